Context: an optimization exercise on an open-source flow, tuned for small area, a short achievable clock period and few clock cycles. The choices shown serve that exercise and are no tape-out recipe.
RTL that was checked went through simulation tests only; none was proved equivalent to the original.
Order is by start time. A run may have started before the one above it ended, and the first run may already hold edits.
Some runs may be left out. An edit can pass the tests and still lose a function that they never use.
The RTL of runs 2 to 9 and 25 was laid out without a check of its function.
The clock cells of runs 18 to 29 and 31 to 35 come from the design's own scripts or RTL, not from TritonCTS.
The clock port is modelled as an ideal driver, which makes a skipped or thinned clock tree look cheaper than it is; a real chip needs a root buffer or a tree.
Power is estimated from default activity; no workload was simulated.

--- design/flow/config.mk ---
export PLATFORM = sky130hd
export DESIGN_NAME = LZ77_Encoder
export DESIGN_NICKNAME = LZ77_Encoder
export VERILOG_FILES = /design/flow/design.v
export SDC_FILE = /design/flow/constraint.sdc
export NUM_CORES = 8
export LEC_CHECK = 0
export CAP_MARGIN = 40
export CORE_MARGIN = 2
export CORE_UTILIZATION = 30
export PLACE_DENSITY = 0.35
export SLEW_MARGIN = 40
--- design/flow/constraint.sdc ---
create_clock -name core_clock -period 13.0 [get_ports {clk}]
set_input_delay 2.6000 -clock core_clock [delete_from_list [all_inputs] [get_ports {clk}]]
set_output_delay 2.6000 -clock core_clock [all_outputs]
set_load 0.01 [all_outputs]
--- design/flow/design.v ---
module LZ77_Encoder(clk,reset,chardata,valid,encode,finish,offset,match_len,char_nxt);
input               clk;
input               reset;
input       [7:0]   chardata;
output reg          valid;
output              encode;
output reg          finish;
output reg  [3:0]   offset;
output reg  [2:0]   match_len;
output      [7:0]   char_nxt;
assign encode = 1'b1;
reg [79:0] hist;
reg [9:0]  vld;
reg        st;
reg [9:1]  al;
always @(posedge clk)
    hist <= {hist[71:0], chardata};
always @(posedge clk or posedge reset)
    if (reset) vld <= 10'd0;
    else       vld <= {vld[8:0], 1'b1};
wire [7:0] cur = hist[7:0];
assign char_nxt = hist[15:8];
wire [9:1] eq;
genvar g;
generate
    for (g = 1; g <= 9; g = g + 1) begin : cmp
        assign eq[g] = (hist[8*g +: 8] == cur);
    end
endgenerate
wire [9:1] ale = st ? vld[9:1] : al;
wire [2:0] je  = st ? 3'd0 : match_len;
wire [9:1] a   = ale & eq;
wire [2:0] jn  = je + 3'd1;
reg        stop;
reg [9:1]  a_pr;
integer k;
always @(*) begin
    stop = 1'b0;
    for (k = 1; k <= 7; k = k + 1)
        if (jn == k && a[k]) stop = 1'b1;
    for (k = 1; k <= 9; k = k + 1)
        a_pr[k] = a[k] & ~(stop && (jn > k));
end
reg [3:0] enc;
always @(*) begin
    enc = 4'd0;
    for (k = 1; k <= 9; k = k + 1)
        if (a_pr[k]) enc = k - 1;
end
wire kill = (a == 9'd0) || (je == 3'd7);
wire en   = vld[0];
wire emit = en & kill & ~finish;
always @(posedge clk) begin
    st <= kill | ~en;
    al <= a_pr;
    if (kill) begin
        match_len <= je;
        if (st) offset <= 4'd0;
    end else begin
        match_len <= jn;
        offset    <= enc;
    end
end
always @(posedge clk or posedge reset)
    if (reset) begin
        valid  <= 1'b0;
        finish <= 1'b0;
    end else begin
        valid <= emit;
        if (emit && cur == 8'h24) finish <= 1'b1;
    end
endmodule
--- design/flow/run.sh ---
#!/bin/bash
# synth_recipe.tcl (not shown) runs the flow's synth.tcl, then flattens the netlist and writes it again
# the make line also repeats each setting of config.mk as NAME=value (left out here)
make -C /OpenROAD-flow-scripts/flow DESIGN_CONFIG=/design/flow/config.mk WORK_HOME=/design/flow/orfs CLKGATE_MAP_FILE= SYNTH_SCRIPT=/design/flow/synth_recipe.tcl finish
==> impl.org, run 1 <==
** Floorplanning
- Floorplan row count :: 42
- Core ar. :: around 0.013 sq mm
- Vertical extent of the die :: 121.4 um
- The die covers about 0.015 sq mm.
- Die X-Extent :: approximately 120 um
- For this configuration, the core starts out at a cell density of 0.3099.
- # IOs :: 28

** Logic synthesis
- Post-synthesis cell area :: between 0.004 and 0.005 sq mm
- Register bit count reported by yosys :: 109
- Counting flops with a built-in enable in the synthesized netlist gives 4.
- In the synthesized netlist, the number of instances is 351.
- Mapped Avg Cell Area :: 11.78 sq um
- For this run, the number of Yosys warnings is 1.
- Main flop type after synthesis :: sky130_fd_sc_hd__dfxtp_1
- Count of different cell masters after synthesis :: between 60 and 70
- Counting flops with an async set or reset pin after synthesis yields a share of 0.1101.
- Sequential area share after synthesis :: 0.5517

** STA
- Final critical-path share of the clock period :: 0.2974
- Number of slew-limit violations in the final report :: 0
- Min Tclk post-route :: a little under 4000 ps
- Setup violations remaining at the end of the flow were counted as 0.
- Transition at the pin with the smallest max-transition slack :: 841.1 ps
- Across the routed clock network, the largest skew measured is around 11 ps.
- Worst rel slew slack :: 0.4341
- Static timing analysis puts the maximum clock frequency at 258.7 MHz.
- Setup repair after global routing left no endpoint under its margin.
- Sum of negative setup slack :: 0 ps
- Final count of hold timing violations :: 0

** Route
- Detailed-routing iteration count for the pre-antenna-repair pass :: 6
- The highest metal layer carrying signal wires in the routed design is met4.
- Wire segments on met2 add up to 4.215 mm in the final route.
- For this block, wires on met1 add up to about 4.1 mm.
- After detailed routing, the number of remaining DRC violations is 0.
- Via count :: approximately 2,400
- In the routed layout, each cell is associated on average with a via count of 4.372.
- The first routing iteration left 103 violations.
- Post-DR wirelength/cell :: approximately 16 um
- The routed design has about 9 mm of wire.
- The routed design uses between 200 and 300 um of met3 wire.
- Once detail routing completed, the nets flagged for antenna violations numbered 0.

** Power
- Cell internal pwr :: approximately 0.51 mW
- Leak :: 1.779 nW
- Power share of the sequential group :: 0.543
- Total power density per cell area :: around 140 mW/mm^2
- The worst-case IR drop observed on VDD is 0.06408 mV.
- For this design the total switching power over the nets is between 0.15 and 0.2 mW.
- Of the total power, the share spent switching nets is 0.2406.
- Portion of total power attributed to combinational logic :: 0.066
- Clk pwr share :: 0.391

** Cells and area
- Number of nets in the layout :: around 380
- Fill cells in the final layout number between 1,000 and 1,500.
- Relative to the synthesized area, the layout overhead comes to 14.13%.
- With fillers left out, the area of the finished cells amounts to roughly 0.0047 sq mm.
- End-of-flow core utilization :: 0.3537
- Final std cells w/o fill :: around 550
- The number of antenna diodes in the final layout is 0.
- Of the cells placed in the final design, the portion with a size suffix greater than 1 is 0.08871.

** Place
- RD Place Congestion :: ~0.84
- Number of I/O port buffers :: 26
- Once placement completed, the tool counted placed cells totaling 532.
- Once detailed placement completed, the half-perimeter wirelength came to 6.953 mm.
- In this run the cell area measured after placement is 0.004436 sq mm.

** GRT
- In the global route stage, overall resource usage came out at 0.1347.
- Number of global-route vias before repair :: 2,505
- The number of antenna violations at the first check in global routing was 0.
- Leftover overflow at the end of global routing :: 0
- Entering global routing, the biggest net connects 19 pins.
- The first global-routing pass estimated around 14 mm of wire.

** Run
- The tool flagged a number of max-cap violations equal to 0.

** Worst setup path
- The kind of cell with the highest combined delay along the critical path is buffers and inverters.
- Startpoint of the most critical setup path :: hist[11]
- Buf+Inv Stages, Crit Path :: 1
- Data arrives at the worst endpoint at about 1300 ps.
- Startpoint Class :: flop
- Slowest Stage Delay on Critical Path :: approximately 550 ps
- Critical path data required time :: 10,400 ps
- The critical path goes through clkdlybuf4s50_1.
- Crit. End Element :: output port
- The critical path in this run is classified as flop to output port.
- Of all nets on the critical path, the largest fanout is 3.
- Startpoint of the lowest-slack register-to-register path :: st
- The largest individual stage delay along the critical path comes from the cell sky130_fd_sc_hd__clkdlybuf4s50_1.

** Clock tree
- Clk buf depth :: 2
- CTS saw 109 sinks.
- Counting the buffers created by CTS gives 9.
- Post CTS Setup Buffer Count :: 0
- Clock-pin slew was measured on the worst setup and hold paths at ~70 ps.
- H-tree depth :: 3
- Hold-fix buffer count after cts :: 0
- The root buffer cell chosen for the clock tree is sky130_fd_sc_hd__clkbuf_16.
- Gates resized, CTS repair :: 0
- Clock insertion delay at the later pin of the skew report :: around 350 ps
- CTS tree :: built

** Worst hold path
- Hold Path Origin :: hist[37]
- Worst min path class :: flop to flop

** Outcome
- The run finished with no timing, DRC or antenna violations.
## layout make-up
cell class / instances / area [sq um] / area share
multi-input combinational: 212 / 1639 / 0.3472
inverter: 9 / 33.78 / 0.007156
tap: 176 / 220.2 / 0.04665
sequential: 109 / 2282 / 0.4834
timing repair buffer: 26 / 260.3 / 0.05513
clock buffer: 11 / 242.7 / 0.05142
clock inverter: 5 / 42.54 / 0.009011
## state kept, by name (all words and copies together) (netlist names)
name,flops
valid,1
hist,80
finish,1
st,1
al,9
match_len,3
offset,4
vld,10
## power by group through the flow
stage / registers [mW] / logic [mW] / clock network [mW]
global placement: 0.376 / 0.0460 / 0
finish: 0.368 / 0.0446 / 0.265
CTS: 0.369 / 0.0462 / 0.274
floorplan: 0.368 / 0.0402 / 0
global route: 0.371 / 0.0498 / 0.292
detailed placement: 0.377 / 0.0461 / 0
## metal layers
metal  GRT usage  up-vias
met2      0.2177       42
met1      0.1679     1107
met4     0.07399        0
li1            -     1232
met5           0        -
met3     0.02773       15
## synth_stat cells, types with 5 or more instances
cell	instances	area (sq um)
sky130_fd_sc_hd__buf_4	9	67.56
sky130_fd_sc_hd__inv_1	8	30.03
sky130_fd_sc_hd__buf_6	10	112.6
sky130_fd_sc_hd__a21oi_1	5	25.02
sky130_fd_sc_hd__nand4_1	7	43.79
sky130_fd_sc_hd__nand3_1	10	50.05
sky130_fd_sc_hd__dfxtp_1	93	1862
sky130_fd_sc_hd__nand2_1	16	60.06
sky130_fd_sc_hd__ha_1	5	62.56
sky130_fd_sc_hd__o211ai_1	6	45.04
sky130_fd_sc_hd__xor2_1	10	87.58
sky130_fd_sc_hd__nor4_1	14	87.58
sky130_fd_sc_hd__nor2_1	8	30.03
sky130_fd_sc_hd__dfrtp_1	12	300.3
sky130_fd_sc_hd__xnor2_1	59	516.8
sky130_fd_sc_hd__nand2b_1	6	37.54
## final timing paths
check                              end  depth (start not counted)  slack (ps)
max in group asynchronous       vld[3]                          2       10090
min                           hist[45]                          0         360
min reg2reg                   hist[45]                          0         360
max reg2reg                  offset[0]                          8        9490
min in group asynchronous       vld[9]                          2        2580
max                        char_nxt[3]                          1        9130
## kinds of logic (layout without fill, tap and decap cells)
kind of cell / Yosys count / after routing / synth area share
AOI/OAI and AO/OA: 33 / 33 / 0.05839
xor gates and xnor gates: 73 / 73 / 0.1618
adders and majority gates: 5 / 5 / 0.01512
buffers and inverters: 31 / 51 / 0.05445
DFF: 109 / 109 / 0.5517
muxes: 7 / 7 / 0.01996
other: 1 / 2 / 0.0009066
and+or+nand+nor: 92 / 92 / 0.1376
## layout by cell type (no fill, tap or decap), types with 3 or more instances in the layout
cell type                          n
sky130_fd_sc_hd__xor2_2            4
sky130_fd_sc_hd__or3_1             3
sky130_fd_sc_hd__xor2_1           10
sky130_fd_sc_hd__clkdlybuf4s50_1  26
sky130_fd_sc_hd__nor2_1            8
sky130_fd_sc_hd__mux2i_1           3
sky130_fd_sc_hd__inv_1             8
sky130_fd_sc_hd__dfxtp_1          93
sky130_fd_sc_hd__nor4_1           13
sky130_fd_sc_hd__and2_1            3
sky130_fd_sc_hd__dfrtp_1          12
sky130_fd_sc_hd__o2111ai_1         3
sky130_fd_sc_hd__nand2_1          16
sky130_fd_sc_hd__o21ai_0           4
sky130_fd_sc_hd__xnor2_1          59
sky130_fd_sc_hd__nand2b_1          6
sky130_fd_sc_hd__ha_1              5
sky130_fd_sc_hd__nand4_1           7
sky130_fd_sc_hd__nor3_1            4
sky130_fd_sc_hd__clkbuf_16         9
sky130_fd_sc_hd__nand3_1          10
sky130_fd_sc_hd__edfxtp_1          4
sky130_fd_sc_hd__a21oi_1           5
sky130_fd_sc_hd__o211ai_1          6
## through the flow
step	hold WS, ps	power, mW	setup slack, ps
floorplan	345.6	0.4078	9950
global placement	353.5	0.4224	9446
detailed placement	354.1	0.4226	9505
CTS	363.7	0.6893	9106
global route	368.7	0.7129	9070
finish	362.2	0.6777	9134
Testbench counts, summed over its fixed seeds: cycles 24,720.
==> inputs of run 2 (changes only) <==
--- a/design/flow/design.v
+++ b/design/flow/design.v
@@ -12,3 +12,3 @@
 reg [79:0] hist;
-reg [9:0]  vld;
+reg [3:0]  cnt;
 reg        st;
@@ -18,4 +18,4 @@
 always @(posedge clk or posedge reset)
-    if (reset) vld <= 10'd0;
-    else       vld <= {vld[8:0], 1'b1};
+    if (reset)           cnt <= 4'd0;
+    else if (cnt != 4'd9) cnt <= cnt + 4'd1;
 wire [7:0] cur = hist[7:0];
@@ -23,2 +23,3 @@
 wire [9:1] eq;
+wire [9:1] mask;
 genvar g;
@@ -26,9 +27,10 @@
     for (g = 1; g <= 9; g = g + 1) begin : cmp
-        assign eq[g] = (hist[8*g +: 8] == cur);
+        assign eq[g]   = (hist[8*g +: 8] == cur);
+        assign mask[g] = (cnt >= g);
     end
 endgenerate
-wire [9:1] ale = st ? vld[9:1] : al;
-wire [2:0] je  = st ? 3'd0 : match_len;
-wire [9:1] a   = ale & eq;
-wire [2:0] jn  = je + 3'd1;
+wire       en = (cnt != 4'd0);
+wire [2:0] je = st ? 3'd0 : match_len;
+wire [9:1] a  = al & eq;
+wire [2:0] jn = je + 3'd1;
 reg        stop;
@@ -47,17 +49,12 @@
     for (k = 1; k <= 9; k = k + 1)
-        if (a_pr[k]) enc = k - 1;
+        if (a[k]) enc = k - 1;
 end
 wire kill = (a == 9'd0) || (je == 3'd7);
-wire en   = vld[0];
+wire nk   = kill | ~en;
 wire emit = en & kill & ~finish;
 always @(posedge clk) begin
-    st <= kill | ~en;
-    al <= a_pr;
-    if (kill) begin
-        match_len <= je;
-        if (st) offset <= 4'd0;
-    end else begin
-        match_len <= jn;
-        offset    <= enc;
-    end
+    st        <= nk;
+    al        <= nk ? mask : a_pr;
+    match_len <= kill ? je : jn;
+    if (!(kill && !st)) offset <= enc;
 end
==> impl.org, run 2 <==
** Floorplanning
- Area of the die :: between 0.01 and 0.015 sq mm
- Core ar. :: around 0.013 sq mm
- Die X-Extent :: between 100 and 150 um
- Vertical extent of the die :: roughly 120 um
- 28 I/O pins were placed.
- The initialized floorplan defines 42 standard-cell rows.
- For this configuration, the core starts out at a cell density of 0.3033.

** Worst setup path
- Flop2flop setup slack :: between 10,000 and 15,000 ps
- Startpoint of the lowest-slack register-to-register path :: hist[4]
- Along the worst path, the maximum fanout reaches 3.
- Kind of cell with the highest combined delay on the critical path :: buffers and inverters
- Number of cells on the worst reg-to-reg path :: 6
- Slowest Stage Delay on Critical Path :: between 500 and 600 ps
- Worst r2r dst :: offset[0]
- Startpoint of the most critical setup path :: hist[8]
- Crit path max-delay cell type :: sky130_fd_sc_hd__clkdlybuf4s50_1
- Traced cell by cell, the critical path runs through clkdlybuf4s50_1.
- Number of logic stages on the critical path including buffering :: 1
- Buf+Inv Stages, Crit Path :: 1
- Crit Path Class :: flop to output port
- Data arrival time at the worst-slack endpoint :: ~1300 ps
- Critical path destination :: char_nxt[0]
- STA classifies the critical path startpoint as a flop.
- The worst setup path is captured at an output port.
- Critical path data required time :: 10,400 ps

** Logic synthesis
- Post-Syn Instances :: roughly 340
- For this run, the register share of the synthesized area comes to 0.5372.
- Of all cell types, the one taking the most synthesized area is sky130_fd_sc_hd__dfxtp_1.
- Dividing the synthesized area by the synthesized cell count gives between 10 and 15 sq um.
- Counting distinct cell types in the post-synthesis netlist gives 48.
- Ranking of synthesized cells by instance count :: sky130_fd_sc_hd__dfxtp_1, sky130_fd_sc_hd__xnor2_1, sky130_fd_sc_hd__nand2_1
- For this run, the number of Yosys warnings is 1.
- Register bit count reported by yosys :: slightly above 100
- The most used flip-flop cell after synthesis is sky130_fd_sc_hd__dfxtp_1.
- The synthesized netlist occupies a cell area of around 0.004 sq mm.
- Yosys instantiated no cell more often than sky130_fd_sc_hd__dfxtp_1.
- Largest cells by area after synthesis :: sky130_fd_sc_hd__dfxtp_1, sky130_fd_sc_hd__xnor2_1, sky130_fd_sc_hd__dfrtp_1, sky130_fd_sc_hd__edfxtp_1, sky130_fd_sc_hd__ha_1
- Counting flops with a built-in enable in the synthesized netlist gives 4.
- Share of flip-flops with an asynchronous set or reset :: 0.05825
- The share of synthesized area in the top cell type comes to 0.4691.

** GRT
- Initial antenna violation count :: 0
- Entering global routing, the biggest net connects 18 pins.
- For this run, the total global-route usage over all layers was measured as 0.1197.
- Global-route wire length before repair :: ~13 mm
- Number of global-route vias before repair :: around 2,300
- Global routing finished with a remaining overflow of 0.

** Route
- Via count :: between 2,000 and 2,500
- For this run, the detailed router's first-pass iteration total came to 4.
- The first routing iteration left 63 violations.
- In the routed design, unresolved DRC markers number 0.
- The final layout contains routed wiring with a total length of around 7.6 mm.
- After detailed routing, the number of vias per cell comes to between 4 and 5.
- Post-DR wirelength/cell :: ~14 um
- Post-detailed-route count of antenna-violating nets :: 0

** STA
- Min Tclk post-route :: ~3900 ps
- Adding up every negative setup slack in the final design gives 0 ps.
- At the pin with the least slew margin, the transition time is slightly below 700 ps.
- Across all hold checks on the routed design, the worst slack comes to between 300 and 400 ps.
- Setup clock skew after layout :: around 10 ps
- Dividing the final minimum period by the clock period gives 0.2972.
- # setup viols final :: 0
- RSZ-0062 raised after global routing :: no
- For this run, the top clock speed supported by timing is approximately 260 MHz.
- Final count of hold timing violations :: 0
- The max-slew violation total from the final report was 0.
- The worst pin sits at a relative slew slack of 0.5363.

** Clock tree
- CTS tree :: built
- H-tree depth :: 3
- Buffers inserted during clock tree synthesis total 9.
- Clock latency on the worst-skew pair, taken at its later pin, is ~340 ps.
- Once the clock tree was built, the resizer swapped 0 gates to a different size.
- Sinks on Clock Net :: between 100 and 150
- Clock tree synthesis selected as its root buffer the cell sky130_fd_sc_hd__clkbuf_16.
- After clock tree synthesis, the clock-pin slew on the worst setup and hold paths is about 70 ps.
- Post CTS Setup Buffer Count :: 0
- Hold-fix buffer count after cts :: 0
- Clk buf depth :: 2

** Run
- Count of maximum capacitance violations :: 0

** Place
- Detailed placement finished with a half-perimeter wire length of approximately 6.0 mm.
- At the end of routability-driven placement, the weighted congestion stood at a little under 0.8.
- Number of I/O port buffers :: 26

** Power
- In this run the power density over the cells is roughly 140 mW/mm^2.
- Peak supply drop :: ~0.048 mV
- Leak :: 1.721 nW

** Outcome
- The flow ran to the end and the layout has no timing, DRC or antenna violations.

** Cells and area
- Most used cells in the layout excluding fill and tap cells :: sky130_fd_sc_hd__dfxtp_1, sky130_fd_sc_hd__xnor2_1, sky130_fd_sc_hd__clkdlybuf4s50_1
- The register with the most flip-flops in the layout has 80 of them.
- The library cell used most frequently in the layout, excluding fill and tap cells, is sky130_fd_sc_hd__dfxtp_1.
- Ratio of cells with drive above 1 in the final layout :: 0.1068
- The largest registers in the layout are hist: 80 flops, al: 9 flops.
- Reg with most FFs :: hist
- Relative to the synthesized area, the layout overhead comes to 15.16%.
- At the end of the flow, the number of nets in the layout was roughly 380.
- Count of antenna diodes in the layout :: 0
- After filler insertion, the fill cell instance count of the layout stands at approximately 1,300.

** Worst hold path
- Worst min path class :: flop to flop
- The worst hold path was traced through 0 stages.
-- run 2: logic make-up after synthesis --
kind of cell | share of synthesized area
AND/OR/NAND/NOR | 0.1283
adder cells (fa/ha/maj) | 0.02837
other | 0.0009449
buffers and inverters | 0.05107
AO/OA/AOI/OAI | 0.06778
flip-flops | 0.5372
XOR/XNOR | 0.1788
multiplexers | 0.007567
-- run 2: power breakdown --
part | leakage, nW | total [mW] | internal (mW) | switching [mW]
Clock | 0.145 | 0.262 | 0.143 | 0.120
Combinational | 0.678 | 0.0479 | 0.0283 | 0.0196
Sequential | 0.898 | 0.351 | 0.335 | 0.0160
-- run 2: metal layers --
layer	part of all wire	track usage	wire (um)
met1	0.49	0.1556	3753
met2	0.45	0.1814	3408
met3	0.036	0.03161	279
met4	0.026	0.06399	202
met5	0	0	0
-- run 2: worst min path at each step --
stage	start	end	slack, ps
6_report	hist[32]	hist[40]	360
5_1_grt	hist[25]	hist[33]	370
4_1_cts	hist[32]	hist[40]	360
3_5_place_dp	hist[67]	hist[75]	360
3_3_place_gp	hist[68]	hist[76]	350
2_1_floorplan	hist[16]	hist[24]	350
-- run 2: cell type report --
type	instances	area, sq um	area share
Sequential cell	103	2132	0.4665
Clock inverter	4	33.78	0.007391
Clock buffer	12	256.5	0.05612
Inverter	9	33.78	0.007391
Timing Repair Buffer	26	260.3	0.05694
Multi-Input combinational cell	211	1634	0.3575
Tap cell	176	220.2	0.04818
-- run 2: through the flow --
step / total power [mW] / setup WS (ps) / area, sq um / util / cells
3_3_place_gp: 0.4083 / 9518 / 4280 / 0.3271 / 525
2_1_floorplan: 0.3931 / 9950 / 3969 / - / 343
3_5_place_dp: 0.4080 / 9501 / 4280 / 0.3271 / 525
6_report: 0.6613 / 9137 / 4571 / 0.3493 / 541
5_1_grt: 0.6923 / 9070 / 4571 / 0.3493 / 541
4_1_cts: 0.6734 / 9105 / 4571 / 0.3493 / 541
==> inputs of run 3 (changes only) <==
==> design/flow/flow/run.sh (new file) <==
#!/bin/bash
# Standard synthesis, then the standard ORFS layout with faster port buffers
# and a setup margin that makes repair_timing work towards a short period.
set -euo pipefail
MARGIN=$(cat flow/margin.txt)
bash standard.sh synth > synth.log 2>&1
bash standard.sh "BUFFER_PORTS_ARGS=-buffer_cell sky130_fd_sc_hd__buf_2" \
  SETUP_SLACK_MARGIN=$MARGIN finish > layout.log 2>&1
==> design/flow/flow/margin.txt (new file) <==
9.6
==> design/flow/standard.sh (new file) <==
#!/bin/bash
# synth_recipe.tcl (not shown) runs the flow's synth.tcl, then flattens the netlist and writes it again
# the make line also repeats each setting of config.mk as NAME=value (left out here)
make -C /OpenROAD-flow-scripts/flow DESIGN_CONFIG=/design/flow/config.mk WORK_HOME=/design/flow/orfs CLKGATE_MAP_FILE= SYNTH_SCRIPT=/design/flow/synth_recipe.tcl "${@:-finish}"
removed: design/flow/run.sh
==> impl.org, run 3 <==
** Power
- Leak :: about 1.8 nW
- Overall power consumption after layout is estimated at between 0.6 and 0.7 mW.
- Peak supply drop :: about 0.086 mV
- Total power density per cell area :: 149.9 mW/mm^2

** Floorplanning
- Starting density of the core :: 0.3033
- Floorplan row count :: 42
- Vertical extent of the die :: about 120 um
- After floorplanning, the core was sized to cover approximately 0.013 sq mm.
- Area of the die :: about 0.014 sq mm
- Measured along the x axis, the die boundary spans about 120 um.
- # IOs :: 28

** Cells and area
- The net count of the finished layout is ~390.
- Count of antenna diodes in the layout :: 0
- Ranked by flip-flop count, first place goes to hist.
- Area growth, synth to finish :: 16.68%
- Once layout is complete, the utilization of the core stands at 0.3539.
- In the layout the commonest cells are sky130_fd_sc_hd__dfxtp_1, sky130_fd_sc_hd__xnor2_1, sky130_fd_sc_hd__nand2_1.
- Final std cells w/o fill :: between 500 and 600
- The largest registers in the layout are hist: 80 flops, al: 9 flops.
- Leaving out fill and tap cells, the most frequent cell in the layout is sky130_fd_sc_hd__dfxtp_1.
- Flip-flop count of the largest register, all copies and words added :: 80
- Summed area of non-filler cells in the final layout :: 0.004631 sq mm
- In the final layout, the share of cells above drive strength 1 is 0.2267.

** STA
- Timing would allow up to 289.5 MHz.
- Min Tclk post-route :: between 3000 and 4000 ps
- Hold is met by roughly 370 ps.
- Transition at the pin with the smallest max-transition slack :: ~700 ps
- The clock arrives with 7.155 ps of skew.
- Setup violations remaining at the end of the flow were counted as 0.
- Final critical-path share of the clock period :: 0.2657
- Setup repair after global routing could not meet its margin everywhere.
- Setup slack on the critical path of the routed design comes to 9546 ps.
- The max-slew violation total from the final report came to 0.
- Sum of negative setup slack :: 0 ps
- In this run the tightest slew margin relative to its limit is 0.5341.
- Final count of hold timing violations :: 0

** Route
- Total Routed Length :: 7.821 mm
- The pre-antenna-repair detailed-routing pass consisted of 4 iterations.
- DRC :: 0
- The detailed router placed 2,346 vias in this run.
- Post-DR wirelength/cell :: around 14 um
- Iteration-0 DRC count of the detailed router :: 77
- The detail route stage leaves a number of antenna-violating nets equal to 0.
- Dividing the detail-routed via count by the number of cells gives around 4.3.

** Clock tree
- The H-tree was split into 3 levels.
- CTS root buffer :: sky130_fd_sc_hd__clkbuf_16
- The clock net in this run drives a total of between 100 and 150 sinks.
- Clock insertion delay at the later pin of the skew report :: between 300 and 400 ps
- No sink is reached through more buffers than the 2 on the longest clock path.
- Post-CTS clock slew at the launch and capture registers of the worst setup and hold paths :: 70 ps
- The number of clock buffers added by TritonCTS is 9.
- CTS tree :: built

** Logic synthesis
- For this run, the leading register cell type out of synthesis is sky130_fd_sc_hd__dfxtp_1.
- For this run, asynchronously set or reset flops after synthesis account for 0.05825.
- For this run, the number of Yosys warnings is 1.
- By count the netlist is led by sky130_fd_sc_hd__dfxtp_1, sky130_fd_sc_hd__xnor2_1, sky130_fd_sc_hd__nand2_1.
- Sequential area share after synthesis :: 0.5372
- Averaged over all synthesized cells, the footprint is ~12 sq um.
- Of all cell types, the one taking the most synthesized area is sky130_fd_sc_hd__dfxtp_1.
- Most numerous cell in the Yosys netlist :: sky130_fd_sc_hd__dfxtp_1
- Ranked by total cell area, the synthesized netlist is headed by sky130_fd_sc_hd__dfxtp_1, sky130_fd_sc_hd__xnor2_1, sky130_fd_sc_hd__dfrtp_1, sky130_fd_sc_hd__edfxtp_1, sky130_fd_sc_hd__ha_1.
- The number of different library cells used by synthesis comes to 48.
- Yosys mapped a number of flops with a built-in enable equal to 4.
- Register bit count reported by yosys :: 103
- Post-Syn Instances :: 343
- Area share of the leading cell type in the synthesized netlist :: 0.4691
- Post-synthesis cell area :: about 0.0040 sq mm

** GRT
- In the global route stage, overall resource usage came out at 0.1238.
- Leftover overflow at the end of global routing :: 0
- Initial antenna violation count :: 0
- Entering global routing, the biggest net connects 18 pins.
- Number of global-route vias before repair :: about 2,400
- The first global-routing pass estimated 13.03 mm of wire.

** Worst setup path
- Crit. End Element :: output port
- Crit Path Class :: flop to output port
- Slowest Stage Delay on Critical Path :: 370 ps
- The number of buffers and inverters on the critical path is 1.
- Of all nets on the critical path, the largest fanout is 2.
- In this design, the largest share of critical-path delay is due to flip-flops.
- STA puts the critical path data arrival time at ~850 ps.
- Crit path max-delay cell type :: sky130_fd_sc_hd__dfrtp_1
- Walking the worst path, the cells encountered are buf_2.
- Critical path data required time :: 10,400 ps
- Startpoint Class :: flop

** Place
- In this run, placement finished with an instance count of between 500 and 600.
- RD Place Congestion :: around 0.81
- OpenSTA, run right after detailed placement, puts the worst setup slack at 9898 ps.
- Placed instance area :: 0.004150 sq mm
- Number of I/O port buffers :: 26
- Once detailed placement completed, the half-perimeter wirelength came to 5.974 mm.

** Outcome
- Status :: timing/DRC/antenna clean

** Run
- The tool flagged a number of max-cap violations equal to 0.

** Worst hold path
- Worst min path class :: flop to flop
[run 3: cell counts after synthesis]
Identical to the previous run, type by type.
[run 3: cell families after synthesis]
kind of cell             count (synthesis)  share of synthesized area
flip-flops                             103                     0.5372
XOR/XNOR                                75                     0.1788
adder cells (fa/ha/maj)                  9                    0.02837
buffers and inverters                   29                    0.05107
multiplexers                             2                   0.007567
AO/OA/AOI/OAI                           39                    0.06778
AND/OR/NAND/NOR                         85                     0.1283
other                                    1                  0.0009449
[run 3: power breakdown]
part / internal [mW] / total, mW / switching, mW
sequential: 0.335 / 0.351 / 0.0155
combinational: 0.0275 / 0.0484 / 0.0208
clock: 0.172 / 0.295 / 0.123
total: 0.534 / 0.694 / 0.160
[run 3: final timing paths]
kind,endpoint,slack [ps],cells after the start,startpoint
setup / recovery,finish,9550,1,finish
hold / removal,hist[75],370,0,hist[67]
setup reg to reg,offset[1],10260,6,hist[4]
hold reg to reg,hist[75],370,0,hist[67]
max in group asynchronous,valid,10660,2,reset
min in group asynchronous,cnt[2],2150,2,reset
[run 3: cell type report]
class | count | area (sq um)
Tap cell | 176 | 220.2
Fill cell | 1350 | 8454
Clock buffer | 11 | 232.7
Multi-Input combinational cell | 211 | 1634
Timing Repair Buffer | 36 | 274.0
Inverter | 9 | 33.78
Clock inverter | 5 | 90.09
Sequential cell | 103 | 2146
[run 3: what timing repair did]
| item | CTS | global route |
|---|---|---|
| endpoints found under the setup margin | 17 | 17 |
| setup buffers | 9 | 1 |
| hold buffers | 0 | 0 |
| gates resized for setup | 20 | 2 |
[run 3: layer usage]
layer | GRT usage | wire length, um
met5 | 0 | 0
met4 | 0.06920 | 190
met3 | 0.02443 | 238
met2 | 0.1839 | 3511
met1 | 0.1681 | 3881
==> inputs of run 4 (changes only) <==
--- a/design/flow/design.v
+++ b/design/flow/design.v
@@ -17,5 +17,18 @@
     hist <= {hist[71:0], chardata};
+reg [3:0] cnt_nx;
+always @(*)
+    case (cnt)
+        4'd0: cnt_nx = 4'd1;
+        4'd1: cnt_nx = 4'd2;
+        4'd2: cnt_nx = 4'd3;
+        4'd3: cnt_nx = 4'd4;
+        4'd4: cnt_nx = 4'd5;
+        4'd5: cnt_nx = 4'd6;
+        4'd6: cnt_nx = 4'd7;
+        4'd7: cnt_nx = 4'd8;
+        default: cnt_nx = 4'd9;
+    endcase
 always @(posedge clk or posedge reset)
-    if (reset)           cnt <= 4'd0;
-    else if (cnt != 4'd9) cnt <= cnt + 4'd1;
+    if (reset) cnt <= 4'd0;
+    else       cnt <= cnt_nx;
 wire [7:0] cur = hist[7:0];
@@ -28,5 +41,13 @@
         assign eq[g]   = (hist[8*g +: 8] == cur);
-        assign mask[g] = (cnt >= g);
     end
 endgenerate
+assign mask[1] = |cnt;
+assign mask[2] = cnt[3] | cnt[2] | cnt[1];
+assign mask[3] = cnt[3] | cnt[2] | (cnt[1] & cnt[0]);
+assign mask[4] = cnt[3] | cnt[2];
+assign mask[5] = cnt[3] | (cnt[2] & (cnt[1] | cnt[0]));
+assign mask[6] = cnt[3] | (cnt[2] & cnt[1]);
+assign mask[7] = cnt[3] | (cnt[2] & cnt[1] & cnt[0]);
+assign mask[8] = cnt[3];
+assign mask[9] = cnt[3] & cnt[0];
 wire       en = (cnt != 4'd0);
@@ -34,3 +55,3 @@
 wire [9:1] a  = al & eq;
-wire [2:0] jn = je + 3'd1;
+wire [2:0] jn = {je[2] ^ (je[1] & je[0]), je[1] ^ je[0], ~je[0]};
 reg        stop;
@@ -41,5 +62,5 @@
     for (k = 1; k <= 7; k = k + 1)
-        if (jn == k && a[k]) stop = 1'b1;
+        if (je == k - 1 && a[k]) stop = 1'b1;
     for (k = 1; k <= 9; k = k + 1)
-        a_pr[k] = a[k] & ~(stop && (jn > k));
+        a_pr[k] = a[k] & ~(stop && (je >= k));
 end
==> design/flow/flow/run.sh (replaced) <==
#!/bin/bash
# Layout flow: the standard synthesis, then the ORFS layout steps with
# settings from flow/params.sh (port buffer cell, setup margin for
# repair_timing, clock tree buffers), and optionally every logic cell reset to
# its smallest drive strength right after synthesis so that repair_timing
# only upsizes what the timing needs. Each tool's output goes to a log here.
set -euo pipefail
source flow/params.sh
R=orfs/results/$FLOW_PLATFORM/LZ77_Encoder/base
bash standard.sh synth > synth.log 2>&1
if [[ "${DOWNSIZE:-0}" == 1 ]]; then
  IN_DB=$R/1_synth.odb openroad -no_init -exit flow/downsize.tcl > downsize.log 2>&1
fi
bash standard.sh "${MAKEVARS[@]}" finish > layout.log 2>&1
==> design/flow/flow/downsize.tcl (new file) <==
# Swap every logic cell to the smallest-area cell of its family (same
# function, other drive strength). Flip-flops keep their type.
read_db $::env(IN_DB)
set db [ord::get_db]
set fam {}
foreach lib [$db getLibs] {
  foreach m [$lib getMasters] {
    set n [$m getName]
    if {[regexp {^(sky130_fd_sc_hd__[a-z0-9]+)_([0-9]+)$} $n -> base drv]} {
      dict lappend fam $base $m
    }
  }
}
set swapped 0
foreach inst [[ord::get_db_block] getInsts] {
  set m [$inst getMaster]
  set n [$m getName]
  if {![regexp {^(sky130_fd_sc_hd__[a-z0-9]+)_([0-9]+)$} $n -> base drv]} continue
  if {[regexp {__(df|edf|sdf|dl|sedf|clk|conb|tap|fill|decap)} $n]} continue
  set best $m
  set ba [expr {[$m getWidth] * [$m getHeight]}]
  foreach c [dict get $fam $base] {
    set a [expr {[$c getWidth] * [$c getHeight]}]
    if {$a < $ba} { set best $c; set ba $a }
  }
  if {$best ne $m} {
    $inst swapMaster $best
    incr swapped
  }
}
puts "downsized $swapped instances"
write_db $::env(IN_DB)
==> design/flow/flow/params.sh (new file) <==
DOWNSIZE=0
MAKEVARS=("BUFFER_PORTS_ARGS=-buffer_cell sky130_fd_sc_hd__buf_2" SETUP_SLACK_MARGIN=9.6)
removed: design/flow/flow/margin.txt
==> impl.org, run 4 <==
** Floorplanning
- Measured along the x axis, the die boundary spans approximately 120 um.
- In this run the core area contains 41 standard-cell rows.
- The floorplan step set the die height to roughly 120 um.
- The core region is ~0.013 sq mm.
- The die covers ~0.014 sq mm.
- # IOs :: 28
- The initial utilization of the core area, before any placement, comes to 0.3069.

** Power
- For this design the static power due to leakage is 1.720 nW.
- VDD sags by at most between 0.08 and 0.09 mV.
- Total Power Consumption :: between 0.6 and 0.7 mW
- Total power density per cell area :: between 150 and 200 mW/mm^2

** Worst setup path
- Cells along the critical path :: buf_2
- Slowest Stage Delay on Critical Path :: between 300 and 400 ps
- Startpoint of the lowest-slack register-to-register path :: hist[2]
- Data arrival time at the worst-slack endpoint :: slightly below 900 ps
- Of all nets on the critical path, the largest fanout is 3.
- Crit Path Class :: flop to output port
- STA classifies the critical path startpoint as a flop.
- The slowest stage of the critical path belongs to the cell sky130_fd_sc_hd__dfrtp_1.
- The number of buffers and inverters on the critical path is 1.
- Data on the critical path is required at its endpoint by between 10,000 and 15,000 ps.
- The endpoint identified for the worst register-to-register timing path is offset[3].
- In this design, the largest share of critical-path delay is due to flip-flops.
- Measured in cells, the most critical reg-to-reg path has a length of 6.
- The worst setup path is captured at an output port.
- Flop2flop setup slack :: about 10,000 ps

** Clock tree
- TritonCTS built the clock tree.
- The clock net in this run drives a total of just over 100 sinks.
- Clock insertion delay at the later pin of the skew report :: around 350 ps
- CTS root buffer :: sky130_fd_sc_hd__clkbuf_16
- The clock tree synthesis step divided the H-tree into 3 levels.
- Clk buf depth :: 2
- Hold-fix buffer count after cts :: 0
- Post-CTS clock slew at the launch and capture registers of the worst setup and hold paths :: 70 ps
- TritonCTS buffer count :: 9

** Cells and area
- Most common library cell in the layout ignoring fill and taps :: sky130_fd_sc_hd__dfxtp_1
- Most used cells in the layout excluding fill and tap cells :: sky130_fd_sc_hd__dfxtp_1, sky130_fd_sc_hd__xnor2_1, sky130_fd_sc_hd__nand2_1
- Number of nets in the layout :: 386
- The layout has between 1,000 and 1,500 filler cells.
- Area growth, synth to finish :: 16.19%
- Counting flops per register, the top entry is hist.
- The number of antenna diodes in the final layout is 0.
- After routing the design area is between 0.004 and 0.005 sq mm.
- The largest registers in the layout are hist: 80 flops, al: 9 flops.
- Of the cells placed in the final design, the portion with a size suffix greater than 1 is 0.1855.
- The register with the most flip-flops in the layout has 80 of them.

** GRT
- The first global-routing pass estimated 12.84 mm of wire.
- Entering global routing, the biggest net connects 19 pins.
- GRT Resource Usage Total :: 0.1241
- The via count of the first global-routing pass is 2,350.
- The number of antenna violations at the first check in global routing is 0.
- For this run the aggregate overflow at the end of global routing stands at 0.

** Logic synthesis
- The synthesized design contains a little over 100 register bits.
- Library cell with the largest summed area after synthesis :: sky130_fd_sc_hd__dfxtp_1
- In the synthesized netlist, the cells that appear most often are sky130_fd_sc_hd__dfxtp_1, sky130_fd_sc_hd__xnor2_1, sky130_fd_sc_hd__nand2_1.
- Area share of the leading cell type in the synthesized netlist :: 0.4826
- Post-Syn Instances :: 342
- Sorting the synthesized cells by area gives the leading types as sky130_fd_sc_hd__dfxtp_1, sky130_fd_sc_hd__xnor2_1, sky130_fd_sc_hd__dfrtp_1, sky130_fd_sc_hd__edfxtp_1, sky130_fd_sc_hd__ha_1.
- Number of synthesis warnings :: 1
- For this run, asynchronously set or reset flops after synthesis account for 0.05825.
- Mapped Avg Cell Area :: ~11 sq um
- The most used flip-flop cell after synthesis is sky130_fd_sc_hd__dfxtp_1.
- Of the synthesized area, sequential elements account for 0.5527.
- Counting flops with a built-in enable in the synthesized netlist gives 4.
- Most numerous cell in the Yosys netlist :: sky130_fd_sc_hd__dfxtp_1
- In this run the cell area of the synthesized design comes to 0.003857 sq mm.
- Count of different cell masters after synthesis :: 44

** STA
- Timing would allow up to between 200 and 300 MHz.
- Setup repair after global routing could not meet its margin everywhere.
- The max-slew violation total from the final report came to 0.
- At the pin with the least slew margin, the transition time is approximately 710 ps.
- Min Tclk post-route :: around 3500 ps
- Final count of hold timing violations :: 0
- # setup viols final :: 0
- Worst rel slew slack :: 0.5216
- Sum of negative setup slack :: 0 ps
- Setup clock skew after layout :: approximately 9 ps
- Final critical-path share of the clock period :: 0.2679

** Route
- In this run, the number of DRC markers left after iteration 0 of detailed routing was 125.
- Before antenna repair, the detailed router went through 4 iterations.
- After detailed routing, the number of remaining DRC violations is 0.
- The routed layout has about 2,300 vias.
- In this run the remaining antenna-violating nets after routing total 0.
- The final layout contains routed wiring with a total length of approximately 8 mm.
- Dividing the detail-routed via count by the number of cells gives 4.270.
- After detailed routing, the average wire length per cell comes to about 15 um.

** Place
- Detailed placement finished with a half-perimeter wire length of a little over 6 mm.
- Number of I/O port buffers :: 26
- At the end of routability-driven placement, the weighted congestion stood at about 0.75.
- In this run the cell area measured after placement is around 0.0040 sq mm.

** Worst hold path
- The worst hold path terminates at hist[29].
- Along the worst hold path, the cell count comes to 0.
- The worst hold path belongs to the class flop to flop.
- The worst hold path begins at hist[21].

** Run
- Count of maximum capacitance violations :: 0

** Outcome
- Status :: timing/DRC/antenna clean
==> run 4: changes by cell type in the layout (fill, tap and decap cells not counted), moves of 3 or more <==
cell                      change
sky130_fd_sc_hd__nor3_1       +8
sky130_fd_sc_hd__xnor2_2      -4
sky130_fd_sc_hd__nor2_1       -6
sky130_fd_sc_hd__a21oi_1      -4
sky130_fd_sc_hd__mux2i_1      +4
sky130_fd_sc_hd__xor2_2       -3
sky130_fd_sc_hd__inv_1        +4
sky130_fd_sc_hd__inv_6        +3
sky130_fd_sc_hd__xor2_1       +7
sky130_fd_sc_hd__o21ai_0      -6
sky130_fd_sc_hd__a31oi_1      +5
sky130_fd_sc_hd__nor4b_1      +3
sky130_fd_sc_hd__nor3_2       -3
==> run 4: layer usage <==
layer	routed length [um]	GRT usage	vias to the layer above	part of all wire
met1	3858	0.1581	1064	0.48
met3	381	0.04183	11	0.048
met4	127	0.04518	0	0.016
li1	-	-	1194	-
met5	0	0	-	0
met2	3621	0.1959	54	0.45
==> run 4: metrics by stage <==
| stage | hold WS (ps) | utilization | instances | setup WS [ps] |
|---|---|---|---|---|
| detailed placement | 354.3 | 0.3203 | 518 | 9817 |
| global route | 368.3 | 0.3566 | 544 | 9471 |
| global placement | 354.7 | 0.3203 | 518 | 9837 |
| floorplan | 331.9 | - | 342 | 9950 |
| CTS | 365.3 | 0.3564 | 544 | 9494 |
| finish | 360.7 | 0.3566 | 544 | 9518 |
==> run 4: cell families after synthesis <==
logic type,share of synthesized area
simple gates,0.1239
buf+inv,0.05774
xor+xnor,0.1657
fa+ha+maj,0.02919
mux,0.01038
compound gates,0.05936
flops,0.5527
other cells,0.0009721
==> run 4: worst max-delay path by stage <==
stage,startpoint,end,slack (ps),cells after the start
2_1_floorplan,hist[8],char_nxt[0],9950,1
3_3_place_gp,match_len[0],match_len[0],9840,1
3_5_place_dp,match_len[0],match_len[0],9820,1
4_1_cts,finish,finish,9490,1
5_1_grt,finish,finish,9470,1
6_report,finish,finish,9520,1
==> run 4: what timing repair did <==
| action | 4_1_cts | 5_1_grt |
|---|---|---|
| gates resized for setup | 21 | 1 |
| setup buffers | 10 | 0 |
| endpoints found under the setup margin | 17 | 17 |
==> run 4: area by class of cell <==
type,instances,area [sq um],share of cell area
timing repair buffer,36,267.8,0.05974
multi-input combinational,205,1503,0.3353
clock buffer,9,225.2,0.05025
sequential,103,2148,0.4793
inverter,12,45.04,0.01005
tap,172,215.2,0.04802
clock inverter,7,77.57,0.01731
==> run 4: report_power, final <==
part	internal [mW]	switching, mW	leakage, nW
sequential	0.335	0.0154	0.900
clock	0.152	0.127	0.153
combinational	0.0247	0.0196	0.668
total	0.512	0.162	1.72
==> inputs of run 5 (changes only) <==
==> design/flow/flow/params.sh (replaced) <==
DOWNSIZE=1
MAKEVARS=("BUFFER_PORTS_ARGS=-buffer_cell sky130_fd_sc_hd__buf_2" SETUP_SLACK_MARGIN=9.6)
==> impl.org, run 5 <==
** Worst setup path
- Kind of cell with the highest combined delay on the critical path :: flip-flops
- STA classifies the critical path startpoint as a flop.
- Buf+Inv Stages, Crit Path :: 1
- The worst setup path is of the flop to output port kind.
- Data arrival time at the worst-slack endpoint :: between 800 and 900 ps
- Crit path max-delay cell type :: sky130_fd_sc_hd__dfrtp_1
- For the worst setup path, the data required time is 10,400 ps.
- Cells along the critical path :: buf_2
- CP max FO :: 3
- Crit. End Element :: output port
- In this design, the stage delay of the slowest critical-path cell is about 380 ps.

** Power
- Leak :: 1.715 nW
- Peak supply drop :: a little under 0.09 mV
- The share of total power dissipated in sequential elements is 0.526.
- The share of total power dissipated in combinational logic is 0.067.
- Clk pwr share :: 0.407
- Switching share of total power :: 0.2256
- Total power density per cell area :: 149.6 mW/mm^2
- Cell internal pwr :: roughly 0.52 mW
- Summed over all nets, the switching power comes to roughly 0.15 mW.

** Floorplanning
- The floorplan has 40 rows.
- During I/O placement, the number of pins put on the boundary was 28.
- For this configuration, the core starts out at a cell density of 0.3078.
- The die covers between 0.01 and 0.015 sq mm.
- Die X-Extent :: ~120 um
- Vertical extent of the die :: 115.2 um
- The total area inside the core boundary comes to 0.01206 sq mm.

** STA
- # setup viols final :: 0
- Final critical-path setup slack :: about 9500 ps
- The number of hold violations in the final report came to 0.
- Hold is met by roughly 360 ps.
- Number of slew-limit violations in the final report :: 0
- Static timing analysis puts the maximum clock frequency at ~290 MHz.
- Final critical-path share of the clock period :: 0.2669
- In the final timing run, aggregate negative setup slack is 0 ps.
- Measured against its own limit, the worst slew margin works out to 0.5427.
- Setup clock skew after layout :: around 7.6 ps
- RSZ-0062 raised after global routing :: yes
- The routed design could run at a clock period as short as ~3500 ps.
- Transition at the pin with the smallest max-transition slack :: roughly 690 ps

** Route
- After detailed routing, the total wire length is ~8 mm.
- Post-detailed-route count of antenna-violating nets :: 0
- Routed vias/inst :: around 4.3
- For this run, the detailed router's first-pass iteration total came to 4.
- Via count :: approximately 2,300
- After detailed routing, the number of remaining DRC violations is 0.
- Post-DR wirelength/cell :: 14.46 um
- Iteration-0 DRC count of the detailed router :: about 130

** Outcome
- Status :: timing/DRC/antenna clean

** Logic synthesis
- In this run the mean area of a mapped cell was roughly 11 sq um.
- After technology mapping, the gate count stands at 342.
- For this run, the number of Yosys warnings is 1.
- Post-synthesis cell area :: 0.003712 sq mm

** Run
- Count of maximum capacitance violations :: 0

** GRT
- Global-route wire length before repair :: between 10 and 15 mm
- GRT Resource Usage Total :: 0.1297
- The number of antenna violations at the first check in global routing was 0.
- Leftover overflow at the end of global routing :: 0
- Number of global-route vias before repair :: roughly 2,300
- Entering global routing, the biggest net connects 19 pins.

** Clock tree
- TritonCTS buffer count :: 9
- CTS root buffer :: sky130_fd_sc_hd__clkbuf_16
- The clock drives between 100 and 150 sinks.
- H-tree depth :: 3
- Clock latency on the worst-skew pair, taken at its later pin, is around 340 ps.
- CTS tree :: built
- The clock passes through at most 2 buffers.
- Clock-pin slew was measured on the worst setup and hold paths at roughly 70 ps.

** Cells and area
- In the final design database the tool counted around 390 nets.
- Most common library cell in the layout ignoring fill and taps :: sky130_fd_sc_hd__dfxtp_1
- Registers with the most flip-flops :: hist: 80 flops, al: 9 flops
- Summed area of non-filler cells in the final layout :: roughly 0.0045 sq mm
- Flip-flop count of the largest register, all copies and words added :: 80
- Leaving out fill and tap cells, the most frequent cells in the layout are sky130_fd_sc_hd__dfxtp_1, sky130_fd_sc_hd__xnor2_1, sky130_fd_sc_hd__nand2_1.
- Relative to the synthesized area, the layout overhead comes to 19.92%.
- Ratio of cells with drive above 1 in the final layout :: 0.1733
- Count of antenna diodes in the layout :: 0
- Reg with most FFs :: hist

** Place
- Setup Slack @ Placement :: 9825 ps
- RD Place Congestion :: around 0.76
- Detailed placer's ending HPWL :: ~6 mm
- After detailed placement, the total cell area comes to between 0.003 and 0.004 sq mm.
- During placement, the flow inserted port buffers numbering 26.

** Worst hold path
- Worst min path class :: flop to flop
-- run 5: cell types whose count changed in the layout (fill, tap and decap cells not counted), moves of 2 or more --
cell                       change
sky130_fd_sc_hd__buf_4         +3
sky130_fd_sc_hd__clkbuf_1      +2
sky130_fd_sc_hd__clkinv_2      -2
sky130_fd_sc_hd__inv_6         -2
-- run 5: worst reg2reg max path: cells and delay by family (launching register included) --
kind	cells	cell delay (ps)
AO/OA/AOI/OAI	1	160
flip-flops	1	730
AND/OR/NAND/NOR	4	1080
buffers and inverters	1	260
XOR/XNOR	1	200
-- run 5: worst paths after layout --
| check | from | endpoint | slack (ps) | depth (start not counted) |
|---|---|---|---|---|
| setup / recovery | finish | finish | 9530 | 1 |
| hold / removal | hist[63] | hist[71] | 360 | 0 |
| setup reg to reg | hist[3] | offset[0] | 10280 | 7 |
| hold reg to reg | hist[63] | hist[71] | 360 | 0 |
| max in group asynchronous | reset | cnt[3] | 10650 | 2 |
| min in group asynchronous | reset | valid | 2160 | 2 |
-- run 5: stage by stage --
stage | std cells | power [mW] | util
after global routing | 543 | 0.6980 | 0.3691
after floorplan | 342 | 0.3857 | -
after CTS | 542 | 0.6788 | 0.3677
final | 543 | 0.6661 | 0.3691
after detailed placement | 516 | 0.3997 | 0.3304
after global placement | 516 | 0.3999 | 0.3304
-- run 5: power groups by stage --
| stage | clock [mW] | combinational (mW) | sequential, mW |
|---|---|---|---|
| after floorplan | 0 | 0.0349 | 0.351 |
| after global placement | 0 | 0.0417 | 0.358 |
| after detailed placement | 0 | 0.0414 | 0.358 |
| after CTS | 0.282 | 0.0454 | 0.351 |
| after global routing | 0.295 | 0.0498 | 0.353 |
| final | 0.271 | 0.0447 | 0.350 |
-- run 5: cell type report --
class / count / area [sq um]
clock buffers: 12 / 246.5
clock inverters: 4 / 52.55
fillers: 1236 / 7610
inverters: 12 / 45.04
multi-input cells: 205 / 1453
flip-flops and latches: 103 / 2148
well taps: 168 / 210.2
repair buffers: 39 / 296.5
-- run 5: timing repair --
action,4_1_cts,5_1_grt
setup buffers,10,1
setup endpoints to repair,17,17
gates resized for setup,21,2
hold buffers,0,0
-- run 5: routing by layer --
layer,part of all wire,vias to the layer above,GRT usage
met1,0.47,1068,0.1604
met2,0.46,51,0.2102
li1,-,1198,-
met5,0,-,0
met4,0.013,0,0.03855
met3,0.050,8,0.05008
==> inputs of run 6 (changes only) <==
==> design/flow/flow/params.sh (replaced) <==
DOWNSIZE=1
MAKEVARS=("BUFFER_PORTS_ARGS=-buffer_cell sky130_fd_sc_hd__buf_2" SETUP_SLACK_MARGIN=9.6 "CTS_BUF_LIST=sky130_fd_sc_hd__clkbuf_8" CTS_CLUSTER_SIZE=30)
==> impl.org, run 6 <==
** GRT
- Entering global routing, the biggest net connects 19 pins.
- Number of global-route vias before repair :: between 2,000 and 2,500
- Across every metal layer, demand over resource in global routing totals 0.1297.
- The number of antenna violations at the first check in global routing was 0.
- Leftover overflow at the end of global routing :: 0
- The first global-routing pass estimated between 10 and 15 mm of wire.

** Floorplanning
- Die X-Extent :: 115.2 um
- The floorplan step defined a core boundary enclosing between 0.01 and 0.015 sq mm.
- Starting density of the core :: 0.3078
- Vertical extent of the die :: 115.2 um
- Pin placement for this block handled 28 I/O pins.
- Area of the die :: roughly 0.013 sq mm
- Floorplan row count :: 40

** Worst setup path
- Crit path max-delay cell type :: sky130_fd_sc_hd__dfrtp_1
- CP max FO :: 3
- The critical path is of the flop to output port type.
- Crit. End Element :: output port
- Kind of cell with the highest combined delay on the critical path :: flip-flops
- The worst setup path is launched from a flop.
- Slowest Stage Delay on Critical Path :: around 400 ps
- At the worst endpoint, the arrival time is around 910 ps.
- Buf+Inv Stages, Crit Path :: 1
- At the worst endpoint, the required time is 10,400 ps.
- Walking the worst path, the cells encountered are buf_2.

** Place
- The placed instances occupy a cell area of roughly 0.0040 sq mm.
- RD Place Congestion :: between 0.7 and 0.8
- Number of I/O port buffers :: 26
- OpenSTA, run right after detailed placement, puts the worst setup slack at ~9800 ps.
- After detailed placement, the design holds a cell count of a little over 500.
- Summed over all nets, the half-perimeter wirelength after detailed placement is roughly 6.0 mm.

** Logic synthesis
- Number of synthesis warnings :: 1
- Each instance of the synthesized netlist takes up on average between 10 and 15 sq um.
- Counting every instance in the synthesized netlist gives about 340.
- Post-synthesis cell area :: around 0.0037 sq mm

** Power
- Leak :: 1.677 nW
- Dividing total power by cell area gives a power density of roughly 140 mW/mm^2.
- VDD sags by at most around 0.079 mV.
- Total Power Consumption :: around 0.60 mW

** Cells and area
- Registers with the most flip-flops :: hist: 80 flops, al: 9 flops
- Compared with the post-synthesis result, the final layout area differs by 17.19%.
- The count of cells in the finished layout, fillers not included, comes to 543.
- The register with the most flip-flops in the layout has 80 of them.
- At the end of the flow, the number of nets in the layout was approximately 390.
- In the layout the commonest cells are sky130_fd_sc_hd__dfxtp_1, sky130_fd_sc_hd__xnor2_1, sky130_fd_sc_hd__nand2_1.
- Of the cells placed in the final design, the portion with a size suffix greater than 1 is 0.1733.
- Leaving out fill and tap cells, the most frequent cell in the layout is sky130_fd_sc_hd__dfxtp_1.
- The register with the most flip-flops in the final layout is hist.
- After routing the design area is about 0.0044 sq mm.
- The number of antenna diodes in the final layout is 0.

** Outcome
- The run finished with no timing, DRC or antenna violations.

** Route
- For this block, the initial DRC count from the detailed router was 136.
- Post-detailed-route count of antenna-violating nets :: 0
- Total Routed Length :: between 7 and 8 mm
- In the final routed layout, each cell accounts on average for approximately 14 um.
- Dividing the detail-routed via count by the number of cells gives 4.271.
- Before antenna repair, the detailed router went through 4 iterations.
- For this block, the via count after detailed routing is between 2,000 and 2,500.
- In the routed design, unresolved DRC markers number 0.

** Clock tree
- In this run, post-CTS hold repair placed 0 buffers.
- H-tree depth :: 3
- The clock net in this run drives a total of 103 sinks.
- Clock insertion delay at the later pin of the skew report :: approximately 380 ps
- Post-CTS clock slew at the launch and capture registers of the worst setup and hold paths :: about 100 ps
- In this run the deepest clock path goes through 2 buffers.
- CTS root buffer :: sky130_fd_sc_hd__clkbuf_8
- CTS tree :: built
- TritonCTS created 9 clock buffers.

** Run
- Across the run, the number of max-cap violations was 0.

** STA
- The worst path needs 3511 ps of the cycle, external delays included.
- Achievable Freq :: ~280 MHz
- Final critical-path share of the clock period :: 0.2701
- Setup repair after global routing could not meet its margin everywhere.
- Transition at the pin with the smallest max-transition slack :: 693.2 ps
- Final critical-path setup slack :: approximately 9500 ps
- Final count of hold timing violations :: 0
- Setup clock skew after layout :: around 12 ps
- Sum of negative setup slack :: 0 ps
- In this run the tightest slew margin relative to its limit is 0.5343.
- # setup viols final :: 0
- Number of slew-limit violations in the final report :: 0

** Worst hold path
- Worst min path class :: flop to flop
run 6: per-stage QoR:
stage / util / hold slack [ps]
detailed placement: 0.3304 / 354.2
global placement: 0.3304 / 353.3
global route: 0.3607 / 374.4
CTS: 0.3593 / 369.3
finish: 0.3607 / 367.6
floorplan: - / 329.1
run 6: routing by layer:
metal  global-route usage  wire length (um)  vias up
met3              0.05166               448        5
li1                     -                 -     1195
met2               0.2098              3634       49
met1               0.1597              3688     1070
met4              0.03855                86        0
met5                    0                 0        -
run 6: what timing repair did:
item,4_1_cts,5_1_grt
resized for setup,21,2
setup endpoints to repair,17,17
pin swaps,0,0
setup buffers,10,1
run 6: final timing paths:
path / slack, ps / cells past startpoint / startpoint / to
worst max-delay path: 9490 / 1 / finish / finish
worst min-delay path: 370 / 0 / hist[30] / hist[38]
worst min register to register: 370 / 0 / hist[30] / hist[38]
max in group asynchronous: 10690 / 2 / reset / cnt[3]
min in group asynchronous: 2120 / 2 / reset / cnt[0]
worst max register to register: 10260 / 7 / hist[3] / offset[0]
run 6: where the power goes:
group          switching [mW]  internal [mW]
Clock                   0.109         0.0938
Combinational          0.0196         0.0251
Sequential             0.0152          0.335
run 6: final cells by class:
type | count | area (sq um)
timing repair buffer | 39 | 296.5
tap | 168 | 210.2
clock inverter | 6 | 60.06
sequential | 103 | 2148
fill | 1243 | 7711
clock buffer | 10 | 137.6
multi-input combinational | 205 | 1453
inverter | 12 | 45.04
run 6: worst register-to-register path, delay by kind of cell, from the launching register on:
kind | cells | cell delay (ps)
and+or+nand+nor | 4 | 1040
DFF | 1 | 730
xor gates and xnor gates | 1 | 190
AOI/OAI and AO/OA | 1 | 230
buffers and inverters | 1 | 260
==> inputs of run 7 (changes only) <==
==> design/flow/flow/params.sh (replaced) <==
DOWNSIZE=1
MAKEVARS=("BUFFER_PORTS_ARGS=-buffer_cell sky130_fd_sc_hd__buf_2" "CTS_BUF_LIST=sky130_fd_sc_hd__clkbuf_8" CTS_CLUSTER_SIZE=30)
==> impl.org, run 7 <==
** Outcome
- The flow ran to the end and the layout has no timing, DRC or antenna violations.

** Worst setup path
- In this design, the stage delay of the slowest critical-path cell is roughly 430 ps.
- On the critical path the largest part of the delay comes from flip-flops.
- The worst setup path is captured at an output port.
- The worst setup path is of the flop to output port kind.
- Along the worst path, the maximum fanout reaches 7.
- Startpoint of the most critical setup path :: match_len[0]
- The critical path goes through buf_2.
- The worst register-to-register path begins at hist[3].
- Data arrival time at the worst-slack endpoint :: between 900 and 1000 ps
- Startpoint Class :: flop
- Crit path max-delay cell type :: sky130_fd_sc_hd__dfxtp_1
- Buf+Inv Stages, Crit Path :: 1
- Worst r2r dst :: offset[0]
- For the worst flop-to-flop path, the logic depth is 7.
- Flop2flop setup slack :: 10,280 ps
- Critical path data required time :: between 10,000 and 15,000 ps

** Logic synthesis
- After synthesis, the mean cell area works out to roughly 11 sq um.
- For this run, the number of Yosys warnings is 1.
- Summing every instance area after synthesis gives 0.003712 sq mm.
- Post-Syn Instances :: 342

** Worst hold path
- Worst min path class :: flop to flop
- In this run the most critical hold path is launched from hist[30].
- Endpoint of the worst hold-timing path :: hist[38]
- Hold path depth :: 0

** Floorplanning
- Die X-Extent :: between 100 and 150 um
- In this run the count of I/O pins placed on the die edge is 28.
- The total area inside the core boundary comes to 0.01206 sq mm.
- The die covers about 0.013 sq mm.
- Vertical extent of the die :: around 120 um
- The floorplan has 40 rows.
- Starting density of the core :: 0.3078

** Cells and area
- Filler cell count :: between 1,000 and 1,500
- Area growth, synth to finish :: 12.67%
- 0 antenna diodes ended up in the layout.
- Flip-flop count of the largest register, all copies and words added :: 80
- The net count of the finished layout is ~380.
- Reg with most FFs :: hist
- Registers with the most flip-flops :: hist: 80 flops, al: 9 flops
- Ratio of cells with drive above 1 in the final layout :: 0.1181
- Leaving out fill and tap cells, the most frequent cell in the layout is sky130_fd_sc_hd__dfxtp_1.
- The top cell types in the final layout, fill and taps aside, are sky130_fd_sc_hd__dfxtp_1, sky130_fd_sc_hd__xnor2_1, sky130_fd_sc_hd__buf_2.

** STA
- For the pin with the worst max-slew slack, the measured transition is a little under 700 ps.
- Sum of negative setup slack :: 0 ps
- # setup viols final :: 0
- Setup repair after global routing left no endpoint under its margin.
- In the finished design, the share of the clock period the worst path needs comes to 0.2743.
- Static timing analysis puts the maximum clock frequency at about 280 MHz.
- After layout, the minimum clock period comes to 3565 ps.
- The number of hold violations in the final report was 0.
- Worst rel slew slack :: 0.5407
- The clock arrives with 9.654 ps of skew.
- Number of slew-limit violations in the final report :: 0

** Clock tree
- The root buffer cell chosen for the clock tree is sky130_fd_sc_hd__clkbuf_8.
- Sinks on Clock Net :: approximately 100
- TritonCTS built the clock tree.
- The number of hold buffers added after CTS was 0.
- H-tree depth :: 3
- TritonCTS buffer count :: 9
- Clock insertion delay at the later pin of the skew report :: approximately 370 ps
- Clk buf depth :: 2
- Post-CTS clock slew at the launch and capture registers of the worst setup and hold paths :: ~90 ps
- Post-CTS timing repair inserted 0 buffers for setup.
- Gates resized, CTS repair :: 0

** Route
- Dividing the detail-routed wire length by the instance count gives 14.65 um.
- Wires add up to 7.794 mm.
- For this run, the detailed router's first-pass iteration total came to 4.
- DRC :: 0
- In this run, the number of DRC markers left after iteration 0 of detailed routing was around 120.
- Using the TritonRoute via totals, the vias-per-cell ratio works out to ~4.3.
- The detail route stage leaves a number of antenna-violating nets equal to 0.
- Detailed routing inserted a total of 2,266 vias.

** Place
- Detailed placer's ending HPWL :: 5.991 mm
- RD Place Congestion :: around 0.76
- Number of I/O port buffers :: 26

** GRT
- The via count of the first global-routing pass was 2,277.
- The first global-routing pass estimated between 10 and 15 mm of wire.
- Initial antenna violation count :: 0
- Global routing finished with a remaining overflow of 0.
- Largest net degree at the start of global routing :: 19
- GRT Resource Usage Total :: 0.1287

** Power
- Total power density per cell area :: roughly 140 mW/mm^2
- Total Power Consumption :: between 0.5 and 0.6 mW
- Leak :: approximately 1.6 nW
- Across the VDD grid, the largest voltage drop is between 0.07 and 0.08 mV.

** Run
- Count of maximum capacitance violations :: 0
[run 7: how the worst max path moves through the flow]
stage,endpoint,slack (ps),cells after the start
global route,match_len[0],9350,1
CTS,match_len[0],9400,1
finish,match_len[0],9430,1
floorplan,char_nxt[0],9930,1
detailed placement,match_len[0],9830,1
global placement,match_len[0],9830,1
[run 7: layout make-up]
cell class | instances | area, sq um | area share
Sequential cell | 103 | 2132 | 0.5097
Tap cell | 168 | 210.2 | 0.05025
Clock inverter | 6 | 60.06 | 0.01436
Clock buffer | 10 | 137.6 | 0.03290
Multi-Input combinational cell | 205 | 1453 | 0.3473
Inverter | 12 | 45.04 | 0.01077
Timing Repair Buffer | 28 | 145.1 | 0.03470
[run 7: through the flow]
step / utilization / cell area (sq um) / hold slack [ps] / instances / worst slack, ps
2_1_floorplan: - / 3712 / 329.1 / 342 / 9927
3_3_place_gp: 0.3304 / 3985 / 353.3 / 516 / 9828
3_5_place_dp: 0.3304 / 3985 / 354.2 / 516 / 9825
4_1_cts: 0.3468 / 4183 / 369.3 / 532 / 9403
5_1_grt: 0.3468 / 4183 / 374.4 / 532 / 9354
6_report: 0.3468 / 4183 / 367.6 / 532 / 9435
[run 7: report_power, final]
| part | leakage (nW) | internal [mW] | switching (mW) |
|---|---|---|---|
| clock | 0.106 | 0.0938 | 0.109 |
| combinational | 0.598 | 0.0216 | 0.0186 |
| sequential | 0.898 | 0.335 | 0.0155 |
[run 7: routing by layer]
layer  part of all wire  global-route usage  wire length (um)  vias to the layer above
met1               0.47              0.1574              3681                     1035
met2               0.46              0.2090              3577                       52
li1                   -                   -                 -                     1174
met3              0.058             0.05166               450                        5
met5                  0                   0                 0                        -
met4              0.011             0.03855                86                        0
==> inputs of run 8 (changes only) <==
==> design/flow/flow/params.sh (replaced) <==
DOWNSIZE=1
MAKEVARS=("BUFFER_PORTS_ARGS=-buffer_cell sky130_fd_sc_hd__buf_2" "CTS_BUF_LIST=sky130_fd_sc_hd__clkbuf_8" CTS_CLUSTER_SIZE=30 SETUP_SLACK_MARGIN=9.45)
==> impl.org, run 8 <==
** Cells and area
- Counting flops per register, the top entry is hist.
- Flip-flop count of the largest register, all copies and words added :: 80
- The number of antenna diodes in the final layout is 0.
- The largest registers in the layout are hist: 80 flops, al: 9 flops.
- In the layout the commonest cells are sky130_fd_sc_hd__dfxtp_1, sky130_fd_sc_hd__xnor2_1, sky130_fd_sc_hd__buf_2.
- Most common library cell in the layout ignoring fill and taps :: sky130_fd_sc_hd__dfxtp_1
- After the last flow step, the layout net total stands at approximately 380.
- From synthesis to final layout, the design area changed by 13.04%.
- Summed area of non-filler cells in the final layout :: ~0.0042 sq mm
- Fill cells in the final layout number 1,251.
- Of the cells placed in the final design, the portion with a size suffix greater than 1 is 0.1429.

** Route
- For this run, design rule violations remaining after detail routing come to 0.
- Using the TritonRoute via totals, the vias-per-cell ratio works out to 4.256.
- In the final routed layout, each cell accounts on average for between 10 and 15 um.
- Via count :: 2,264
- Top Layer Used :: met4
- Total Routed Length :: 7.786 mm
- Iteration-0 DRC count of the detailed router :: roughly 120
- Wire length the detailed router placed on met1 :: 3.668 mm
- Detailed-routing iteration count for the pre-antenna-repair pass :: 4
- Summed over all nets, wire length on met2 after detailed routing comes to 3.581 mm.
- Post-detailed-route count of antenna-violating nets :: 0
- Metal3 WL :: between 400 and 500 um

** Floorplanning
- The floorplan step defined a core boundary enclosing 0.01206 sq mm.
- In this run the count of I/O pins placed on the die edge is 28.
- Vertical extent of the die :: between 100 and 150 um
- Die X-Extent :: 115.2 um
- Starting density of the core :: 0.3078
- Area of the die :: 0.01328 sq mm
- Floorplan row count :: 40

** Worst setup path
- Crit. End Element :: output port
- Number of logic stages on the critical path including buffering :: 1
- The largest single stage delay on the critical path is 390 ps.
- Buf+Inv Stages, Crit Path :: 1
- Data arrival time at the worst-slack endpoint :: about 910 ps
- The worst setup path is of the flop to output port kind.
- Worst r2r dst :: offset[0]
- In this run the critical register-to-register path is launched from hist[3].
- Along the worst path, the maximum fanout reaches 3.
- Data on the critical path is required at its endpoint by roughly 10,000 ps.
- For this design, the slowest cell found on the critical path is sky130_fd_sc_hd__dfrtp_1.
- Critical path destination :: finish
- The critical path goes through buf_2.
- Flop2flop setup slack :: a little over 10,000 ps
- The worst setup path is launched from a flop.
- The worst register-to-register path has a depth of 7.
- On the critical path the largest part of the delay comes from flip-flops.
- In this run the worst setup path begins at finish.

** Clock tree
- Sinks on Clock Net :: about 100
- CTS tree :: built
- TritonCTS buffer count :: 9
- The clock passes through at most 2 buffers.
- Post-CTS clock slew at the launch and capture registers of the worst setup and hold paths :: approximately 100 ps
- Clock insertion delay at the later pin of the skew report :: 370 ps
- Post CTS Setup Buffer Count :: 0
- H-tree depth :: 3
- CTS root buffer :: sky130_fd_sc_hd__clkbuf_8

** Power
- Leak :: ~1.6 nW
- Portion of total power attributed to combinational logic :: 0.068
- Cell internal pwr :: approximately 0.45 mW
- Power share of the sequential group :: 0.591
- The share of total power dissipated in the clock network is 0.341.
- The worst-case IR drop observed on VDD is a little under 0.08 mV.
- Switching share of total power :: 0.2404
- Power spread over the standard cell area amounts to 141.3 mW/mm^2.
- Net switching component of the power :: between 0.1 and 0.15 mW

** STA
- Setup repair after global routing could not meet its margin everywhere.
- Transition at the pin with the smallest max-transition slack :: 718.7 ps
- Achievable Freq :: 285.0 MHz
- Dividing the final minimum period by the clock period gives 0.2699.
- Setup clock skew after layout :: roughly 9.5 ps
- The worst path needs roughly 3500 ps of the cycle, external delays included.
- After routing, the total negative slack on setup checks comes to 0 ps.
- The number of hold violations in the final report came to 0.
- # setup viols final :: 0
- Worst rel slew slack :: 0.5172
- Number of slew-limit violations in the final report :: 0

** GRT
- The number of antenna violations at the first check in global routing was 0.
- Entering global routing, the biggest net connects 19 pins.
- Number of global-route vias before repair :: 2,277
- For this run, the total global-route usage over all layers was measured as 0.1285.
- Leftover overflow at the end of global routing :: 0
- Global-route wire length before repair :: between 10 and 15 mm

** Place
- The wire-length estimate of the detail-placed layout is approximately 6.0 mm.
- Input and output buffers added on the ports amount to 26.
- Placed instance area :: 0.003985 sq mm
- Routability-driven placement finished with a final weighted congestion of about 0.76.

** Outcome
- The flow ran to the end and the layout has no timing, DRC or antenna violations.

** Logic synthesis
- Post-synthesis cell area :: between 0.003 and 0.004 sq mm
- After synthesis, the mean cell area works out to 10.85 sq um.
- In the synthesized netlist, the number of instances is about 340.
- For this run, the number of Yosys warnings is 1.

** Run
- Count of maximum capacitance violations :: 0

** Worst hold path
- The worst hold path belongs to the class flop to flop.
-- run 8: worst min-delay path by stage --
stage                     cells after the start  slack, ps  endpoint     start
final                                         0        370  hist[38]  hist[30]
after global routing                          0        370  hist[71]  hist[63]
after CTS                                     0        370  hist[53]  hist[45]
after detailed placement                      0        350  hist[71]  hist[63]
after global placement                        0        350  hist[76]  hist[68]
after floorplan                               0        330  hist[10]   hist[2]
-- run 8: metal layers --
layer / track usage / up-vias
met5: 0 / -
met4: 0.03855 / 0
met3: 0.05166 / 5
met2: 0.2090 / 52
met1: 0.1571 / 1033
li1: - / 1174
-- run 8: cell type report --
cell class / instances / area, sq um / share of cell area
flip-flops and latches: 103 / 2146 / 0.5113
well taps: 168 / 210.2 / 0.05009
multi-input cells: 205 / 1453 / 0.3462
repair buffers: 28 / 145.1 / 0.03459
inverters: 12 / 45.04 / 0.01073
clock buffers: 10 / 137.6 / 0.03280
clock inverters: 6 / 60.06 / 0.01431
-- run 8: power by group through the flow --
stage               Sequential (mW)  Combinational (mW)  Clock [mW]
floorplan                     0.351              0.0349           0
global placement              0.358              0.0417           0
detailed placement            0.358              0.0414           0
CTS                           0.351              0.0416       0.213
global route                  0.354              0.0450       0.224
finish                        0.351              0.0403       0.202
-- run 8: metrics by stage --
stage	power (mW)	utilization	setup WS [ps]	instances	hold slack, ps
floorplan	0.3857	-	9927	342	329.1
global placement	0.3999	0.3304	9828	516	353.3
detailed placement	0.3997	0.3304	9825	516	354.2
CTS	0.6053	0.3469	9456	532	369.3
global route	0.6227	0.3479	9433	532	374.4
finish	0.5930	0.3479	9492	532	367.6
-- run 8: what timing repair did --
item | CTS | global route
resized for setup | 1 | 9
endpoints found under the setup margin | 1 | 10
hold buffers | 0 | 0
pin swaps | 0 | 0
==> inputs of run 9 (changes only) <==
==> design/flow/flow/params.sh (replaced) <==
DOWNSIZE=1
MAKEVARS=("BUFFER_PORTS_ARGS=-buffer_cell sky130_fd_sc_hd__buf_2" "CTS_BUF_LIST=sky130_fd_sc_hd__clkbuf_8" CTS_CLUSTER_SIZE=30 SETUP_SLACK_MARGIN=9.3)
==> impl.org, run 9 <==
** Route
- Via count :: ~2,300
- Wire length the detailed router placed on met1 :: about 3.7 mm
- Dividing the detail-routed wire length by the instance count gives 14.65 um.
- Summed over all nets, wire length on met3 after detailed routing comes to around 450 um.
- Met2 Wirelength :: 3.577 mm
- In the routed layout, each cell is associated on average with a via count of ~4.3.
- DRC :: 0
- The detail route stage leaves a number of antenna-violating nets equal to 0.
- For this block, the initial DRC count from the detailed router was ~120.
- Summed over all layers, the routed wires come to between 7 and 8 mm.
- Top Layer Used :: met4
- Detailed-routing iteration count for the pre-antenna-repair pass :: 4

** Worst setup path
- STA classifies the critical path startpoint as a flop.
- Data arrival time at the worst-slack endpoint :: 970 ps
- Counting cells, the worst reg-to-reg path comes to 7.
- Of all nets on the critical path, the largest fanout is 7.
- In this run the number of cells on the critical path is 1.
- Critical path data required time :: about 10,000 ps
- The critical path starts at match_len[0].
- The critical path in this run is classified as flop to output port.
- Crit. End Element :: output port
- The largest single stage delay on the critical path is approximately 430 ps.
- Kind of cell with the highest combined delay on the critical path :: flip-flops
- The slowest stage of the critical path is the sky130_fd_sc_hd__dfxtp_1 cell.
- Together, buffers and inverters on the worst path number 1.
- Startpoint of the lowest-slack register-to-register path :: hist[3]
- Cells along the critical path :: buf_2

** Cells and area
- Of the cells placed in the final design, the portion with a size suffix greater than 1 is 0.1181.
- After the last flow step, the layout net total stands at 378.
- The largest registers in the layout are hist: 80 flops, al: 9 flops.
- The library cell used most frequently in the layout, excluding fill and tap cells, is sky130_fd_sc_hd__dfxtp_1.
- Count of antenna diodes in the layout :: 0
- Reg with most FFs :: hist
- Leaving out fill and tap cells, the most frequent cells in the layout are sky130_fd_sc_hd__dfxtp_1, sky130_fd_sc_hd__xnor2_1, sky130_fd_sc_hd__buf_2.
- Area growth, synth to finish :: 12.67%
- After routing the design area is between 0.004 and 0.005 sq mm.
- The register with the most flip-flops in the layout has 80 of them.
- Filler cell count :: 1,246

** Run
- Count of maximum capacitance violations :: 0

** Outcome
- The flow ran to the end and the layout has no timing, DRC or antenna violations.

** STA
- Achievable Freq :: between 200 and 300 MHz
- Final critical-path setup slack :: between 9000 and 10,000 ps
- Headroom to the max-slew limit came out at 0.5407.
- # setup viols final :: 0
- RSZ-0062 raised after global routing :: no
- Final critical-path share of the clock period :: 0.2743
- Number of slew-limit violations in the final report :: 0
- The number of hold violations in the final report came to 0.
- Between clock sinks in the finished design, the worst skew comes to between 9 and 10 ps.
- The worst path in the final design needs a cycle of between 3000 and 4000 ps, including I/O delays and setup.
- At the pin with the least slew margin, the transition time is just under 700 ps.
- Sum of negative setup slack :: 0 ps

** Place
- Detailed placer's ending HPWL :: about 6 mm
- Before CTS, the worst setup slack after placement is a little under 10,000 ps.
- Once placement finished, the instance area stood at around 0.004 sq mm.
- At the end of routability-driven placement, the weighted congestion stood at around 0.76.
- Number of I/O port buffers :: 26

** Floorplanning
- Core ar. :: ~0.012 sq mm
- For this configuration, the core starts out at a cell density of 0.3078.
- The floorplan step defined a die boundary enclosing about 0.013 sq mm.
- Pin placement for this block handled 28 I/O pins.
- Measured along the y axis, the die boundary spans roughly 120 um.
- Floorplan row count :: 40
- Die X-Extent :: between 100 and 150 um

** Clock tree
- Gates resized during post-CTS repair numbered 0.
- CTS tree :: built
- The H-tree was split into 3 levels.
- Sinks on Clock Net :: 103
- The number of setup buffers added after CTS is 0.
- TritonCTS buffer count :: 9
- The tree is rooted in a sky130_fd_sc_hd__clkbuf_8.
- At the later pin of the worst-skew pair, clock insertion delay measures 370 ps.
- Hold-fix buffer count after cts :: 0
- The longest clock path from root to sink contains 2 buffers.
- After clock tree synthesis, the clock-pin slew on the worst setup and hold paths is ~90 ps.

** Worst hold path
- Counting instances, the worst hold path has a depth of 0.
- Hold Path Origin :: hist[30]
- The path class of the tightest hold or removal check is flop to flop.

** Power
- Total power density per cell area :: approximately 140 mW/mm^2
- Across the VDD grid, the largest voltage drop is 0.07719 mV.
- Leak :: roughly 1.6 nW

** Logic synthesis
- In this run the mean area of a mapped cell was 10.85 sq um.
- The cell count after synthesis came out at 342.
- For this run, the number of Yosys warnings is 1.
- Post-synthesis cell area :: 0.003712 sq mm

** GRT
- Entering global routing, the biggest net connects 19 pins.
- Global-route wire length before repair :: between 10 and 15 mm
- Leftover overflow at the end of global routing :: 0
- The number of antenna violations at the first check in global routing came to 0.
- Number of global-route vias before repair :: roughly 2,300
- GRT Resource Usage Total :: 0.1287
run 9: metal layers:
layer,global-route usage,up-vias
met5,0,-
met4,0.03855,0
met3,0.05166,5
met2,0.2090,52
met1,0.1574,1035
li1,-,1174
run 9: area by class of cell:
type / count / area (sq um) / share of cell area
clock inverter: 6 / 60.06 / 0.01436
tap: 168 / 210.2 / 0.05025
clock buffer: 10 / 137.6 / 0.03290
inverter: 12 / 45.04 / 0.01077
multi-input combinational: 205 / 1453 / 0.3473
sequential: 103 / 2132 / 0.5097
timing repair buffer: 28 / 145.1 / 0.03470
run 9: final timing paths:
check | slack [ps] | end
worst max-delay path | 9430 | match_len[0]
worst min-delay path | 370 | hist[38]
worst max register to register | 10280 | offset[0]
worst min register to register | 370 | hist[38]
max in group asynchronous | 10690 | cnt[3]
min in group asynchronous | 2120 | cnt[0]
run 9: stage by stage:
step | cells | hold WS [ps] | power, mW | utilization
global placement | 516 | 353.3 | 0.3999 | 0.3304
detailed placement | 516 | 354.2 | 0.3997 | 0.3304
global route | 532 | 374.4 | 0.6225 | 0.3468
floorplan | 342 | 329.1 | 0.3857 | -
finish | 532 | 367.6 | 0.5931 | 0.3468
CTS | 532 | 369.3 | 0.6053 | 0.3468
run 9: power breakdown:
part | total (mW) | switching (mW) | internal [mW]
Clock | 0.203 | 0.109 | 0.0938
Sequential | 0.350 | 0.0155 | 0.335
Combinational | 0.0402 | 0.0186 | 0.0216
==> inputs of run 10 (changes only) <==
--- a/design/flow/design.v
+++ b/design/flow/design.v
@@ -36,3 +36,2 @@
 wire [9:1] eq;
-wire [9:1] mask;
 genvar g;
@@ -40,5 +39,6 @@
     for (g = 1; g <= 9; g = g + 1) begin : cmp
-        assign eq[g]   = (hist[8*g +: 8] == cur);
+        assign eq[g] = (hist[8*g +: 8] == cur);
     end
 endgenerate
+wire [9:1] mask;
 assign mask[1] = |cnt;
@@ -56,13 +56,4 @@
 wire [2:0] jn = {je[2] ^ (je[1] & je[0]), je[1] ^ je[0], ~je[0]};
-reg        stop;
-reg [9:1]  a_pr;
+reg [3:0] enc;
 integer k;
-always @(*) begin
-    stop = 1'b0;
-    for (k = 1; k <= 7; k = k + 1)
-        if (je == k - 1 && a[k]) stop = 1'b1;
-    for (k = 1; k <= 9; k = k + 1)
-        a_pr[k] = a[k] & ~(stop && (je >= k));
-end
-reg [3:0] enc;
 always @(*) begin
@@ -77,3 +68,3 @@
     st        <= nk;
-    al        <= nk ? mask : a_pr;
+    al        <= nk ? mask : a;
     match_len <= kill ? je : jn;
==> design/flow/flow/params.sh (replaced) <==
DOWNSIZE=1
MAKEVARS=("BUFFER_PORTS_ARGS=-buffer_cell sky130_fd_sc_hd__buf_2" "CTS_BUF_LIST=sky130_fd_sc_hd__clkbuf_8" CTS_CLUSTER_SIZE=30 SETUP_SLACK_MARGIN=9.45)
==> impl.org, run 10 <==
** Cells and area
- In the layout the commonest cells are sky130_fd_sc_hd__dfxtp_1, sky130_fd_sc_hd__xnor2_1, sky130_fd_sc_hd__buf_2.
- hist holds more flip-flops than any other register.
- The library cell used most frequently in the layout, excluding fill and tap cells, is sky130_fd_sc_hd__dfxtp_1.
- Ratio of cells with drive above 1 in the final layout :: 0.1605
- The largest registers in the layout are hist: 80 flops, al: 9 flops.
- Area growth, synth to finish :: 13.53%
- Final std cells w/o fill :: approximately 490
- Summed area of non-filler cells in the final layout :: just over 0.004 sq mm
- 0 antenna diodes ended up in the layout.
- Once layout is complete, the utilization of the core stands at 0.3523.
- Filler cell count :: around 1,200
- The register with the most flip-flops in the layout has 80 of them.
- Number of nets in the layout :: between 300 and 400

** Floorplanning
- Vertical extent of the die :: 113.4 um
- Die X-Extent :: between 100 and 150 um
- Floorplan row count :: 39
- Starting density of the core :: 0.3103
- 28 I/O pins were placed.
- The core region is 0.01156 sq mm.
- Area of the die :: around 0.013 sq mm

** STA
- Post-route worst hold slack :: 362.2 ps
- Setup violations remaining at the end of the flow were counted as 0.
- Between clock sinks in the finished design, the worst skew comes to 9.304 ps.
- Achievable Freq :: 286.1 MHz
- In the finished design, the share of the clock period the worst path needs comes to 0.2689.
- Worst rel slew slack :: 0.5497
- Number of slew-limit violations in the final report :: 0
- Final count of hold timing violations :: 0
- Sum of negative setup slack :: 0 ps
- Setup repair after global routing left no endpoint under its margin.
- Final critical-path setup slack :: ~9500 ps
- The routed design could run at a clock period as short as roughly 3500 ps.
- For the pin with the worst max-slew slack, the measured transition is roughly 670 ps.

** Logic synthesis
- For this run, the number of Yosys warnings is 1.
- Post-Syn Instances :: 325
- Mapped Avg Cell Area :: about 11 sq um
- Post-synthesis cell area :: about 0.0036 sq mm

** Worst setup path
- The worst setup path is captured at an output port.
- Crit Path Class :: flop to output port
- Startpoint Class :: flop
- CP max FO :: 2
- At the worst endpoint, the required time is 10,400 ps.
- In this design, the largest share of critical-path delay is due to flip-flops.
- Walking the worst path, the cells encountered are buf_2.
- Crit path max-delay cell type :: sky130_fd_sc_hd__dfrtp_1
- Counting both buffers and inverters, the worst setup path holds a total of 1.
- For this run, the slowest stage of the critical path takes 380 ps.
- At the worst endpoint, the arrival time is 900 ps.

** Clock tree
- After clock tree synthesis, the clock-pin slew on the worst setup and hold paths is roughly 100 ps.
- The later pin in the worst-skew pair is clocked with a latency of ~380 ps.
- In this run the number of H-tree levels came out at 3.
- In this run the deepest clock path goes through 2 buffers.
- TritonCTS buffer count :: 9
- The clock drives approximately 100 sinks.
- CTS root buffer :: sky130_fd_sc_hd__clkbuf_8
- Hold-fix buffer count after cts :: 0
- TritonCTS built the clock tree.

** Route
- Post-detailed-route count of antenna-violating nets :: 0
- Detailed-routing iteration count for the pre-antenna-repair pass :: 4
- Iteration-0 DRC count of the detailed router :: approximately 90
- In the routed design, unresolved DRC markers number 0.
- For this block, the routed nets add up to approximately 7.6 mm of wire.
- Detailed routing inserted a total of about 2,200 vias.
- In the final routed layout, each cell accounts on average for around 15 um.
- Routed vias/inst :: 4.413

** Power
- Power spread over the standard cell area amounts to roughly 150 mW/mm^2.
- Total power for the finished layout comes to about 0.6 mW.
- Peak supply drop :: ~0.08 mV
- Leak :: between 1.5 and 2 nW

** Place
- RD Place Congestion :: 0.7316
- Summing all placed instances gives a cell area of 0.003826 sq mm.
- Placed insts :: roughly 480
- Setup Slack @ Placement :: between 9000 and 10,000 ps
- Port buffering added 26 buffers.
- Once detailed placement completed, the half-perimeter wirelength came to 5.865 mm.

** GRT
- Entering global routing, the biggest net connects 17 pins.
- Global-route wire length before repair :: roughly 12 mm
- Summed over all layers, the global routing overflow is 0.
- The number of antenna violations at the first check in global routing came to 0.
- The via count of the first global-routing pass came to between 2,000 and 2,500.
- For this run, the total global-route usage over all layers was measured as 0.1324.

** Run
- The tool flagged a number of max-cap violations equal to 0.

** Outcome
- The run finished with no timing, DRC or antenna violations.

** Worst hold path
- Worst min path class :: flop to flop
==> run 10: final timing paths <==
check | from | to | slack [ps] | cells after the start
worst max-delay path | finish | finish | 9500 | 1
worst min-delay path | hist[26] | hist[34] | 360 | 0
worst max register to register | hist[4] | offset[0] | 10210 | 7
worst min register to register | hist[26] | hist[34] | 360 | 0
max in group asynchronous | reset | cnt[1] | 10690 | 2
min in group asynchronous | reset | cnt[3] | 2110 | 2
==> run 10: layout make-up <==
cell class                      count  area (sq um)  area share
Clock buffer                       10         137.6     0.03378
Sequential cell                   103          2141      0.5255
Clock inverter                      6         83.83     0.02058
Timing Repair Buffer               27         137.6     0.03378
Inverter                            5         18.77    0.004607
Tap cell                          143         178.9     0.04392
Multi-Input combinational cell    198          1376      0.3378
==> run 10: repair_timing <==
item,in CTS,in global routing
gates resized for setup,0,7
buffers inserted,1,0
cloned,0,0
setup endpoints to repair,1,7
==> run 10: worst register-to-register path, delay by kind of cell (launching register included) <==
kind	cells	cell delay, ps
xor+xnor	1	200
flops	1	740
compound gates	1	460
simple gates	5	1100
==> run 10: power breakdown <==
part | total (mW) | internal, mW | leakage (nW) | switching, mW
Sequential | 0.350 | 0.335 | 0.898 | 0.0154
Clock | 0.223 | 0.113 | 0.118 | 0.110
Combinational | 0.0441 | 0.0230 | 0.549 | 0.0210
Total | 0.618 | 0.471 | 1.56 | 0.147
==> run 10: metal layers <==
| layer | routed length [um] | up-vias | global-route usage |
|---|---|---|---|
| met5 | 0 | - | 0 |
| met2 | 3507 | 33 | 0.2040 |
| li1 | - | 1113 | - |
| met4 | 159 | 0 | 0.04553 |
| met1 | 3664 | 1013 | 0.1704 |
| met3 | 290 | 12 | 0.05154 |
Testbench counts for the RTL of run 10, summed over its fixed seeds: cycles 24,720.
==> inputs of run 11 (changes only) <==
==> design/flow/flow/params.sh (replaced) <==
DOWNSIZE=1
MAKEVARS=("BUFFER_PORTS_ARGS=-buffer_cell sky130_fd_sc_hd__buf_2" "CTS_ARGS=-sink_clustering_enable -repair_clock_nets -dont_use_dummy_load -sink_clustering_size 30 -buf_list sky130_fd_sc_hd__clkbuf_8" SETUP_SLACK_MARGIN=9.45)
==> impl.org, run 11 <==
** Cells and area
- Fill cells in the final layout number about 1,200.
- Registers with the most flip-flops :: hist: 80 flops, al: 9 flops
- Across the whole layout, storage elements account for approximately 0.0021 sq mm.
- Leaving out fill and tap cells, the most frequent cell in the layout is sky130_fd_sc_hd__dfxtp_1.
- In the final layout, the multi-input gates occupy between 0.001 and 0.0015 sq mm.
- The register with the most flip-flops in the final layout is hist.
- Ratio of cells with drive above 1 in the final layout :: 0.1462
- The register with the most flip-flops in the layout has 80 of them.
- Measured on the finished design, the core utilization comes to 0.3438.
- Once layout is done, the placed cells without fillers occupy between 0.003 and 0.004 sq mm.
- In the layout the commonest cells are sky130_fd_sc_hd__dfxtp_1, sky130_fd_sc_hd__xnor2_1, sky130_fd_sc_hd__buf_2.
- After the last flow step, the layout net total stands at roughly 360.
- Area growth, synth to finish :: 10.81%
- Count of antenna diodes in the layout :: 0

** Power
- Dividing total power by cell area gives a power density of 139.1 mW/mm^2.
- Total Power Consumption :: around 0.55 mW
- IR analysis of the VDD net gives a maximum drop of roughly 0.08 mV.
- Leak :: between 1.5 and 2 nW

** STA
- Final critical-path setup slack :: 9507 ps
- Measured against its own limit, the worst slew margin works out to 0.5458.
- The max-slew violation total from the final report came to 0.
- RSZ-0062 raised after global routing :: no
- Achievable Freq :: around 290 MHz
- Setup clock skew after layout :: 15.77 ps
- Sum of negative setup slack :: 0 ps
- Final critical-path share of the clock period :: 0.2687
- # setup viols final :: 0
- Final count of hold timing violations :: 0
- Transition at the pin with the smallest max-transition slack :: ~680 ps
- Min Tclk post-route :: between 3000 and 4000 ps

** Place
- OpenSTA, run right after detailed placement, puts the worst setup slack at slightly below 10,000 ps.
- RD Place Congestion :: roughly 0.73
- Detailed placer's ending HPWL :: slightly below 6 mm
- In this run the tool buffered the top-level ports with 26 buffer cells.
- Placed instance area :: around 0.0038 sq mm

** Worst setup path
- STA puts the critical path data arrival time at ~890 ps.
- The worst setup path is launched from a flop.
- Critical path data required time :: 10,400 ps
- Cells along the critical path :: buf_2
- The kind of cell with the highest combined delay along the critical path is flip-flops.
- Buf+Inv Stages, Crit Path :: 1
- Crit path max-delay cell type :: sky130_fd_sc_hd__dfxtp_1
- Slowest Stage Delay on Critical Path :: between 300 and 400 ps
- CP max FO :: 3
- STA classifies the critical path endpoint as an output port.
- Crit Path Class :: flop to output port

** GRT
- Met1 capacity usage during global routing :: 0.1687
- Global Route met2 Usage :: 0.2060
- Most crowded layer after global routing :: met2
- Met3 layer usage reported by global route :: 0.04835
- In the global route stage, overall resource usage came out at 0.1317.
- The via count of the first global-routing pass was between 2,000 and 2,500.
- The total overflow left after global routing is 0.
- The first global-routing pass estimated 12.30 mm of wire.
- Largest net degree at the start of global routing :: 17
- The number of antenna violations at the first check in global routing came to 0.

** Clock tree
- Sinks on Clock Net :: 103
- Clock latency on the worst-skew pair, taken at its later pin, is between 300 and 400 ps.
- Clk buf depth :: 2
- After clock tree synthesis, the clock-pin slew on the worst setup and hold paths is around 90 ps.
- The cell sitting at the root of the clock tree is a sky130_fd_sc_hd__clkbuf_8.
- Hold-fix buffer count after cts :: 0
- TritonCTS buffer count :: 9
- CTS tree :: built
- H-tree depth :: 3

** Route
- The pre-antenna-repair detailed-routing pass consisted of 4 iterations.
- Post-DR wirelength/cell :: roughly 16 um
- Via count :: around 2,200
- Total Routed Length :: between 7 and 8 mm
- Routed vias/inst :: between 4 and 5
- In this run the remaining antenna-violating nets after routing total 0.
- DRC :: 0
- Iteration-0 DRC count of the detailed router :: a little over 90

** Floorplanning
- After floorplanning, the core was sized to cover 0.01156 sq mm.
- Vertical extent of the die :: roughly 110 um
- During I/O placement, the number of pins put on the boundary was 28.
- For this configuration, the core starts out at a cell density of 0.3103.
- The die is 113.4 um wide.
- Floorplan row count :: 39
- The die covers 0.01285 sq mm.

** Logic synthesis
- The synthesized netlist occupies a cell area of between 0.003 and 0.004 sq mm.
- Synthesis produced ~330 cells.
- Number of synthesis warnings :: 1
- Mapped Avg Cell Area :: around 11 sq um

** Run
- Across the run, the number of max-cap violations was 0.

** Outcome
- Status :: timing/DRC/antenna clean

** Worst hold path
- The tightest min-delay check is of the flop to flop type.
run 11: cell type report:
type	instances	area share
Clock buffer	9	0.03115
Inverter	5	0.004720
Multi-Input combinational cell	198	0.3461
Sequential cell	103	0.5384
Tap cell	143	0.04500
Timing Repair Buffer	27	0.03461
run 11: metrics by stage:
step | hold slack [ps] | cells
global route | 373.6 | 485
detailed placement | 355.9 | 475
CTS | 365.3 | 484
floorplan | 329.1 | 325
global placement | 354.2 | 475
finish | 363.4 | 485
run 11: worst paths after layout:
check	start	to	slack [ps]	cells after the start
max	hist[13]	char_nxt[5]	9510	1
min	hist[67]	hist[75]	360	0
max reg2reg	hist[3]	offset[0]	10190	7
min reg2reg	hist[67]	hist[75]	360	0
max in group asynchronous	reset	valid	10680	2
min in group asynchronous	reset	cnt[2]	2130	2
run 11: what timing repair did:
item / in CTS / in global routing
hold endpoints to repair: 0 / 0
endpoints found under the setup margin: 0 / 8
buffers inserted: 0 / 1
gates resized for setup: 0 / 7
run 11: report_power, final:
| group | internal (mW) | total (mW) | leakage (nW) | switching, mW |
|---|---|---|---|---|
| Sequential | 0.335 | 0.350 | 0.898 | 0.0154 |
| Combinational | 0.0230 | 0.0440 | 0.549 | 0.0210 |
| Clock | 0.0623 | 0.159 | 0.0647 | 0.0962 |
| Total | 0.420 | 0.553 | 1.51 | 0.133 |
run 11: metal layers:
layer	up-vias	wire, um
met3	11	300
li1	1107	-
met4	0	157
met1	1008	3627
met2	36	3490
met5	-	0
==> inputs of run 12 (changes only) <==
==> design/flow/flow/params.sh (replaced) <==
DOWNSIZE=1
MAKEVARS=("BUFFER_PORTS_ARGS=-buffer_cell sky130_fd_sc_hd__buf_2" "CTS_ARGS=-sink_clustering_enable -repair_clock_nets -dont_use_dummy_load -sink_clustering_size 55 -buf_list sky130_fd_sc_hd__clkbuf_16" SETUP_SLACK_MARGIN=9.45)
==> impl.org, run 12 <==
** Outcome
- Status :: timing/DRC/antenna clean

** Floorplanning
- Row generation in the floorplan step produced 39 rows.
- Area of the die :: approximately 0.013 sq mm
- Die X-Extent :: between 100 and 150 um
- For this design the top-level I/O count stands at 28.
- The die is between 100 and 150 um tall.
- Core ar. :: 0.01156 sq mm
- The initial utilization of the core area, before any placement, comes to 0.3103.

** STA
- Transition at the pin with the smallest max-transition slack :: ~690 ps
- # setup viols final :: 0
- Dividing the final minimum period by the clock period gives 0.2671.
- Final count of hold timing violations :: 0
- Once routing completed, OpenROAD measured the worst setup slack at approximately 9500 ps.
- Setup repair after global routing left no endpoint under its margin.
- For this run, the top clock speed supported by timing is around 290 MHz.
- Setup total negative slack on the finished layout was measured at 0 ps.
- The max-slew violation total from the final report was 0.
- Worst rel slew slack :: 0.5415
- Post-route worst hold slack :: between 300 and 400 ps
- Setup clock skew after layout :: approximately 10 ps
- The smallest clock period supported by the final layout is computed as 3473 ps.

** Worst setup path
- Slowest Stage Delay on Critical Path :: about 400 ps
- CP max FO :: 3
- The worst setup path is captured at an output port.
- Crit Path Class :: flop to output port
- In this run the critical register-to-register path is launched from hist[4].
- Critical path data required time :: 10,400 ps
- The worst setup path is launched from a flop.
- Data arrival time at the worst-slack endpoint :: between 800 and 900 ps
- The largest individual stage delay along the critical path comes from the cell sky130_fd_sc_hd__dfrtp_1.
- Startpoint of the most critical setup path :: finish
- The cell family contributing the most delay on the critical path is flip-flops.
- Together, buffers and inverters on the worst path number 1.
- Walking the worst path, the cells encountered are buf_2.

** Cells and area
- Once layout is complete, the cells apart from fillers number slightly below 500.
- Registers with the most flip-flops :: hist: 80 flops, al: 9 flops
- Area growth, synth to finish :: 13.18%
- 0 antenna diodes ended up in the layout.
- Most used cells in the layout excluding fill and tap cells :: sky130_fd_sc_hd__dfxtp_1, sky130_fd_sc_hd__xnor2_1, sky130_fd_sc_hd__buf_2
- For this run, the post-layout net count is ~360.
- Flip-flop count of the largest register, all copies and words added :: 80
- The library cell used most frequently in the layout, excluding fill and tap cells, is sky130_fd_sc_hd__dfxtp_1.
- Sequential cell area in the final layout :: 0.002132 sq mm
- The layout has 1,172 filler cells.
- Of the cells placed in the final design, the portion with a size suffix greater than 1 is 0.1232.
- The register with the most flip-flops in the final layout is hist.
- In the final layout, the multi-input gates occupy 0.001376 sq mm.

** Place
- Before CTS, the worst setup slack after placement is about 9900 ps.
- Counting tap cells, the placed design contains a total of about 480 instances.
- RD Place Congestion :: ~0.73
- Detailed placement finished with a half-perimeter wire length of between 5 and 6 mm.
- Input and output buffers added on the ports amount to 26.

** Route
- Wires add up to 7.591 mm.
- Post-DR wirelength/cell :: 15.68 um
- In this run the remaining antenna-violating nets after routing total 0.
- DRC :: 0
- Detailed-routing iteration count for the pre-antenna-repair pass :: 4
- The first routing iteration left 76 violations.
- Routed vias/inst :: 4.467
- The detailed router placed 2,162 vias in this run.

** Clock tree
- TritonCTS buffer count :: 9
- CTS root buffer :: sky130_fd_sc_hd__clkbuf_16
- TritonCTS built the clock tree.
- Sinks on Clock Net :: between 100 and 150
- Clock-pin slew was measured on the worst setup and hold paths at roughly 60 ps.
- Hold-fix buffer count after cts :: 0
- In this run, post-CTS repair resized a total of 0 instances.
- The later pin in the worst-skew pair is clocked with a latency of about 350 ps.
- H-tree depth :: 3
- After clock tree synthesis, the setup repair step added 0 buffers.
- Clk buf depth :: 2

** GRT
- Leftover overflow at the end of global routing :: 0
- Largest net degree at the start of global routing :: 17
- Number of global-route vias before repair :: 2,263
- Across every metal layer, demand over resource in global routing totals 0.1327.
- Initial antenna violation count :: 0
- The first global-routing pass estimated 12.31 mm of wire.

** Power
- VDD sags by at most between 0.08 and 0.09 mV.
- Switching share of total power :: 0.2285
- Summed over all nets, the switching power comes to roughly 0.14 mW.
- Of the total power, registers draw 0.564.
- Cell internal pwr :: approximately 0.48 mW
- In this run the power density over the cells is approximately 150 mW/mm^2.
- In this run the static leakage power is approximately 1.6 nW.
- Total Power Consumption :: slightly above 0.6 mW
- Portion of total power attributed to combinational logic :: 0.069
- Clk pwr share :: 0.367

** Worst hold path
- The worst hold path belongs to the class flop to flop.
- The worst hold path begins at hist[67].

** Logic synthesis
- A synthesized cell averages 11.04 sq um.
- Summing every instance area after synthesis gives between 0.003 and 0.004 sq mm.
- For this run, the number of Yosys warnings is 1.
- Post-Syn Instances :: 325

** Run
- Max-cap violations in this run came to 0.
run 12: cell types whose count changed in the layout (fill, tap and decap cells not counted), sizes merged:
cell | before | now
buf | 27 | 26
run 12: worst paths after layout:
check | end | slack (ps) | cells after the start
max in group asynchronous | valid | 10650 | 2
hold reg to reg | hist[75] | 360 | 0
setup reg to reg | offset[2] | 10190 | 7
hold / removal | hist[75] | 360 | 0
min in group asynchronous | cnt[2] | 2150 | 2
setup / recovery | finish | 9530 | 1
run 12: through the flow:
| step | utilization | instance area, sq um |
|---|---|---|
| global placement | 0.3308 | 3826 |
| floorplan | - | 3588 |
| finish | 0.3512 | 4061 |
| CTS | 0.3503 | 4051 |
| global route | 0.3512 | 4061 |
| detailed placement | 0.3308 | 3826 |
run 12: final cells by class:
type                       count  share of cell area
tap                          143             0.04405
inverter                       5            0.004621
clock buffer                   9             0.05545
multi-input combinational    198              0.3389
timing repair buffer          26             0.03204
sequential                   103              0.5250
run 12: routing by layer:
layer / vias up / share of wire / track usage
met5: - / 0 / 0
met4: 0 / 0.025 / 0.05691
met3: 13 / 0.042 / 0.04942
met2: 43 / 0.45 / 0.2044
met1: 998 / 0.48 / 0.1676
li1: 1108 / - / -
run 12: power groups by stage:
stage / registers [mW] / logic (mW) / clock network [mW]
2_1_floorplan: 0.351 / 0.0368 / 0
3_3_place_gp: 0.359 / 0.0448 / 0
3_5_place_dp: 0.358 / 0.0443 / 0
4_1_cts: 0.351 / 0.0445 / 0.238
5_1_grt: 0.354 / 0.0488 / 0.251
6_report: 0.351 / 0.0432 / 0.228
==> inputs of run 13 (changes only) <==
==> design/flow/flow/params.sh (replaced) <==
DOWNSIZE=1
MAKEVARS=("BUFFER_PORTS_ARGS=-buffer_cell sky130_fd_sc_hd__buf_2" "CTS_ARGS=-sink_clustering_enable -repair_clock_nets -dont_use_dummy_load -sink_clustering_size 30 -buf_list {sky130_fd_sc_hd__clkbuf_4 sky130_fd_sc_hd__clkbuf_8}" SETUP_SLACK_MARGIN=9.45)
==> impl.org, run 13 <==
** Outcome
- Status :: timing/DRC/antenna clean

** Cells and area
- The largest registers in the layout are hist: 80 flops, al: 9 flops.
- More flip-flops sit in one register than any other, and that register is hist.
- Ratio of cells with drive above 1 in the final layout :: 0.1462
- Once layout is complete, the utilization of the core stands at 0.3438.
- Most used cells in the layout excluding fill and tap cells :: sky130_fd_sc_hd__dfxtp_1, sky130_fd_sc_hd__xnor2_1, sky130_fd_sc_hd__buf_2
- Most common library cell in the layout ignoring fill and taps :: sky130_fd_sc_hd__dfxtp_1
- At the end of the flow, the number of nets in the layout was between 300 and 400.
- Area growth, synth to finish :: 10.81%
- Flip-flop count of the largest register, all copies and words added :: 80
- The number of antenna diodes in the final layout is 0.
- Filler cell count :: between 1,000 and 1,500

** Route
- The first TritonRoute pass finished after 4 iterations.
- After detailed routing, the total wire length is ~7.6 mm.
- Post-detailed-route count of antenna-violating nets :: 0
- Iteration-0 DRC count of the detailed router :: between 90 and 100
- After detailed routing, the average wire length per cell comes to 15.62 um.
- Using the TritonRoute via totals, the vias-per-cell ratio works out to roughly 4.5.
- In the routed design, unresolved DRC markers number 0.
- The routed layout has 2,162 vias.

** Worst setup path
- Crit. End Element :: output port
- Walking the worst path, the cells encountered are buf_2.
- Critical path data required time :: between 10,000 and 15,000 ps
- The worst register-to-register path begins at hist[3].
- Crit Path Class :: flop to output port
- In this design, the largest share of critical-path delay is due to flip-flops.
- Flop2flop setup slack :: just over 10,000 ps
- Crit path max-delay cell type :: sky130_fd_sc_hd__dfxtp_1
- Number of logic stages on the critical path including buffering :: 1
- Counting both buffers and inverters, the worst setup path holds a total of 1.
- For this run, the slowest stage of the critical path takes about 370 ps.
- Number of cells on the worst reg-to-reg path :: 7
- Of all nets on the critical path, the largest fanout is 3.
- Critical path destination :: char_nxt[5]
- Startpoint of the most critical setup path :: hist[13]
- STA puts the critical path data arrival time at 890 ps.
- STA classifies the critical path startpoint as a flop.
- Worst r2r dst :: offset[0]

** Floorplanning
- In this run the horizontal extent of the chip is 113.4 um.
- The floorplan step defined a die boundary enclosing around 0.013 sq mm.
- Vertical extent of the die :: 113.4 um
- Starting density of the core :: 0.3103
- 28 I/O pins were placed.
- The initialized floorplan defines 39 standard-cell rows.
- The total area inside the core boundary comes to approximately 0.012 sq mm.

** STA
- After routing, the total negative slack on setup checks comes to 0 ps.
- Transition at the pin with the smallest max-transition slack :: between 600 and 700 ps
- Final count of hold timing violations :: 0
- Of the available clock period, the critical path in the final layout requires 0.2687.
- Setup violations remaining at the end of the flow were counted as 0.
- Worst rel slew slack :: 0.5458
- Number of slew-limit violations in the final report :: 0
- Setup repair after global routing left no endpoint under its margin.
- For the final database, setup skew stands at 15.77 ps.
- Achievable Freq :: ~290 MHz
- For the finished layout, the period the worst path requires is 3493 ps.

** Clock tree
- Hold repair after CTS inserted 0 buffers.
- Clk buf depth :: 2
- H-tree depth :: 3
- At the later pin of the worst-skew pair, clock insertion delay measures about 370 ps.
- Clock-pin slew was measured on the worst setup and hold paths at 90 ps.
- TritonCTS buffer count :: 9
- CTS tree :: built
- The root buffer cell chosen for the clock tree is sky130_fd_sc_hd__clkbuf_8.
- Clock tree synthesis found a total of 103 sinks.

** Run
- Count of maximum capacitance violations :: 0

** Place
- The wire-length estimate of the detail-placed layout is 5.865 mm.
- At the end of routability-driven placement, the weighted congestion stood at about 0.73.
- Number of I/O port buffers :: 26

** GRT
- Initial antenna violation count :: 0
- Largest net degree at the start of global routing :: 17
- The total overflow left after global routing is 0.
- Number of global-route vias before repair :: roughly 2,300
- GRT Resource Usage Total :: 0.1317
- Global-route wire length before repair :: ~12 mm

** Worst hold path
- The tightest min-delay check is of the flop to flop type.

** Logic synthesis
- Number of synthesis warnings :: 1
- After technology mapping, the gate count stands at 325.
- After synthesis, the mean cell area works out to 11.04 sq um.
- The mapped netlist covers 0.003588 sq mm.

** Power
- Summed over all cells, the static leakage comes to around 1.5 nW.
- The worst-case IR drop observed on VDD is around 0.078 mV.
- Total Power Consumption :: approximately 0.55 mW
- Total power density per cell area :: roughly 140 mW/mm^2
==> run 13: layer usage <==
| metal | global-route usage | vias to the layer above | share of wire | routed length, um |
|---|---|---|---|---|
| met5 | 0 | - | 0 | 0 |
| met4 | 0.04553 | 0 | 0.021 | 157 |
| met3 | 0.04835 | 11 | 0.040 | 300 |
| met2 | 0.2060 | 36 | 0.46 | 3490 |
| met1 | 0.1687 | 1008 | 0.48 | 3627 |
| li1 | - | 1107 | - | - |
==> run 13: what timing repair did <==
| action | in CTS | in global routing |
|---|---|---|
| endpoints found under the setup margin | 0 | 8 |
| gates resized for setup | 0 | 7 |
| endpoints found under the hold margin | 0 | 0 |
| setup buffers | 0 | 1 |
==> run 13: worst min path at each step <==
stage,endpoint,slack [ps],startpoint,cells past startpoint
3_3_place_gp,hist[39],350,hist[31],0
4_1_cts,hist[75],370,hist[67],0
5_1_grt,hist[29],370,hist[21],0
3_5_place_dp,hist[31],360,hist[23],0
2_1_floorplan,hist[10],330,hist[2],0
6_report,hist[75],360,hist[67],0
==> run 13: cell type report <==
type | instances | area (sq um) | share of cell area
clock buffers | 9 | 123.9 | 0.03115
repair buffers | 27 | 137.6 | 0.03461
well taps | 143 | 178.9 | 0.04500
inverters | 5 | 18.77 | 0.004720
multi-input cells | 198 | 1376 | 0.3461
flip-flops and latches | 103 | 2141 | 0.5384
==> run 13: report_power, final <==
| part | switching [mW] | total (mW) | leakage (nW) | internal (mW) |
|---|---|---|---|---|
| clock | 0.0962 | 0.159 | 0.0647 | 0.0623 |
| sequential | 0.0154 | 0.350 | 0.898 | 0.335 |
| combinational | 0.0210 | 0.0440 | 0.549 | 0.0230 |
==> run 13: metrics by stage <==
stage	instances	cell area, sq um	setup slack, ps	hold WS, ps
finish	485	3976	9507	363.4
global route	485	3976	9458	373.6
CTS	484	3950	9459	365.3
detailed placement	475	3826	9856	355.9
global placement	475	3826	9893	354.2
floorplan	325	3588	9927	329.1
==> inputs of run 14 (changes only) <==
==> design/flow/flow/params.sh (replaced) <==
DOWNSIZE=1
MAKEVARS=("BUFFER_PORTS_ARGS=-buffer_cell sky130_fd_sc_hd__buf_2" "CTS_ARGS=-sink_clustering_enable -repair_clock_nets -dont_use_dummy_load -sink_clustering_size 30 -buf_list sky130_fd_sc_hd__clkbuf_8" SETUP_SLACK_MARGIN=9.6)
==> impl.org, run 14 <==
** Floorplanning
- # IOs :: 28
- The core region is around 0.012 sq mm.
- Measured along the x axis, the die boundary spans between 100 and 150 um.
- The die covers 0.01285 sq mm.
- The floorplan has 39 rows.
- Vertical extent of the die :: between 100 and 150 um
- Starting density of the core :: 0.3103

** Cells and area
- The net count of the finished layout is 366.
- The largest registers in the layout are hist: 80 flops, al: 9 flops.
- The register with the most flip-flops in the layout has 80 of them.
- End-of-flow core utilization :: 0.3548
- Area growth, synth to finish :: 14.33%
- Ratio of cells with drive above 1 in the final layout :: 0.1748
- Reg with most FFs :: hist
- Most common library cell in the layout ignoring fill and taps :: sky130_fd_sc_hd__dfxtp_1
- Count of antenna diodes in the layout :: 0
- Most used cells in the layout excluding fill and tap cells :: sky130_fd_sc_hd__dfxtp_1, sky130_fd_sc_hd__xnor2_1, sky130_fd_sc_hd__nand2_1

** STA
- RSZ-0062 raised after global routing :: yes
- Setup clock skew after layout :: about 16 ps
- Final critical-path setup slack :: roughly 9500 ps
- Static timing analysis puts the maximum clock frequency at between 200 and 300 MHz.
- Headroom to the max-slew limit came out at 0.5632.
- For the final routed database, the setup TNS stands at 0 ps.
- For the pin with the worst max-slew slack, the measured transition is about 650 ps.
- The number of hold violations in the final report was 0.
- The max-slew violation total from the final report was 0.
- Post-route worst hold slack :: around 360 ps
- For the finished layout, the period the worst path requires is around 3500 ps.
- # setup viols final :: 0
- Final critical-path share of the clock period :: 0.2677

** Clock tree
- Clk buf depth :: 2
- Post-CTS clock slew at the launch and capture registers of the worst setup and hold paths :: approximately 90 ps
- CTS root buffer :: sky130_fd_sc_hd__clkbuf_8
- Counting every sink on the clock net gives a little over 100.
- TritonCTS built the clock tree.
- H-tree depth :: 3
- TritonCTS buffer count :: 9
- The clock reaches the later pin of the worst-skew pair after between 300 and 400 ps.

** Power
- Total power density per cell area :: 135.8 mW/mm^2
- Portion of total power attributed to combinational logic :: 0.086
- The completed layout was analyzed and its total power is about 0.56 mW.
- Of the total power, the share spent switching nets is 0.2399.
- Internal power comes to around 0.42 mW.
- In this run the power spent charging and discharging nets is around 0.13 mW.
- Peak supply drop :: 0.07797 mV
- The analysis attributes to cell leakage a power of about 1.6 nW.
- Of the total power, the clock network draws 0.285.
- Of the total power, registers draw 0.629.

** Route
- The first TritonRoute pass finished after 4 iterations.
- In the routed layout, each cell is associated on average with a via count of about 4.4.
- The detail route stage leaves a number of antenna-violating nets equal to 0.
- For this block, the routed nets add up to between 7 and 8 mm of wire.
- For this run, design rule violations remaining after detail routing come to 0.
- After detailed routing, the average wire length per cell comes to 15.62 um.
- Iteration-0 DRC count of the detailed router :: between 100 and 150
- For this block, the via count after detailed routing is roughly 2,200.

** Place
- Detailed placer's ending HPWL :: between 5 and 6 mm
- RD Place Congestion :: about 0.73
- Before CTS, the worst setup slack after placement is slightly below 10,000 ps.
- Input and output buffers added on the ports amount to 26.

** Worst setup path
- Crit. End Element :: output port
- Kind of cell with the highest combined delay on the critical path :: flip-flops
- Critical path data required time :: roughly 10,000 ps
- The number of buffers and inverters on the critical path is 1.
- CP max FO :: 2
- Data arrival time at the worst-slack endpoint :: just under 900 ps
- Among all stages on the critical path, the largest delay is contributed by sky130_fd_sc_hd__dfrtp_1.
- Slowest Stage Delay on Critical Path :: approximately 380 ps
- Startpoint Class :: flop
- Cells along the critical path :: buf_2
- Crit Path Class :: flop to output port

** Logic synthesis
- The cell count after synthesis came out at about 330.
- Mapped Avg Cell Area :: approximately 11 sq um
- After synthesis the cells add up to between 0.003 and 0.004 sq mm.
- For this run, the number of Yosys warnings is 1.

** GRT
- Global-route wire length before repair :: 12.43 mm
- The number of antenna violations at the first check in global routing is 0.
- For met2 alone, demand over resource in global routing was 0.2084.
- Number of global-route vias before repair :: roughly 2,300
- For this run, global-route usage on met3 was measured as 0.04835.
- Largest net degree at the start of global routing :: 17
- Leftover overflow at the end of global routing :: 0
- After global routing, the most crowded layer is met2.
- GRT Resource Usage Total :: 0.1329
- For met1 alone, demand over resource in global routing was 0.1701.

** Outcome
- Status :: timing/DRC/antenna clean

** Run
- Count of maximum capacitance violations :: 0

** Worst hold path
- Worst min path class :: flop to flop
[run 14: what timing repair did]
item	4_1_cts	5_1_grt
buffers inserted	7	1
hold buffers	0	0
setup endpoints to repair	17	17
gates resized for setup	22	0
[run 14: per-stage QoR]
stage / instances / area (sq um)
floorplan: 325 / 3588
global placement: 475 / 3826
detailed placement: 475 / 3826
CTS: 491 / 4085
global route: 492 / 4103
finish: 492 / 4103
[run 14: area by class of cell]
cell class                      instances  area (sq um)
Timing Repair Buffer                   34         259.0
Fill cell                            1176          7462
Clock buffer                            9         123.9
Inverter                                5         18.77
Tap cell                              143         178.9
Multi-Input combinational cell        198          1376
Sequential cell                       103          2146
[run 14: per-layer routing]
metal | vias up | routed length, um | share of wire
li1 | 1123 | - | -
met1 | 1019 | 3645 | 0.47
met2 | 36 | 3574 | 0.46
met3 | 11 | 309 | 0.040
met4 | 0 | 157 | 0.020
met5 | - | 0 | 0
[run 14: power by group through the flow]
stage / registers, mW / logic [mW] / clock network [mW]
2_1_floorplan: 0.351 / 0.0368 / 0
3_3_place_gp: 0.359 / 0.0448 / 0
3_5_place_dp: 0.358 / 0.0443 / 0
4_1_cts: 0.351 / 0.0487 / 0.170
5_1_grt: 0.354 / 0.0533 / 0.182
6_report: 0.351 / 0.0477 / 0.159
[run 14: worst paths after layout]
check	start	end	slack [ps]	cells past startpoint
max	finish	finish	9520	1
max in group asynchronous	reset	valid	10680	2
min reg2reg	hist[67]	hist[75]	360	0
min	hist[67]	hist[75]	360	0
max reg2reg	hist[4]	offset[0]	10160	7
min in group asynchronous	reset	cnt[1]	2130	2
==> inputs of run 15 (changes only) <==
==> design/flow/flow/params.sh (replaced) <==
DOWNSIZE=1
MAKEVARS=("BUFFER_PORTS_ARGS=-buffer_cell sky130_fd_sc_hd__buf_2" "CTS_ARGS=-sink_clustering_enable -repair_clock_nets -dont_use_dummy_load -sink_clustering_size 30 -buf_list sky130_fd_sc_hd__clkbuf_8" SETUP_SLACK_MARGIN=9.75)
==> impl.org, run 15 <==
** Outcome
- The flow ran to the end and the layout has no timing, DRC or antenna violations.

** STA
- # setup viols final :: 0
- Number of slew-limit violations in the final report :: 0
- For the final database, setup skew stands at 16.36 ps.
- Once routing completed, OpenROAD measured the worst setup slack at 9520 ps.
- Achievable Freq :: about 290 MHz
- Final critical-path share of the clock period :: 0.2677
- RSZ-0062 raised after global routing :: yes
- Counting I/O delays and the setup requirement, the final critical path takes 3480 ps.
- At the pin with the least slew margin, the transition time is 654.4 ps.
- The number of hold violations in the final report came to 0.
- The worst pin sits at a relative slew slack of 0.5632.
- In the final timing run, aggregate negative setup slack is 0 ps.

** Worst setup path
- STA classifies the critical path startpoint as a flop.
- Buf+Inv Stages, Crit Path :: 1
- Crit Path Class :: flop to output port
- STA classifies the critical path endpoint as an output port.
- Kind of cell with the highest combined delay on the critical path :: flip-flops
- Data arrival time at the worst-slack endpoint :: 880 ps
- CP max FO :: 2
- The slowest stage of the critical path belongs to the cell sky130_fd_sc_hd__dfrtp_1.
- Critical path data required time :: about 10,000 ps
- Traced cell by cell, the critical path runs through buf_2.
- Slowest Stage Delay on Critical Path :: around 380 ps

** Cells and area
- The library cell used most frequently in the layout, excluding fill and tap cells, is sky130_fd_sc_hd__dfxtp_1.
- Once layout is complete, the cells apart from fillers number 492.
- The register with the most flip-flops in the layout has 80 of them.
- After routing the design area is 0.004103 sq mm.
- In the final layout, the registers with the most flip-flops are hist: 80 flops, al: 9 flops.
- Most used cells in the layout excluding fill and tap cells :: sky130_fd_sc_hd__dfxtp_1, sky130_fd_sc_hd__xnor2_1, sky130_fd_sc_hd__nand2_1
- Ratio of cells with drive above 1 in the final layout :: 0.1748
- Number of nets in the layout :: 366
- Count of antenna diodes in the layout :: 0
- The area growth from synthesis to layout is 14.33%.
- Ranked by flip-flop count, first place goes to hist.

** Floorplanning
- Floorplan row count :: 39
- Die X-Extent :: roughly 110 um
- # IOs :: 28
- The die is about 110 um tall.
- The floorplan step defined a core boundary enclosing ~0.012 sq mm.
- For this configuration, the core starts out at a cell density of 0.3103.
- The floorplan step defined a die boundary enclosing 0.01285 sq mm.

** GRT
- Initial antenna violation count :: 0
- GRT Resource Usage Total :: 0.1329
- Entering global routing, the biggest net connects 17 pins.
- The first global-routing pass estimated 12.43 mm of wire.
- Summed over all layers, the global routing overflow is 0.
- Number of global-route vias before repair :: roughly 2,300

** Place
- Placed instance area :: approximately 0.0038 sq mm
- Number of I/O port buffers :: 26
- Including well taps, the total number of placed cells is 475.
- RD Place Congestion :: ~0.73
- Detailed placer's ending HPWL :: 5.865 mm
- Setup Slack @ Placement :: between 9000 and 10,000 ps

** Worst hold path
- Worst min path class :: flop to flop

** Clock tree
- In this run the number of H-tree levels came out at 3.
- TritonCTS buffer count :: 9
- In this run the clock root is driven by a sky130_fd_sc_hd__clkbuf_8.
- Clock-pin slew was measured on the worst setup and hold paths at around 90 ps.
- The clock passes through at most 2 buffers.
- Clock insertion delay at the later pin of the skew report :: between 300 and 400 ps
- The clock drives ~100 sinks.
- CTS tree :: built
- Hold-fix buffer count after cts :: 0

** Route
- After detailed routing, the number of remaining DRC violations is 0.
- The first routing iteration left about 110 violations.
- Via count :: 2,189
- Detailed-routing iteration count for the pre-antenna-repair pass :: 4
- Post-detailed-route count of antenna-violating nets :: 0
- Total Routed Length :: around 7.7 mm
- Post-DR wirelength/cell :: 15.62 um
- In the routed layout, each cell is associated on average with a via count of 4.449.

** Logic synthesis
- Mapped Avg Cell Area :: ~11 sq um
- Number of synthesis warnings :: 1
- In the synthesized netlist, the number of instances is between 300 and 400.
- In this run the cell area of the synthesized design comes to about 0.0036 sq mm.

** Power
- Overall power consumption after layout is estimated at roughly 0.56 mW.
- Total power density per cell area :: between 100 and 150 mW/mm^2
- Peak supply drop :: 0.07797 mV
- Leak :: between 1.5 and 2 nW

** Run
- Count of maximum capacitance violations :: 0
[run 15: where the power goes]
group | internal (mW) | leakage, nW | switching (mW)
clock | 0.0623 | 0.0647 | 0.0966
combinational | 0.0260 | 0.601 | 0.0217
sequential | 0.335 | 0.899 | 0.0154
[run 15: layout make-up]
cell class,instances,area [sq um]
fillers,1176,7462
flip-flops and latches,103,2146
multi-input cells,198,1376
repair buffers,34,259.0
well taps,143,178.9
clock buffers,9,123.9
inverters,5,18.77
[run 15: worst paths after layout]
kind	start	to	slack, ps	cells after the start
max in group asynchronous	reset	valid	10680	2
hold reg to reg	hist[67]	hist[75]	360	0
setup / recovery	finish	finish	9520	1
hold / removal	hist[67]	hist[75]	360	0
setup reg to reg	hist[4]	offset[0]	10160	7
min in group asynchronous	reset	cnt[1]	2130	2
[run 15: repair_timing]
action / CTS / global route
setup buffers: 7 / 1
resized for setup: 22 / 0
hold endpoints to repair: 0 / 0
endpoints found under the setup margin: 17 / 17
[run 15: metrics by stage]
step	utilization	hold slack, ps
2_1_floorplan	-	329.1
3_3_place_gp	0.3308	354.2
3_5_place_dp	0.3308	355.9
4_1_cts	0.3532	365.3
5_1_grt	0.3548	373.3
6_report	0.3548	363.7
[run 15: metal layers]
metal  share of wire  track usage  vias to the layer above
li1                -            -                     1123
met1            0.47       0.1701                     1019
met2            0.46       0.2084                       36
met3           0.040      0.04835                       11
met4           0.020      0.04553                        0
met5               0            0                        -
==> inputs of run 16 (changes only) <==
==> design/flow/flow/params.sh (replaced) <==
DOWNSIZE=1
MAKEVARS=("BUFFER_PORTS_ARGS=-buffer_cell sky130_fd_sc_hd__buf_2" "CTS_ARGS=-sink_clustering_enable -repair_clock_nets -dont_use_dummy_load -sink_clustering_size 30 -buf_list sky130_fd_sc_hd__clkbuf_8" SETUP_SLACK_MARGIN=9.6 SETUP_MOVE_SEQUENCE=sizeup,swap)
==> impl.org, run 16 <==
** Worst setup path
- Slowest Stage Delay on Critical Path :: between 300 and 400 ps
- The kind of cell with the highest combined delay along the critical path is flip-flops.
- Startpoint Class :: flop
- Crit Path Class :: flop to output port
- Walking the worst path, the cells encountered are buf_2.
- STA puts the critical path data required time at around 10,000 ps.
- The worst setup path is captured at an output port.
- Crit path max-delay cell type :: sky130_fd_sc_hd__dfrtp_1
- CP max FO :: 3
- Data arrives at the worst endpoint at roughly 900 ps.
- Together, buffers and inverters on the worst path number 1.

** Cells and area
- The layout has ~1,200 filler cells.
- The repair_antennas step left the layout with diodes totalling 0.
- The final layout contains 358 nets.
- In the final layout, the share of cells above drive strength 1 is 0.1554.
- The library cell used most frequently in the layout, excluding fill and tap cells, is sky130_fd_sc_hd__dfxtp_1.
- Registers with the most flip-flops :: hist: 80 flops, al: 9 flops
- The register with the most flip-flops in the layout has 80 of them.
- Compared with the post-synthesis result, the final layout area differs by 12.66%.
- Reg with most FFs :: hist
- Summing all non-filler instances in the final layout gives an area of between 0.004 and 0.005 sq mm.
- The library cells used most frequently in the layout, excluding fill and tap cells, are sky130_fd_sc_hd__dfxtp_1, sky130_fd_sc_hd__xnor2_1, sky130_fd_sc_hd__nand2_1.

** Place
- After detailed placement, the total cell area comes to around 0.0038 sq mm.
- Detailed placer's ending HPWL :: between 5 and 6 mm
- Before CTS, the worst setup slack after placement is between 9000 and 10,000 ps.
- Number of I/O port buffers :: 26
- RD Place Congestion :: roughly 0.73

** STA
- Post-route worst hold slack :: roughly 360 ps
- Setup slack on the critical path of the routed design comes to between 9000 and 10,000 ps.
- Final count of hold timing violations :: 0
- RSZ-0062 raised after global routing :: yes
- Min Tclk post-route :: around 3500 ps
- Of the available clock period, the critical path in the final layout requires 0.2696.
- Achievable Freq :: ~290 MHz
- Clock skew on the completed layout was measured at between 15 and 20 ps.
- Number of slew-limit violations in the final report :: 0
- Sum of negative setup slack :: 0 ps
- Headroom to the max-slew limit came out at 0.5672.
- Transition at the pin with the smallest max-transition slack :: approximately 650 ps
- Setup violations remaining at the end of the flow were counted as 0.

** Floorplanning
- Core ar. :: approximately 0.012 sq mm
- For this configuration, the core starts out at a cell density of 0.3103.
- From bottom edge to top edge, the die measures between 100 and 150 um.
- The floorplan step defined a die boundary enclosing 0.01285 sq mm.
- 28 I/O pins were placed.
- Die X-Extent :: between 100 and 150 um
- Row generation in the floorplan step produced 39 rows.

** Power
- Peak supply drop :: about 0.08 mV
- For this design the ratio of total power to cell area is 137.2 mW/mm^2.
- Total Power Consumption :: around 0.55 mW
- For this design the static power due to leakage is about 1.5 nW.

** Logic synthesis
- Post-Syn Instances :: about 330
- In this run the mean area of a mapped cell was between 10 and 15 sq um.
- Post-synthesis cell area :: roughly 0.0036 sq mm
- For this run, the number of Yosys warnings is 1.

** Route
- After the first detailed-routing iteration, the DRC count stood at 82.
- DRC :: 0
- Via count :: 2,158
- Dividing the detail-routed wire length by the instance count gives 15.71 um.
- Detailed-routing iteration count for the pre-antenna-repair pass :: 4
- In the routed layout, each cell is associated on average with a via count of 4.459.
- The detail route stage leaves a number of antenna-violating nets equal to 0.
- The final layout contains routed wiring with a total length of ~7.6 mm.

** GRT
- The total overflow left after global routing is 0.
- The via count of the first global-routing pass was about 2,300.
- Entering global routing, the biggest net connects 17 pins.
- Initial antenna violation count :: 0
- Global-route wire length before repair :: about 12 mm
- For this run, the total global-route usage over all layers was measured as 0.1321.

** Worst hold path
- Worst min path class :: flop to flop

** Clock tree
- CTS tree :: built
- Hold-fix buffer count after cts :: 0
- The longest clock path from root to sink contains 2 buffers.
- CTS root buffer :: sky130_fd_sc_hd__clkbuf_8
- Sinks on Clock Net :: just over 100
- Clock-pin slew was measured on the worst setup and hold paths at 90 ps.
- TritonCTS buffer count :: 9
- Clock insertion delay at the later pin of the skew report :: ~370 ps
- H-tree depth :: 3

** Outcome
- The run finished with no timing, DRC or antenna violations.

** Run
- Across the run, the number of max-cap violations was 0.
## run 16: changes by cell type in the layout (fill, tap and decap cells not counted)
cell	delta
sky130_fd_sc_hd__buf_4	-8
## run 16: metrics by stage
step                      cells  utilization
after floorplan             325            -
after global placement      475       0.3308
after detailed placement    475       0.3308
after CTS                   484       0.3487
after global routing        484       0.3496
final                       484       0.3496
## run 16: cell type report
class / instances / area [sq um] / share of cell area
tap: 143 / 178.9 / 0.04426
clock buffer: 9 / 123.9 / 0.03064
inverter: 5 / 18.77 / 0.004643
sequential: 103 / 2146 / 0.5308
timing repair buffer: 26 / 198.9 / 0.04921
multi-input combinational: 198 / 1376 / 0.3405
## run 16: path summary, 6_finish.rpt
kind	from	endpoint	slack [ps]	depth (start not counted)
max	finish	finish	9500	1
min	hist[67]	hist[75]	360	0
max reg2reg	hist[4]	offset[0]	10160	7
min reg2reg	hist[67]	hist[75]	360	0
max in group asynchronous	reset	valid	10680	2
min in group asynchronous	reset	cnt[2]	2120	2
## run 16: timing repair
action,4_1_cts,5_1_grt
setup endpoints to repair,17,17
gates resized for setup,22,0
endpoints found under the hold margin,0,0
buffers inserted,0,0
## run 16: where the power goes
part / total [mW] / internal [mW] / switching [mW]
registers: 0.351 / 0.335 / 0.0159
clock network: 0.159 / 0.0623 / 0.0964
logic: 0.0449 / 0.0242 / 0.0207
total: 0.555 / 0.422 / 0.133
## run 16: layer usage
layer  vias up  share of wire  wire (um)  GRT usage
li1       1108              -          -          -
met1       998           0.48       3622     0.1687
met2        38           0.46       3475     0.2072
met3        14          0.040        307    0.04835
met4         0          0.026        198    0.04553
met5         -              0          0          0
==> inputs of run 17 (changes only) <==
==> design/flow/flow/params.sh (replaced) <==
DOWNSIZE=1
MAKEVARS=("BUFFER_PORTS_ARGS=-buffer_cell sky130_fd_sc_hd__buf_2" "CTS_ARGS=-sink_clustering_enable -repair_clock_nets -dont_use_dummy_load -sink_clustering_size 30 -buf_list sky130_fd_sc_hd__clkbuf_8" SETUP_SLACK_MARGIN=9.75 SETUP_MOVE_SEQUENCE=sizeup,swap)
==> impl.org, run 17 <==
** Clock tree
- Gates resized, CTS repair :: 22
- The later pin in the worst-skew pair is clocked with a latency of between 300 and 400 ps.
- CTS tree :: built
- Sinks on Clock Net :: a little over 100
- The root buffer cell chosen for the clock tree is sky130_fd_sc_hd__clkbuf_8.
- Clk buf depth :: 2
- H-tree depth :: 3
- After clock tree synthesis, the setup repair step added 0 buffers.
- Post-CTS clock slew at the launch and capture registers of the worst setup and hold paths :: ~90 ps
- Clock tree synthesis inserted a total of 9 buffers.
- In this run, post-CTS hold repair placed 0 buffers.

** Cells and area
- Most common library cell in the layout ignoring fill and taps :: sky130_fd_sc_hd__dfxtp_1
- After the last flow step, the layout net total stands at roughly 360.
- Measured on the finished design, the core utilization comes to 0.3496.
- Of the cells placed in the final design, the portion with a size suffix greater than 1 is 0.1554.
- Registers with the most flip-flops :: hist: 80 flops, al: 9 flops
- Count of antenna diodes in the layout :: 0
- Reg with most FFs :: hist
- Summed area of non-filler cells in the final layout :: a little over 0.004 sq mm
- Excluding fillers, the count of instances in the completed layout stands at ~480.
- The top cell types in the final layout, fill and taps aside, are sky130_fd_sc_hd__dfxtp_1, sky130_fd_sc_hd__xnor2_1, sky130_fd_sc_hd__nand2_1.
- The register with the most flip-flops in the layout has 80 of them.
- Area growth, synth to finish :: 12.66%

** Logic synthesis
- Counting every instance in the synthesized netlist gives approximately 330.
- Post-synthesis cell area :: approximately 0.0036 sq mm
- Mapped Avg Cell Area :: around 11 sq um
- For this run, the number of Yosys warnings is 1.

** Worst setup path
- Number of cells on the worst reg-to-reg path :: 7
- STA classifies the critical path endpoint as an output port.
- The startpoint identified for the worst register-to-register timing path is hist[4].
- STA classifies the critical path startpoint as a flop.
- The worst setup path is of the flop to output port kind.
- For this design, the slowest cell found on the critical path is sky130_fd_sc_hd__dfrtp_1.
- Across all register-to-register paths, the minimum setup slack is between 10,000 and 15,000 ps.
- CP max FO :: 3
- STA puts the critical path data arrival time at around 900 ps.
- Slowest Stage Delay on Critical Path :: about 390 ps
- Worst r2r dst :: offset[0]
- The critical path goes through buf_2.
- Buf+Inv Stages, Crit Path :: 1
- The cell family contributing the most delay on the critical path is flip-flops.
- Critical path data required time :: 10,400 ps

** Worst hold path
- The worst hold path belongs to the class flop to flop.
- Endpoint of the worst hold-timing path :: hist[75]
- Hold Path Origin :: hist[67]
- Hold path depth :: 0

** STA
- Worst rel slew slack :: 0.5672
- Setup violations remaining at the end of the flow were counted as 0.
- Dividing the final minimum period by the clock period gives 0.2696.
- For the final database, setup skew stands at between 15 and 20 ps.
- The tightest hold path in the finished design has a slack of around 360 ps.
- Number of slew-limit violations in the final report :: 0
- At the pin with the least slew margin, the transition time is between 600 and 700 ps.
- The smallest clock period supported by the final layout is computed as between 3000 and 4000 ps.
- Setup total negative slack on the finished layout was measured at 0 ps.
- The number of hold violations in the final report is 0.
- RSZ-0062 raised after global routing :: yes
- Derived from the worst setup path, the maximum achievable clock frequency is 285.4 MHz.
- Final critical-path setup slack :: between 9000 and 10,000 ps

** Floorplanning
- The initial utilization of the core area, before any placement, comes to 0.3103.
- Floorplan row count :: 39
- Die X-Extent :: about 110 um
- Measured along the y axis, the die boundary spans 113.4 um.
- # IOs :: 28
- Core ar. :: roughly 0.012 sq mm
- The floorplan step defined a die boundary enclosing roughly 0.013 sq mm.

** Outcome
- Status :: timing/DRC/antenna clean

** GRT
- Number of global-route vias before repair :: between 2,000 and 2,500
- Across every metal layer, demand over resource in global routing totals 0.1321.
- In this run the most used layer during global routing was met2.
- Largest net degree at the start of global routing :: 17
- In the global route stage, met2 resource usage came out at 0.2072.
- For met3 alone, demand over resource in global routing was 0.04835.
- The first global-routing pass estimated between 10 and 15 mm of wire.
- For this run, global-route usage on met1 was measured as 0.1687.
- Leftover overflow at the end of global routing :: 0
- The number of antenna violations at the first check in global routing was 0.

** Route
- After detailed routing, the average wire length per cell comes to about 16 um.
- After detailed routing, the number of remaining DRC violations is 0.
- Detailed-routing iteration count for the pre-antenna-repair pass :: 4
- Routed vias/inst :: about 4.5
- Iteration-0 DRC count of the detailed router :: a little over 80
- In this run the remaining antenna-violating nets after routing total 0.
- Via count :: 2,158
- The final layout contains routed wiring with a total length of between 7 and 8 mm.

** Power
- Total Power Consumption :: between 0.5 and 0.6 mW
- In this run the power density over the cells is between 100 and 150 mW/mm^2.
- The analysis attributes to cell leakage a power of ~1.5 nW.
- Peak supply drop :: 0.07851 mV

** Place
- Timing analysis after detailed placement gives a worst setup slack of around 10000 ps.
- Routability-driven placement finished with a final weighted congestion of 0.7316.
- In this run the tool buffered the top-level ports with 26 buffer cells.
- Detailed placer's ending HPWL :: between 5 and 6 mm
- In this run the cell area measured after placement is 0.003826 sq mm.
- Once placement completed, the tool counted placed cells totaling between 400 and 500.

** Run
- Count of maximum capacitance violations :: 0
## run 17: power breakdown
| part | total, mW | leakage (nW) | switching, mW | internal [mW] |
|---|---|---|---|---|
| combinational | 0.0449 | 0.562 | 0.0207 | 0.0242 |
| clock | 0.159 | 0.0647 | 0.0964 | 0.0623 |
| sequential | 0.351 | 0.899 | 0.0159 | 0.335 |
| total | 0.555 | 1.53 | 0.133 | 0.422 |
## run 17: worst max-delay path by stage
stage                     cells past startpoint           to  slack (ps)     from
after floorplan                               1  char_nxt[0]        9930  hist[8]
after global placement                        1       finish        9890   finish
after detailed placement                      7    offset[0]        9860  hist[4]
after CTS                                     1       finish        9460   finish
after global routing                          1       finish        9440   finish
final                                         1       finish        9500   finish
## run 17: per-layer routing
metal	share of wire	routed length (um)
met1	0.48	3622
met2	0.46	3475
met3	0.040	307
met4	0.026	198
met5	0	0
## run 17: layout make-up
| cell class | count | area, sq um |
|---|---|---|
| tap | 143 | 178.9 |
| fill | 1180 | 7522 |
| sequential | 103 | 2146 |
| multi-input combinational | 198 | 1376 |
| inverter | 5 | 18.77 |
| timing repair buffer | 26 | 198.9 |
| clock buffer | 9 | 123.9 |
## run 17: worst reg2reg max path, stage by stage, from the launching register on
cell,delay [ps]
sky130_fd_sc_hd__dfxtp_1,750
sky130_fd_sc_hd__xnor2_1,200
sky130_fd_sc_hd__nand3_1,130
sky130_fd_sc_hd__nor3_1,380
sky130_fd_sc_hd__nor2_1,100
sky130_fd_sc_hd__and2_1,240
sky130_fd_sc_hd__a21oi_2,470
sky130_fd_sc_hd__or2_1,260
==> inputs of run 18 (changes only) <==
==> design/flow/flow/run.sh (replaced) <==
#!/bin/bash
# Layout flow: the standard synthesis, then the ORFS layout steps with
# settings from flow/params.sh (port buffer cell, setup margin for
# repair_timing), every logic cell first reset to its smallest drive strength
# so that repair only upsizes what timing needs, and the clock tree that CTS
# builds replaced by one level of buffers (flow/clocktree.tcl).
# Each tool's output goes to a log file here.
set -euo pipefail
source flow/params.sh
R=orfs/results/$FLOW_PLATFORM/LZ77_Encoder/base
bash standard.sh synth > synth.log 2>&1
if [[ "${DOWNSIZE:-0}" == 1 ]]; then
  IN_DB=$R/1_synth.odb openroad -no_init -exit flow/downsize.tcl > downsize.log 2>&1
fi
export CLK_GROUPS CLK_BUF
bash standard.sh "${MAKEVARS[@]}" POST_CTS_TCL=$PWD/flow/clocktree.tcl finish > layout.log 2>&1
==> design/flow/flow/clocktree.tcl (new file) <==
# POST_CTS hook: replace the clock tree that CTS built with one level of
# clock buffers driven by the clock port. The registers are split into
# CLK_GROUPS groups of about equal size by recursive median cuts of their
# positions; each group gets one buffer (CLK_BUF) at its centre, so every
# register sees the same structure: port -> one buffer -> clock pin.
set block [ord::get_db_block]
set db [ord::get_db]
set ngroups $::env(CLK_GROUPS)
set bufm [$db findMaster $::env(CLK_BUF)]

set clkport [$block findBTerm clk]
set clknet [$clkport getNet]

# every clock pin of a register, wherever in the tree it hangs now
set sinks {}
set cts_insts {}
foreach inst [$block getInsts] {
  set mname [[$inst getMaster] getName]
  if {[regexp {__(df|edf|sdf)} $mname]} {
    set ck [$inst findITerm CLK]
    if {$ck ne "NULL"} { lappend sinks $ck }
  }
}
# the buffers CTS made: instances whose output drives a clock net
foreach net [$block getNets] {
  if {[$net getSigType] ne "CLOCK"} continue
  foreach it [$net getITerms] {
    set inst [$it getInst]
    set mname [[$inst getMaster] getName]
    if {[regexp {__(clkbuf|clkinv|buf|inv|bufinv|clkdly)} $mname] && [$it isOutputSignal]} {
      lappend cts_insts $inst
    }
  }
}
set cts_insts [lsort -unique $cts_insts]
puts "clocktree: [llength $sinks] sinks, removing [llength $cts_insts] CTS cells"
set oldnets {}
foreach inst $cts_insts {
  foreach it [$inst getITerms] {
    set n [$it getNet]
    if {$n ne "NULL" && $n ne $clknet} { lappend oldnets $n }
    $it disconnect
  }
  odb::dbInst_destroy $inst
}
foreach ck $sinks { if {[$ck getNet] ne "NULL"} { $ck disconnect } }
foreach n [lsort -unique $oldnets] {
  if {[llength [$n getITerms]] == 0 && [llength [$n getBTerms]] == 0} { odb::dbNet_destroy $n }
}

proc pin_xy {it} {
  set inst [$it getInst]
  set b [$inst getBBox]
  return [list [expr {([$b xMin] + [$b xMax]) / 2}] [expr {([$b yMin] + [$b yMax]) / 2}]]
}
proc split_groups {items n axis} {
  if {$n <= 1} { return [list $items] }
  set keyed {}
  foreach it $items { lappend keyed [list [lindex [pin_xy $it] $axis] $it] }
  set keyed [lsort -integer -index 0 $keyed]
  set n1 [expr {$n / 2}]
  set cut [expr {int(round([llength $keyed] * double($n1) / $n))}]
  set a {}; set b {}
  set i 0
  foreach k $keyed { if {$i < $cut} { lappend a [lindex $k 1] } else { lappend b [lindex $k 1] }; incr i }
  set nx [expr {1 - $axis}]
  return [concat [split_groups $a $n1 $nx] [split_groups $b [expr {$n - $n1}] $nx]]
}
# cut first across the longer side of the sink region
set xs {}; set ys {}
foreach ck $sinks { lassign [pin_xy $ck] x y; lappend xs $x; lappend ys $y }
set xs [lsort -integer $xs]; set ys [lsort -integer $ys]
set axis [expr {([lindex $xs end] - [lindex $xs 0]) >= ([lindex $ys end] - [lindex $ys 0]) ? 0 : 1}]
set groups [split_groups $sinks $ngroups $axis]

set gi 0
foreach g $groups {
  set sx 0; set sy 0
  foreach ck $g { lassign [pin_xy $ck] x y; set sx [expr {$sx + $x}]; set sy [expr {$sy + $y}] }
  set cx [expr {$sx / [llength $g]}]; set cy [expr {$sy / [llength $g]}]
  set buf [odb::dbInst_create $block $bufm "clkbuf_root_$gi"]
  set net [odb::dbNet_create $block "clknet_root_$gi"]
  $net setSigType CLOCK
  [$buf findITerm A] connect $clknet
  [$buf findITerm X] connect $net
  foreach ck $g { $ck connect $net }
  $buf setLocation [expr {$cx - [$bufm getWidth] / 2}] [expr {$cy - [$bufm getHeight] / 2}]
  $buf setPlacementStatus PLACED
  puts "clocktree: group $gi: [llength $g] sinks, buffer at $cx $cy"
  incr gi
}
detailed_placement
check_placement -verbose
estimate_parasitics -placement
report_clock_latency -include_internal_latency
report_clock_skew
==> design/flow/flow/params.sh (replaced) <==
DOWNSIZE=1
CLK_GROUPS=4
CLK_BUF=sky130_fd_sc_hd__clkbuf_16
MAKEVARS=("BUFFER_PORTS_ARGS=-buffer_cell sky130_fd_sc_hd__buf_2" "CTS_ARGS=-sink_clustering_enable -repair_clock_nets -dont_use_dummy_load -sink_clustering_size 30 -buf_list sky130_fd_sc_hd__clkbuf_8" SETUP_SLACK_MARGIN=9.6 SETUP_MOVE_SEQUENCE=sizeup,swap)
==> impl.org, run 18 <==
** Outcome
- Status :: timing/DRC/antenna clean

** Cells and area
- Number of nets in the layout :: between 300 and 400
- Count of antenna diodes in the layout :: 0
- Most used cells in the layout excluding fill and tap cells :: sky130_fd_sc_hd__dfxtp_1, sky130_fd_sc_hd__xnor2_1, sky130_fd_sc_hd__nand2_1
- Registers with the most flip-flops :: hist: 80 flops, al: 9 flops
- Final std cells w/o fill :: 479
- In the final layout, the share of cells above drive strength 1 is 0.1429.
- Area growth, synth to finish :: 11.99%
- hist holds more flip-flops than any other register.
- Flip-flop count of the largest register, all copies and words added :: 80
- Summed area of non-filler cells in the final layout :: 0.004019 sq mm
- After filler insertion, the fill cell instance count of the layout stands at between 1,000 and 1,500.
- Most common library cell in the layout ignoring fill and taps :: sky130_fd_sc_hd__dfxtp_1

** STA
- Min Tclk post-route :: roughly 3300 ps
- Final critical-path setup slack :: 9694 ps
- Measured against its own limit, the worst slew margin works out to 0.5640.
- Transition at the pin with the smallest max-transition slack :: 653.0 ps
- Static timing analysis puts the maximum clock frequency at about 300 MHz.
- Sum of negative setup slack :: 0 ps
- Final count of hold timing violations :: 0
- Dividing the final minimum period by the clock period gives 0.2543.
- Setup clock skew after layout :: between 7 and 8 ps
- Number of slew-limit violations in the final report :: 0
- # setup viols final :: 0
- RSZ-0062 raised after global routing :: no

** Worst hold path
- In this run the worst hold path is classified as flop to flop.
- Hold path depth :: 0
- Hold Path Origin :: hist[36]
- Endpoint of the worst hold-timing path :: hist[44]

** Place
- Detailed placer's ending HPWL :: just under 6 mm
- RD Place Congestion :: 0.7316
- Placed instance area :: about 0.0038 sq mm
- Number of I/O port buffers :: 26
- Before CTS, the worst setup slack after placement is about 10000 ps.
- Placed insts :: roughly 480

** Power
- Total power density per cell area :: ~130 mW/mm^2
- For this design the static power due to leakage is 1.511 nW.
- The worst-case IR drop observed on VDD is between 0.07 and 0.08 mV.

** Floorplanning
- Die X-Extent :: approximately 110 um
- Area of the die :: roughly 0.013 sq mm
- Core ar. :: ~0.012 sq mm
- The die is between 100 and 150 um tall.
- Floorplan row count :: 39
- # IOs :: 28
- Starting density of the core :: 0.3103

** GRT
- GRT Resource Usage Total :: 0.1262
- The via count of the first global-routing pass was roughly 2,300.
- Initial antenna violation count :: 0
- Entering global routing, the biggest net connects 27 pins.
- Global-route wire length before repair :: ~12 mm
- Leftover overflow at the end of global routing :: 0

** Route
- DRC :: 0
- Iteration-0 DRC count of the detailed router :: ~110
- Using the TritonRoute via totals, the vias-per-cell ratio works out to roughly 4.5.
- Post-DR wirelength/cell :: roughly 16 um
- After detailed routing, the total wire length is between 7 and 8 mm.
- Post-detailed-route count of antenna-violating nets :: 0
- The detailed router placed between 2,000 and 2,500 vias in this run.
- The first detailed-routing pass took 4 iterations.

** Logic synthesis
- Number of synthesis warnings :: 1
- Dividing the synthesized area by the synthesized cell count gives ~11 sq um.
- The cell area that synthesis handed to floorplanning was 0.003588 sq mm.
- Post-Syn Instances :: 325

** Worst setup path
- Kind of cell with the highest combined delay on the critical path :: flip-flops
- Cells along the critical path :: buf_2
- The critical path is of the flop to output port type.
- Measured in cells, the most critical reg-to-reg path has a length of 7.
- The slowest stage of the critical path is the sky130_fd_sc_hd__dfrtp_1 cell.
- For the worst setup path, the data required time is between 10,000 and 15,000 ps.
- The worst setup path is launched from a flop.
- Flop2flop setup slack :: slightly above 10,000 ps
- Data arrival time at the worst-slack endpoint :: about 710 ps
- Startpoint of the lowest-slack register-to-register path :: hist[4]
- Worst r2r dst :: offset[0]
- Of all nets on the critical path, the largest fanout is 3.
- The number of buffers and inverters on the critical path is 1.
- Slowest Stage Delay on Critical Path :: ~400 ps
- Crit. End Element :: output port

** Run
- Count of maximum capacitance violations :: 0

** Clock tree
- Sinks on Clock Net :: a little over 100
- Clock insertion delay at the later pin of the skew report :: between 150 and 200 ps
- Clock-pin slew was measured on the worst setup and hold paths at approximately 100 ps.
run 18: through the flow:
step | power (mW) | hold WS (ps) | util
finish | 0.5329 | 360.8 | 0.3475
global route | 0.5604 | 370.3 | 0.3475
detailed placement | 0.4025 | 355.9 | 0.3308
global placement | 0.4033 | 354.2 | 0.3308
floorplan | 0.3875 | 329.1 | -
run 18: where the power goes:
part	switching [mW]	internal [mW]	total, mW
clock network	0.0800	0.0568	0.137
logic	0.0209	0.0242	0.0450
registers	0.0159	0.335	0.351
total	0.117	0.416	0.533
run 18: routing by layer:
layer,track usage,part of all wire
met4,0.03821,0.024
met2,0.2000,0.45
met3,0.03188,0.033
met1,0.1708,0.49
met5,0,0
run 18: layout make-up:
class	count	area [sq um]	area share
Buffer	4	100.1	0.02491
Multi-Input combinational cell	198	1376	0.3425
Inverter	5	18.77	0.004670
Sequential cell	103	2146	0.5339
Timing Repair Buffer	26	198.9	0.04950
Tap cell	143	178.9	0.04452
run 18: worst max path at each step:
stage | start | end | slack (ps) | cells past startpoint
finish | finish | finish | 9690 | 1
global route | finish | finish | 9660 | 1
detailed placement | hist[4] | offset[0] | 9860 | 7
global placement | finish | finish | 9890 | 1
floorplan | hist[8] | char_nxt[0] | 9930 | 1
==> inputs of run 19 (changes only) <==
==> design/flow/flow/params.sh (replaced) <==
DOWNSIZE=1
CLK_GROUPS=4
CLK_BUF=sky130_fd_sc_hd__clkbuf_16
MAKEVARS=("BUFFER_PORTS_ARGS=-buffer_cell sky130_fd_sc_hd__buf_2" "CTS_ARGS=-sink_clustering_enable -repair_clock_nets -dont_use_dummy_load -sink_clustering_size 30 -buf_list sky130_fd_sc_hd__clkbuf_8" SETUP_SLACK_MARGIN=9.75 SETUP_MOVE_SEQUENCE=sizeup,swap)
==> impl.org, run 19 <==
** STA
- Number of slew-limit violations in the final report :: 0
- The number of hold violations in the final report was 0.
- Across all setup checks in the final design, the least slack found is just under 10,000 ps.
- Hold timing on the final database bottoms out at a slack of about 360 ps.
- Setup repair after global routing could not meet its margin everywhere.
- Worst rel slew slack :: 0.5640
- After routing, the total negative slack on setup checks comes to 0 ps.
- Transition at the pin with the smallest max-transition slack :: 653.0 ps
- Setup violations remaining at the end of the flow were counted as 0.
- Clock skew on the completed layout was measured at around 7.6 ps.
- Achievable Freq :: between 300 and 400 MHz
- Min Tclk post-route :: around 3300 ps
- Dividing the final minimum period by the clock period gives 0.2543.

** Floorplanning
- The die is between 100 and 150 um wide.
- From bottom edge to top edge, the die measures between 100 and 150 um.
- The initial utilization of the core area, before any placement, comes to 0.3103.
- Floorplan row count :: 39
- Area of the die :: around 0.013 sq mm
- # IOs :: 28
- The core region is around 0.012 sq mm.

** Power
- Summed over all nets, the switching power comes to around 0.12 mW.
- Switching share of total power :: 0.2191
- Of the total power, registers draw 0.659.
- Peak supply drop :: approximately 0.08 mV
- Cell internal pwr :: 0.4161 mW
- For this design the ratio of total power to cell area is 132.6 mW/mm^2.
- Total Power Consumption :: between 0.5 and 0.6 mW
- Portion of total power attributed to combinational logic :: 0.084
- Summed over all cells, the static leakage comes to ~1.5 nW.
- Of the total power, the clock network draws 0.257.

** Run
- Across the run, the number of max-cap violations was 0.

** Route
- Post-DR wirelength/cell :: roughly 16 um
- After detailed routing, the number of vias per cell comes to approximately 4.5.
- The count of nets left with antenna violations once routing finished came out at 0.
- Total Routed Length :: 7.484 mm
- After detailed routing, the number of remaining DRC violations is 0.
- The detailed router placed approximately 2,100 vias in this run.
- The first routing iteration left 108 violations.
- The first detailed-routing pass took 4 iterations.

** Outcome
- The flow ran to the end and the layout has no timing, DRC or antenna violations.

** Worst setup path
- Data arrives at the worst endpoint at approximately 710 ps.
- Among cell families on the critical path, the largest total delay comes from flip-flops.
- Traced cell by cell, the critical path runs through buf_2.
- On the worst path, the slowest cell contributes a delay of approximately 400 ps.
- The setup path with the least slack is of type flop to output port.
- CP max FO :: 3
- Crit path max-delay cell type :: sky130_fd_sc_hd__dfrtp_1
- The number of buffers and inverters on the critical path is 1.
- STA classifies the critical path endpoint as an output port.
- At the worst endpoint, the required time is 10,400 ps.
- Startpoint Class :: flop

** Cells and area
- The register with the most flip-flops in the layout has 80 of them.
- In the final design database the tool counted approximately 350 nets.
- The repair_antennas step left the layout with diodes totalling 0.
- Of the cells placed in the final design, the portion with a size suffix greater than 1 is 0.1429.
- Registers with the most flip-flops :: hist: 80 flops, al: 9 flops
- More flip-flops sit in one register than any other, and that register is hist.
- Most common library cell in the layout ignoring fill and taps :: sky130_fd_sc_hd__dfxtp_1
- The top cell types in the final layout, fill and taps aside, are sky130_fd_sc_hd__dfxtp_1, sky130_fd_sc_hd__xnor2_1, sky130_fd_sc_hd__nand2_1.
- Compared with the post-synthesis result, the final layout area differs by 11.99%.
- Final std cells w/o fill :: about 480

** GRT
- The number of antenna violations at the first check in global routing was 0.
- For this run, the total global-route usage over all layers was measured as 0.1262.
- After global routing the overflow that remains totals 0.
- The via count of the first global-routing pass is 2,270.
- Entering global routing, the biggest net connects 27 pins.
- Global-route wire length before repair :: 12.17 mm

** Clock tree
- Sinks on Clock Net :: ~100
- The clock reaches the later pin of the worst-skew pair after 160 ps.
- Clock-pin slew was measured on the worst setup and hold paths at approximately 100 ps.

** Logic synthesis
- Mapped Avg Cell Area :: about 11 sq um
- Post-Syn Instances :: 325
- Post-synthesis cell area :: between 0.003 and 0.004 sq mm
- For this run, the number of Yosys warnings is 1.

** Place
- Buffers placed on the I/O ports in this run total 26.
- The congestion estimate from routability-driven global placement came to about 0.73.
- Placed insts :: roughly 480
- Setup Slack @ Placement :: between 9000 and 10,000 ps
- Once detailed placement completed, the half-perimeter wirelength came to 5.865 mm.

** Worst hold path
- The path class of the tightest hold or removal check is flop to flop.
run 19: cell type report:
class                   count  area [sq um]
fillers                  1178          7546
flip-flops and latches    103          2146
multi-input cells         198          1376
repair buffers             26         198.9
well taps                 143         178.9
plain buffers               4         100.1
inverters                   5         18.77
run 19: path summary, 6_finish.rpt:
| path | from | end | slack, ps | depth (start not counted) |
|---|---|---|---|---|
| min in group asynchronous | reset | cnt[2] | 2330 | 2 |
| hold / removal | hist[36] | hist[44] | 360 | 0 |
| setup / recovery | finish | finish | 9690 | 1 |
| max in group asynchronous | reset | cnt[0] | 10470 | 2 |
| hold reg to reg | hist[36] | hist[44] | 360 | 0 |
| setup reg to reg | hist[4] | offset[0] | 10180 | 7 |
run 19: metal layers:
metal	GRT usage	part of all wire
met4	0.03821	0.024
met3	0.03188	0.033
met2	0.2000	0.45
met5	0	0
met1	0.1708	0.49
run 19: power groups by stage:
stage	Combinational, mW	Sequential (mW)	Clock [mW]
after global routing	0.0505	0.354	0.156
after detailed placement	0.0443	0.358	0
after global placement	0.0448	0.359	0
after floorplan	0.0368	0.351	0
final	0.0450	0.351	0.137
run 19: metrics by stage:
step	instance area, sq um	utilization
floorplan	3588	-
global route	4019	0.3475
global placement	3826	0.3308
finish	4019	0.3475
detailed placement	3826	0.3308
==> inputs of run 20 (changes only) <==
==> design/flow/flow/params.sh (replaced) <==
DOWNSIZE=1
CLK_GROUPS=4
CLK_BUF=sky130_fd_sc_hd__clkbuf_16
MAKEVARS=("BUFFER_PORTS_ARGS=-buffer_cell sky130_fd_sc_hd__buf_2" "CTS_ARGS=-sink_clustering_enable -repair_clock_nets -dont_use_dummy_load -sink_clustering_size 30 -buf_list sky130_fd_sc_hd__clkbuf_8" SETUP_SLACK_MARGIN=9.9 SETUP_MOVE_SEQUENCE=sizeup,swap)
==> impl.org, run 20 <==
** Cells and area
- Count of antenna diodes in the layout :: 0
- Counting flops per register, the top entry is hist.
- Filler cell count :: about 1,200
- The register with the most flip-flops in the layout has 80 of them.
- Of the cells placed in the final design, the portion with a size suffix greater than 1 is 0.1607.
- Leaving out fill and tap cells, the most frequent cells in the layout are sky130_fd_sc_hd__dfxtp_1, sky130_fd_sc_hd__xnor2_1, sky130_fd_sc_hd__nand2_1.
- The library cell used most frequently in the layout, excluding fill and tap cells, is sky130_fd_sc_hd__dfxtp_1.
- Area growth, synth to finish :: 12.20%
- The largest registers in the layout are hist: 80 flops, al: 9 flops.
- At the end of the flow, the number of nets in the layout was 353.

** Route
- Total Routed Length :: around 7.5 mm
- Routed vias/inst :: between 4 and 5
- DRC :: 0
- The first detailed-routing pass took 4 iterations.
- Detailed routing inserted a total of roughly 2,100 vias.
- In the final routed layout, each cell accounts on average for 15.65 um.
- After the first detailed-routing iteration, the DRC count stood at 99.
- The detail route stage leaves a number of antenna-violating nets equal to 0.

** Worst setup path
- The most critical setup path has its endpoint at finish.
- Crit path max-delay cell type :: sky130_fd_sc_hd__dfrtp_1
- CP max FO :: 3
- Data arrival time at the worst-slack endpoint :: slightly above 700 ps
- At the worst endpoint, the required time is around 10,000 ps.
- Number of cells on the worst reg-to-reg path :: 7
- Crit. End Element :: output port
- Setup slack on the worst reg-to-reg path comes out at 10,250 ps.
- Walking the worst path, the cells encountered are buf_2.
- Slowest Stage Delay on Critical Path :: 400 ps
- Buf+Inv Stages, Crit Path :: 1
- In this run the critical register-to-register path is captured at offset[0].
- Startpoint Class :: flop
- Crit Path Class :: flop to output port
- Kind of cell with the highest combined delay on the critical path :: flip-flops
- Startpoint of the lowest-slack register-to-register path :: hist[7]
- Startpoint of the most critical setup path :: finish
- In this run the number of cells on the critical path is 1.

** GRT
- The number of antenna violations at the first check in global routing is 0.
- The first global-routing pass estimated around 12 mm of wire.
- The via count of the first global-routing pass is 2,275.
- Entering global routing, the biggest net connects 27 pins.
- GRT Resource Usage Total :: 0.1262
- Leftover overflow at the end of global routing :: 0

** Floorplanning
- Core ar. :: between 0.01 and 0.015 sq mm
- In this run the count of I/O pins placed on the die edge is 28.
- The floorplan step defined a die boundary enclosing approximately 0.013 sq mm.
- Floorplan row count :: 39
- The die is around 110 um tall.
- Die X-Extent :: about 110 um
- Starting density of the core :: 0.3103

** Clock tree
- For the worst-skew pair, the clock arrives at the later sink with an insertion delay of approximately 160 ps.
- Clock tree synthesis found a total of around 100 sinks.
- Post-CTS clock slew at the launch and capture registers of the worst setup and hold paths :: 100 ps

** STA
- # setup viols final :: 0
- The number of hold violations in the final report was 0.
- Setup clock skew after layout :: around 7.3 ps
- Dividing the final minimum period by the clock period gives 0.2543.
- After routing, the total negative slack on setup checks comes to 0 ps.
- Transition at the pin with the smallest max-transition slack :: around 600 ps
- Setup repair after global routing could not meet its margin everywhere.
- Worst rel slew slack :: 0.6101
- Min Tclk post-route :: ~3300 ps
- The max-slew violation total from the final report came to 0.
- Achievable Freq :: 302.4 MHz
- Post-route worst hold slack :: 361.1 ps

** Worst hold path
- Worst min path class :: flop to flop

** Logic synthesis
- After technology mapping, the gate count stands at 325.
- Post-synthesis cell area :: 0.003588 sq mm
- Number of synthesis warnings :: 1
- Mapped Avg Cell Area :: around 11 sq um

** Power
- Peak supply drop :: between 0.07 and 0.08 mV
- Total power density per cell area :: 132.4 mW/mm^2
- Leak :: about 1.5 nW

** Place
- At the end of routability-driven placement, the weighted congestion stood at 0.7316.
- During placement, the flow inserted port buffers numbering 26.
- Once detailed placement completed, the half-perimeter wirelength came to between 5 and 6 mm.

** Run
- Count of maximum capacitance violations :: 0

** Outcome
- The flow ran to the end and the layout has no timing, DRC or antenna violations.
run 20: layout make-up:
type | count | area [sq um] | share of cell area
timing repair buffer | 26 | 198.9 | 0.04941
sequential | 103 | 2153 | 0.5348
buffer | 4 | 100.1 | 0.02486
tap | 143 | 178.9 | 0.04444
multi-input combinational | 198 | 1376 | 0.3418
inverter | 5 | 18.77 | 0.004661
run 20: metal layers:
layer	share of wire	wire length [um]	global-route usage
met1	0.49	3680	0.1708
met3	0.032	242	0.03188
met4	0.024	178	0.03821
met2	0.45	3395	0.2000
met5	0	0	0
run 20: power breakdown:
| group | internal, mW | switching (mW) | leakage, nW |
|---|---|---|---|
| Clock | 0.0568 | 0.0800 | 0.0493 |
| Combinational | 0.0242 | 0.0208 | 0.562 |
| Sequential | 0.335 | 0.0159 | 0.899 |
| Total | 0.416 | 0.117 | 1.51 |
run 20: worst min path at each step:
stage	from	endpoint	slack, ps	cells past startpoint
2_1_floorplan	hist[2]	hist[10]	330	0
3_3_place_gp	hist[31]	hist[39]	350	0
3_5_place_dp	hist[23]	hist[31]	360	0
5_1_grt	hist[36]	hist[44]	370	0
6_report	hist[36]	hist[44]	360	0
run 20: metrics by stage:
step | util | cell area, sq um | total power [mW] | cells | setup WS [ps]
global route | 0.3482 | 4026 | 0.5607 | 479 | 9662
finish | 0.3482 | 4026 | 0.5331 | 479 | 9694
detailed placement | 0.3308 | 3826 | 0.4025 | 475 | 9856
floorplan | - | 3588 | 0.3875 | 325 | 9927
global placement | 0.3308 | 3826 | 0.4033 | 475 | 9893
==> inputs of run 21 (changes only) <==
==> design/flow/flow/params.sh (replaced) <==
DOWNSIZE=1
CLK_GROUPS=4
CLK_BUF=sky130_fd_sc_hd__clkbuf_16
MAKEVARS=("BUFFER_PORTS_ARGS=-buffer_cell sky130_fd_sc_hd__buf_2" "CTS_ARGS=-sink_clustering_enable -repair_clock_nets -dont_use_dummy_load -sink_clustering_size 30 -buf_list sky130_fd_sc_hd__clkbuf_8" SETUP_SLACK_MARGIN=9.75)
==> impl.org, run 21 <==
** Route
- Top Layer Used :: met4
- The final layout contains routed wiring with a total length of around 7.5 mm.
- Via count :: around 2,200
- Post-detailed-route count of antenna-violating nets :: 0
- In the final routing, the length of wire on met1 measures between 3 and 4 mm.
- Met2 Wirelength :: between 3 and 4 mm
- Wire segments on met3 add up to ~250 um in the final route.
- The first detailed-routing pass took 4 iterations.
- DRC :: 0
- In the routed layout, each cell is associated on average with a via count of between 4 and 5.
- In this run, the number of DRC markers left after iteration 0 of detailed routing was 76.
- After detailed routing, the average wire length per cell comes to around 15 um.

** STA
- Achievable Freq :: about 310 MHz
- Number of slew-limit violations in the final report :: 0
- Across the routed clock network, the largest skew measured is around 6.3 ps.
- RSZ-0062 raised after global routing :: yes
- Final critical-path setup slack :: a little under 10,000 ps
- Final hold analysis gives a worst-case slack of between 300 and 400 ps.
- Measured against its own limit, the worst slew margin works out to 0.5643.
- Transition at the pin with the smallest max-transition slack :: 652.6 ps
- Final count of hold timing violations :: 0
- Final critical-path share of the clock period :: 0.2522
- The worst path in the final design needs a cycle of approximately 3300 ps, including I/O delays and setup.
- Summed over all failing endpoints, the final setup total negative slack is 0 ps.
- # setup viols final :: 0

** Cells and area
- Once layout is complete, the utilization of the core stands at 0.3527.
- Of the cells placed in the final design, the portion with a size suffix greater than 1 is 0.1628.
- Area growth, synth to finish :: 13.67%
- At the end of the flow, the number of nets in the layout was about 360.
- The register with the most flip-flops in the layout has 80 of them.
- Registers with the most flip-flops :: hist: 80 flops, al: 9 flops
- Most used cells in the layout excluding fill and tap cells :: sky130_fd_sc_hd__dfxtp_1, sky130_fd_sc_hd__xnor2_1, sky130_fd_sc_hd__nand2_1
- The register with the most flip-flops in the final layout is hist.
- The repair_antennas step left the layout with diodes totalling 0.
- Most common library cell in the layout ignoring fill and taps :: sky130_fd_sc_hd__dfxtp_1

** Power
- The share of total power dissipated in the clock network is 0.256.
- Of the total power, the share spent switching nets is 0.2193.
- Portion of total power attributed to combinational logic :: 0.089
- Of the total power, registers draw 0.655.
- In this run the power spent charging and discharging nets is ~0.12 mW.
- Cell internal power was estimated by the tool at roughly 0.42 mW.
- Leak :: roughly 1.5 nW
- Power spread over the standard cell area amounts to 131.2 mW/mm^2.
- Total power for the finished layout comes to 0.5353 mW.
- IR analysis of the VDD net gives a maximum drop of just under 0.08 mV.

** Floorplanning
- Vertical extent of the die :: 113.4 um
- The die is 113.4 um wide.
- After floorplanning, the core was divided into 39 placement rows.
- Pin placement for this block handled 28 I/O pins.
- The initial utilization of the core area, before any placement, comes to 0.3103.
- Core ar. :: around 0.012 sq mm
- Area of the die :: ~0.013 sq mm

** Worst hold path
- In this run the worst hold path is classified as flop to flop.
- Endpoint of the worst hold-timing path :: hist[44]
- In this run the most critical hold path is launched from hist[36].
- Along the worst hold path, the cell count comes to 0.

** Worst setup path
- Flop2flop setup slack :: 10,180 ps
- Together, buffers and inverters on the worst path number 1.
- Data on the critical path is required at its endpoint by roughly 10,000 ps.
- Kind of cell with the highest combined delay on the critical path :: flip-flops
- The endpoint identified for the worst register-to-register timing path is offset[0].
- The worst setup path is captured at an output port.
- The worst setup path is launched from a flop.
- Crit Path Class :: flop to output port
- CP max FO :: 1
- The startpoint identified for the worst register-to-register timing path is hist[4].
- Crit path max-delay cell type :: sky130_fd_sc_hd__edfxtp_1
- Walking the worst path, the cells encountered are buf_2.
- Slowest Stage Delay on Critical Path :: between 300 and 400 ps
- For the worst setup path, the data arrival time is 680 ps.
- Number of cells on the worst reg-to-reg path :: 7

** Clock tree
- Sinks on Clock Net :: 103
- Post-CTS clock slew at the launch and capture registers of the worst setup and hold paths :: approximately 100 ps
- Clock insertion delay at the later pin of the skew report :: approximately 160 ps

** Place
- RD Place Congestion :: approximately 0.73
- Setup Slack @ Placement :: 9856 ps
- Detailed placer's ending HPWL :: approximately 5.9 mm
- Input and output buffers added on the ports amount to 26.

** Outcome
- The flow ran to the end and the layout has no timing, DRC or antenna violations.

** GRT
- The first global-routing pass estimated roughly 12 mm of wire.
- Number of global-route vias before repair :: between 2,000 and 2,500
- Entering global routing, the biggest net connects 27 pins.
- For this run the aggregate overflow at the end of global routing stands at 0.
- Initial antenna violation count :: 0
- Across every metal layer, demand over resource in global routing totals 0.1270.

** Logic synthesis
- Number of synthesis warnings :: 1
- After synthesis the cells add up to 0.003588 sq mm.
- After synthesis, the mean cell area works out to ~11 sq um.
- Post-Syn Instances :: 325

** Run
- Max-cap violations in this run came to 0.
[run 21: power groups by stage]
stage | Combinational (mW) | Clock (mW) | Sequential [mW]
2_1_floorplan | 0.0368 | 0 | 0.351
3_3_place_gp | 0.0448 | 0 | 0.359
3_5_place_dp | 0.0443 | 0 | 0.358
5_1_grt | 0.0534 | 0.155 | 0.354
6_report | 0.0476 | 0.137 | 0.351
[run 21: worst max path at each step]
stage | startpoint | end | slack (ps) | depth (start not counted)
final | offset[2] | offset[2] | 9720 | 1
after global routing | offset[2] | offset[2] | 9690 | 1
after detailed placement | hist[4] | offset[0] | 9860 | 7
after global placement | finish | finish | 9890 | 1
after floorplan | hist[8] | char_nxt[0] | 9930 | 1
[run 21: routing by layer]
layer,global-route usage,vias up
li1,-,1112
met1,0.1721,1011
met2,0.2012,34
met3,0.03188,11
met4,0.03821,0
met5,0,-
[run 21: layout make-up]
cell class | count | area [sq um]
buffer | 4 | 100.1
fill | 1174 | 7486
inverter | 5 | 18.77
multi-input combinational | 198 | 1376
sequential | 103 | 2146
tap | 143 | 178.9
timing repair buffer | 34 | 259.0
[run 21: per-stage QoR]
stage,cell area (sq um),std cells
6_report,4079,487
5_1_grt,4079,487
3_5_place_dp,3826,475
3_3_place_gp,3826,475
2_1_floorplan,3588,325
==> inputs of run 22 (changes only) <==
==> design/flow/flow/params.sh (replaced) <==
DOWNSIZE=1
CLK_GROUPS=4
CLK_BUF=sky130_fd_sc_hd__clkbuf_16
MAKEVARS=("BUFFER_PORTS_ARGS=-buffer_cell sky130_fd_sc_hd__buf_2" "CTS_ARGS=-sink_clustering_enable -repair_clock_nets -dont_use_dummy_load -sink_clustering_size 30 -buf_list sky130_fd_sc_hd__clkbuf_8" SETUP_SLACK_MARGIN=9.45)
==> impl.org, run 22 <==
** Cells and area
- After filler insertion, the fill cell instance count of the layout stands at approximately 1,200.
- In the final layout, the share of cells above drive strength 1 is 0.1101.
- Measured on the finished design, the core utilization comes to 0.3404.
- Registers with the most flip-flops :: hist: 80 flops, al: 9 flops
- Final std cells w/o fill :: around 480
- In the layout the commonest cells are sky130_fd_sc_hd__dfxtp_1, sky130_fd_sc_hd__xnor2_1, sky130_fd_sc_hd__buf_2.
- Relative to the synthesized area, the layout overhead comes to 9.693%.
- Flip-flop count of the largest register, all copies and words added :: 80
- Number of nets in the layout :: roughly 350
- Reg with most FFs :: hist
- Leaving out fill and tap cells, the most frequent cell in the layout is sky130_fd_sc_hd__dfxtp_1.
- The number of antenna diodes in the final layout is 0.

** Route
- DRC :: 0
- Detailed-routing iteration count for the pre-antenna-repair pass :: 4
- Post-detailed-route count of antenna-violating nets :: 0
- For this block, the via count after detailed routing is approximately 2,100.
- In the final routed layout, each cell accounts on average for about 16 um.
- Routed vias/inst :: roughly 4.4
- In this run, the number of DRC markers left after iteration 0 of detailed routing was 74.
- Total Routed Length :: between 7 and 8 mm

** GRT
- The via count of the first global-routing pass came to 2,244.
- The first global-routing pass estimated roughly 12 mm of wire.
- Leftover overflow at the end of global routing :: 0
- Initial antenna violation count :: 0
- Entering global routing, the biggest net connects 27 pins.
- GRT Resource Usage Total :: 0.1259

** Floorplanning
- For this configuration, the core starts out at a cell density of 0.3103.
- Die X-Extent :: approximately 110 um
- Area of the die :: 0.01285 sq mm
- The die is roughly 110 um tall.
- Row generation in the floorplan step produced 39 rows.
- The floorplan step defined a core boundary enclosing around 0.012 sq mm.
- # IOs :: 28

** STA
- Setup repair after global routing left no endpoint under its margin.
- Setup clock skew after layout :: between 6 and 7 ps
- Achievable Freq :: 302.4 MHz
- Headroom to the max-slew limit came out at 0.5485.
- Summed over all failing endpoints, the final setup total negative slack is 0 ps.
- Of the available clock period, the critical path in the final layout requires 0.2544.
- The max-slew violation total from the final report was 0.
- After layout, the minimum clock period comes to around 3300 ps.
- For the pin with the worst max-slew slack, the measured transition is about 680 ps.
- The number of hold violations in the final report was 0.
- # setup viols final :: 0

** Worst hold path
- The tightest min-delay check is of the flop to flop type.

** Power
- Of the total power, the share spent switching nets is 0.2192.
- Power share of the sequential group :: 0.661
- Cell internal power was estimated by the tool at roughly 0.41 mW.
- Total power density per cell area :: between 100 and 150 mW/mm^2
- Across the VDD grid, the largest voltage drop is around 0.079 mV.
- Overall power consumption after layout is estimated at roughly 0.53 mW.
- Leak :: 1.491 nW
- For this design the total switching power over the nets is around 0.12 mW.
- The share of total power dissipated in combinational logic is 0.082.
- Clk pwr share :: 0.258

** Place
- Including well taps, the total number of placed cells is 475.
- Port buffering added 26 buffers.
- At the end of routability-driven placement, the weighted congestion stood at around 0.73.
- Summed over all nets, the half-perimeter wirelength after detailed placement is between 5 and 6 mm.

** Clock tree
- Clock insertion delay at the later pin of the skew report :: about 160 ps
- After clock tree synthesis, the clock-pin slew on the worst setup and hold paths is around 100 ps.
- Sinks on Clock Net :: approximately 100

** Worst setup path
- Grouping stages by cell kind, the critical path spends the most delay in flip-flops.
- Crit Path Class :: flop to output port
- Walking the worst path, the cells encountered are buf_2.
- Slowest Stage Delay on Critical Path :: 400 ps
- Buf+Inv Stages, Crit Path :: 1
- In this run the worst path has a maximum fanout of 3.
- Crit path max-delay cell type :: sky130_fd_sc_hd__dfrtp_1
- Data on the critical path arrives at its endpoint at between 700 and 800 ps.
- Crit. End Element :: output port
- STA classifies the critical path startpoint as a flop.
- For the worst setup path, the data required time is between 10,000 and 15,000 ps.

** Logic synthesis
- Number of synthesis warnings :: 1
- Post-Syn Instances :: between 300 and 400
- Post-synthesis cell area :: approximately 0.0036 sq mm
- Dividing the synthesized area by the synthesized cell count gives approximately 11 sq um.

** Outcome
- The flow ran to the end and the layout has no timing, DRC or antenna violations.

** Run
- Count of maximum capacitance violations :: 0
==> run 22: cell count changes in the layout (fill, tap and decap cells not counted), sizes merged <==
cell,change
buf,-8
==> run 22: layer usage <==
| layer | vias up | part of all wire | GRT usage |
|---|---|---|---|
| met5 | - | 0 | 0 |
| met4 | 0 | 0.023 | 0.03821 |
| met3 | 10 | 0.033 | 0.03188 |
| met2 | 36 | 0.45 | 0.1988 |
| met1 | 988 | 0.49 | 0.1708 |
| li1 | 1094 | - | - |
==> run 22: power groups by stage <==
stage / registers (mW) / clock network (mW) / logic [mW]
finish: 0.350 / 0.137 / 0.0432
global placement: 0.359 / 0 / 0.0448
global route: 0.354 / 0.156 / 0.0488
floorplan: 0.351 / 0 / 0.0368
detailed placement: 0.358 / 0 / 0.0443
==> run 22: path summary, 6_finish.rpt <==
path	start	depth (start not counted)	endpoint	slack, ps
setup / recovery	finish	1	finish	9690
hold / removal	hist[36]	0	hist[44]	360
setup reg to reg	hist[4]	7	offset[0]	10180
hold reg to reg	hist[36]	0	hist[44]	360
max in group asynchronous	reset	2	cnt[0]	10470
min in group asynchronous	reset	2	cnt[2]	2330
==> run 22: stage by stage <==
step           worst slack (ps)  hold WS (ps)  instance area (sq um)
5_1_grt                    9662         370.5                   3936
6_report                   9693         361.9                   3936
3_5_place_dp               9856         355.9                   3826
2_1_floorplan              9927         329.1                   3588
3_3_place_gp               9893         354.2                   3826
==> run 22: layout make-up <==
class / instances / area, sq um / area share
well taps: 143 / 178.9 / 0.04545
repair buffers: 26 / 130.1 / 0.03306
flip-flops and latches: 103 / 2132 / 0.5416
multi-input cells: 198 / 1376 / 0.3496
plain buffers: 4 / 100.1 / 0.02543
inverters: 5 / 18.77 / 0.004768
==> inputs of run 23 (changes only) <==
==> design/flow/flow/params.sh (replaced) <==
DOWNSIZE=1
CLK_GROUPS=4
CLK_BUF=sky130_fd_sc_hd__buf_12
MAKEVARS=("BUFFER_PORTS_ARGS=-buffer_cell sky130_fd_sc_hd__buf_2" "CTS_ARGS=-sink_clustering_enable -repair_clock_nets -dont_use_dummy_load -sink_clustering_size 30 -buf_list sky130_fd_sc_hd__clkbuf_8" SETUP_SLACK_MARGIN=9.45)
==> impl.org, run 23 <==
** Power
- In this run the power density over the cells is approximately 130 mW/mm^2.
- Peak supply drop :: roughly 0.077 mV
- Leak :: between 1 and 1.5 nW
- The design draws 0.5255 mW.

** Cells and area
- Measured on the finished design, the core utilization comes to 0.3386.
- Ratio of cells with drive above 1 in the final layout :: 0.1101
- Number of nets in the layout :: about 350
- Filler cell count :: 1,178
- Reg with most FFs :: hist
- Flip-flop count of the largest register, all copies and words added :: 80
- Most common library cell in the layout ignoring fill and taps :: sky130_fd_sc_hd__dfxtp_1
- The top cell types in the final layout, fill and taps aside, are sky130_fd_sc_hd__dfxtp_1, sky130_fd_sc_hd__xnor2_1, sky130_fd_sc_hd__buf_2.
- Area growth, synth to finish :: 9.135%
- Leaving out filler cells and counting taps, the final layout contains 479.
- The number of antenna diodes in the final layout is 0.
- Registers with the most flip-flops :: hist: 80 flops, al: 9 flops

** Worst setup path
- CP max FO :: 3
- Counting both buffers and inverters, the worst setup path holds a total of 1.
- STA classifies the critical path endpoint as an output port.
- Critical path data required time :: ~10,000 ps
- Data arrival time at the worst-slack endpoint :: roughly 680 ps
- Kind of cell with the highest combined delay on the critical path :: flip-flops
- The setup path with the least slack is of type flop to output port.
- The worst setup path is launched from a flop.
- Crit path max-delay cell type :: sky130_fd_sc_hd__dfrtp_1
- The signal on the critical path passes through buf_2.
- Slowest Stage Delay on Critical Path :: around 400 ps

** Clock tree
- Post-CTS clock slew at the launch and capture registers of the worst setup and hold paths :: 100 ps
- The clock reaches the later pin of the worst-skew pair after 140 ps.
- The clock net in this run drives a total of a little over 100 sinks.

** Floorplanning
- The die is approximately 110 um wide.
- Measured along the y axis, the die boundary spans 113.4 um.
- # IOs :: 28
- The floorplan has 39 rows.
- Starting density of the core :: 0.3103
- Core ar. :: around 0.012 sq mm
- Area of the die :: 0.01285 sq mm

** Route
- Post-detailed-route count of antenna-violating nets :: 0
- Routed vias/inst :: approximately 4.4
- Via count :: between 2,000 and 2,500
- For this block, the initial DRC count from the detailed router was 67.
- Total Routed Length :: between 7 and 8 mm
- Detailed-routing iteration count for the pre-antenna-repair pass :: 4
- After detailed routing, the average wire length per cell comes to ~16 um.
- DRC :: 0

** GRT
- Largest net degree at the start of global routing :: 27
- Leftover overflow at the end of global routing :: 0
- The number of antenna violations at the first check in global routing came to 0.
- The first global-routing pass estimated 12.16 mm of wire.
- The via count of the first global-routing pass was around 2,300.
- Across every metal layer, demand over resource in global routing totals 0.1259.

** STA
- Setup violations remaining at the end of the flow were counted as 0.
- The clock arrives with ~6.6 ps of skew.
- The tightest hold path in the finished design has a slack of about 360 ps.
- Transition at the pin with the smallest max-transition slack :: 675.0 ps
- The number of hold violations in the final report was 0.
- RSZ-0062 raised after global routing :: no
- Number of slew-limit violations in the final report :: 0
- The worst pin sits at a relative slew slack of 0.5494.
- For the finished layout, the period the worst path requires is about 3300 ps.
- In the finished design, the share of the clock period the worst path needs comes to 0.2521.
- Achievable Freq :: ~300 MHz
- Sum of negative setup slack :: 0 ps

** Logic synthesis
- The synthesized netlist occupies a cell area of about 0.0036 sq mm.
- Number of synthesis warnings :: 1
- After technology mapping, the gate count stands at between 300 and 400.
- A synthesized cell averages about 11 sq um.

** Run
- Count of maximum capacitance violations :: 0

** Place
- Number of I/O port buffers :: 26
- RD Place Congestion :: between 0.7 and 0.8
- Placed insts :: about 480
- The HPWL after detailed placement is just under 6 mm.

** Worst hold path
- Worst min path class :: flop to flop

** Outcome
- The run finished with no timing, DRC or antenna violations.
[run 23: changes by cell type in the layout (fill, tap and decap cells not counted)]
cell / change
sky130_fd_sc_hd__clkbuf_16: -4
sky130_fd_sc_hd__buf_12: +4
[run 23: stage by stage]
step | setup slack (ps) | instance area (sq um)
3_5_place_dp | 9856 | 3826
5_1_grt | 9684 | 3916
3_3_place_gp | 9893 | 3826
2_1_floorplan | 9927 | 3588
6_report | 9723 | 3916
[run 23: metal layers]
metal / vias to the layer above / track usage / part of all wire
met4: 0 / 0.03821 / 0.024
met1: 986 / 0.1695 / 0.50
met2: 30 / 0.2004 / 0.45
li1: 1100 / - / -
met5: - / 0 / 0
met3: 10 / 0.03188 / 0.030
[run 23: layout make-up]
cell class | instances | area [sq um] | share of cell area
Inverter | 5 | 18.77 | 0.004792
Buffer | 4 | 80.08 | 0.02045
Tap cell | 143 | 178.9 | 0.04569
Sequential cell | 103 | 2132 | 0.5444
Timing Repair Buffer | 26 | 130.1 | 0.03323
Multi-Input combinational cell | 198 | 1376 | 0.3514
[run 23: path summary, 6_finish.rpt]
check,startpoint,to,slack (ps),cells after the start
worst max-delay path,finish,finish,9720,1
worst min-delay path,hist[36],hist[44],360,0
worst max register to register,hist[4],offset[0],10160,7
worst min register to register,hist[36],hist[44],360,0
max in group asynchronous,reset,cnt[0],10450,2
min in group asynchronous,reset,cnt[2],2360,2
[run 23: where the power goes]
group	internal [mW]	total (mW)	leakage [nW]	switching, mW
combinational	0.0225	0.0433	0.544	0.0208
clock	0.0502	0.132	0.0376	0.0816
sequential	0.335	0.350	0.898	0.0156
total	0.408	0.526	1.48	0.118
==> inputs of run 24 (changes only) <==
--- a/design/flow/design.v
+++ b/design/flow/design.v
@@ -28,3 +28,4 @@
         4'd7: cnt_nx = 4'd8;
-        default: cnt_nx = 4'd9;
+        4'd8: cnt_nx = 4'd9;
+        default: cnt_nx = 4'd10;
     endcase
@@ -42,15 +43,15 @@
 endgenerate
-wire [9:1] mask;
-assign mask[1] = |cnt;
-assign mask[2] = cnt[3] | cnt[2] | cnt[1];
-assign mask[3] = cnt[3] | cnt[2] | (cnt[1] & cnt[0]);
-assign mask[4] = cnt[3] | cnt[2];
-assign mask[5] = cnt[3] | (cnt[2] & (cnt[1] | cnt[0]));
-assign mask[6] = cnt[3] | (cnt[2] & cnt[1]);
-assign mask[7] = cnt[3] | (cnt[2] & cnt[1] & cnt[0]);
-assign mask[8] = cnt[3];
-assign mask[9] = cnt[3] & cnt[0];
+wire [9:1] vm;
+assign vm[1] = cnt[3] | cnt[2] | cnt[1];
+assign vm[2] = cnt[3] | cnt[2] | (cnt[1] & cnt[0]);
+assign vm[3] = cnt[3] | cnt[2];
+assign vm[4] = cnt[3] | (cnt[2] & (cnt[1] | cnt[0]));
+assign vm[5] = cnt[3] | (cnt[2] & cnt[1]);
+assign vm[6] = cnt[3] | (cnt[2] & cnt[1] & cnt[0]);
+assign vm[7] = cnt[3];
+assign vm[8] = cnt[3] & (cnt[1] | cnt[0]);
+assign vm[9] = cnt[3] & cnt[1];
 wire       en = (cnt != 4'd0);
 wire [2:0] je = st ? 3'd0 : match_len;
-wire [9:1] a  = al & eq;
+wire [9:1] a  = al & eq & vm;
 wire [2:0] jn = {je[2] ^ (je[1] & je[0]), je[1] ^ je[0], ~je[0]};
@@ -61,3 +62,3 @@
     for (k = 1; k <= 9; k = k + 1)
-        if (a[k]) enc = k - 1;
+        if (al[k]) enc = k - 1;
 end
@@ -68,5 +69,5 @@
     st        <= nk;
-    al        <= nk ? mask : a;
+    al        <= a | {9{nk}};
     match_len <= kill ? je : jn;
-    if (!(kill && !st)) offset <= enc;
+    offset    <= st ? 4'd0 : enc;
 end
==> design/flow/flow/params.sh (replaced) <==
DOWNSIZE=1
CLK_GROUPS=4
CLK_BUF=sky130_fd_sc_hd__clkbuf_16
MAKEVARS=("BUFFER_PORTS_ARGS=-buffer_cell sky130_fd_sc_hd__buf_2" "CTS_ARGS=-sink_clustering_enable -repair_clock_nets -dont_use_dummy_load -sink_clustering_size 30 -buf_list sky130_fd_sc_hd__clkbuf_8" SETUP_SLACK_MARGIN=9.45)
==> impl.org, run 24 <==
** Outcome
- Status :: timing/DRC/antenna clean

** Worst setup path
- Number of cells on the worst reg-to-reg path :: 6
- Crit path max-delay cell type :: sky130_fd_sc_hd__dfrtp_1
- Flop2flop setup slack :: roughly 10,000 ps
- Kind of cell with the highest combined delay on the critical path :: flip-flops
- Startpoint Class :: flop
- Data on the critical path is required at its endpoint by 10,400 ps.
- STA puts the critical path data arrival time at about 700 ps.
- The critical path is of the flop to output port type.
- Along the worst path, the maximum fanout reaches 3.
- Cells along the critical path :: buf_2
- Crit. End Element :: output port
- Worst r2r dst :: match_len[2]
- In this run the critical register-to-register path is launched from hist[4].
- Slowest Stage Delay on Critical Path :: approximately 400 ps
- Buf+Inv Stages, Crit Path :: 1

** Route
- Post-detailed-route count of antenna-violating nets :: 0
- The routed design uses between 3 and 4 mm of met2 wire.
- Post-DR wirelength/cell :: about 15 um
- Total Routed Length :: 6.625 mm
- In the routed design, unresolved DRC markers number 0.
- Iteration-0 DRC count of the detailed router :: 35
- Top Layer Used :: met4
- Wire length the detailed router placed on met1 :: ~3.3 mm
- Dividing the detail-routed via count by the number of cells gives between 4 and 5.
- For this block, the via count after detailed routing is ~1,900.
- Detailed-routing iteration count for the pre-antenna-repair pass :: 4
- Metal3 WL :: between 200 and 250 um

** Cells and area
- Leaving out fill and tap cells, the most frequent cell in the layout is sky130_fd_sc_hd__dfxtp_1.
- Number of nets in the layout :: about 320
- Most used cells in the layout excluding fill and tap cells :: sky130_fd_sc_hd__dfxtp_1, sky130_fd_sc_hd__xor2_1, sky130_fd_sc_hd__buf_2
- Ratio of cells with drive above 1 in the final layout :: 0.09901
- Counting the fill cells in the layout gives between 1,000 and 1,500.
- Flip-flop count of the largest register, all copies and words added :: 80
- Excluding fillers, the count of instances in the completed layout stands at ~440.
- In the final layout, the registers with the most flip-flops are hist: 80 flops, al: 9 flops.
- Compared with the post-synthesis result, the final layout area differs by 9.974%.
- 0 antenna diodes ended up in the layout.
- More flip-flops sit in one register than any other, and that register is hist.

** STA
- Hold is met by around 360 ps.
- Worst rel slew slack :: 0.4610
- On the final layout, the worst clock skew is around 6.6 ps.
- Setup repair after global routing left no endpoint under its margin.
- In the final timing run, aggregate negative setup slack is 0 ps.
- At the pin with the least slew margin, the transition time is between 800 and 900 ps.
- For the finished layout, the period the worst path requires is around 3300 ps.
- Achievable Freq :: 303.0 MHz
- Number of slew-limit violations in the final report :: 0
- Final critical-path share of the clock period :: 0.2539
- The number of hold violations in the final report was 0.
- # setup viols final :: 0

** Logic synthesis
- Counting every instance in the synthesized netlist gives 291.
- For this run, the number of Yosys warnings is 1.
- Mapped Avg Cell Area :: between 10 and 15 sq um
- Post-synthesis cell area :: 0.003387 sq mm

** GRT
- Global-route wire length before repair :: 10.48 mm
- Number of global-route vias before repair :: 1,946
- Leftover overflow at the end of global routing :: 0
- Largest net degree at the start of global routing :: 27
- In the global route stage, overall resource usage came out at 0.1201.
- Initial antenna violation count :: 0

** Floorplanning
- # IOs :: 28
- Die X-Extent :: ~110 um
- The floorplan has 38 rows.
- Vertical extent of the die :: around 110 um
- The core region is about 0.011 sq mm.
- Starting density of the core :: 0.3097
- Area of the die :: about 0.012 sq mm

** Worst hold path
- Hold path depth :: 0
- Worst min path class :: flop to flop
- The startpoint identified for the worst hold timing path is hist[39].
- The worst hold path terminates at hist[47].

** Clock tree
- The later pin in the worst-skew pair is clocked with a latency of roughly 160 ps.
- Post-CTS clock slew at the launch and capture registers of the worst setup and hold paths :: 100 ps
- The clock net in this run drives a total of ~100 sinks.

** Power
- Peak supply drop :: between 0.06 and 0.07 mV
- For this design the static power due to leakage is approximately 1.5 nW.
- Total power density per cell area :: 138.4 mW/mm^2

** Place
- Placed insts :: 439
- At the end of routability-driven placement, the weighted congestion stood at 0.6724.
- Detailed placer's ending HPWL :: around 5.1 mm
- Buffers placed on the I/O ports in this run total 26.

** Run
- Count of maximum capacitance violations :: 0
[run 24: how the worst max path moves through the flow]
stage                       start     endpoint  slack [ps]  cells after the start
final                      finish       finish        9700                      1
after global routing       finish       finish        9660                      1
after detailed placement   finish       finish        9900                      1
after global placement     finish       finish        9900                      1
after floorplan           hist[8]  char_nxt[0]        9930                      1
[run 24: per-layer routing]
metal  up-vias  track usage
li1        986            -
met2        24       0.1928
met3         4      0.03469
met1       882       0.1606
met5         -            0
met4         0      0.02679
[run 24: metrics by stage]
step                      cell area, sq um    util  power, mW  setup WS, ps
final                                 3725  0.3406     0.5156          9700
after global routing                  3725  0.3406     0.5416          9656
after detailed placement              3625  0.3315     0.3875          9897
after global placement                3625  0.3315     0.3876          9898
after floorplan                       3387       -     0.3751          9928
[run 24: final cells by class]
| type | count | area [sq um] | share of cell area |
|---|---|---|---|
| timing repair buffer | 26 | 130.1 | 0.03493 |
| multi-input combinational | 164 | 1205 | 0.3235 |
| sequential | 103 | 2092 | 0.5616 |
| inverter | 6 | 22.52 | 0.006046 |
| buffer | 4 | 100.1 | 0.02687 |
| tap | 140 | 175.2 | 0.04703 |
[run 24: report_power, final]
group          leakage [nW]  switching [mW]  internal [mW]  total (mW)
Sequential            0.882          0.0157          0.332       0.348
Clock                0.0493          0.0803         0.0568       0.137
Combinational         0.593          0.0143         0.0163      0.0306
Testbench counts for the RTL of run 24, summed over its fixed seeds: cycles 24,720.
==> inputs of run 25 (changes only) <==
--- a/design/flow/design.v
+++ b/design/flow/design.v
@@ -28,4 +28,3 @@
         4'd7: cnt_nx = 4'd8;
-        4'd8: cnt_nx = 4'd9;
-        default: cnt_nx = 4'd10;
+        default: cnt_nx = 4'd9;
     endcase
@@ -43,15 +42,15 @@
 endgenerate
-wire [9:1] vm;
-assign vm[1] = cnt[3] | cnt[2] | cnt[1];
-assign vm[2] = cnt[3] | cnt[2] | (cnt[1] & cnt[0]);
-assign vm[3] = cnt[3] | cnt[2];
-assign vm[4] = cnt[3] | (cnt[2] & (cnt[1] | cnt[0]));
-assign vm[5] = cnt[3] | (cnt[2] & cnt[1]);
-assign vm[6] = cnt[3] | (cnt[2] & cnt[1] & cnt[0]);
-assign vm[7] = cnt[3];
-assign vm[8] = cnt[3] & (cnt[1] | cnt[0]);
-assign vm[9] = cnt[3] & cnt[1];
+wire [9:1] mask;
+assign mask[1] = |cnt;
+assign mask[2] = cnt[3] | cnt[2] | cnt[1];
+assign mask[3] = cnt[3] | cnt[2] | (cnt[1] & cnt[0]);
+assign mask[4] = cnt[3] | cnt[2];
+assign mask[5] = cnt[3] | (cnt[2] & (cnt[1] | cnt[0]));
+assign mask[6] = cnt[3] | (cnt[2] & cnt[1]);
+assign mask[7] = cnt[3] | (cnt[2] & cnt[1] & cnt[0]);
+assign mask[8] = cnt[3];
+assign mask[9] = cnt[3] & cnt[0];
 wire       en = (cnt != 4'd0);
 wire [2:0] je = st ? 3'd0 : match_len;
-wire [9:1] a  = al & eq & vm;
+wire [9:1] a  = al & eq;
 wire [2:0] jn = {je[2] ^ (je[1] & je[0]), je[1] ^ je[0], ~je[0]};
@@ -69,3 +68,3 @@
     st        <= nk;
-    al        <= a | {9{nk}};
+    al        <= nk ? mask : a;
     match_len <= kill ? je : jn;
==> design/flow/flow/params.sh (replaced) <==
DOWNSIZE=1
CLK_GROUPS=4
CLK_BUF=sky130_fd_sc_hd__buf_12
MAKEVARS=("BUFFER_PORTS_ARGS=-buffer_cell sky130_fd_sc_hd__buf_2" "CTS_ARGS=-sink_clustering_enable -repair_clock_nets -dont_use_dummy_load -sink_clustering_size 30 -buf_list sky130_fd_sc_hd__clkbuf_8" SETUP_SLACK_MARGIN=9.45)
==> impl.org, run 25 <==
** Cells and area
- Leaving out fill and tap cells, the most frequent cell in the layout is sky130_fd_sc_hd__dfxtp_1.
- From synthesis to final layout, the design area changed by 9.206%.
- Final std cells w/o fill :: 462
- The final layout contains between 300 and 400 nets.
- Flip-flop count of the largest register, all copies and words added :: 80
- Most used cells in the layout excluding fill and tap cells :: sky130_fd_sc_hd__dfxtp_1, sky130_fd_sc_hd__xnor2_1, sky130_fd_sc_hd__buf_2
- In the final layout, the share of cells above drive strength 1 is 0.09718.
- Registers with the most flip-flops :: hist: 80 flops, al: 9 flops
- 0 antenna diodes ended up in the layout.
- Reg with most FFs :: hist

** Place
- Before CTS, the worst setup slack after placement is 9888 ps.
- The wire-length estimate of the detail-placed layout is 4.987 mm.
- RD Place Congestion :: ~0.83
- Input and output buffers added on the ports amount to 26.
- Placed insts :: 458

** Logic synthesis
- Post-Syn Instances :: 308
- For this run, the number of Yosys warnings is 1.
- In this run the cell area of the synthesized design comes to ~0.0035 sq mm.
- Each instance of the synthesized netlist takes up on average between 10 and 15 sq um.

** Power
- Peak supply drop :: approximately 0.090 mV
- Total Power Consumption :: 0.5159 mW
- Dividing total power by cell area gives a power density of roughly 140 mW/mm^2.
- Net switching component of the power :: about 0.11 mW
- For this design the static power due to leakage is between 1 and 1.5 nW.
- Clk pwr share :: 0.255
- The internal portion of the total power is 0.4038 mW.
- The share of total power dissipated in combinational logic is 0.072.
- Of the total power, registers draw 0.674.
- Switching share of total power :: 0.2172

** Worst setup path
- The number of buffers and inverters on the critical path is 1.
- In this run the number of cells on the critical path is 1.
- The largest single stage delay on the critical path is about 400 ps.
- Crit Path Class :: flop to output port
- Critical path data required time :: roughly 10,000 ps
- Data arrival time at the worst-slack endpoint :: between 600 and 700 ps
- Number of cells on the worst reg-to-reg path :: 7
- Startpoint Class :: flop
- Traced cell by cell, the critical path runs through buf_2.
- Crit. End Element :: output port
- Flop2flop setup slack :: a little over 10,000 ps
- The slowest stage of the critical path is the sky130_fd_sc_hd__dfrtp_1 cell.
- CP max FO :: 3
- Broken down by cell family, the worst path's largest delay share belongs to flip-flops.

** STA
- Final critical-path share of the clock period :: 0.2532
- Setup clock skew after layout :: about 13 ps
- For the pin with the worst max-slew slack, the measured transition is 753.7 ps.
- The clock period could shrink to 3291 ps.
- Worst rel slew slack :: 0.4975
- The number of hold violations in the final report was 0.
- Sum of negative setup slack :: 0 ps
- Across all setup checks in the final design, the least slack found is just under 10,000 ps.
- Setup repair after global routing left no endpoint under its margin.
- Setup violations remaining at the end of the flow were counted as 0.
- Number of slew-limit violations in the final report :: 0
- For this run, the top clock speed supported by timing is just over 300 MHz.

** Clock tree
- Post-CTS clock slew at the launch and capture registers of the worst setup and hold paths :: 110 ps
- Clock insertion delay at the later pin of the skew report :: ~140 ps
- Sinks on Clock Net :: roughly 100

** Worst hold path
- The worst hold path passes through 0 cells.
- In this run the worst hold path is classified as flop to flop.

** GRT
- The global routing stage identified its most utilized layer as met2.
- In the global route stage, met3 resource usage came out at 0.01695.
- Across every metal layer, demand over resource in global routing totals 0.1127.
- The number of antenna violations at the first check in global routing came to 0.
- The total overflow left after global routing is 0.
- The via count of the first global-routing pass was approximately 2,000.
- Global Route met2 Usage :: 0.1902
- Global-route wire length before repair :: 10.65 mm
- For this run, global-route usage on met1 was measured as 0.1459.
- Largest net degree at the start of global routing :: 27

** Route
- Post-DR wirelength/cell :: around 14 um
- Post-detailed-route count of antenna-violating nets :: 0
- Iteration-0 DRC count of the detailed router :: slightly below 90
- Total Routed Length :: approximately 6.5 mm
- Via count :: approximately 2,000
- For this run, the detailed router's first-pass iteration total came to 4.
- DRC :: 0
- In the routed layout, each cell is associated on average with a via count of approximately 4.2.

** Floorplanning
- 28 I/O pins were placed.
- The die covers 0.01238 sq mm.
- The die is 111.3 um tall.
- The die is 111.3 um wide.
- Core ar. :: 0.01132 sq mm
- The initial utilization of the core area, before any placement, comes to 0.3049.
- Floorplan row count :: 39

** Outcome
- Status :: timing/DRC/antenna clean

** Run
- Count of maximum capacitance violations :: 0
run 25: final cells by class:
cell class / count / area (sq um)
flip-flops and latches: 103 / 2092
multi-input cells: 179 / 1262
fillers: 1200 / 7551
inverters: 7 / 26.28
plain buffers: 4 / 80.08
repair buffers: 26 / 130.1
well taps: 143 / 178.9
run 25: metrics by stage:
step	utilization	area (sq um)	hold WS [ps]
3_3_place_gp	0.3259	3690	354.0
2_1_floorplan	-	3452	329.1
3_5_place_dp	0.3259	3690	355.0
5_1_grt	0.3330	3770	370.0
6_report	0.3330	3770	356.7
run 25: power groups by stage:
stage	combinational, mW	clock (mW)	sequential, mW
after global placement	0.0391	0	0.355
after global routing	0.0416	0.152	0.351
after floorplan	0.0332	0	0.348
final	0.0370	0.131	0.348
after detailed placement	0.0386	0	0.355
run 25: final timing paths:
path,startpoint,to
worst max-delay path,finish,finish
worst min-delay path,hist[43],hist[51]
worst max register to register,hist[4],al[9]
worst min register to register,hist[43],hist[51]
max in group asynchronous,reset,finish
min in group asynchronous,reset,cnt[1]
run 25: layer usage:
layer | wire [um] | part of all wire
met3 | 195 | 0.030
met2 | 3161 | 0.49
met5 | 0 | 0
met1 | 3031 | 0.47
met4 | 106 | 0.016
==> inputs of run 26 (changes only) <==
--- a/design/flow/design.v
+++ b/design/flow/design.v
@@ -28,3 +28,4 @@
         4'd7: cnt_nx = 4'd8;
-        default: cnt_nx = 4'd9;
+        4'd8: cnt_nx = 4'd9;
+        default: cnt_nx = 4'd10;
     endcase
@@ -42,15 +43,15 @@
 endgenerate
-wire [9:1] mask;
-assign mask[1] = |cnt;
-assign mask[2] = cnt[3] | cnt[2] | cnt[1];
-assign mask[3] = cnt[3] | cnt[2] | (cnt[1] & cnt[0]);
-assign mask[4] = cnt[3] | cnt[2];
-assign mask[5] = cnt[3] | (cnt[2] & (cnt[1] | cnt[0]));
-assign mask[6] = cnt[3] | (cnt[2] & cnt[1]);
-assign mask[7] = cnt[3] | (cnt[2] & cnt[1] & cnt[0]);
-assign mask[8] = cnt[3];
-assign mask[9] = cnt[3] & cnt[0];
+wire [9:1] vm;
+assign vm[1] = cnt[3] | cnt[2] | cnt[1];
+assign vm[2] = cnt[3] | cnt[2] | (cnt[1] & cnt[0]);
+assign vm[3] = cnt[3] | cnt[2];
+assign vm[4] = cnt[3] | (cnt[2] & (cnt[1] | cnt[0]));
+assign vm[5] = cnt[3] | (cnt[2] & cnt[1]);
+assign vm[6] = cnt[3] | (cnt[2] & cnt[1] & cnt[0]);
+assign vm[7] = cnt[3];
+assign vm[8] = cnt[3] & (cnt[1] | cnt[0]);
+assign vm[9] = cnt[3] & cnt[1];
 wire       en = (cnt != 4'd0);
 wire [2:0] je = st ? 3'd0 : match_len;
-wire [9:1] a  = al & eq;
+wire [9:1] a  = al & eq & vm;
 wire [2:0] jn = {je[2] ^ (je[1] & je[0]), je[1] ^ je[0], ~je[0]};
@@ -68,3 +69,3 @@
     st        <= nk;
-    al        <= nk ? mask : a;
+    al        <= a | {9{nk}};
     match_len <= kill ? je : jn;
==> impl.org, run 26 <==
** Cells and area
- Reg with most FFs :: hist
- Ratio of cells with drive above 1 in the final layout :: 0.09901
- Summing all multi-input logic gate instances after layout gives 0.001205 sq mm.
- In the layout the commonest cells are sky130_fd_sc_hd__dfxtp_1, sky130_fd_sc_hd__xor2_1, sky130_fd_sc_hd__buf_2.
- Flip-flop count of the largest register, all copies and words added :: 80
- 0 antenna diodes ended up in the layout.
- Final std cells w/o fill :: 443
- Fill cells in the final layout number approximately 1,100.
- For this run, the share of the core covered by cells in the final layout is 0.3388.
- Number of nets in the layout :: between 300 and 400
- Leaving out fill and tap cells, the most frequent cell in the layout is sky130_fd_sc_hd__dfxtp_1.
- Registers with the most flip-flops :: hist: 80 flops, al: 9 flops
- Sequential cell area in the final layout :: 0.002092 sq mm
- Summed area of non-filler cells in the final layout :: 0.003705 sq mm
- The area growth from synthesis to layout is 9.383%.

** STA
- Of the available clock period, the critical path in the final layout requires 0.2519.
- # setup viols final :: 0
- Min Tclk post-route :: approximately 3300 ps
- Across all hold checks on the routed design, the worst slack comes to approximately 370 ps.
- RSZ-0062 raised after global routing :: no
- On the final layout, the worst clock skew is 4.097 ps.
- Achievable Freq :: ~310 MHz
- Worst rel slew slack :: 0.4660
- The number of hold violations in the final report came to 0.
- Transition at the pin with the smallest max-transition slack :: around 800 ps
- Sum of negative setup slack :: 0 ps
- Across all setup checks in the final design, the least slack found is roughly 10000 ps.
- Number of slew-limit violations in the final report :: 0

** Floorplanning
- In this run the count of I/O pins placed on the die edge is 28.
- The floorplan step defined a core boundary enclosing roughly 0.011 sq mm.
- In this run the horizontal extent of the chip is ~110 um.
- The initial utilization of the core area, before any placement, comes to 0.3097.
- The floorplan has 38 rows.
- Vertical extent of the die :: roughly 110 um
- The die covers around 0.012 sq mm.

** Worst setup path
- Walking the worst path, the cells encountered are buf_2.
- Crit path max-delay cell type :: sky130_fd_sc_hd__dfrtp_1
- The worst register-to-register path begins at hist[4].
- In this design, the largest share of critical-path delay is due to flip-flops.
- STA classifies the critical path endpoint as an output port.
- For the worst setup path, the data required time is ~10,000 ps.
- The most critical setup path has its startpoint at finish.
- Slowest Stage Delay on Critical Path :: roughly 400 ps
- CP max FO :: 3
- Data arrival time at the worst-slack endpoint :: approximately 670 ps
- STA classifies the critical path startpoint as a flop.
- The critical path in this run is classified as flop to output port.
- Buf+Inv Stages, Crit Path :: 1

** Logic synthesis
- Synthesis produced around 290 cells.
- Number of synthesis warnings :: 1
- After synthesis the cells add up to about 0.0034 sq mm.
- Mapped Avg Cell Area :: roughly 12 sq um

** Route
- Detailed routing inserted a total of approximately 1,900 vias.
- For this block, the routed nets add up to between 6 and 7 mm of wire.
- DRC :: 0
- The first routing iteration left 25 violations.
- Using the TritonRoute via totals, the vias-per-cell ratio works out to between 4 and 5.
- Post-DR wirelength/cell :: between 10 and 15 um
- Detailed-routing iteration count for the pre-antenna-repair pass :: 4
- In this run the remaining antenna-violating nets after routing total 0.

** Place
- The HPWL after detailed placement is 5.095 mm.
- Number of I/O port buffers :: 26
- Placed instance area :: 0.003625 sq mm
- RD Place Congestion :: just under 0.7
- Setup Slack @ Placement :: roughly 10000 ps
- Placed insts :: between 400 and 500

** GRT
- The via count of the first global-routing pass was between 1,500 and 2,000.
- Entering global routing, the biggest net connects 27 pins.
- The number of antenna violations at the first check in global routing is 0.
- The first global-routing pass estimated around 10 mm of wire.
- For this run the aggregate overflow at the end of global routing stands at 0.
- GRT Resource Usage Total :: 0.1196

** Clock tree
- The tree built by TritonCTS fans out to between 100 and 150 sinks.
- At the later pin of the worst-skew pair, clock insertion delay measures roughly 130 ps.
- Post-CTS clock slew at the launch and capture registers of the worst setup and hold paths :: approximately 100 ps

** Power
- Total power for the finished layout comes to 0.5085 mW.
- Total power density per cell area :: between 100 and 150 mW/mm^2
- For this design the static power due to leakage is approximately 1.5 nW.
- VDD sags by at most 0.06118 mV.

** Worst hold path
- The worst hold path belongs to the class flop to flop.
- In this run the most critical hold path is launched from hist[33].

** Outcome
- Status :: timing/DRC/antenna clean

** Run
- Count of maximum capacitance violations :: 0
## run 26: where the power goes
| part | total (mW) | internal [mW] | switching, mW |
|---|---|---|---|
| clock | 0.130 | 0.0502 | 0.0797 |
| sequential | 0.348 | 0.332 | 0.0157 |
| combinational | 0.0306 | 0.0163 | 0.0143 |
| total | 0.508 | 0.399 | 0.110 |
## run 26: area by class of cell
type / instances / area share
flip-flops and latches: 103 / 0.5647
multi-input cells: 164 / 0.3252
well taps: 140 / 0.04728
repair buffers: 26 / 0.03512
plain buffers: 4 / 0.02161
inverters: 6 / 0.006079
## run 26: worst paths after layout
| check | to | slack (ps) | depth (start not counted) |
|---|---|---|---|
| worst min register to register | hist[41] | 370 | 0 |
| max in group asynchronous | cnt[1] | 10450 | 2 |
| worst max-delay path | finish | 9730 | 1 |
| worst max register to register | match_len[1] | 10140 | 6 |
| worst min-delay path | hist[41] | 370 | 0 |
| min in group asynchronous | valid | 2360 | 2 |
## run 26: per-layer routing
| layer | vias to the layer above | track usage | routed length, um | part of all wire |
|---|---|---|---|---|
| met3 | 3 | 0.03292 | 211 | 0.032 |
| met4 | 0 | 0.02679 | 70 | 0.011 |
| met5 | - | 0 | 0 | 0 |
| met1 | 883 | 0.1602 | 3282 | 0.50 |
| li1 | 988 | - | - | - |
| met2 | 24 | 0.1928 | 3042 | 0.46 |
Testbench counts for the RTL of run 26, summed over its fixed seeds: cycles 24,720.
==> inputs of run 27 (changes only) <==
--- a/design/flow/flow/run.sh
+++ b/design/flow/flow/run.sh
@@ -4,4 +4,5 @@
 # repair_timing), every logic cell first reset to its smallest drive strength
-# so that repair only upsizes what timing needs, and the clock tree that CTS
-# builds replaced by one level of buffers (flow/clocktree.tcl).
+# so that repair only upsizes what timing needs, the ports buffered by
+# flow/ports.tcl, and the clock tree that CTS builds replaced by one level of
+# buffers (flow/clocktree.tcl).
 # Each tool's output goes to a log file here.
@@ -14,3 +15,4 @@
 fi
-export CLK_GROUPS CLK_BUF
-bash standard.sh "${MAKEVARS[@]}" POST_CTS_TCL=$PWD/flow/clocktree.tcl finish > layout.log 2>&1
+export CLK_GROUPS CLK_BUF IN_PORT_BUF OUT_PORT_BUF
+bash standard.sh "${MAKEVARS[@]}" POST_CTS_TCL=$PWD/flow/clocktree.tcl \
+  DONT_BUFFER_PORTS=1 PRE_GLOBAL_PLACE_TCL=$PWD/flow/ports.tcl finish > layout.log 2>&1
==> design/flow/flow/params.sh (replaced) <==
DOWNSIZE=1
CLK_GROUPS=4
CLK_BUF=sky130_fd_sc_hd__buf_12
IN_PORT_BUF=sky130_fd_sc_hd__buf_1
OUT_PORT_BUF=sky130_fd_sc_hd__buf_2
MAKEVARS=("CTS_ARGS=-sink_clustering_enable -repair_clock_nets -dont_use_dummy_load -sink_clustering_size 30 -buf_list sky130_fd_sc_hd__clkbuf_8" SETUP_SLACK_MARGIN=9.45)
==> design/flow/flow/ports.tcl (new file) <==
# PRE_GLOBAL_PLACE hook: buffer every input and output port, with a small
# buffer on the inputs (which have timing slack) and a faster one on the
# outputs. ORFS's own port buffering is turned off (DONT_BUFFER_PORTS=1).
buffer_ports -inputs -buffer_cell $::env(IN_PORT_BUF)
buffer_ports -outputs -buffer_cell $::env(OUT_PORT_BUF)
==> impl.org, run 27 <==
** Floorplanning
- Row generation in the floorplan step produced 38 rows.
- Die X-Extent :: approximately 110 um
- The die covers about 0.012 sq mm.
- In this run the count of I/O pins placed on the die edge is 28.
- The total area inside the core boundary comes to around 0.011 sq mm.
- Vertical extent of the die :: 110.3 um
- Starting density of the core :: 0.3097

** Power
- Total power density per cell area :: 141.0 mW/mm^2
- Switching share of total power :: 0.2149
- Of the total power, combinational logic draws 0.051.
- Net switching component of the power :: around 0.11 mW
- The share of total power dissipated in the clock network is 0.256.
- Leak :: between 1 and 1.5 nW
- Across the VDD grid, the largest voltage drop is approximately 0.096 mV.
- Internal power comes to about 0.4 mW.
- Power share of the sequential group :: 0.693

** Cells and area
- Number of nets in the layout :: 295
- Area growth, synth to finish :: 5.652%
- The register with the most flip-flops in the layout has 80 of them.
- Summed area of non-filler cells in the final layout :: about 0.0036 sq mm
- Final std cells w/o fill :: approximately 420
- The number of antenna diodes in the final layout is 0.
- Leaving out fill and tap cells, the most frequent cell in the layout is sky130_fd_sc_hd__dfxtp_1.
- Registers with the most flip-flops :: hist: 80 flops, al: 9 flops
- In the final layout, the share of cells above drive strength 1 is 0.01805.
- Leaving out fill and tap cells, the most frequent cells in the layout are sky130_fd_sc_hd__dfxtp_1, sky130_fd_sc_hd__xor2_1, sky130_fd_sc_hd__xnor2_1.
- More flip-flops sit in one register than any other, and that register is hist.

** Place
- Placed instance area :: around 0.0035 sq mm
- At the end of routability-driven placement, the weighted congestion stood at slightly below 0.7.
- OpenSTA, run right after detailed placement, puts the worst setup slack at around 10000 ps.
- Placed insts :: just over 400
- Input and output buffers added on the ports amount to 26.
- Summed over all nets, the half-perimeter wirelength after detailed placement is between 5 and 6 mm.

** GRT
- Number of global-route vias before repair :: about 1,900
- The first global-routing pass estimated about 10 mm of wire.
- After global routing the overflow that remains totals 0.
- Across every metal layer, demand over resource in global routing totals 0.1160.
- Initial antenna violation count :: 0
- Largest net degree at the start of global routing :: 27

** Worst setup path
- Flop2flop setup slack :: 10,150 ps
- Startpoint of the most critical setup path :: finish
- Counting cells, the worst reg-to-reg path comes to 6.
- CP max FO :: 3
- The worst register-to-register path begins at hist[4].
- Critical path data required time :: about 10,000 ps
- Crit. End Element :: output port
- The critical path crosses 0 cells after its start point.
- Startpoint Class :: flop
- The critical path is of the flop to output port type.
- Critical path destination :: finish
- Data on the critical path arrives at its endpoint at between 500 and 600 ps.
- Worst r2r dst :: match_len[2]

** Clock tree
- At the later pin of the worst-skew pair, clock insertion delay measures 140 ps.
- Clock-pin slew was measured on the worst setup and hold paths at roughly 110 ps.
- Sinks on Clock Net :: between 100 and 150

** Logic synthesis
- Dividing the synthesized area by the synthesized cell count gives 11.64 sq um.
- Post-synthesis cell area :: 0.003387 sq mm
- Counting every instance in the synthesized netlist gives about 290.
- For this run, the number of Yosys warnings is 1.

** STA
- Setup slack on the critical path of the routed design comes to approximately 9800 ps.
- Worst rel slew slack :: 0.5708
- Summed over all failing endpoints, the final setup total negative slack is 0 ps.
- Timing would allow up to 314.6 MHz.
- Min Tclk post-route :: about 3200 ps
- Transition at the pin with the smallest max-transition slack :: about 640 ps
- On the final layout, the worst clock skew is 11.14 ps.
- Number of slew-limit violations in the final report :: 0
- Final critical-path share of the clock period :: 0.2445
- Setup repair after global routing left no endpoint under its margin.
- Setup violations remaining at the end of the flow were counted as 0.
- The number of hold violations in the final report was 0.

** Route
- Dividing the detail-routed via count by the number of cells gives approximately 4.4.
- Wires add up to 6.490 mm.
- The detail route stage leaves a number of antenna-violating nets equal to 0.
- Via count :: 1,839
- Detailed-routing iteration count for the pre-antenna-repair pass :: 4
- In this run, the number of DRC markers left after iteration 0 of detailed routing was 52.
- In the final routed layout, each cell accounts on average for about 16 um.
- For this run, design rule violations remaining after detail routing come to 0.

** Outcome
- The run finished with no timing, DRC or antenna violations.

** Run
- Count of maximum capacitance violations :: 0

** Worst hold path
- The worst hold path belongs to the class flop to flop.
## run 27: area by class of cell
cell class | count | area [sq um]
Inverter | 6 | 22.52
Multi-Input combinational cell | 164 | 1209
Buffer | 4 | 80.08
Sequential cell | 103 | 2092
Tap cell | 140 | 175.2
Fill cell | 1157 | 7357
## run 27: metrics by stage
stage | total power [mW] | utilization | hold WS, ps
2_1_floorplan | 0.3751 | - | 329.1
5_1_grt | 0.5271 | 0.3272 | 373.3
3_3_place_gp | 0.3845 | 0.3196 | 351.1
3_5_place_dp | 0.3842 | 0.3196 | 353.0
6_report | 0.5046 | 0.3272 | 361.7
## run 27: worst min-delay path by stage
stage	start	endpoint	slack, ps	cells after the start
floorplan	hist[2]	hist[10]	330	0
global placement	hist[64]	hist[72]	350	0
detailed placement	hist[22]	hist[30]	350	0
global route	hist[67]	hist[75]	370	0
finish	hist[24]	hist[32]	360	0
## run 27: routing by layer
layer	routed length (um)	GRT usage	share of wire	vias to the layer above
li1	-	-	-	938
met1	3134	0.1511	0.48	875
met2	3047	0.1884	0.47	22
met3	232	0.03469	0.036	4
met4	75	0.02946	0.012	0
met5	0	0	0	-
## run 27: power by group through the flow
stage / Combinational (mW) / Sequential [mW] / Clock, mW
after global placement: 0.0271 / 0.357 / 0
after detailed placement: 0.0267 / 0.358 / 0
after global routing: 0.0292 / 0.352 / 0.145
final: 0.0256 / 0.350 / 0.129
after floorplan: 0.0271 / 0.348 / 0
==> inputs of run 28 (changes only) <==
==> design/flow/flow/params.sh (replaced) <==
DOWNSIZE=1
CLK_GROUPS=4
CLK_BUF=sky130_fd_sc_hd__buf_12
IN_PORT_BUF=sky130_fd_sc_hd__buf_2
OUT_PORT_BUF=sky130_fd_sc_hd__buf_2
MAKEVARS=("CTS_ARGS=-sink_clustering_enable -repair_clock_nets -dont_use_dummy_load -sink_clustering_size 30 -buf_list sky130_fd_sc_hd__clkbuf_8" SETUP_SLACK_MARGIN=9.45 CORE_UTILIZATION=60 PLACE_DENSITY=0.7)
==> impl.org, run 28 <==
** Cells and area
- Reg with most FFs :: hist
- End-of-flow core utilization :: 0.6376
- The library cell used most frequently in the layout, excluding fill and tap cells, is sky130_fd_sc_hd__dfxtp_1.
- 0 antenna diodes ended up in the layout.
- Area growth, synth to finish :: 3.029%
- Registers with the most flip-flops :: hist: 80 flops, al: 9 flops
- The register with the most flip-flops in the layout has 80 of them.
- The library cells used most frequently in the layout, excluding fill and tap cells, are sky130_fd_sc_hd__dfxtp_1, sky130_fd_sc_hd__xor2_1, sky130_fd_sc_hd__xnor2_1.
- The filler cells instantiated in the layout total between 400 and 500.
- Ratio of cells with drive above 1 in the final layout :: 0.01444
- Number of nets in the layout :: between 200 and 300

** Route
- Total Routed Length :: 5.468 mm
- Dividing the detail-routed wire length by the instance count gives ~16 um.
- In the routed design, unresolved DRC markers number 0.
- In this run the remaining antenna-violating nets after routing total 0.
- Iteration-0 DRC count of the detailed router :: 130
- Via count :: approximately 1,900
- Routed vias/inst :: approximately 5.4
- The first detailed-routing pass ran for 4 iterations.

** Clock tree
- The later pin in the worst-skew pair is clocked with a latency of about 130 ps.
- Post-CTS clock slew at the launch and capture registers of the worst setup and hold paths :: ~100 ps
- Sinks on Clock Net :: ~100

** Worst setup path
- Number of logic stages on the critical path including buffering :: 0
- CP max FO :: 3
- Data arrival time at the worst-slack endpoint :: roughly 580 ps
- Startpoint of the lowest-slack register-to-register path :: hist[7]
- Flop2flop setup slack :: approximately 10,000 ps
- STA classifies the critical path endpoint as an output port.
- In this run the critical register-to-register path is captured at match_len[2].
- Critical path data required time :: roughly 10,000 ps
- Crit Path Class :: flop to output port
- STA classifies the critical path startpoint as a flop.
- Counting cells, the worst reg-to-reg path comes to 6.

** STA
- The max-slew violation total from the final report is 0.
- In this run the tightest slew margin relative to its limit is 0.5015.
- For the final database, setup skew stands at about 7.4 ps.
- Transition at the pin with the smallest max-transition slack :: 747.7 ps
- For the final routed database, the setup TNS stands at 0 ps.
- In the finished design, the share of the clock period the worst path needs comes to 0.2446.
- The worst path needs ~3200 ps of the cycle, external delays included.
- # setup viols final :: 0
- Setup repair after global routing left no endpoint under its margin.
- The number of hold violations in the final report came to 0.
- Static timing analysis puts the maximum clock frequency at 314.4 MHz.

** Worst hold path
- The worst hold path begins at hist[33].
- Worst min path class :: flop to flop
- Endpoint of the worst hold-timing path :: hist[41]
- Hold path depth :: 0

** Logic synthesis
- Synthesis produced a netlist whose cell count is 291.
- Averaged over all synthesized cells, the footprint is 11.64 sq um.
- Summing every instance area after synthesis gives 0.003387 sq mm.
- Number of synthesis warnings :: 1

** GRT
- Number of global-route vias before repair :: 1,863
- Initial antenna violation count :: 0
- Leftover overflow at the end of global routing :: 0
- The first global-routing pass estimated between 8 and 9 mm of wire.
- In the global route stage, overall resource usage came out at 0.1926.
- Entering global routing, the biggest net connects 27 pins.

** Floorplanning
- # IOs :: 28
- Die X-Extent :: roughly 79 um
- Core ar. :: roughly 0.0055 sq mm
- The floorplan step set the die height to 79.14 um.
- Floorplan row count :: 27
- For this configuration, the core starts out at a cell density of 0.6189.
- The die covers 0.006262 sq mm.

** Power
- Dividing total power by cell area gives a power density of roughly 140 mW/mm^2.
- Peak supply drop :: approximately 0.16 mV
- Leak :: 1.399 nW

** Run
- Count of maximum capacitance violations :: 0

** Place
- At the end of routability-driven placement, the weighted congestion stood at about 0.84.
- Detailed placement ended at an HPWL of just over 4 mm.
- Buffers placed on the I/O ports in this run total 26.

** Outcome
- Status :: timing/DRC/antenna clean
[run 28: worst max-delay path by stage]
stage,from,to,slack (ps)
2_1_floorplan,hist[8],char_nxt[0],9930
3_3_place_gp,finish,finish,10000
6_report,finish,finish,9820
3_5_place_dp,finish,finish,9980
5_1_grt,finish,finish,9790
[run 28: layer usage]
metal | part of all wire | global-route usage
met5 | 0 | 0
met4 | 0.016 | 0.05000
met3 | 0.046 | 0.05114
met2 | 0.48 | 0.3271
met1 | 0.45 | 0.2437
[run 28: metrics by stage]
stage | instance area (sq um) | setup WS (ps) | cells | hold slack (ps) | power (mW)
3_5_place_dp | 3410 | 9984 | 345 | 353.0 | 0.3824
3_3_place_gp | 3410 | 10000 | 345 | 350.6 | 0.3808
2_1_floorplan | 3387 | 9928 | 291 | 329.1 | 0.3751
5_1_grt | 3490 | 9795 | 349 | 362.4 | 0.5182
6_report | 3490 | 9820 | 349 | 356.2 | 0.4981
[run 28: area by class of cell]
class | instances | area, sq um | share of cell area
multi-input combinational | 164 | 1205 | 0.3453
inverter | 6 | 22.52 | 0.006454
sequential | 103 | 2092 | 0.5995
tap | 72 | 90.09 | 0.02582
buffer | 4 | 80.08 | 0.02295
[run 28: power by group]
part	total [mW]	switching, mW	internal (mW)
registers	0.350	0.0172	0.332
logic	0.0252	0.0115	0.0137
clock network	0.123	0.0732	0.0501
total	0.498	0.102	0.396
==> inputs of run 29 (changes only) <==
--- a/design/flow/flow/params.sh
+++ b/design/flow/flow/params.sh
@@ -3,3 +3,3 @@
 CLK_BUF=sky130_fd_sc_hd__buf_12
-IN_PORT_BUF=sky130_fd_sc_hd__buf_2
+IN_PORT_BUF=sky130_fd_sc_hd__buf_1
 OUT_PORT_BUF=sky130_fd_sc_hd__buf_2
==> impl.org, run 29 <==
** Outcome
- The run finished with no timing, DRC or antenna violations.

** Cells and area
- Number of nets in the layout :: 295
- After routing the design area is roughly 0.0035 sq mm.
- Area growth, synth to finish :: 3.029%
- Flip-flop count of the largest register, all copies and words added :: 80
- Most used cells in the layout excluding fill and tap cells :: sky130_fd_sc_hd__dfxtp_1, sky130_fd_sc_hd__xor2_1, sky130_fd_sc_hd__xnor2_1
- Most common library cell in the layout ignoring fill and taps :: sky130_fd_sc_hd__dfxtp_1
- In the final layout, the multi-input gates occupy around 0.0012 sq mm.
- Filler cell count :: between 400 and 500
- The largest registers in the layout are hist: 80 flops, al: 9 flops.
- hist holds more flip-flops than any other register.
- Count of antenna diodes in the layout :: 0
- Sequential cell area in the final layout :: around 0.0021 sq mm
- Of the cells placed in the final design, the portion with a size suffix greater than 1 is 0.01444.

** Floorplanning
- Vertical extent of the die :: between 70 and 80 um
- After floorplanning, the core was divided into 27 placement rows.
- Core ar. :: around 0.0055 sq mm
- Area of the die :: 0.006262 sq mm
- In this run the horizontal extent of the chip is between 70 and 80 um.
- 28 I/O pins were placed.
- Starting density of the core :: 0.6189

** Route
- DRC :: 0
- Iteration-0 DRC count of the detailed router :: around 120
- Via count :: around 1,900
- Total Routed Length :: 5.442 mm
- Routed vias/inst :: roughly 5.4
- The count of nets left with antenna violations once routing finished came out at 0.
- Detailed-routing iteration count for the pre-antenna-repair pass :: 4
- In the final routed layout, each cell accounts on average for roughly 16 um.

** Power
- Peak supply drop :: around 0.16 mV
- Leak :: between 1 and 1.5 nW
- Power spread over the standard cell area amounts to roughly 140 mW/mm^2.

** STA
- After routing, the total negative slack on setup checks comes to 0 ps.
- Achievable Freq :: between 300 and 400 MHz
- Measured against its own limit, the worst slew margin works out to 0.5047.
- The max-slew violation total from the final report came to 0.
- Of the available clock period, the critical path in the final layout requires 0.2446.
- Setup violations remaining at the end of the flow were counted as 0.
- Setup clock skew after layout :: between 7 and 8 ps
- At the pin with the least slew margin, the transition time is between 700 and 800 ps.
- Post-route worst hold slack :: approximately 360 ps
- Setup repair after global routing left no endpoint under its margin.
- Across all setup checks in the final design, the least slack found is just under 10,000 ps.
- Min Tclk post-route :: approximately 3200 ps
- The number of hold violations in the final report is 0.

** Worst setup path
- Critical path data required time :: ~10,000 ps
- The worst setup path is of the flop to output port kind.
- CP max FO :: 3
- STA puts the critical path data arrival time at 580 ps.
- STA classifies the critical path endpoint as an output port.
- STA classifies the critical path startpoint as a flop.

** GRT
- Leftover overflow at the end of global routing :: 0
- Entering global routing, the biggest net connects 27 pins.
- In the global route stage, met2 resource usage came out at 0.3271.
- Most crowded layer after global routing :: met2
- Number of global-route vias before repair :: 1,863
- GRT Resource Usage Total :: 0.1926
- Initial antenna violation count :: 0
- Global-route wire length before repair :: 8.990 mm
- For this run, global-route usage on met1 was measured as 0.2437.
- For met3 alone, demand over resource in global routing was 0.05114.

** Clock tree
- Sinks on Clock Net :: 103
- The clock reaches the later pin of the worst-skew pair after approximately 130 ps.
- Post-CTS clock slew at the launch and capture registers of the worst setup and hold paths :: 90 ps

** Place
- Number of I/O port buffers :: 26
- Summing all placed instances gives a cell area of between 0.003 and 0.004 sq mm.
- Detailed placer's ending HPWL :: 4.127 mm
- RD Place Congestion :: ~0.84
- Setup Slack @ Placement :: ~10000 ps

** Run
- The tool flagged a number of max-cap violations equal to 0.

** Logic synthesis
- In this run the cell area of the synthesized design comes to about 0.0034 sq mm.
- A synthesized cell averages around 12 sq um.
- For this run, the number of Yosys warnings is 1.
- Post-Syn Instances :: approximately 290

** Worst hold path
- Worst min path class :: flop to flop
==> run 29: cell counts in the layout (fill, tap and decap cells not counted) <==
No cell type changed its count.
==> run 29: cell type report <==
type                       instances  share of cell area
tap                               72             0.02582
sequential                       103              0.5995
inverter                           6            0.006454
multi-input combinational        164              0.3453
buffer                             4             0.02295
==> run 29: stage by stage <==
step | total power [mW] | util | instances
floorplan | 0.3751 | - | 291
global placement | 0.3808 | 0.6230 | 345
detailed placement | 0.3824 | 0.6230 | 345
global route | 0.5182 | 0.6376 | 349
finish | 0.4974 | 0.6376 | 349
==> run 29: power breakdown <==
group	internal (mW)	total (mW)	switching (mW)
Clock	0.0501	0.123	0.0724
Sequential	0.332	0.350	0.0172
Combinational	0.0137	0.0252	0.0115
==> run 29: routing by layer <==
layer	routed length, um	vias to the layer above
met5	0	-
met4	88	0
met3	225	6
met2	2642	41
met1	2486	882
li1	-	944
==> run 29: worst paths after layout <==
check,from,end,slack [ps],cells past startpoint
min in group asynchronous,reset,cnt[2],2260,1
hold reg to reg,hist[33],hist[41],360,0
hold / removal,hist[33],hist[41],360,0
setup reg to reg,hist[7],match_len[2],10240,6
setup / recovery,finish,finish,9820,0
max in group asynchronous,reset,valid,10540,1
==> inputs of run 30 (changes only) <==
--- a/design/flow/flow/run.sh
+++ b/design/flow/flow/run.sh
@@ -4,4 +4,4 @@
 # repair_timing), every logic cell first reset to its smallest drive strength
-# so that repair only upsizes what timing needs, the ports buffered by
-# flow/ports.tcl, and the clock tree that CTS builds replaced by one level of
+# so that repair only upsizes what timing needs, the input port buffers
+# made smaller (flow/ports.tcl), and the clock tree that CTS builds replaced by one level of
 # buffers (flow/clocktree.tcl).
@@ -17,2 +17,2 @@
 bash standard.sh "${MAKEVARS[@]}" POST_CTS_TCL=$PWD/flow/clocktree.tcl \
-  DONT_BUFFER_PORTS=1 PRE_GLOBAL_PLACE_TCL=$PWD/flow/ports.tcl finish > layout.log 2>&1
+  "BUFFER_PORTS_ARGS=-buffer_cell $OUT_PORT_BUF" POST_GLOBAL_PLACE_TCL=$PWD/flow/ports.tcl finish > layout.log 2>&1
==> design/flow/flow/params.sh (replaced) <==
DOWNSIZE=1
CLK_GROUPS=4
CLK_BUF=sky130_fd_sc_hd__buf_12
IN_PORT_BUF=sky130_fd_sc_hd__buf_1
OUT_PORT_BUF=sky130_fd_sc_hd__buf_2
MAKEVARS=("CTS_ARGS=-sink_clustering_enable -repair_clock_nets -dont_use_dummy_load -sink_clustering_size 30 -buf_list sky130_fd_sc_hd__clkbuf_8" SETUP_SLACK_MARGIN=9.45)
==> design/flow/flow/ports.tcl (replaced) <==
# POST_GLOBAL_PLACE hook: ORFS has buffered every port with BUFFER_PORTS_ARGS'
# cell; the input buffers, whose paths have timing slack, get the smaller
# IN_PORT_BUF cell instead.
set m [[ord::get_db] findMaster $::env(IN_PORT_BUF)]
foreach p [get_ports -quiet *] {
  if {[get_property $p direction] ne "input"} continue
  foreach pin [get_pins -quiet -of_objects [get_nets -of_objects $p]] {
    set inst [[ord::get_db_block] findInst [get_full_name [get_cells -of_objects $pin]]]
    if {$inst eq "NULL"} continue
    if {[regexp {__(buf|clkbuf)_} [[$inst getMaster] getName]] && [string match "input*" [$inst getName]]} {
      puts "ports: [$inst getName] -> $::env(IN_PORT_BUF)"
      $inst swapMaster $m
    }
  }
}
==> impl.org, run 30 <==
** Outcome
- The run stopped with a tool error.
- It got as far as global placement (3_3_place_gp) and failed there.
- The tool reported: "[ERROR STA-0100] unsupported object type Port".

** Place
- During placement, the flow inserted port buffers numbering 26.

** Logic synthesis
- For this run, the number of Yosys warnings is 1.
- In this run the cell area of the synthesized design comes to roughly 0.0034 sq mm.
- In this run the mean area of a mapped cell was about 12 sq um.
- Post-Syn Instances :: between 200 and 300

** Floorplanning
- Die X-Extent :: 110.3 um
- Vertical extent of the die :: around 110 um
- In this run the count of I/O pins placed on the die edge is 28.
- For this configuration, the core starts out at a cell density of 0.3097.
- After floorplanning, the core was divided into 38 placement rows.
==> inputs of run 31 (changes only) <==
==> design/flow/flow/ports.tcl (replaced) <==
# POST_GLOBAL_PLACE hook: ORFS has buffered every port with BUFFER_PORTS_ARGS'
# cell; the input buffers (instances inputN), whose paths have timing slack,
# get the smaller IN_PORT_BUF cell instead.
set m [[ord::get_db] findMaster $::env(IN_PORT_BUF)]
foreach inst [[ord::get_db_block] getInsts] {
  if {[regexp {^input[0-9]+$} [$inst getName]] && [regexp {__buf_} [[$inst getMaster] getName]]} {
    puts "ports: [$inst getName] -> $::env(IN_PORT_BUF)"
    $inst swapMaster $m
  }
}
==> impl.org, run 31 <==
** Route
- Routed vias/inst :: between 4 and 5
- Top Layer Used :: met4
- For this run, design rule violations remaining after detail routing come to 0.
- Across all layers, the routed design uses around 1,900 vias.
- Wire length the detailed router placed on met1 :: ~3.3 mm
- Post-detailed-route count of antenna-violating nets :: 0
- Met2 Wirelength :: between 3 and 4 mm
- Summed over all layers, the routed wires come to 6.611 mm.
- Iteration-0 DRC count of the detailed router :: between 40 and 50
- Dividing the detail-routed wire length by the instance count gives between 10 and 15 um.
- Before antenna repair, the detailed router went through 4 iterations.
- Metal3 WL :: between 200 and 250 um

** Worst setup path
- Flop2flop setup slack :: 10,120 ps
- The most critical setup path has its startpoint at finish.
- The critical path in this run is classified as flop to output port.
- For the worst setup path, the data required time is between 10,000 and 15,000 ps.
- Buf+Inv Stages, Crit Path :: 1
- Kind of cell with the highest combined delay on the critical path :: flip-flops
- Startpoint of the lowest-slack register-to-register path :: hist[4]
- Crit. End Element :: output port
- Worst r2r dst :: match_len[1]
- The worst register-to-register path has a depth of 6.
- STA classifies the critical path startpoint as a flop.
- STA puts the critical path data arrival time at 670 ps.
- Walking the worst path, the cells encountered are buf_2.
- In this run the number of cells on the critical path is 1.
- Critical path destination :: finish
- The largest single stage delay on the critical path is 400 ps.
- Crit path max-delay cell type :: sky130_fd_sc_hd__dfrtp_1
- Along the worst path, the maximum fanout reaches 3.

** Cells and area
- Filler cell count :: 1,150
- Area growth, synth to finish :: 9.051%
- 0 antenna diodes ended up in the layout.
- In the final layout, the share of cells above drive strength 1 is 0.06931.
- Reg with most FFs :: hist
- End-of-flow core utilization :: 0.3378
- Once layout is done, the placed cells without fillers occupy between 0.003 and 0.004 sq mm.
- In the layout the commonest cells are sky130_fd_sc_hd__dfxtp_1, sky130_fd_sc_hd__xor2_1, sky130_fd_sc_hd__xnor2_1, sky130_fd_sc_hd__buf_2, sky130_fd_sc_hd__nand3_1.
- The library cell used most frequently in the layout, excluding fill and tap cells, is sky130_fd_sc_hd__dfxtp_1.
- The register with the most flip-flops in the layout has 80 of them.
- The largest registers in the layout are hist: 80 flops, al: 9 flops.
- The net count of the finished layout is 321.

** Floorplanning
- Vertical extent of the die :: roughly 110 um
- Starting density of the core :: 0.3097
- After floorplanning, the core was sized to cover 0.01094 sq mm.
- Floorplan row count :: 38
- # IOs :: 28
- Area of the die :: approximately 0.012 sq mm
- Die X-Extent :: 110.3 um

** Power
- Peak supply drop :: 0.06886 mV
- For this design the static power due to leakage is around 1.5 nW.
- The design draws about 0.51 mW.
- For this design the ratio of total power to cell area is between 100 and 150 mW/mm^2.

** STA
- For the final database, setup skew stands at roughly 3.4 ps.
- Achievable Freq :: around 310 MHz
- Post-route worst hold slack :: roughly 370 ps
- Min Tclk post-route :: between 3000 and 4000 ps
- RSZ-0062 raised after global routing :: no
- Final critical-path share of the clock period :: 0.2517
- The max-slew violation total from the final report came to 0.
- Sum of negative setup slack :: 0 ps
- Worst rel slew slack :: 0.4618
- The number of hold violations in the final report was 0.
- Transition at the pin with the smallest max-transition slack :: roughly 800 ps
- # setup viols final :: 0

** Place
- The placed instances occupy a cell area of around 0.0036 sq mm.
- Number of I/O port buffers :: 26
- Detailed placement finished with a half-perimeter wire length of 5.098 mm.

** Clock tree
- The clock reaches the later pin of the worst-skew pair after around 130 ps.
- Sinks on Clock Net :: between 100 and 150
- Clock-pin slew was measured on the worst setup and hold paths at approximately 100 ps.

** GRT
- Global-route wire length before repair :: between 10 and 15 mm
- Across every metal layer, demand over resource in global routing totals 0.1201.
- Initial antenna violation count :: 0
- Number of global-route vias before repair :: slightly below 2,000
- After global routing the overflow that remains totals 0.
- Entering global routing, the biggest net connects 27 pins.

** Logic synthesis
- Number of synthesis warnings :: 1
- The cell count after synthesis came out at between 200 and 300.
- Post-synthesis cell area :: 0.003387 sq mm
- The average instance in the mapped netlist occupies roughly 12 sq um.

** Worst hold path
- Worst min path class :: flop to flop

** Outcome
- The flow ran to the end and the layout has no timing, DRC or antenna violations.

** Run
- Count of maximum capacitance violations :: 0
[run 31: cell type report]
type                    instances  area, sq um  share of cell area
repair buffers                 26        118.9             0.03218
flip-flops and latches        103         2092              0.5664
plain buffers                   4        80.08             0.02168
inverters                       6        22.52            0.006098
well taps                     140        175.2             0.04743
multi-input cells             164         1205              0.3262
[run 31: how the worst min path moves through the flow]
stage | start | end | slack, ps | depth (start not counted)
finish | hist[39] | hist[47] | 370 | 0
global route | hist[34] | hist[42] | 370 | 0
detailed placement | hist[65] | hist[73] | 350 | 0
global placement | hist[66] | hist[74] | 350 | 0
floorplan | hist[2] | hist[10] | 330 | 0
[run 31: metrics by stage]
| stage | instances | setup WS [ps] |
|---|---|---|
| global route | 443 | 9682 |
| floorplan | 291 | 9928 |
| global placement | 439 | 9898 |
| detailed placement | 439 | 9897 |
| finish | 443 | 9727 |
[run 31: report_power, final]
| part | switching [mW] | internal, mW | total, mW |
|---|---|---|---|
| combinational | 0.0144 | 0.0160 | 0.0304 |
| sequential | 0.0157 | 0.332 | 0.348 |
| clock | 0.0791 | 0.0502 | 0.129 |
[run 31: routing by layer]
metal | up-vias | GRT usage
met3 | 4 | 0.03292
met1 | 870 | 0.1620
met5 | - | 0
met2 | 23 | 0.1924
li1 | 987 | -
met4 | 0 | 0.02679
==> inputs of run 32 (changes only) <==
==> design/flow/flow/run.sh (replaced) <==
#!/bin/bash
# Layout flow: the standard synthesis, then the ORFS layout steps with
# settings from flow/params.sh, and these changes:
#  - flow/resynth.tcl: the logic re-mapped for area (optional) and every logic
#    cell reset to its smallest drive strength, so that repair only upsizes
#    what timing needs;
#  - flow/ports.tcl: smaller buffers on the input ports;
#  - flow/clocktree.tcl: the clock tree that CTS builds replaced by one level
#    of buffers driven by the clock port.
# Each tool's output goes to a log file here.
set -euo pipefail
source flow/params.sh
R=orfs/results/$FLOW_PLATFORM/LZ77_Encoder/base
bash standard.sh synth > synth.log 2>&1
IN_DB=$R/1_synth.odb IN_SDC=$R/1_synth.sdc RESTRUCTURE=${RESTRUCTURE:-0} \
  openroad -no_init -exit flow/resynth.tcl > resynth.log 2>&1
export CLK_GROUPS CLK_BUF IN_PORT_BUF OUT_PORT_BUF
bash standard.sh "${MAKEVARS[@]}" POST_CTS_TCL=$PWD/flow/clocktree.tcl \
  "BUFFER_PORTS_ARGS=-buffer_cell $OUT_PORT_BUF" POST_GLOBAL_PLACE_TCL=$PWD/flow/ports.tcl finish > layout.log 2>&1
--- a/design/flow/flow/params.sh
+++ b/design/flow/flow/params.sh
@@ -1,2 +1,2 @@
-DOWNSIZE=1
+RESTRUCTURE=0
 CLK_GROUPS=4
==> design/flow/flow/resynth.tcl (new file) <==
# After the standard synthesis: re-map the combinational logic for area
# with OpenROAD's restructure (ABC), then swap every logic cell to the
# smallest-area cell of its family (same function, other drive strength), so
# that the later repair steps only upsize what timing needs. Registers are
# not touched.
set lib $::env(FLOW_HOME)/platforms/$::env(FLOW_PLATFORM)/lib/sky130_fd_sc_hd__tt_025C_1v80.lib
read_liberty $lib
read_db $::env(IN_DB)
read_sdc $::env(IN_SDC)
report_design_area
if {$::env(RESTRUCTURE)} {
  file mkdir restructure_work
  restructure -liberty_file $lib -target area \
    -tiehi_port sky130_fd_sc_hd__conb_1/HI -tielo_port sky130_fd_sc_hd__conb_1/LO \
    -work_dir restructure_work
  report_design_area
}
set db [ord::get_db]
set fam {}
foreach l [$db getLibs] {
  foreach m [$l getMasters] {
    set n [$m getName]
    if {[regexp {^(sky130_fd_sc_hd__[a-z0-9]+)_([0-9]+)$} $n -> base drv]} {
      dict lappend fam $base $m
    }
  }
}
set swapped 0
foreach inst [[ord::get_db_block] getInsts] {
  set m [$inst getMaster]
  set n [$m getName]
  if {[regexp {lpflow|probe} $n]} { error "don't-use cell $n in the netlist" }
  if {![regexp {^(sky130_fd_sc_hd__[a-z0-9]+)_([0-9]+)$} $n -> base drv]} continue
  if {[regexp {__(df|edf|sdf|dl|sedf|clk|conb|tap|fill|decap)} $n]} continue
  set best $m
  set ba [expr {[$m getWidth] * [$m getHeight]}]
  foreach c [dict get $fam $base] {
    set a [expr {[$c getWidth] * [$c getHeight]}]
    if {$a < $ba} { set best $c; set ba $a }
  }
  if {$best ne $m} {
    $inst swapMaster $best
    incr swapped
  }
}
puts "downsized $swapped instances"
report_design_area
write_db $::env(IN_DB)
removed: design/flow/flow/downsize.tcl
==> impl.org, run 32 <==
** Floorplanning
- Core ar. :: around 0.011 sq mm
- The die is 110.3 um tall.
- Floorplan row count :: 38
- The initial utilization of the core area, before any placement, comes to 0.3097.
- Die X-Extent :: 110.3 um
- Pin placement for this block handled 28 I/O pins.
- The die covers roughly 0.012 sq mm.

** STA
- RSZ-0062 raised after global routing :: no
- The max-slew violation total from the final report is 0.
- In the finished design, the share of the clock period the worst path needs comes to 0.2517.
- Final count of hold timing violations :: 0
- At the pin with the least slew margin, the transition time is between 800 and 900 ps.
- Setup violations remaining at the end of the flow were counted as 0.
- On the final layout, the worst hold slack is 366.5 ps.
- Final critical-path setup slack :: 9727 ps
- Min Tclk post-route :: between 3000 and 4000 ps
- Worst rel slew slack :: 0.4618
- In the final timing run, aggregate negative setup slack is 0 ps.
- For the final database, setup skew stands at 3.413 ps.
- For this run, the top clock speed supported by timing is around 310 MHz.

** Logic synthesis
- Post-synthesis cell area :: roughly 0.0034 sq mm
- For this run, the number of Yosys warnings is 1.
- In the synthesized netlist, the number of instances is approximately 290.
- Mapped Avg Cell Area :: around 12 sq um

** Cells and area
- Ratio of cells with drive above 1 in the final layout :: 0.06931
- Leaving out fill and tap cells, the most frequent cell in the layout is sky130_fd_sc_hd__dfxtp_1.
- Area growth, synth to finish :: 9.051%
- Registers with the most flip-flops :: hist: 80 flops, al: 9 flops
- The register with the most flip-flops in the layout has 80 of them.
- At the end of the flow, the number of nets in the layout was approximately 320.
- Most used cells in the layout excluding fill and tap cells :: sky130_fd_sc_hd__dfxtp_1, sky130_fd_sc_hd__xor2_1, sky130_fd_sc_hd__xnor2_1, sky130_fd_sc_hd__buf_2, sky130_fd_sc_hd__nand3_1
- More flip-flops sit in one register than any other, and that register is hist.
- The repair_antennas step left the layout with diodes totalling 0.
- The finished layout holds ~440 standard cells, fillers aside.

** Worst setup path
- Cells along the critical path :: buf_2
- Critical path data required time :: 10,400 ps
- Slowest Stage Delay on Critical Path :: about 400 ps
- Counting both buffers and inverters, the worst setup path holds a total of 1.
- Worst r2r dst :: match_len[1]
- The critical path in this run is classified as flop to output port.
- At the worst endpoint, the arrival time is around 670 ps.
- Crit path max-delay cell type :: sky130_fd_sc_hd__dfrtp_1
- Flop2flop setup slack :: a little over 10,000 ps
- Startpoint of the most critical setup path :: finish
- The cell family contributing the most delay on the critical path is flip-flops.
- CP max FO :: 3
- The worst setup path is launched from a flop.
- Startpoint of the lowest-slack register-to-register path :: hist[4]
- Number of cells on the worst reg-to-reg path :: 6
- Crit. End Element :: output port

** Route
- Via count :: between 1,500 and 2,000
- Wires add up to roughly 6.6 mm.
- Post-DR wirelength/cell :: about 15 um
- DRC :: 0
- Post-detailed-route count of antenna-violating nets :: 0
- For this block, the initial DRC count from the detailed router was 43.
- For this run, the detailed router's first-pass iteration total came to 4.
- Routed vias/inst :: 4.253

** Worst hold path
- Endpoint of the worst hold-timing path :: hist[47]
- The worst hold path begins at hist[39].
- In this run the worst hold path is classified as flop to flop.
- Hold path depth :: 0

** Power
- In this run the power density over the cells is about 140 mW/mm^2.
- For this design the static power due to leakage is between 1 and 1.5 nW.
- Peak supply drop :: between 0.06 and 0.07 mV

** Clock tree
- After clock tree synthesis, the clock-pin slew on the worst setup and hold paths is around 100 ps.
- Clock insertion delay at the later pin of the skew report :: 130 ps
- Counting every sink on the clock net gives 103.

** Outcome
- Status :: timing/DRC/antenna clean

** Place
- Once placement completed, the tool counted placed cells totaling 439.
- Port buffering added 26 buffers.
- Setup Slack @ Placement :: slightly below 10,000 ps
- Detailed placer's ending HPWL :: between 5 and 6 mm

** GRT
- For this run, the total global-route usage over all layers was measured as 0.1201.
- The first global-routing pass estimated about 11 mm of wire.
- The via count of the first global-routing pass was between 1,500 and 2,000.
- Largest net degree at the start of global routing :: 27
- The total overflow left after global routing is 0.
- The number of antenna violations at the first check in global routing is 0.

** Run
- Count of maximum capacitance violations :: 0
[run 32: cell counts in the layout (fill, tap and decap cells not counted)]
Identical to the previous run, type by type.
[run 32: area by class of cell]
class | count | area (sq um)
inverters | 6 | 22.52
repair buffers | 26 | 118.9
multi-input cells | 164 | 1205
well taps | 140 | 175.2
plain buffers | 4 | 80.08
fillers | 1150 | 7242
flip-flops and latches | 103 | 2092
[run 32: power breakdown]
part | switching (mW) | total [mW] | internal (mW)
sequential | 0.0157 | 0.348 | 0.332
clock | 0.0791 | 0.129 | 0.0502
combinational | 0.0144 | 0.0304 | 0.0160
total | 0.109 | 0.508 | 0.398
[run 32: worst max-delay path by stage]
stage	slack, ps	depth (start not counted)	end
6_report	9730	1	finish
5_1_grt	9680	1	finish
3_5_place_dp	9900	1	finish
3_3_place_gp	9900	1	finish
2_1_floorplan	9930	1	char_nxt[0]
[run 32: per-stage QoR]
step	area [sq um]	utilization	power [mW]
finish	3694	0.3378	0.5076
global route	3694	0.3378	0.5343
detailed placement	3613	0.3304	0.3872
global placement	3625	0.3315	0.3876
floorplan	3387	-	0.3751
[run 32: metal layers]
metal	GRT usage	routed length (um)
met5	0	0
met4	0.02679	65
met3	0.03292	206
met2	0.1924	3006
met1	0.1620	3332
==> inputs of run 33 (changes only) <==
--- a/design/flow/flow/params.sh
+++ b/design/flow/flow/params.sh
@@ -1,2 +1,2 @@
-RESTRUCTURE=0
+RESTRUCTURE=1
 CLK_GROUPS=4
==> impl.org, run 33 <==
** Cells and area
- The register with the most flip-flops in the final layout is hist.
- Number of nets in the layout :: 321
- Most common library cell in the layout ignoring fill and taps :: sky130_fd_sc_hd__dfxtp_1
- In the final layout, the share of cells above drive strength 1 is 0.07767.
- After routing the design area is 0.003572 sq mm.
- Registers with the most flip-flops :: hist: 80 flops, al: 9 flops
- Most used cells in the layout excluding fill and tap cells :: sky130_fd_sc_hd__dfxtp_1, sky130_fd_sc_hd__clkinv_1, sky130_fd_sc_hd__buf_2
- Area growth, synth to finish :: 10.83%
- Count of antenna diodes in the layout :: 0
- The register with the most flip-flops in the layout has 80 of them.

** Floorplanning
- In this run the standard cell core region covers just over 0.01 sq mm.
- The die is 107.7 um wide.
- # IOs :: 28
- Floorplan row count :: 37
- The die is ~110 um tall.
- Area of the die :: around 0.012 sq mm
- Starting density of the core :: 0.3108

** STA
- At the pin with the least slew margin, the transition time is between 600 and 700 ps.
- Min Tclk post-route :: between 3000 and 4000 ps
- Setup clock skew after layout :: 4.664 ps
- For the final routed database, the setup TNS stands at 0 ps.
- Measured against its own limit, the worst slew margin works out to 0.5779.
- In the finished design, the share of the clock period the worst path needs comes to 0.2560.
- Final count of hold timing violations :: 0
- Number of slew-limit violations in the final report :: 0
- Setup repair after global routing left no endpoint under its margin.
- Setup violations remaining at the end of the flow were counted as 0.
- Achievable Freq :: between 300 and 400 MHz

** Logic synthesis
- After synthesis the cells add up to 0.003223 sq mm.
- In this run the mean area of a mapped cell was between 10 and 15 sq um.
- For this run, the number of Yosys warnings is 1.
- Post-Syn Instances :: about 290

** GRT
- Initial antenna violation count :: 0
- GRT Resource Usage Total :: 0.1530
- Global-route wire length before repair :: around 13 mm
- Entering global routing, the biggest net connects 27 pins.
- Leftover overflow at the end of global routing :: 0
- The via count of the first global-routing pass is 2,220.

** Route
- Post-detailed-route count of antenna-violating nets :: 0
- DRC :: 0
- The final route contains ~2,300 vias.
- Total Routed Length :: 8.322 mm
- After detailed routing, the average wire length per cell comes to 18.70 um.
- Routed vias/inst :: approximately 5
- Detailed-routing iteration count for the pre-antenna-repair pass :: 4
- Iteration-0 DRC count of the detailed router :: 138

** Worst setup path
- Cells along the critical path :: buf_2
- By startpoint and endpoint, the worst setup path is classified as flop to output port.
- Among all stages on the critical path, the largest delay is contributed by sky130_fd_sc_hd__dfxtp_1.
- Startpoint Class :: flop
- Crit. End Element :: output port
- The critical path starts at hist[12].
- Buf+Inv Stages, Crit Path :: 1
- In this design, the largest share of critical-path delay is due to flip-flops.
- Data arrives at the worst endpoint at around 730 ps.
- CP max FO :: 4
- The worst register-to-register path begins at hist[1].
- For the worst setup path, the data required time is 10,400 ps.
- The largest single stage delay on the critical path is 430 ps.

** Place
- Detailed placement finished with a half-perimeter wire length of slightly above 6 mm.
- The placed instances occupy a cell area of roughly 0.0035 sq mm.
- Number of I/O port buffers :: 26

** Power
- Power share of the sequential group :: 0.673
- Of the total power, the clock network draws 0.254.
- Of the total power, combinational logic draws 0.073.
- Total Power Consumption :: 0.5162 mW
- In this run the power spent charging and discharging nets is between 0.1 and 0.15 mW.
- The internal portion of the total power is 0.3995 mW.
- Leak :: ~1.3 nW
- For this design the ratio of total power to cell area is between 100 and 150 mW/mm^2.
- Peak supply drop :: around 0.09 mV
- Of the total power, the share spent switching nets is 0.2261.

** Clock tree
- Clock-pin slew was measured on the worst setup and hold paths at ~100 ps.
- Clock insertion delay at the later pin of the skew report :: 140 ps
- Sinks on Clock Net :: around 100

** Outcome
- Status :: timing/DRC/antenna clean

** Worst hold path
- In this run the most critical hold path is launched from hist[1].
- The min-delay analysis places its worst path in the category flop to flop.

** Run
- The tool flagged a number of max-cap violations equal to 0.
==> run 33: power by group through the flow <==
stage,logic [mW],clock network [mW],registers [mW]
after global routing,0.0425,0.148,0.350
after global placement,0.0393,0,0.355
final,0.0377,0.131,0.347
after detailed placement,0.0382,0,0.355
after floorplan,0.0258,0,0.350
==> run 33: stage by stage <==
step             util  worst slack (ps)  hold WS [ps]  std cells
2_1_floorplan       -              9923         338.0        287
3_3_place_gp   0.3369              9747         342.6        441
3_5_place_dp   0.3358              9617         345.4        441
5_1_grt        0.3445              9513         366.7        445
6_report       0.3445              9672         352.1        445
==> run 33: path summary, 6_finish.rpt <==
path	slack, ps	depth (start not counted)	to
max in group asynchronous	10550	2	cnt[1]
max reg2reg	9830	9	al[9]
max	9670	1	char_nxt[4]
min	350	0	hist[9]
min reg2reg	350	0	hist[9]
min in group asynchronous	2300	2	cnt[0]
==> run 33: cell type report <==
type | count | area, sq um
sequential | 103 | 2097
fill | 1094 | 6798
tap | 136 | 170.2
timing repair buffer | 26 | 118.9
multi-input combinational | 152 | 1012
buffer | 4 | 80.08
inverter | 24 | 93.84
==> run 33: worst reg2reg max path: cells and delay by family (launching register included) <==
family,cells,cell delay [ps]
buf+inv,2,770
simple gates,4,1240
compound gates,3,710
flops,1,340
==> run 33: metal layers <==
layer,vias to the layer above,global-route usage,wire [um]
met5,-,0,0
met4,0,0.03480,98
met3,8,0.03087,387
met2,61,0.2574,4047
met1,1072,0.2023,3789
li1,1126,-,-
==> inputs of run 34 (changes only) <==
--- a/design/flow/flow/clocktree.tcl
+++ b/design/flow/flow/clocktree.tcl
@@ -96 +96,2 @@
 report_clock_skew
+source [file join [file dirname [info script]] tune.tcl]
--- a/design/flow/flow/params.sh
+++ b/design/flow/flow/params.sh
@@ -1,2 +1,2 @@
-RESTRUCTURE=1
+RESTRUCTURE=0
 CLK_GROUPS=4
==> design/flow/flow/tune.tcl (new file) <==
proc tune_area {} {
  set a 0.0
  foreach inst [[ord::get_db_block] getInsts] {
    set m [$inst getMaster]
    if {[$m getType] ne "CORE"} continue
    if {[regexp {tapvpwr|fill|decap} [$m getName]]} continue
    set a [expr {$a + [$m getWidth] * [$m getHeight] / 1e6}]
  }
  return $a
}
proc tune_cost {} {
  set p [expr {$::env(FLOW_PERIOD_NS) - [sta::worst_slack -max]}]
  return [expr {[tune_area] * $p}]
}
proc tune_family {m} {
  set n [$m getName]
  if {![regexp {^(sky130_fd_sc_hd__[a-z0-9]+)_([0-9]+)$} $n -> base drv]} { return {} }
  set out {}
  foreach d {1 2 4 8} {
    set c [[ord::get_db] findMaster ${base}_$d]
    if {$c ne "NULL"} { lappend out $c }
  }
  return $out
}
estimate_parasitics -placement
set cands {}
foreach inst [[ord::get_db_block] getInsts] {
  if {[regexp {^output[0-9]+$} [$inst getName]]} {
    lappend cands $inst
    # the register that drives this output buffer
    set net [[$inst findITerm A] getNet]
    if {$net ne "NULL"} {
      foreach it [$net getITerms] {
        if {[$it isOutputSignal] && [regexp {__(df|edf|sdf)} [[[$it getInst] getMaster] getName]]} {
          lappend cands [$it getInst]
        }
      }
    }
  }
}
set cands [lsort -unique $cands]
set best [tune_cost]

for {set pass 0} {$pass < 3} {incr pass} {
  set changed 0
  foreach inst $cands {
    set cur [$inst getMaster]
    set keep $cur
    foreach m [tune_family $cur] {
      if {$m eq $cur} continue
      $inst swapMaster $m
      estimate_parasitics -placement
      set c [tune_cost]
      if {$c < $best - 1e-6} { set best $c; set keep $m; set changed 1 }
      $inst swapMaster $cur
    }
    if {$keep ne $cur} {
      $inst swapMaster $keep
      puts "tune: [$inst getName] [$cur getName] -> [$keep getName] cost $best"
    }
    estimate_parasitics -placement
  }
  if {!$changed} break
}
detailed_placement
estimate_parasitics -placement

==> impl.org, run 34 <==
** Outcome
- The run finished with no timing, DRC or antenna violations.

** Floorplanning
- The initial utilization of the core area, before any placement, comes to 0.3097.
- Die X-Extent :: roughly 110 um
- The region available for standard cell placement spans roughly 0.011 sq mm.
- Floorplan row count :: 38
- Vertical extent of the die :: 110.3 um
- 28 I/O pins were placed.
- The die covers 0.01216 sq mm.

** Place
- Detailed placement finished with a half-perimeter wire length of 5.098 mm.
- After detailed placement, the total cell area comes to approximately 0.0036 sq mm.
- Number of I/O port buffers :: 26
- Placed insts :: about 440
- Prior to clock tree synthesis, the placed netlist has a worst setup slack of 9897 ps.

** Route
- In the final routed layout, each cell accounts on average for roughly 15 um.
- The detailed router finished its first iteration with between 40 and 50 violations.
- Post-detailed-route count of antenna-violating nets :: 0
- Routed vias/inst :: approximately 4.3
- Detailed-routing iteration count for the pre-antenna-repair pass :: 4
- The routed design has approximately 6.6 mm of wire.
- For this run, design rule violations remaining after detail routing come to 0.
- Via count :: 1,884

** Cells and area
- Number of nets in the layout :: 321
- Reg with most FFs :: hist
- Most used cells in the layout excluding fill and tap cells :: sky130_fd_sc_hd__dfxtp_1, sky130_fd_sc_hd__xor2_1, sky130_fd_sc_hd__buf_1
- The register with the most flip-flops in the layout has 80 of them.
- Final std cells w/o fill :: 443
- Leaving out fill and tap cells, the most frequent cell in the layout is sky130_fd_sc_hd__dfxtp_1.
- Fill cells in the final layout number approximately 1,200.
- The sequential cells in the finished layout cover a total of around 0.0021 sq mm.
- Count of antenna diodes in the layout :: 0
- In the final layout, the share of cells above drive strength 1 is 0.03960.
- Summed area of non-filler cells in the final layout :: about 0.0037 sq mm
- Registers with the most flip-flops :: hist: 80 flops, al: 9 flops
- The multi-input combinational cells in the finished layout cover a total of about 0.0012 sq mm.
- Relative to the synthesized area, the layout overhead comes to 8.718%.

** GRT
- Largest net degree at the start of global routing :: 27
- Leftover overflow at the end of global routing :: 0
- Initial antenna violation count :: 0
- For this run, the total global-route usage over all layers was measured as 0.1201.
- The via count of the first global-routing pass came to 1,972.
- Global-route wire length before repair :: 10.52 mm

** Power
- Total power density per cell area :: 137.8 mW/mm^2
- Cell internal pwr :: around 0.4 mW
- Portion of total power attributed to combinational logic :: 0.059
- Switching share of total power :: 0.2153
- In this run the power spent charging and discharging nets is roughly 0.11 mW.
- Peak supply drop :: just under 0.07 mV
- Power share of the sequential group :: 0.686
- Clk pwr share :: 0.255
- Leak :: between 1 and 1.5 nW
- Total Power Consumption :: 0.5073 mW

** Worst setup path
- Buf+Inv Stages, Crit Path :: 1
- Data arrival time at the worst-slack endpoint :: 670 ps
- CP max FO :: 3
- Kind of cell with the highest combined delay on the critical path :: flip-flops
- Slowest Stage Delay on Critical Path :: ~400 ps
- Crit Path Class :: flop to output port
- Critical path data required time :: between 10,000 and 15,000 ps
- Crit path max-delay cell type :: sky130_fd_sc_hd__dfrtp_1
- Startpoint Class :: flop
- Cells along the critical path :: buf_1
- Crit. End Element :: output port

** STA
- In the finished design, the share of the clock period the worst path needs comes to 0.2512.
- The worst path meets setup with between 9000 and 10,000 ps of slack.
- Number of slew-limit violations in the final report :: 0
- In the final timing run, aggregate negative setup slack is 0 ps.
- For the pin with the worst max-slew slack, the measured transition is ~810 ps.
- The number of hold violations in the final report is 0.
- Achievable Freq :: 306.2 MHz
- The clock period could shrink to about 3300 ps.
- Headroom to the max-slew limit came out at 0.4618.
- Clock skew on the completed layout was measured at between 3 and 4 ps.
- Setup repair after global routing left no endpoint under its margin.
- # setup viols final :: 0

** Logic synthesis
- Mapped Avg Cell Area :: between 10 and 15 sq um
- Post-synthesis cell area :: 0.003387 sq mm
- Post-Syn Instances :: slightly below 300
- Number of synthesis warnings :: 1

** Clock tree
- Post-CTS clock slew at the launch and capture registers of the worst setup and hold paths :: approximately 100 ps
- Clock insertion delay at the later pin of the skew report :: roughly 130 ps
- CTS saw around 100 sinks.

** Run
- Count of maximum capacitance violations :: 0

** Worst hold path
- The min-delay analysis places its worst path in the category flop to flop.
[run 34: stage by stage]
| stage | utilization | hold slack, ps |
|---|---|---|
| 3_3_place_gp | 0.3315 | 352.8 |
| 3_5_place_dp | 0.3304 | 353.3 |
| 2_1_floorplan | - | 329.1 |
| 5_1_grt | 0.3367 | 373.7 |
| 6_report | 0.3367 | 366.5 |
[run 34: power groups by stage]
stage | combinational, mW | sequential, mW | clock, mW
6_report | 0.0300 | 0.348 | 0.129
3_3_place_gp | 0.0320 | 0.356 | 0
3_5_place_dp | 0.0314 | 0.356 | 0
2_1_floorplan | 0.0271 | 0.348 | 0
5_1_grt | 0.0340 | 0.351 | 0.149
[run 34: layout make-up]
class / count / area share
tap: 140 / 0.04757
timing repair buffer: 26 / 0.02922
inverter: 6 / 0.006116
buffer: 4 / 0.02175
multi-input combinational: 164 / 0.3272
sequential: 103 / 0.5681
[run 34: routing by layer]
metal | global-route usage | vias up | wire (um) | share of wire
li1 | - | 987 | - | -
met1 | 0.1620 | 870 | 3332 | 0.50
met2 | 0.1924 | 23 | 3006 | 0.45
met3 | 0.03292 | 4 | 206 | 0.031
met4 | 0.02679 | 0 | 65 | 0.0098
met5 | 0 | - | 0 | 0
[run 34: worst paths after layout]
path / from / to / slack, ps / cells past startpoint
max: finish / finish / 9730 / 1
min: hist[39] / hist[47] / 370 / 0
max reg2reg: hist[4] / match_len[1] / 10120 / 6
min reg2reg: hist[39] / hist[47] / 370 / 0
max in group asynchronous: reset / cnt[1] / 10460 / 2
min in group asynchronous: reset / cnt[0] / 2340 / 2
==> inputs of run 35 (changes only) <==
--- a/design/flow/flow/params.sh
+++ b/design/flow/flow/params.sh
@@ -1,2 +1,2 @@
-RESTRUCTURE=0
+RESTRUCTURE=1
 CLK_GROUPS=4
==> impl.org, run 35 <==
** Worst setup path
- Buf+Inv Stages, Crit Path :: 1
- Kind of cell with the highest combined delay on the critical path :: flip-flops
- STA classifies the critical path endpoint as an output port.
- Crit path max-delay cell type :: sky130_fd_sc_hd__dfxtp_1
- Slowest Stage Delay on Critical Path :: ~480 ps
- Data arrival time at the worst-slack endpoint :: around 800 ps
- The critical path goes through buf_1.
- Crit Path Class :: flop to output port
- For the worst setup path, the data required time is ~10,000 ps.
- STA classifies the critical path startpoint as a flop.
- Along the worst path, the maximum fanout reaches 4.
- Flop2flop setup slack :: slightly below 10,000 ps

** Clock tree
- Post-CTS clock slew at the launch and capture registers of the worst setup and hold paths :: 100 ps
- Clock insertion delay at the later pin of the skew report :: between 100 and 150 ps
- Sinks on Clock Net :: around 100

** Outcome
- Status :: timing/DRC/antenna clean

** Route
- Via count :: between 2,000 and 2,500
- Wires add up to roughly 8.3 mm.
- Metal3 WL :: 343 um
- Wire length the detailed router placed on met1 :: between 3 and 4 mm
- Post-detailed-route count of antenna-violating nets :: 0
- In this run the top signal layer used is met4.
- The first TritonRoute pass finished after 4 iterations.
- Post-DR wirelength/cell :: 18.70 um
- In the routed design, unresolved DRC markers number 0.
- Met2 Wirelength :: 4.068 mm
- Routed vias/inst :: just over 5
- The first routing iteration left between 100 and 150 violations.

** Logic synthesis
- For this run, the number of Yosys warnings is 1.
- Post-synthesis cell area :: around 0.0032 sq mm
- Mapped Avg Cell Area :: roughly 11 sq um
- Counting every instance in the synthesized netlist gives approximately 290.

** GRT
- The via count of the first global-routing pass came to 2,220.
- The number of antenna violations at the first check in global routing came to 0.
- Global-route wire length before repair :: about 13 mm
- Entering global routing, the biggest net connects 27 pins.
- For this run the aggregate overflow at the end of global routing stands at 0.
- GRT Resource Usage Total :: 0.1530

** Power
- The analysis attributes to cell leakage a power of ~1.3 nW.
- Total power density per cell area :: roughly 150 mW/mm^2
- Cell internal pwr :: about 0.40 mW
- Power share of the sequential group :: 0.676
- The share of total power dissipated in combinational logic is 0.072.
- For this design the total switching power over the nets is about 0.12 mW.
- VDD sags by at most between 0.08 and 0.09 mV.
- Of the total power, the clock network draws 0.253.
- Of the total power, the share spent switching nets is 0.2247.

** Cells and area
- In the final design database the tool counted approximately 320 nets.
- The number of antenna diodes in the final layout is 0.
- Leaving out fill and tap cells, the most frequent cell in the layout is sky130_fd_sc_hd__dfxtp_1.
- In the layout the commonest cells are sky130_fd_sc_hd__dfxtp_1, sky130_fd_sc_hd__buf_1, sky130_fd_sc_hd__clkinv_1.
- Ratio of cells with drive above 1 in the final layout :: 0.01618
- Registers with the most flip-flops :: hist: 80 flops, al: 9 flops
- The area growth from synthesis to layout is 10.02%.
- Reg with most FFs :: hist
- The register with the most flip-flops in the layout has 80 of them.

** STA
- Static timing analysis puts the maximum clock frequency at 294.3 MHz.
- Post-route worst hold slack :: around 360 ps
- Number of slew-limit violations in the final report :: 0
- Of the available clock period, the critical path in the final layout requires 0.2613.
- Summed over all failing endpoints, the final setup total negative slack is 0 ps.
- Final count of hold timing violations :: 0
- The smallest clock period supported by the final layout is computed as roughly 3400 ps.
- Setup violations remaining at the end of the flow were counted as 0.
- Measured against its own limit, the worst slew margin works out to 0.5792.
- Setup repair after global routing left no endpoint under its margin.
- Setup clock skew after layout :: roughly 5.6 ps
- Transition at the pin with the smallest max-transition slack :: approximately 630 ps

** Place
- Detailed placer's ending HPWL :: 6.156 mm
- Number of I/O port buffers :: 26

** Floorplanning
- Row generation in the floorplan step produced 37 rows.
- Vertical extent of the die :: between 100 and 150 um
- From left edge to right edge, the die measures approximately 110 um.
- For this design the top-level I/O count stands at 28.
- The die covers 0.01159 sq mm.
- Starting density of the core :: 0.3108
- Core ar. :: around 0.010 sq mm

** Worst hold path
- The tightest min-delay check is of the flop to flop type.

** Run
- Count of maximum capacitance violations :: 0
==> run 35: changes by cell type in the layout (fill, tap and decap cells not counted), moves of 9 or more <==
| cell | before | now |
|---|---|---|
| sky130_fd_sc_hd__xor2_1 | 56 | 0 |
| sky130_fd_sc_hd__clkinv_1 | 0 | 23 |
| sky130_fd_sc_hd__xnor2_1 | 17 | 3 |
| sky130_fd_sc_hd__a2bb2oi_1 | 0 | 13 |
| sky130_fd_sc_hd__nand3_1 | 16 | 3 |
| sky130_fd_sc_hd__a221oi_1 | 0 | 12 |
| sky130_fd_sc_hd__o22ai_1 | 0 | 12 |
| sky130_fd_sc_hd__nor2_1 | 6 | 16 |
| sky130_fd_sc_hd__nand2b_1 | 0 | 9 |
==> run 35: worst paths after layout <==
kind,start,end,cells past startpoint
setup / recovery,hist[9],char_nxt[1],1
hold / removal,hist[1],hist[9],0
setup reg to reg,hist[1],al[9],9
hold reg to reg,hist[1],hist[9],0
max in group asynchronous,reset,cnt[1],2
min in group asynchronous,reset,cnt[0],2
==> run 35: area by class of cell <==
type,count,area [sq um]
Buffer,4,80.08
Fill cell,1097,6824
Inverter,24,93.84
Multi-Input combinational cell,152,1012
Sequential cell,103,2092
Tap cell,136,170.2
Timing Repair Buffer,26,97.59
==> run 35: metal layers <==
metal / GRT usage / vias to the layer above
li1: - / 1124
met1: 0.2023 / 1087
met2: 0.2574 / 50
met3: 0.03087 / 6
met4: 0.03480 / 0
met5: 0 / -
==> run 35: power groups by stage <==
stage | registers [mW] | logic (mW) | clock network [mW]
final | 0.348 | 0.0369 | 0.130
after global placement | 0.355 | 0.0393 | 0
after detailed placement | 0.355 | 0.0382 | 0
after global routing | 0.350 | 0.0417 | 0.148
after floorplan | 0.350 | 0.0258 | 0
==> run 35: metrics by stage <==
stage	total power, mW	instance area (sq um)	instances	worst slack [ps]	util
after detailed placement	0.3933	3482	441	9617	0.3358
after global routing	0.5398	3546	445	9513	0.3419
after floorplan	0.3763	3223	287	9923	-
final	0.5144	3546	445	9603	0.3419
after global placement	0.3947	3493	441	9747	0.3369

## re-timing with driven ports
Ports are ideal in the flow. The routed layouts listed here were re-timed in OpenROAD. Step 1: set_driving_cell puts a clkbuf_16 on clk and a buf_2 on each other input, an assumption about the parent block. Step 2 also shifts input and output timing later by t, the mid clock arrival at the registers, as if the neighbouring blocks saw the same clock. Three values: ideal ports, drivers, drivers and shift; two values: the first two.
| run | t, ns | setup slack, ns | worst setup path at the end | clock arrival spread, ns |
|---|---|---|---|---|
| run 1 | 0.388 | 9.134 / 9.092 / 9.480 | register to output | 0.011 / 0.010 |
| run 2 | 0.379 | 9.136 / 9.097 / 9.476 | register to output | 0.010 / 0.010 |
| run 3 | 0.385 | 9.546 / 9.506 / 9.891 | register to output | 0.007 / 0.007 |
| run 4 | 0.390 | 9.518 / 9.477 / 9.866 | register to output | 0.010 / 0.009 |
| run 5 | 0.378 | 9.531 / 9.493 / 9.871 | register to output | 0.007 / 0.008 |
| run 6 | 0.402 | 9.489 / 9.456 / 9.858 | register to output | 0.012 / 0.012 |
| run 7 | 0.401 | 9.435 / 9.402 / 9.803 | register to output | 0.009 / 0.010 |
| run 8 | 0.402 | 9.492 / 9.459 / 9.860 | register to output | 0.009 / 0.009 |
| run 9 | 0.401 | 9.435 / 9.402 / 9.803 | register to output | 0.009 / 0.010 |
| run 10 | 0.407 | 9.505 / 9.470 / 9.877 | register to output | 0.009 / 0.010 |
| run 11 | 0.398 | 9.507 / 9.473 / 9.871 | register to output | 0.018 / 0.018 |
| run 12 | 0.383 | 9.527 / 9.489 / 9.872 | register to output | 0.011 / 0.011 |
| run 13 | 0.398 | 9.507 / 9.473 / 9.871 | register to output | 0.018 / 0.018 |
| run 14 | 0.399 | 9.520 / 9.486 / 9.885 | register to output | 0.020 / 0.019 |
| run 15 | 0.399 | 9.520 / 9.486 / 9.885 | register to output | 0.020 / 0.019 |
| run 16 | 0.398 | 9.496 / 9.461 / 9.860 | register to output | 0.019 / 0.019 |
| run 17 | 0.398 | 9.496 / 9.461 / 9.860 | register to output | 0.019 / 0.019 |
| run 18 | 0.239 | 9.694 / 9.612 / 9.851 | register to output | 0.008 / 0.008 |
| run 19 | 0.239 | 9.694 / 9.612 / 9.851 | register to output | 0.008 / 0.008 |
| run 20 | 0.239 | 9.694 / 9.612 / 9.851 | register to output | 0.008 / 0.008 |
| run 21 | 0.239 | 9.722 / 9.641 / 9.880 | register to output | 0.007 / 0.007 |
| run 22 | 0.239 | 9.693 / 9.612 / 9.851 | register to output | 0.008 / 0.008 |
| run 23 | 0.223 | 9.723 / 9.635 / 9.857 | register to output | 0.007 / 0.007 |
| run 24 | 0.241 | 9.700 / 9.617 / 9.858 | register to output | 0.007 / 0.007 |
| run 25 | 0.220 | 9.709 / 9.625 / 9.845 | register to output | 0.014 / 0.014 |
| run 26 | 0.221 | 9.726 / 9.637 / 9.858 | register to output | 0.005 / 0.004 |
| run 27 | 0.223 | 9.822 / 9.733 / 9.956 | register to output | 0.011 / 0.011 |
| run 28 | 0.211 | 9.820 / 9.735 / 9.947 | register to output | 0.008 / 0.009 |
| run 29 | 0.210 | 9.820 / 9.736 / 9.947 | register to output | 0.007 / 0.007 |
| run 31 | 0.219 | 9.727 / 9.641 / 9.860 | register to output | 0.004 / 0.004 |
| run 32 | 0.219 | 9.727 / 9.641 / 9.860 | register to output | 0.004 / 0.004 |
| run 33 | 0.223 | 9.672 / 9.585 / 9.807 | register to output | 0.004 / 0.005 |
| run 34 | 0.219 | 9.735 / 9.648 / 9.867 | register to output | 0.004 / 0.004 |
| run 35 | 0.222 | 9.603 / 9.515 / 9.736 | register to output | 0.006 / 0.007 |
After both steps every run listed still meets setup and hold.
